Background: an optimization exercise with open tools, aiming at small area and a short achievable clock period. Do not read the settings as production practice.
Function was checked by simulation only, so behaviour that the tests miss may differ from the original.
The runs stand in the order in which they began. Some may have run side by side, so a run need not build on the results above it, and the first need not be the original design.
The series may have gaps, and a smaller design here may also do less where the tests do not look.
No activity file was given, so power comes from the tool's default toggle rates.

**design/flow/design.v**
```verilog
`timescale 1ns / 1ps
module AddID(
	input [31:0] outShift,PostPc,
	output [31:0] outAddId
    );
reg [31:0] tmpOut;
always @(*)
begin
	tmpOut = PostPc + outShift - 1'b1;
end
assign outAddId = tmpOut;
endmodule
`timescale 1ns / 1ps
module AluEX(
input [31:0] inOutMuxForwardA, inOutMuxForwardB,
input [5:0] instReg,
input [4:0] sa,
input [1:0] ALUOp,
output reg [31:0] outAlu
    );
	always @(*)
	begin
		if(ALUOp == 2'b10 || ALUOp == 2'b11)  
			begin
				case (instReg)
					6'b000000:
						outAlu <= inOutMuxForwardB * 2**sa;
					6'b000010:
						outAlu <= inOutMuxForwardB / 2**sa;
					6'b000011:
						outAlu <= $signed(inOutMuxForwardB) >>> sa;
					6'b000110:
						outAlu <= inOutMuxForwardB >> inOutMuxForwardA;
					6'b000111:
						outAlu <= $signed(inOutMuxForwardB) >>> inOutMuxForwardA;
					6'b100001:
						outAlu <= inOutMuxForwardA + inOutMuxForwardB;
					6'b100011:
						outAlu <= inOutMuxForwardA - inOutMuxForwardB;
					6'b100100:
						outAlu <= inOutMuxForwardA & inOutMuxForwardB;
					6'b100101:
						outAlu <= inOutMuxForwardA | inOutMuxForwardB;
					6'b100110:
						outAlu <= inOutMuxForwardA ^ inOutMuxForwardB;
					6'b101010:
						outAlu <= ($signed(inOutMuxForwardA) < $signed(inOutMuxForwardB)) ? 1 : 0;
					6'b001000:
						outAlu <= inOutMuxForwardA + inOutMuxForwardB;
					6'b001001:
						outAlu <= inOutMuxForwardA + inOutMuxForwardB;			
					6'b001100:
						outAlu <= inOutMuxForwardA & (inOutMuxForwardB & 32'b00000000_00000000_11111111_11111111);
					6'b001101:
						outAlu <= inOutMuxForwardA | (inOutMuxForwardB & 32'b00000000_00000000_11111111_11111111);
					6'b001110:
						outAlu <= inOutMuxForwardA ^ (inOutMuxForwardB & 32'b00000000_00000000_11111111_11111111);
					6'b001111:
						outAlu <= inOutMuxForwardB << 16;
					6'b001010:
						outAlu <= ($signed(inOutMuxForwardA) < $signed(inOutMuxForwardB)) ? 1 : 0;
					6'b001011:
						outAlu <= ($unsigned(inOutMuxForwardA) < $unsigned(inOutMuxForwardB)) ? 1 : 0;
					default:
						outAlu <= {32{1'b1}};
					endcase
			end
		else if(ALUOp == 2'b00)  
			begin
				outAlu <= inOutMuxForwardA + inOutMuxForwardB;
			end
		else
			begin
				outAlu <= 0;
			end
end		
endmodule
`timescale 1ns / 1ps
module EX_MEM_Latch(
	input [31:0] inOutAlu,indataRt,
	input inRegWrite,inMemRead,inMemWrite,clk,rst,inEX_Flush,enable,
	input [1:0] inMemtoReg,inflagStoreWordDividerMEM,
	input [4:0] inOutMuxRtRd, inRegRt,
	input [2:0] inflagLoadWordDividerMEM,
	output reg [31:0] outAlu, dataRt,
	output reg outMemRead,outMemWrite,outRegWrite,
	output reg [4:0] outMuxRtRd,outRegRt,
	output reg [1:0] outMemtoReg, outflagStoreWordDividerMEM,
	output reg [2:0] outflagLoadWordDividerMEM
		);
always @(posedge clk)
begin
if(rst)
	begin
		outRegWrite <= 0;
		outMemRead <= 0;
		outMemWrite <= 0;
		outMemtoReg <= 0;
		outRegRt <= 0;
		outAlu <= 0;
		dataRt <= 0;
		outMuxRtRd <= 0;
		outflagLoadWordDividerMEM <= 0;
		outflagStoreWordDividerMEM <= 0;
	end
else if(enable)
	begin
		if(inEX_Flush)  
			begin
				outRegWrite <= 0;
				outMemRead <= 0;
				outMemWrite <= 0;
				outMemtoReg <= 0;
			end
		else
			begin
				outRegWrite <= inRegWrite;
				outMemRead <= inMemRead;
				outMemWrite <= inMemWrite;
				outMemtoReg <= inMemtoReg;
			end
		outRegRt <= inRegRt;
		outAlu <= inOutAlu;
		dataRt <= indataRt;
		outMuxRtRd <= inOutMuxRtRd;
		outflagLoadWordDividerMEM <= inflagLoadWordDividerMEM;
		outflagStoreWordDividerMEM <= inflagStoreWordDividerMEM;
	end
end
endmodule
`timescale 1ns / 1ps
module EqualBranch(
	input inBranch, inflagBranch,
	input [31:0] inDataAEq, inDataBEq,
	output  outPCSrc
    );
reg tmp;
always @(*)
	begin
			if(inBranch)
				begin
					if(inflagBranch  
					&( inDataAEq == inDataBEq))
						begin
							tmp = 1;  
						end
					else if((inflagBranch == 0)  
						&( inDataAEq != inDataBEq))
						begin
							tmp = 1;
						end
					else
						begin
							tmp = 0;
						end
				end
			else
				begin
					tmp = 0;
				end
	end
assign outPCSrc = tmp;
endmodule
`timescale 1ns / 1ps
module ForwardingUnit(
	input [4:0] inRs, inRt,inRdEX_MEM,inRdMEM_WB,inRegRtMEM_WB,inRegRtEX_MEM,
	input inRegWriteEX_MEM, inRegWriteMEM_WB,inBranch,
   output  [1:0] outForwardA, outForwardB,
	output outForwardAD,outForwardBD
		);
	reg [1:0] tmpA,tmpB;
	reg tmpAD,tmpBD;
always @(*)
begin
	if(inRegWriteEX_MEM
	& (inRdEX_MEM != 0)
	& (inRdEX_MEM == inRs))
		tmpA = 2'b10;  
	else if(inRegWriteMEM_WB
	& (inRdMEM_WB != 0)
	& (inRdEX_MEM != inRs)
	& (inRdMEM_WB == inRs))
		tmpA = 2'b01;
	else
		tmpA = 2'b00;
	if(inRegWriteEX_MEM
	& (inRdEX_MEM != 0)
	& (inRdEX_MEM == inRt))
		tmpB = 2'b10;  
	else if(inRegWriteMEM_WB
	& (inRdMEM_WB != 0)
	& (inRdEX_MEM != inRt)
	& (inRdMEM_WB == inRt))
		tmpB = 2'b01;
	else
		tmpB = 2'b00;
	if(inBranch
	& (inRs != 0)
	& (inRs == inRdEX_MEM ))
		tmpAD = 1;
	else
		tmpAD = 0;
	if(inBranch
	& (inRt != 0)
	& (inRt == inRdEX_MEM ))
		tmpBD = 1;
	else
		tmpBD = 0;
end
assign outForwardA = tmpA;
assign outForwardB = tmpB;
assign outForwardAD = tmpAD;
assign outForwardBD = tmpBD;
endmodule
`timescale 1ns / 1ps
module HazardDetectionUnit(
input inMemRead,inPCSrc,
input [4:0] inID_EXRt,inIF_IDRs,inIF_IDRt,inRegRtMEM,
output reg outPCWrite,outIF_IDWrite,outIF_Flush,outEX_Flush,outStall
    );
always@ (*)
begin			
			if(inPCSrc)  
				begin
					outPCWrite = 1;  
					outIF_IDWrite = 1;  
					outStall=0;  
					outIF_Flush = 1;  
					outEX_Flush = 0;  
				end
			else if(inMemRead
			& ((inID_EXRt == inIF_IDRs)
				| (inID_EXRt == inIF_IDRt)))  
				begin
					outPCWrite = 0;
					outIF_IDWrite = 0;
					outStall = 0;
					outIF_Flush  = 0;
					outEX_Flush = 0;
				end
			else  
				begin
					outPCWrite = 1;
					outIF_IDWrite = 1;
					outStall = 1;
					outIF_Flush = 0;
					outEX_Flush = 0;
				end	
end
endmodule
`timescale 1ns / 1ps
module ID_EX_Latch(
input clk,rst,inMemRead,inMemWrite,inALUSrc,inRegWrite,inoutBranch,enable,
input [31:0] inPc,dataRs,dataRt,inSignExtend,
input [4:0] inRegRt,inRegRd,inRegRs,inSa,
input [1:0] inRegDst,inMemtoReg,inALUOp,inflagStoreWordDividerMEM,
input [2:0] inflagLoadWordDividerMEM,
input [5:0] inoutFunction,
output reg [31:0] outPcLatch,outImmediateLatch,
output reg [4:0] outRegRt,outRegRd,outRegRs,outSa,
output reg [2:0] flagLoadWordDividerMEM,
output reg [1:0] RegDst,MemtoReg,flagStoreWordDividerMEM,
output reg MemRead,MemWrite,ALUSrc,Branch,RegWrite,
output reg [5:0] outFunction,
output reg [31:0] outDataRs,outDataRt,
output reg [1:0] ALUOp
    );
always @(posedge clk)
begin
	if(rst)
	begin
		Branch <= 0;
		MemRead <= 0;
		MemWrite <= 0;
		ALUSrc <= 0;
		RegWrite <= 0;
		outPcLatch <= 0;
		outDataRs <= 0;
		outDataRt <= 0;
		outImmediateLatch <= 0;
		outRegRt <= 0;
		outRegRd <= 0;
		outRegRs <= 0;
		outSa <= 0;
		RegDst <= 0;
		MemtoReg <= 0;
		ALUOp <= 0;
		flagLoadWordDividerMEM <= 0;
		flagStoreWordDividerMEM <= 0;
		outFunction <= 0;
	end
	else if(enable)
	begin
		Branch <= inoutBranch;
		MemRead <= inMemRead;
		MemWrite <= inMemWrite;
		ALUSrc <= inALUSrc;
		RegWrite <= inRegWrite;
		outPcLatch <= inPc;
		outDataRs <= dataRs;
		outDataRt <= dataRt;
		outImmediateLatch <= inSignExtend;
		outRegRt <= inRegRt;
		outRegRd <= inRegRd;
		outRegRs <= inRegRs;
		outSa <= inSa;
		RegDst <= inRegDst;
		MemtoReg <= inMemtoReg;
		ALUOp <= inALUOp;
		flagLoadWordDividerMEM <= inflagLoadWordDividerMEM;
		flagStoreWordDividerMEM <= inflagStoreWordDividerMEM;
		outFunction <= inoutFunction;
	end
end
endmodule
`timescale 1ns / 1ps
module IF_ID_Latch(
input clk,rst,inIF_IDWrite,inIF_Flush,enablePc,
input [31:0] inPc,inInstruction,
output reg [31:0] outPc, outInstruction
    );
always @(posedge clk)
begin
if(rst)
	begin
		outPc <= 0;
		outInstruction <= 0;
	end
else if(enablePc)
	begin
	if (inIF_Flush)
		begin
			outPc <= inPc;
			outInstruction <= 32'b000000_000000_000000_000000;
		end
	else if (inIF_IDWrite)
		begin
			outPc <= inPc;
			outInstruction <= inInstruction;
		end
	end
end
endmodule
`timescale 1ns / 1ps
module InstDecode(
	input [4:0] inInstDecodeRsReg,inInstDecodeRtReg,inInstDecodeWriteReg,
	input RegWrite,clk,rst,enable,
	input [31:0] inInstDecodeWriteData,
	output [31:0] outInstDecodeRsReg,outInstDecodeRtReg
    );
reg [31:0] register[31:0];
always @(posedge clk)
begin
	if(rst)
		begin
			register[0] <= 32'h00000000;
			register[1] <= 32'h00000001;
			register[2] <= 32'h00000002;
			register[3] <= 32'h00000014;
			register[4] <= 32'h00000004;
			register[5] <= 32'h00000005;
			register[6] <= 32'h00000006;
			register[7] <= 32'h00000007;
			register[8] <= 32'h00000008;
			register[9] <= 32'h00000009;
			register[10] <= 32'h0000000a;
			register[11] <= 32'h0000000b;
			register[12] <= 32'h0000000c;
			register[13] <= 32'h0000000d;
			register[14] <= 32'h0000000e;
			register[15] <= 32'h0000000f;
			register[16] <= 32'h06040010;
			register[17] <= 32'h00000011;
			register[18] <= 32'h00000012;
			register[19] <= 32'h00000013;
			register[20] <= 32'hc1800614;
			register[21] <= 32'h00000015;
			register[22] <= 32'h00000016;
			register[23] <= 32'h00000017;
			register[24] <= 32'h00000018;
			register[25] <= 32'h00000018;
			register[26] <= 32'h0000001a;
			register[27] <= 32'h0000001b;
			register[28] <= 32'h0000001c;
			register[29] <= 32'h0000001d;
			register[30] <= 32'h0000001e;
			register[31] <= 32'h0000001f;
		end
	else if(enable & RegWrite)
		register[inInstDecodeWriteReg] <= inInstDecodeWriteData;
end
assign outInstDecodeRsReg = (enable & RegWrite & (inInstDecodeWriteReg == inInstDecodeRsReg)) ? inInstDecodeWriteData : register[inInstDecodeRsReg];
assign outInstDecodeRtReg = (enable & RegWrite & (inInstDecodeWriteReg == inInstDecodeRtReg)) ? inInstDecodeWriteData : register[inInstDecodeRtReg];
endmodule
`timescale 1ns / 1ps
module MEM_WB_Latch(
	input [31:0] inLoadWordDividerMEM, inAluLatch,
	input [4:0] inMuxRtRd,inRegRtMEM,
	input inRegWrite,clk,rst,enable,
	input [1:0]inMemtoReg,
	output reg [31:0] outLoadWordDividerMEM,outAluLatch,
	output reg [4:0] outMuxRtRd,outRegRtMEM,
	output reg outRegWrite,
	output reg [1:0] outMemtoReg
	);
always @(posedge clk)
begin
	if(rst)
		begin
			outLoadWordDividerMEM <= 0;
			outAluLatch <= 0;
			outMuxRtRd <= 0;
			outRegWrite <= 0;
			outMemtoReg <= 0;
			outRegRtMEM <= 0;
		end
	else if(enable)
		begin
			outLoadWordDividerMEM <= inLoadWordDividerMEM;
			outAluLatch <= inAluLatch;
			outMuxRtRd <= inMuxRtRd;
			outRegWrite <= inRegWrite;
			outMemtoReg <= inMemtoReg;
			outRegRtMEM <= inRegRtMEM;
		end
end
endmodule
`timescale 1ns / 1ps
module MuxDataA_ALU(
	input [31:0] inDataRs,inAluOut_EX_MEM,
	input inForwardAD,
	output [31:0] outDataAEq
    );
 reg [31:0] tmp;
always @(*)
begin
	if(inForwardAD)
		begin
			tmp = inAluOut_EX_MEM;
		end
	else
		begin
			tmp = inDataRs;
		end
end
assign outDataAEq = tmp;
endmodule
`timescale 1ns / 1ps
module MuxDataB_ALU(
	input [31:0] inDataRt,inAluOut_EX_MEM,
	input inForwardBD,
	output [31:0] outDataBEq
    );
 reg [31:0] tmp;
always @(*)
begin
	if(inForwardBD)
		begin
			tmp = inAluOut_EX_MEM;
		end
	else
		begin
			tmp = inDataRt;
		end
end
assign outDataBEq = tmp;
endmodule
`timescale 1ns / 1ps
module MuxExForwardA(
	input [31:0] inDataRs, inMuxWb,inOutAlu,
	input [1:0] inForwardA,
	output  [31:0] outMuxForwardA
    );
reg [31:0] tmp;
always @(*)
begin
	case(inForwardA)
		2'b00:
			tmp = inDataRs;
		2'b01:
			tmp = inMuxWb;	
		2'b10:
			tmp = inOutAlu;
		default:
			tmp = 0;
	endcase		
end
assign outMuxForwardA = tmp;
endmodule
`timescale 1ns / 1ps
module MuxExForwardB(
	input [31:0] inDataRt, inMuxWb,inOutAlu,inSignExt,
	input [1:0] inForwardB,
	input ALUSrc,
	output [31:0] outMuxForwardB
    );
reg [31:0] tmp;
always @(*)
begin
	if(ALUSrc)
		begin
			tmp = inSignExt;
		end
	else
		begin
			case(inForwardB)
				2'b00:
					tmp = inDataRt;
				2'b01:
					tmp = inMuxWb;
				2'b10:
					tmp = inOutAlu;
				2'b11:
					tmp = inDataRt;
			endcase		
		end
end
assign outMuxForwardB = tmp;
endmodule
`timescale 1ns / 1ps
module MuxRtRd(
	input [4:0] rt,rd,
	input [1:0] RegDst,
	output reg [4:0] outMuxRtRd
    );
always @(*)
begin
	if(RegDst == 1)
		begin
			outMuxRtRd = rd;  
		end
	else if(RegDst == 0)
		begin
			outMuxRtRd = rt;  
		end
	else if(RegDst == 2)
		begin
			outMuxRtRd = rd;  
		end
	else
		begin
			outMuxRtRd = rd;
		end
end
endmodule
`timescale 1ns / 1ps
module MuxJumpPc(
input [31:0] inMuxPc,inMuxJumpPc,
input Jump,
output [31:0] outMuxJumpPc
    );
reg [31:0] tmp;
always @(*)
begin
	if(Jump)
		begin
			tmp = inMuxJumpPc;
		end
	else
		begin
			tmp = inMuxPc;
		end
end
assign outMuxJumpPc = tmp;
endmodule
`timescale 1ns / 1ps
module MuxWB(
	input [1:0] MemtoReg,
	input [31:0] readDataMem, outAlu, currentPC,
	output reg [31:0] outMuxWb
    );
always @(*)
begin
	if(MemtoReg == 1)
		begin
			outMuxWb = readDataMem;
		end
	else if(MemtoReg == 0)
		begin
			outMuxWb = outAlu;
		end
	else if(MemtoReg == 2)
		begin
			outMuxWb = currentPC;
		end
	else
		begin
			outMuxWb = outAlu;
		end
end
endmodule
`timescale 1ns / 1ps
module ShiftID(
	input [31:0] signExt,
	output reg [31:0] outShift
    );
always @(*)
begin
	outShift = signExt * 1;  
end
endmodule
`timescale 1ns / 1ps
module ShiftIF(
	input [25:0] inInstruction,
	input [5:0] inPostPc,
	output [31:0] outShiftIF
    );
assign outShiftIF = {inPostPc, inInstruction};
endmodule
`timescale 1ns / 1ps
module SignExtend(
input [15:0] immediate,
output reg [31:0] outImmediate
    );
	always @(*)
	begin
		if(immediate[15] == 1'b0)
			outImmediate = immediate & 32'b00000000_00000000_11111111_11111111;
		else
			outImmediate = immediate | 32'b11111111_11111111_00000000_00000000;
	end
endmodule
`timescale 1ns / 1ps
module StageEX(
	input clk,rst,
	input MemRead,MemWrite,ALUSrc,RegWrite,inEX_Flush,enable,
	input [1:0] RegDst,MemtoReg,ALUOp,inflagStoreWordDividerMEM,inForwardA,inForwardB,
	input [2:0] inflagLoadWordDividerMEM,
	input [5:0] instReg,
	input [31:0] inPc,dataRs,dataRt,signExt,inOutMuxWb,
	input [4:0] inRegRt,inRegRd,sa,
	output outMemRead,outMemWrite,outRegWrite,
	output [31:0] outAlu,outDataRt,
	output [4:0] outMuxRtRd,outRegRt,
   output [1:0] outMemtoReg, outflagStoreWordDividerMEM,
	output [2:0] outflagLoadWordDividerMEM
 );
wire [31:0] outMuxEx,outAddExTmp,outAluTmp,outMuxForwardA,outMuxForwardB;
wire [4:0] outMuxRtRdTmp;
	MuxExForwardA callMuxExForwardA(
	.inDataRs(dataRs),
	.inMuxWb(inOutMuxWb),
	.inOutAlu(outAlu),  
	.inForwardA(inForwardA),
	.outMuxForwardA(outMuxForwardA)  
	);
	MuxExForwardB callMuxExForwardB(
	.inDataRt(dataRt),
	.inSignExt(signExt),
	.inMuxWb(inOutMuxWb),
	.inOutAlu(outAlu),  
	.inForwardB(inForwardB),
	.ALUSrc(ALUSrc),
	.outMuxForwardB(outMuxForwardB)  
	);
	MuxRtRd callMuxRtRd(  
	.RegDst(RegDst),
	.rt(inRegRt),
	.rd(inRegRd),
	.outMuxRtRd(outMuxRtRdTmp)
	);
	AluEX callAluEx(
	.ALUOp(ALUOp),
	.inOutMuxForwardA(outMuxForwardA),
	.inOutMuxForwardB(outMuxForwardB),
	.instReg(instReg),
	.sa(sa),
	.outAlu(outAluTmp)
	);
	EX_MEM_Latch callEX_MEM_Latch(
	.clk(clk),
	.rst(rst),
	.inOutAlu(outAluTmp),
	.indataRt(dataRt),
	.inOutMuxRtRd(outMuxRtRdTmp),
	.inMemtoReg(MemtoReg),
	.inRegWrite(RegWrite),
	.inMemRead(MemRead),
	.inMemWrite(MemWrite),
	.inflagLoadWordDividerMEM(inflagLoadWordDividerMEM),
	.inflagStoreWordDividerMEM(inflagStoreWordDividerMEM),
	.inEX_Flush(inEX_Flush),
	.enable(enable),
	.inRegRt(inRegRt),
	.outAlu(outAlu),
	.dataRt(outDataRt),
	.outMuxRtRd(outMuxRtRd),
	.outRegRt(outRegRt),
	.outMemtoReg(outMemtoReg),
	.outRegWrite(outRegWrite),
	.outMemRead(outMemRead),
	.outMemWrite(outMemWrite),
	.outflagLoadWordDividerMEM(outflagLoadWordDividerMEM),
	.outflagStoreWordDividerMEM(outflagStoreWordDividerMEM)
	);
endmodule
`timescale 1ns / 1ps
module StageID(
input clk, rst, inRegWrite, inStall,ForwardAD,ForwardBD,enable,
input [4:0] rs,rt,rd,writeReg,sa,
input [5:0] opCode, inFunction,
input [31:0] writeData, inPc,AluOut_EX_MEM, instruction,
input [15:0] immediate,
output  Branch,MemRead,MemWrite,ALUSrc,RegWrite,Jump,PCSrc,
output  [1:0] ALUOp, MemtoReg, RegDst,
output  [2:0] flagLoadWordDividerMEM,
output  [1:0] flagStoreWordDividerMEM,
output  [31:0] outPcLatch, outDataRs,outDataRt,outImmediateLatch,outAddBranch,outJumpTarget,
output  [4:0] outRegRt,outRegRd,outRegRs,outSa,
output  [5:0] Function
    );
wire [31:0] dataRs,dataRt, outImmediate,DataAEq,DataBEq,outShift;
wire outBranch,outMemRead,outMemWrite,outALUSrc,outRegWrite,outflagBranch;
wire [1:0] outALUOp, outMemtoReg, outRegDst;
wire [2:0] outflagLoadWordDividerMEM;
wire [1:0] outflagStoreWordDividerMEM;
wire [5:0] outFunction;
	ControlUnit callControlUnit(
	.clk(clk),
	.inOpcode(opCode),  
	.inFunction(inFunction),
	.instruction(instruction),
	.inStall(inStall),
	.RegDst(outRegDst),  
	.Branch(outBranch),
	.MemRead(outMemRead),
	.MemtoReg(outMemtoReg),
	.ALUOp(outALUOp),
	.MemWrite(outMemWrite),
	.ALUSrc(outALUSrc),
	.RegWrite(outRegWrite),
	.flagLoadWordDividerMEM(outflagLoadWordDividerMEM),
	.flagStoreWordDividerMEM(outflagStoreWordDividerMEM),
	.outFunction(outFunction),
	.flagBranch(outflagBranch),
	.Jump(Jump)
	);
	InstDecode callInstDecode (
		.inInstDecodeRsReg(rs),  
		.inInstDecodeRtReg(rt),
		.inInstDecodeWriteReg(writeReg),  
		.inInstDecodeWriteData(writeData),
		.RegWrite(inRegWrite),
		.clk(clk),
		.rst(rst),
		.enable(enable),
		.outInstDecodeRsReg(dataRs),  
		.outInstDecodeRtReg(dataRt)
		);
	MuxDataA_ALU callMuxDataA_ALU(  
	.inDataRs(dataRs),
	.inAluOut_EX_MEM(AluOut_EX_MEM),
	.inForwardAD(ForwardAD),
	.outDataAEq(DataAEq)
	);
	MuxDataB_ALU callMuxDataB_ALU(
	.inDataRt(dataRt),
	.inAluOut_EX_MEM(AluOut_EX_MEM),
	.inForwardBD(ForwardBD),
	.outDataBEq(DataBEq)
	);
	EqualBranch callEqualBranch(
	.inBranch(outBranch),  
	.inflagBranch(outflagBranch),  
	.inDataAEq(DataAEq),
	.inDataBEq(DataBEq),
	.outPCSrc(PCSrc)
	);
	SignExtend callSignExtend(
	.immediate(immediate),
	.outImmediate(outImmediate)  
	);
	ShiftID callShiftID(
	.signExt(outImmediate),  
	.outShift(outShift)
	);
	AddID callAddID(
	.PostPc(inPc),  
	.outShift(outShift),  
	.outAddId(outAddBranch)
	);
	ShiftIF callShiftIF(  
	.inInstruction(instruction[25:0]),
	.inPostPc(inPc[31:26]),
	.outShiftIF(outJumpTarget)
	);
	ID_EX_Latch callID_EX_Latch(
	.inoutBranch(outBranch),
	.clk(clk),
	.rst(rst),
	.inPc(inPc),
	.dataRs(dataRs),
	.dataRt(dataRt),
	.inSignExtend(outImmediate),
	.inRegRt(rt),
	.inRegRd(rd),
	.inRegRs(rs),
	.inSa(sa),
	.inRegDst(outRegDst),
	.inMemRead(outMemRead),
	.inMemtoReg(outMemtoReg),
	.inALUOp(outALUOp),
	.inMemWrite(outMemWrite),
	.inALUSrc(outALUSrc),
	.inRegWrite(outRegWrite),
	.inflagLoadWordDividerMEM(outflagLoadWordDividerMEM),
	.inflagStoreWordDividerMEM(outflagStoreWordDividerMEM),
	.inoutFunction(outFunction),
	.enable(enable),
	.outPcLatch(outPcLatch),
	.outDataRs(outDataRs),
	.outDataRt(outDataRt),
	.outImmediateLatch(outImmediateLatch),
	.outRegRt(outRegRt),
	.outRegRd(outRegRd),
	.outRegRs(outRegRs),
	.outSa(outSa),
	.RegDst(RegDst),
	.MemRead(MemRead),
	.MemtoReg(MemtoReg),
	.ALUOp(ALUOp),
	.MemWrite(MemWrite),
	.ALUSrc(ALUSrc),
	.RegWrite(RegWrite),
	.flagLoadWordDividerMEM(flagLoadWordDividerMEM),
	.flagStoreWordDividerMEM(flagStoreWordDividerMEM),
	.outFunction(Function),
	.Branch(Branch)
	);
endmodule
`timescale 1ns / 1ps
module StageIF(
	input clk,rst,Jump,inPCWrite,inIF_IDWrite,inIF_Flush,PCSrc,enablePc,
	input [31:0] outAddId,
	input [31:0] inJumpTarget,
	input [31:0] inInstruction,
	output [31:0] outPc,
	output [31:0] outInstructionLatch,outPostPc
    );
wire [31:0] PcMux, Pc, PcMuxJump, PostPc;
	Pc callPc (
	.inPc(PcMuxJump),
	.clk(clk),
	.rst(rst),
	.inPCWrite(inPCWrite),
	.enablePc(enablePc),
	.outPc(Pc)
	);
	addPc callAddPc (
	.inAddPc(Pc),
	.outAddPc(PostPc)
	);
	muxPc callMuxPc (  
	.inMuxAddPc(PostPc),
	.inMuxAddJmp(outAddId),  
	.PCSrc(PCSrc),
	.outMuxPc(PcMux)
	);
	MuxJumpPc callMuxJumpPc(  
	.inMuxJumpPc(inJumpTarget),
	.inMuxPc(PcMux),
	.Jump(Jump),
	.outMuxJumpPc(PcMuxJump)
	);
	IF_ID_Latch callIF_ID_Latch(
	.clk(clk),
	.rst(rst),
	.inInstruction(inInstruction),
	.inPc(PostPc),
	.inIF_IDWrite(inIF_IDWrite),
	.inIF_Flush(inIF_Flush),
	.enablePc(enablePc),
	.outInstruction(outInstructionLatch),
	.outPc(outPostPc)
	);
assign outPc = Pc;
endmodule
`timescale 1ns / 1ps
module StageMEM(
input [31:0] inMemAddress, inStoreWordDividerMEM,
input MemWrite,MemRead, clk,rst,inRegWrite,enable,
input [1:0] flagStoreWordDividerMEM,inMemtoReg,
input [2:0] flagLoadWordDividerMEM,
input [4:0] inMuxRtRd,inRegRtMEM,
input [31:0] inMemReadData,
output [31:0] outMemAddress, outMemWriteData,
output outMemWrite, outMemRead,
output [31:0] outLoadWordDividerMEM,outAluLatch,
output [1:0] outMemtoReg,
output outRegWrite,
output [4:0] outWriteReg,outRegRtMEM
);
wire [31:0] inMemWriteData,LoadWordDividerMEM;
	StoreWordDividerMEM callStoreWordDividerMEM(
	.flagStoreWordDividerMEM(flagStoreWordDividerMEM),
	.inStoreWordDividerMEM(inStoreWordDividerMEM),
	.outStoreWordDividerMEM(inMemWriteData)
	);
	LoadWordDividerMEM callLoadWordDividerMEM(
	.flagLoadWordDividerMEM(flagLoadWordDividerMEM),  
	.inLoadWordDividerMEM(inMemReadData),
	.outLoadWordDividerMEM(LoadWordDividerMEM)
	);
	MEM_WB_Latch callMEM_WB_Latch(
	.inLoadWordDividerMEM(LoadWordDividerMEM),
	.inAluLatch(inMemAddress),
	.inMuxRtRd(inMuxRtRd),
	.inRegRtMEM(inRegRtMEM),
	.inMemtoReg(inMemtoReg),
	.inRegWrite(inRegWrite),
	.clk(clk),
	.rst(rst),
	.enable(enable),
	.outLoadWordDividerMEM(outLoadWordDividerMEM),
	.outAluLatch(outAluLatch),
	.outMuxRtRd(outWriteReg),
	.outRegRtMEM(outRegRtMEM),
	.outMemtoReg(outMemtoReg),
	.outRegWrite(outRegWrite)
	);
assign outMemAddress = inMemAddress;
assign outMemWriteData = inMemWriteData;
assign outMemWrite = MemWrite & enable;
assign outMemRead = MemRead & enable;
endmodule
`timescale 1ns / 1ps
module StageWB(
	input [1:0] MemtoReg,
	input [31:0] readDataMem, outAlu, currentPC,
	output [31:0] outMuxWb
    );
	MuxWB callMuxWB(
	.MemtoReg(MemtoReg),
	.readDataMem(readDataMem),
	.currentPC(currentPC),  
	.outAlu(outAlu),
	.outMuxWb(outMuxWb)
	);
endmodule
`timescale 1ns / 1ps
module StoreWordDividerMEM(
	input [1:0] flagStoreWordDividerMEM,
	input [31:0] inStoreWordDividerMEM,
	output [31:0] outStoreWordDividerMEM
    );
reg [31:0] tmpStoreWordDividerMEM;
always @ (*)
begin
case(flagStoreWordDividerMEM) 
	0: 
		begin
			tmpStoreWordDividerMEM = inStoreWordDividerMEM;
		end
	1: 
		begin
			if(inStoreWordDividerMEM[7] == 0)
				begin
					tmpStoreWordDividerMEM = inStoreWordDividerMEM & 32'b00000000_00000000_00000000_11111111;
				end
			else
				begin
					tmpStoreWordDividerMEM = inStoreWordDividerMEM | 32'b11111111_11111111_11111111_00000000;
				end
		end
	2:
		begin
			if(inStoreWordDividerMEM[15] == 0)
				begin
					tmpStoreWordDividerMEM = inStoreWordDividerMEM & 32'b00000000_00000000_11111111_11111111;
				end
			else
				begin
					tmpStoreWordDividerMEM = inStoreWordDividerMEM | 32'b11111111_11111111_00000000_00000000;
				end
		end
	default:
		begin
			tmpStoreWordDividerMEM = inStoreWordDividerMEM;
		end
	endcase
end
assign outStoreWordDividerMEM = tmpStoreWordDividerMEM;
endmodule
`timescale 1ns / 1ps
module LoadWordDividerMEM( 
	 input [2:0] flagLoadWordDividerMEM,
    input [31:0] inLoadWordDividerMEM, 
	 output [31:0] outLoadWordDividerMEM
	 );
reg [31:0] tmpLoadWordDividerMEM;
always @(*)
begin
	case(flagLoadWordDividerMEM) 
	0:  
		begin
			tmpLoadWordDividerMEM = inLoadWordDividerMEM;
		end
	1:  
		begin
			tmpLoadWordDividerMEM = inLoadWordDividerMEM;
		end
	2:
		begin
			if(inLoadWordDividerMEM[7] == 0)
				begin
					tmpLoadWordDividerMEM = inLoadWordDividerMEM & 32'b00000000_00000000_00000000_11111111;
				end
			else
				begin
					tmpLoadWordDividerMEM = inLoadWordDividerMEM | 32'b11111111_11111111_11111111_00000000;
				end
		end
	3:
		begin
			tmpLoadWordDividerMEM = inLoadWordDividerMEM & 32'b00000000_00000000_00000000_11111111;
		end
	4:
		begin
			if(inLoadWordDividerMEM[15] == 0)
				begin
					tmpLoadWordDividerMEM = inLoadWordDividerMEM & 32'b00000000_00000000_11111111_11111111;
				end
			else
				begin
					tmpLoadWordDividerMEM = inLoadWordDividerMEM | 32'b11111111_11111111_00000000_00000000;
				end
		end
	5:
		begin
			tmpLoadWordDividerMEM = inLoadWordDividerMEM & 32'b00000000_00000000_11111111_11111111;
		end
	default:
		begin
			tmpLoadWordDividerMEM = inLoadWordDividerMEM;
		end
	endcase
end
assign outLoadWordDividerMEM = tmpLoadWordDividerMEM;
endmodule
`timescale 1ns / 1ps
module addPc(
	input [31:0] inAddPc,
	output [31:0] outAddPc
    );
assign outAddPc = inAddPc + 1;
endmodule
`timescale 1ns / 1ps
module ControlUnit(
	input [5:0] inOpcode, inFunction,  
	input [31:0] instruction,
	input clk,inStall,
	output reg Branch,MemRead,MemWrite,ALUSrc,flagBranch,Jump,RegWrite,
	output reg [1:0] ALUOp, MemtoReg, RegDst,
	output reg [2:0] flagLoadWordDividerMEM,
	output reg [1:0] flagStoreWordDividerMEM,
	output reg [5:0] outFunction
    );
	 reg opCode;
always @(*)
begin
			if(inStall)  
			begin
				if ( inOpcode == 0 & inFunction != 0)  
					begin
						RegDst = 1;
						Branch = 0;
						MemtoReg = 0;
						MemRead = 0;
						MemWrite = 0;
						ALUSrc = 0;
						RegWrite = 1;
						ALUOp = 2'b10;
						flagLoadWordDividerMEM = 0;
						flagStoreWordDividerMEM = 0;
						outFunction = inFunction;  
						flagBranch = 0;  
						Jump = 0;
					end
				else if (inOpcode == 35 )  
					begin
						RegDst = 0;
						Branch = 0;
						MemtoReg = 1;  
						MemRead = 1;
						MemWrite = 0;
						ALUSrc = 1;
						RegWrite = 1;
						ALUOp = 2'b00;
						flagLoadWordDividerMEM = 0;
						flagStoreWordDividerMEM = 0;
						outFunction = inOpcode;  
						flagBranch = 0;  
						Jump = 0;
					end
				else if (inOpcode == 39 )  
					begin
						RegDst = 0;
						Branch = 0;
						MemtoReg = 1;
						MemRead = 1;
						MemWrite = 0;
						ALUSrc = 1;
						RegWrite = 1;
						ALUOp = 2'b00;
						flagLoadWordDividerMEM = 1;
						flagStoreWordDividerMEM = 0;
						outFunction = inOpcode;  
						flagBranch = 0;  
						Jump = 0;
					end
				else if (inOpcode == 32 )  
					begin
						RegDst = 0;
						Branch = 0;
						MemtoReg = 1;
						MemRead = 1;
						MemWrite = 0;
						ALUSrc = 1;
						RegWrite = 1;
						ALUOp = 2'b00;
						flagLoadWordDividerMEM = 2;
						flagStoreWordDividerMEM = 0;
						outFunction = inOpcode;  
						flagBranch = 0;  
						Jump = 0;
					end
				else if (inOpcode == 36 )  
					begin
						RegDst = 0;
						Branch = 0;
						MemtoReg = 1;
						MemRead = 1;
						MemWrite = 0;
						ALUSrc = 1;
						RegWrite = 1;
						ALUOp = 2'b00;
						flagLoadWordDividerMEM = 3;
						flagStoreWordDividerMEM = 0;
						outFunction = inOpcode;  
						flagBranch = 0;  
						Jump = 0;
					end
				else if (inOpcode == 33 )  
					begin
						RegDst = 0;
						Branch = 0;
						MemtoReg = 1;
						MemRead = 1;
						MemWrite = 0;
						ALUSrc = 1;
						RegWrite = 1;
						ALUOp = 2'b00;
						flagLoadWordDividerMEM = 4;
						flagStoreWordDividerMEM = 0;
						outFunction = inOpcode;  
						flagBranch = 0;  
						Jump = 0;
					end
				else if (inOpcode == 37 )  
					begin
						RegDst = 0;
						Branch = 0;
						MemtoReg = 1;
						MemRead = 1;
						MemWrite = 0;
						ALUSrc = 1;
						RegWrite = 1;
						ALUOp = 2'b00;
						flagLoadWordDividerMEM = 5;
						flagStoreWordDividerMEM = 0;
						outFunction = inOpcode;  
						flagBranch = 0;  
						Jump = 0;
					end
				else if (inOpcode == 43 )  
					begin
						RegDst = 0;
						Branch = 0;
						MemtoReg = 0;
						MemRead = 0;
						MemWrite = 1;
						ALUSrc = 1;
						RegWrite = 0;
						ALUOp = 2'b00;
						flagLoadWordDividerMEM = 0;
						flagStoreWordDividerMEM = 0;
						outFunction = inOpcode;  
						flagBranch = 0;  
						Jump = 0;
					end
				else if (inOpcode == 40 )  
					begin
						RegDst = 0;
						Branch = 0;
						MemtoReg = 0;
						MemRead = 0;
						MemWrite = 1;
						ALUSrc = 1;
						RegWrite = 0;
						ALUOp = 2'b00;
						flagLoadWordDividerMEM = 0;
						flagStoreWordDividerMEM = 1;
						outFunction = inOpcode;  
						flagBranch = 0;  
						Jump = 0;
					end
				else if (inOpcode == 41 )  
					begin
						RegDst = 0;
						Branch = 0;
						MemtoReg = 0;
						MemRead = 0;
						MemWrite = 1;
						ALUSrc = 1;
						RegWrite = 0;
						ALUOp = 2'b00;
						flagLoadWordDividerMEM = 0;
						flagStoreWordDividerMEM = 2;
						outFunction = inOpcode;  
						flagBranch = 0;  
						Jump = 0;
					end
				else if (inOpcode == 4 )  
					begin
						RegDst = 0;
						Branch = 1;
						MemtoReg = 0;
						MemRead = 0;
						MemWrite = 0;
						ALUSrc = 0;
						RegWrite = 0;
						ALUOp = 2'b01;
						flagLoadWordDividerMEM = 0;
						flagStoreWordDividerMEM = 0;
						outFunction = inOpcode;  
						flagBranch = 1;  
						Jump = 0;
					end
				else if (inOpcode == 5 )  
					begin
						RegDst = 0;
						Branch = 1;
						MemtoReg = 0;
						MemRead = 0;
						MemWrite = 0;
						ALUSrc = 0;
						RegWrite = 0;
						ALUOp = 2'b01;
						flagLoadWordDividerMEM = 0;
						flagStoreWordDividerMEM = 0;
						outFunction = inOpcode;  
						flagBranch = 0;  
						Jump = 0;
					end
				else if (inOpcode == 2 )  
					begin
						RegDst = 0;
						Branch = 0;
						MemtoReg = 0;
						MemRead = 0;
						MemWrite = 0;
						ALUSrc = 0;
						RegWrite = 0;
						ALUOp = 2'b00;
						flagLoadWordDividerMEM = 0;
						flagStoreWordDividerMEM = 0;
						outFunction = inOpcode;  
						flagBranch = 0;  
						Jump = 1;
					end
				else if (inOpcode == 3 )  
					begin
						RegDst = 2;
						Branch = 0;
						MemtoReg = 2;
						MemRead = 0;
						MemWrite = 0;
						ALUSrc = 0;
						RegWrite = 0;
						ALUOp = 2'b00;
						flagLoadWordDividerMEM = 0;
						flagStoreWordDividerMEM = 0;
						outFunction = inOpcode;  
						flagBranch = 0;  
						Jump = 1;
					end
				else  
					begin
						RegDst = 0;
						Branch = 0;
						MemtoReg = 0;
						MemRead = 0;
						MemWrite = 0;
						ALUSrc = 1;
						RegWrite = 1;
						ALUOp = 2'b11;
						flagLoadWordDividerMEM = 0;
						flagStoreWordDividerMEM = 0;
						outFunction = inOpcode;  
						flagBranch = 0;  
						Jump = 0;
					end
			end
		else
			begin
				RegDst = 0;
				Branch = 0;
				MemtoReg = 0;
				MemRead = 0;
				MemWrite = 0;
				ALUSrc = 0;
				RegWrite = 0;
				ALUOp = 2'b00;
				flagLoadWordDividerMEM = 0;
				flagStoreWordDividerMEM = 0;
				outFunction = inOpcode;  
				flagBranch = 0;  
				Jump = 0;
			end
end
endmodule
`timescale 1ns / 1ps
module muxPc # (parameter tam=8)( 
input [31:0] inMuxAddPc,inMuxAddJmp,
input PCSrc,
output [31:0] outMuxPc
    );
	 reg [31:0] tmp;
always @(*)
begin
	if(PCSrc)
		begin
			tmp = inMuxAddJmp;
		end
	else
		begin
			tmp = inMuxAddPc;
		end
end
assign outMuxPc = tmp;
endmodule
`timescale 1ns / 1ps
module Pc(
input [31:0] inPc,
input clk,rst,inPCWrite,enablePc,
output  [31:0] outPc
    );
reg [31:0] tmpPc;
always @(posedge clk)
begin
	if(rst)
		tmpPc <= 0;
	else if(enablePc & inPCWrite)  
		tmpPc <= inPc;
end
assign outPc = tmpPc;
endmodule
`timescale 1ns / 1ps
module pipeline(
input clk,
input rst,
input en,
output [31:0] imem_addr,
input  [31:0] imem_data,
output [31:0] dmem_addr,
output [31:0] dmem_wdata,
output dmem_we,
output dmem_re,
input  [31:0] dmem_rdata,
output wb_en,
output [4:0] wb_reg,
output [31:0] wb_data
  );
wire [31:0] outPcLatch;
wire [31:0] outImmediate;
wire [31:0] readDataMem;
wire [31:0] jumpTarget;
wire [4:0] sa;
wire Jump,RegWriteMem,MemReadId,MemWriteId,ALUSrcId,RegWriteId,MemReadEx,MemWriteEx,RegWriteEx;
wire PCSrc,PCWrite,IF_IDWrite,IF_Flush,EX_Flush,Stall,ForwardAD,ForwardBD,BranchId;
wire [31:0] instruction,outMuxWb,outAddId,PostPc,dataRsId,dataRtId,dataRtEx,outAluLatchEx,outAluLatchMem;
wire [5:0] FunctionId;
wire [4:0] outMuxRtRd,WriteReg,outRegRt,outRegRd,outRegRs,regRtEX,regRtMEM;
wire [1:0] RegDstId,MemtoRegId,MemtoRegEx,MemtoRegMem,ALUOpId,flagStoreWordDividerMEMId,flagStoreWordDividerMEMEx,forwardA,forwardB;
wire [2:0] flagLoadWordDividerMEMId, flagLoadWordDividerMEMEx;
wire loadUse;
assign loadUse = MemReadId & ((outRegRt == instruction[25:21]) | (outRegRt == instruction[20:16]));
	StageIF callStageIF(
	.Jump(Jump),
	.clk(clk),
	.rst(rst),
	.outAddId(outAddId),
	.inJumpTarget(jumpTarget),
	.inInstruction(imem_data),
	.PCSrc(PCSrc),
	.inPCWrite(PCWrite),
	.inIF_IDWrite(IF_IDWrite),
	.inIF_Flush(IF_Flush),
	.enablePc(en),
	.outPc(imem_addr),
	.outInstructionLatch(instruction),
	.outPostPc(PostPc)
	);
	StageID callStageID(
	.clk(clk),
	.rst(rst),
	.inPc(PostPc),
	.instruction(instruction),
	.inFunction(instruction[5:0]),
	.opCode(instruction[31:26]),
	.rs(instruction[25:21]),
	.rt(instruction[20:16]),
	.rd(instruction[15:11]),
	.immediate(instruction[15:0]),
	.sa(instruction[10:6]),
	.writeData(outMuxWb),
	.writeReg(WriteReg),
	.inRegWrite(RegWriteMem),
	.inStall(~loadUse),
	.AluOut_EX_MEM(outAluLatchEx),
	.ForwardAD(ForwardAD),
	.ForwardBD(ForwardBD),
	.enable(en),
	.outAddBranch(outAddId),
	.outJumpTarget(jumpTarget),
	.outPcLatch(outPcLatch),
	.outDataRs(dataRsId),
	.outDataRt(dataRtId),
	.outImmediateLatch(outImmediate),
	.RegDst(RegDstId),
	.Branch(BranchId),
	.MemRead(MemReadId),
	.MemtoReg(MemtoRegId),
	.ALUOp(ALUOpId),
	.MemWrite(MemWriteId),
	.ALUSrc(ALUSrcId),
	.RegWrite(RegWriteId),
	.flagLoadWordDividerMEM(flagLoadWordDividerMEMId),
	.flagStoreWordDividerMEM(flagStoreWordDividerMEMId),
	.Function(FunctionId),
	.Jump(Jump),
	.outRegRt(outRegRt),
	.outRegRd(outRegRd),
	.outRegRs(outRegRs),
	.outSa(sa),
	.PCSrc(PCSrc)
	);
	StageEX callStageEX(
	.clk(clk),
	.rst(rst),
	.RegDst(RegDstId),
	.MemRead(MemReadId),
	.MemtoReg(MemtoRegId),
	.ALUOp(ALUOpId),
	.MemWrite(MemWriteId),
	.ALUSrc(ALUSrcId),
	.RegWrite(RegWriteId),
	.inflagLoadWordDividerMEM(flagLoadWordDividerMEMId),
	.inflagStoreWordDividerMEM(flagStoreWordDividerMEMId),
	.inPc(outPcLatch),
	.dataRs(dataRsId),
	.dataRt(dataRtId),
	.signExt(outImmediate),
	.sa(sa),
	.inRegRt(outRegRt),
	.inRegRd(outRegRd),
	.instReg(FunctionId),
	.inForwardA(forwardA),
	.inForwardB(forwardB),
	.inOutMuxWb(outMuxWb),
	.inEX_Flush(EX_Flush),
	.enable(en),
	.outAlu(outAluLatchEx),
	.outDataRt(dataRtEx),
	.outMuxRtRd(outMuxRtRd),
	.outRegRt(regRtEX),
	.outMemRead(MemReadEx),
	.outMemWrite(MemWriteEx),
	.outMemtoReg(MemtoRegEx),
	.outRegWrite(RegWriteEx),
	.outflagLoadWordDividerMEM(flagLoadWordDividerMEMEx),
	.outflagStoreWordDividerMEM(flagStoreWordDividerMEMEx)
	);
	StageMEM callStageMEM(
	.clk(clk),
	.rst(rst),
	.inMemAddress(outAluLatchEx),
	.inStoreWordDividerMEM(dataRtEx),
	.MemRead(MemReadEx),
	.MemWrite(MemWriteEx),
	.flagStoreWordDividerMEM(flagStoreWordDividerMEMEx),
	.flagLoadWordDividerMEM(flagLoadWordDividerMEMEx),
	.inMemtoReg(MemtoRegEx),
	.inRegWrite(RegWriteEx),
	.inMuxRtRd(outMuxRtRd),
	.inRegRtMEM(regRtEX),
	.enable(en),
	.inMemReadData(dmem_rdata),
	.outMemAddress(dmem_addr),
	.outMemWriteData(dmem_wdata),
	.outMemWrite(dmem_we),
	.outMemRead(dmem_re),
	.outLoadWordDividerMEM(readDataMem),
	.outAluLatch(outAluLatchMem),
	.outMemtoReg(MemtoRegMem),
	.outRegWrite(RegWriteMem),
	.outWriteReg(WriteReg),
	.outRegRtMEM(regRtMEM)
	);
	StageWB callStageWB(
	.outAlu(outAluLatchMem),
	.readDataMem(readDataMem),
	.currentPC(outPcLatch),
	.MemtoReg(MemtoRegMem),
	.outMuxWb(outMuxWb)
	);
	ForwardingUnit callForwardingUnit(
	.inRs(outRegRs),
	.inRt(outRegRt),
	.inRdEX_MEM(outMuxRtRd),
	.inRdMEM_WB(WriteReg),
	.inRegWriteEX_MEM(RegWriteEx),
	.inRegWriteMEM_WB(RegWriteMem),
	.inBranch(BranchId),
	.inRegRtMEM_WB(regRtMEM),
	.inRegRtEX_MEM(regRtEX),
	.outForwardA(forwardA),
	.outForwardB(forwardB),
	.outForwardAD(ForwardAD),
	.outForwardBD(ForwardBD)
	);
	HazardDetectionUnit callHazardDetectionUnit(
	.inMemRead(MemReadId),
	.inPCSrc(PCSrc),
	.inID_EXRt(outRegRt),
	.inIF_IDRs(instruction[25:21]),
	.inIF_IDRt(instruction[20:16]),
	.inRegRtMEM(regRtMEM),
	.outPCWrite(PCWrite),
	.outIF_IDWrite(IF_IDWrite),
	.outIF_Flush(IF_Flush),
	.outEX_Flush(EX_Flush),
	.outStall(Stall)
	);
assign wb_en = RegWriteMem & en;
assign wb_reg = WriteReg;
assign wb_data = outMuxWb;
endmodule
```
**design/flow/run.sh**
```bash
#!/bin/bash
# synth_recipe.tcl (not shown) runs the flow's synth.tcl, then flattens the netlist and writes it again
# the make line also repeats each setting of config.mk as NAME=value (left out here)
make -C /OpenROAD-flow-scripts/flow DESIGN_CONFIG=/design/flow/config.mk WORK_HOME=/design/flow/orfs CLKGATE_MAP_FILE= SYNTH_SCRIPT=/design/flow/synth_recipe.tcl finish
```
**design/flow/config.mk**
```make
export PLATFORM = sky130hd
export DESIGN_NAME = pipeline
export DESIGN_NICKNAME = pipeline
export VERILOG_FILES = /design/flow/design.v
export SDC_FILE = /design/flow/constraint.sdc
export NUM_CORES = 4
export LEC_CHECK = 0
export CAP_MARGIN = 20
export CORE_MARGIN = 2
export CORE_UTILIZATION = 40
export SLEW_MARGIN = 20
```
**design/flow/constraint.sdc**
```tcl
create_clock -name core_clock -period 70.0 [get_ports {clk}]
set_input_delay 14.0000 -clock core_clock [delete_from_list [all_inputs] [get_ports {clk}]]
set_output_delay 14.0000 -clock core_clock [all_outputs]
set_load 0.01 [all_outputs]
```
==> impl_results.md, run 1 <==
* Gr ovfl total at 0
* Worst-path clk slew at 0.08 ns
* Cell row count at 208
* Setup slack, reg-to-reg at 2.69 ns
* Total negative setup slack at 0 ns
* Total GRT Usage at 0.343
* Avg Cell Area, Syn at 9.45 sq um
* Register area at 38800 sq um
* Skew final at 0.0675 ns
* Syn Inst Count at 13690
* Placed insts at 17954
* Setup crit start kind: flip-flop
* DP HPWL at 425000 um
* Synth warn at 24
* Initial DRC count at 13206
* CP Data Required Time at 70.69 ns
* Hold_buf cts at 0
* Filler cells at 30779
* Layout cells sized above 1 at 0.153
* Post-layout min period at 67.31 ns
* Root Buffer: clkbuf_16
* Worst hold path class: reg2reg
* Worst setup path end: callStageEX.callEX_MEM_Latch.outAlu[0]$_SDFFE_PP0P_
* H-tree Lvls at 4
* CP max stage delay at 0.67 ns
* Post-place setup slack at -2.39 ns
* Multi-input logic area at 84800 sq um
* Worst setup startpoint: callStageEX.callEX_MEM_Latch.outMuxRtRd[0]$_SDFFE_PP0P_
* Vias per cell at 6.32
* Post-layout worst setup margin at 2.69 ns
* Boundary Pins at 203
* Maxcap violations at 0
* Final std cells w/o fill at 18311
* Worst-Margin Slew at 1.23 ns
* Worst slew margin relative to its limit at 0.171
* Final setup violation count at 0
* Post-Syn Area at 129000 sq um
* DR WL/cell at 31.5 um
* Starting Density at 0.402
* Unique masters post-synth at 119
* Post-synth ARST share at 0
* TritonCTS clock tree: done
* CP max FO at 23
* # clock sinks at 1424
* RR Startpoint: callStageEX.callEX_MEM_Latch.outMuxRtRd[0]$_SDFFE_PP0P_
* Max Freq at 14.9 MHz
* Status: timing/DRC/antenna clean
* Sequential area share after synthesis at 0.300
* Endpoint of the worst-slack reg-to-reg timing path: callStageEX.callEX_MEM_Latch.outAlu[0]$_SDFFE_PP0P_
* Main synth FF type: edfxtp_1
* Worst path arrival time at 67.99 ns
* Synth Net Count at 14984
* Seq cells post-synth at 1424
* Clk latency of the worst-skew pair at 0.86 ns
* ANT nets after route at 0
* Slowest-stage cell, CP: or4b_2
* PortBufs at 202
* Final period util at 0.962
* Pin count of the biggest net entering global routing at 110
* First-pass GRT wire length at 815000 um
* WL final at 576000 um
* Number of synthesized flops with an enable pin at 1024
* Total number of vias at 115813
* Final hold violation count at 0
* Gp weighted congestion at 1.07
* Core ar. at 321000 sq um
* DRC violations left at 0
* Die area at 328000 sq um
* # nets final at 15164
* Area Overhead vs Synth at 12.5%
* Die Y at 573 um
* Pins Over Slew Limit at 0
* Initial antenna violation count at 28
* CTS max path bufs at 3
* Die X at 573 um
* Final core utilization at 0.453
* CP Capture Type: flip-flop
* Most frequent CP cell: buf_4
* Reg2Reg Depth at 310
* CP Class: reg2reg
* Total CTS buffers at 153
* TritonRoute pass-1 iters at 8
* Vias in the first global route at 111389
-- sequential cells by signal (all words and copies together), names as in the netlist, 5 cells and up, named ones only --
register and cells:
callStageID.callID_EX_Latch.outDataRt 32, callStageID.callID_EX_Latch.outPcLatch 32, callStageEX.callEX_MEM_Latch.outMuxRtRd 5, callStageIF.callPc.tmpPc 32, callStageIF.callIF_ID_Latch.outPc 32, callStageIF.callIF_ID_Latch.outInstruction 32
callStageID.callID_EX_Latch.outRegRs 5, callStageID.callID_EX_Latch.outDataRs 32, callStageID.callID_EX_Latch.outFunction 6, callStageEX.callEX_MEM_Latch.outAlu 32, callStageMEM.callMEM_WB_Latch.outAluLatch 32, callStageID.callID_EX_Latch.outRegRt 5
callStageMEM.callMEM_WB_Latch.outMuxRtRd 5, callStageMEM.callMEM_WB_Latch.outLoadWordDividerMEM 32, callStageID.callInstDecode.register 1024, callStageID.callID_EX_Latch.outImmediateLatch 12, callStageEX.callEX_MEM_Latch.dataRt 32
-- repair_timing --
| action | CTS | global route |
|---|---|---|
| setup endpoints to repair | 2 | 3 |
| resized for setup | 47 | 243 |
| gates cloned | 0 | 4 |
| pin swaps | 5 | 55 |
| setup buffers | 7 | 48 |
-- routing by layer --
metal / track usage / share of wire
met1: 0.403 / 0.36
met2: 0.548 / 0.45
met3: 0.0762 / 0.093
met4: 0.261 / 0.094
met5: 0 / 0.00027
-- worst min-delay path by stage --
stage,start,cells past startpoint,endpoint
floorplan,callStageIF.callIF_ID_Latch.outInstruction[14]$_SDFFE_PP0P_,2,callStageIF.callIF_ID_Latch.outInstruction[14]$_SDFFE_PP0P_
global placement,callStageID.callID_EX_Latch.MemtoReg[0]$_SDFFE_PP0P_,2,callStageID.callID_EX_Latch.MemtoReg[0]$_SDFFE_PP0P_
detailed placement,callStageID.callID_EX_Latch.MemtoReg[0]$_SDFFE_PP0P_,2,callStageID.callID_EX_Latch.MemtoReg[0]$_SDFFE_PP0P_
CTS,callStageID.callID_EX_Latch.MemtoReg[0]$_SDFFE_PP0P_,2,callStageID.callID_EX_Latch.MemtoReg[0]$_SDFFE_PP0P_
global route,callStageID.callID_EX_Latch.MemtoReg[0]$_SDFFE_PP0P_,2,callStageID.callID_EX_Latch.MemtoReg[0]$_SDFFE_PP0P_
finish,callStageID.callID_EX_Latch.MemtoReg[0]$_SDFFE_PP0P_,2,callStageID.callID_EX_Latch.MemtoReg[0]$_SDFFE_PP0P_
-- critical path, delay by kind of cell (launching register included) --
kind	cells	cell delay [ns]
fa+ha+maj	32	9.72
simple gates	66	12.87
buf+inv	42	7.77
compound gates	164	34.07
flops	1	0.33
mux	6	2.19
-- stage by stage --
stage               hold WS [ns]  cell area [sq um]
floorplan                  0.445             129000
finish                     0.470             145000
global placement           0.458             139000
global route               0.495             145000
CTS                        0.469             144000
detailed placement         0.460             139000
-- Yosys cell counts (79+ instances only) --
master	count	share of area
nor3_1	268	0.010
nand2_1	1136	0.033
o21a_1	159	0.0092
o211ai_1	109	0.0063
o22ai_1	88	0.0043
xnor2_1	351	0.024
buf_2	123	0.0048
edfxtp_1	1024	0.24
and3_1	83	0.0040
mux4_2	577	0.10
xor2_1	201	0.014
a21oi_1	643	0.025
a31oi_1	124	0.0060
o21ai_0	436	0.017
or3_1	79	0.0038
nand2b_1	90	0.0044
a21o_1	248	0.014
inv_1	901	0.026
clkbuf_1	579	0.017
a221oi_1	86	0.0058
nand3_1	259	0.010
fa_1	411	0.064
a211oi_1	144	0.0084
buf_1	153	0.0044
nor2_1	2059	0.060
mux2i_1	728	0.056
mux2_2	104	0.0091
dfxtp_1	400	0.062
ha_1	816	0.079
-- cells in the final DEF (no fill, tap or decap), types with 130 or more instances in the layout --
cell / Yosys / final
a211oi_1: 144 / 130
a21o_1: 248 / 248
a21oi_1: 643 / 606
buf_4: 60 / 719
clkbuf_16: 0 / 155
clkdlybuf4s50_1: 0 / 200
dfxtp_1: 400 / 382
edfxtp_1: 1024 / 1024
fa_1: 411 / 411
ha_1: 816 / 812
inv_1: 901 / 887
mux2i_1: 728 / 717
mux4_2: 577 / 577
nand2_1: 1136 / 1096
nand3_1: 259 / 256
nor2_1: 2059 / 2034
nor3_1: 268 / 257
o21a_1: 159 / 158
o21ai_0: 436 / 400
xnor2_1: 351 / 350
xor2_1: 201 / 201
-- logic make-up after synthesis --
group | Yosys count | share of synthesized area
simple gates | 4393 | 0.147
compound gates | 2826 | 0.149
buf+inv | 1852 | 0.0573
flops | 1424 | 0.300
mux | 1416 | 0.167
fa+ha+maj | 1227 | 0.143
xor+xnor | 552 | 0.0374
-- area by class of cell --
type	instances	area share
diodes	11	0.000189
multi-input cells	10415	0.583
repair buffers	951	0.0543
clock inverters	87	0.00713
well taps	4305	0.0370
flip-flops and latches	1424	0.267
clock buffers	193	0.0276
inverters	925	0.0239
Power of run 1 is left out: the tool's default activity adds up to more than one toggle a clock period on the data nets, which glitch-free logic cannot reach.
==> run 2: changes to the inputs <==
==> design/flow/design.v (replaced) <==
`timescale 1ns / 1ps
module pipeline(
input clk,
input rst,
input en,
output [31:0] imem_addr,
input  [31:0] imem_data,
output [31:0] dmem_addr,
output [31:0] dmem_wdata,
output dmem_we,
output dmem_re,
input  [31:0] dmem_rdata,
output wb_en,
output [4:0] wb_reg,
output [31:0] wb_data
  );
localparam OP_ADD  = 5'd0,  OP_SUB  = 5'd1,  OP_AND  = 5'd2,  OP_OR   = 5'd3,
           OP_XOR  = 5'd4,  OP_ANDM = 5'd5,  OP_ORM  = 5'd6,  OP_XORM = 5'd7,
           OP_LUI  = 5'd8,  OP_SLT  = 5'd9,  OP_SLTU = 5'd10, OP_SLL  = 5'd11,
           OP_SRL  = 5'd12, OP_SRA  = 5'd13, OP_SRLV = 5'd14, OP_SRAV = 5'd15,
           OP_ONES = 5'd16, OP_ZERO = 5'd17;
function [32:0] radd;
	input [31:0] a, b;
	input cin;
	integer k;
	reg c;
	begin
		c = cin;
		for (k = 0; k < 32; k = k + 1) begin
			radd[k] = a[k] ^ b[k] ^ c;
			c = (a[k] & b[k]) | (c & (a[k] ^ b[k]));
		end
		radd[32] = c;
	end
endfunction
function [31:0] rev32;
	input [31:0] a;
	integer k;
	begin
		for (k = 0; k < 32; k = k + 1) rev32[k] = a[31-k];
	end
endfunction
reg  [31:0] pc;
reg  [31:0] id_ir, id_pc;
reg         ex_regwrite, ex_memread, ex_memwrite, ex_branch;
reg         ex_alusrc, ex_regdst;
reg  [4:0]  ex_op;
reg         ex_sbyte, ex_shalf, ex_lbyte, ex_lhalf, ex_lsx;
reg  [31:0] ex_a, ex_b;
reg  [15:0] ex_imm;
reg  [4:0]  ex_rs, ex_rt;
reg         m_regwrite, m_memread, m_memwrite;
reg         m_lbyte, m_lhalf, m_lsx;
reg  [31:0] m_alu, m_st;
reg  [4:0]  m_dest;
reg         w_regwrite;
reg  [4:0]  w_dest;
reg  [31:0] w_data;
wire        fill8  = m_lsx & dmem_rdata[7];
wire        fill16 = m_lsx & dmem_rdata[15];
wire [31:0] ldv = {m_lbyte ? {16{fill8}} : (m_lhalf ? {16{fill16}} : dmem_rdata[31:16]),
                   m_lbyte ? {8{fill8}} : dmem_rdata[15:8],
                   dmem_rdata[7:0]};
wire [31:0] memres = m_memread ? ldv : m_alu;
wire [31:0] rfq [0:31];
genvar gi;
generate
	for (gi = 0; gi < 32; gi = gi + 1) begin : RF
		reg [31:0] q;
		wire [31:0] init = (gi == 3)  ? 32'h00000014 :
		                   (gi == 16) ? 32'h06040010 :
		                   (gi == 20) ? 32'hc1800614 :
		                   (gi == 25) ? 32'h00000018 : gi;
		always @(posedge clk)
			if (rst | (en & m_regwrite & (m_dest == gi)))
				q <= rst ? init : memres;
		assign rfq[gi] = q;
	end
endgenerate
wire [5:0] op = id_ir[31:26];
wire [5:0] fn = id_ir[5:0];
wire [4:0] rs = id_ir[25:21];
wire [4:0] rt = id_ir[20:16];
wire rtype   = (op == 6'd0) & (fn != 6'd0);
wire isLoad  = (op == 6'd35) | (op == 6'd39) | (op == 6'd32) | (op == 6'd36) | (op == 6'd33) | (op == 6'd37);
wire isStore = (op == 6'd43) | (op == 6'd40) | (op == 6'd41);
wire isBr    = (op == 6'd4) | (op == 6'd5);
wire isJ     = (op == 6'd2) | (op == 6'd3);
wire immc    = ~rtype & ~isLoad & ~isStore & ~isBr & ~isJ;
wire loadUse = ex_memread & ((ex_rt == rs) | (ex_rt == rt));
wire [5:0] code = rtype ? fn : op;
reg  [4:0] tabop;
always @(*) begin
	case (code)
		6'h00: tabop = OP_SLL;
		6'h02: tabop = OP_SRL;
		6'h03: tabop = OP_SRA;
		6'h06: tabop = OP_SRLV;
		6'h07: tabop = OP_SRAV;
		6'h21, 6'h08, 6'h09: tabop = OP_ADD;
		6'h23: tabop = OP_SUB;
		6'h24: tabop = OP_AND;
		6'h25: tabop = OP_OR;
		6'h26: tabop = OP_XOR;
		6'h2a, 6'h0a: tabop = OP_SLT;
		6'h0b: tabop = OP_SLTU;
		6'h0c: tabop = OP_ANDM;
		6'h0d: tabop = OP_ORM;
		6'h0e: tabop = OP_XORM;
		6'h0f: tabop = OP_LUI;
		default: tabop = OP_ONES;
	endcase
end
wire [4:0] idop = loadUse ? OP_ADD : ((rtype | immc) ? tabop : (isBr ? OP_ZERO : OP_ADD));
wire [31:0] rsv = rfq[rs];
wire [31:0] rtv = rfq[rt];
wire fwdAD = ex_branch & (ex_rs != 5'd0) & (ex_rs == m_dest);
wire fwdBD = ex_branch & (ex_rt != 5'd0) & (ex_rt == m_dest);
wire [31:0] cmpA = fwdAD ? m_alu : rsv;
wire [31:0] cmpB = fwdBD ? m_alu : rtv;
wire eq = (cmpA == cmpB);
wire pcsrc = ~loadUse & isBr & (op[0] ? ~eq : eq);
wire [31:0] sext_id = {{16{id_ir[15]}}, id_ir[15:0]};
wire [31:0] btarget = radd(id_pc, sext_id, 1'b0);
wire [5:0]  jhi = id_pc[31:26] + {5'd0, &id_pc[25:0]};
wire [31:0] jtarget = {jhi, id_ir[25:0]};
wire [31:0] pcinc = radd(pc, 32'd0, 1'b1);
wire [31:0] pcnext = isJ ? jtarget : (pcsrc ? btarget : pcinc);
always @(posedge clk) begin
	if (rst) begin
		pc <= 32'd0;
		id_ir <= 32'd0;
	end else if (en & ~loadUse) begin
		pc <= pcnext;
		id_ir <= pcsrc ? 32'd0 : imem_data;
	end
end
always @(posedge clk)
	if (en & ~loadUse) id_pc <= pc;
always @(posedge clk) begin
	if (rst) begin
		ex_regwrite <= 1'b0;
		ex_memread <= 1'b0;
		ex_memwrite <= 1'b0;
		ex_branch <= 1'b0;
	end else if (en) begin
		ex_regwrite <= ~loadUse & (rtype | isLoad | immc);
		ex_memread <= ~loadUse & isLoad;
		ex_memwrite <= ~loadUse & isStore;
		ex_branch <= ~loadUse & isBr;
	end
end
always @(posedge clk) begin
	if (en) begin
		ex_alusrc <= ~loadUse & (isLoad | isStore | immc);
		ex_regdst <= ~loadUse & (rtype | (op == 6'd3));
		ex_op <= idop;
		ex_sbyte <= (op == 6'd40);
		ex_shalf <= (op == 6'd41);
		ex_lbyte <= (op == 6'd32) | (op == 6'd36);
		ex_lhalf <= (op == 6'd33) | (op == 6'd37);
		ex_lsx <= (op == 6'd32) | (op == 6'd33);
		ex_a <= rsv;
		ex_b <= rtv;
		ex_imm <= id_ir[15:0];
		ex_rs <= rs;
		ex_rt <= rt;
	end
end
wire [4:0] ex_rd = ex_imm[15:11];
wire [4:0] ex_sa = ex_imm[10:6];
wire [4:0] ex_dest = ex_regdst ? ex_rd : ex_rt;
wire mfw = m_regwrite & (m_dest != 5'd0);
wire wfw = w_regwrite & (w_dest != 5'd0);
wire mhitA = (m_dest == ex_rs);
wire mhitB = (m_dest == ex_rt);
wire [31:0] fa = (mfw & mhitA) ? m_alu : ((wfw & ~mhitA & (w_dest == ex_rs)) ? w_data : ex_a);
wire [31:0] fb = (mfw & mhitB) ? m_alu : ((wfw & ~mhitB & (w_dest == ex_rt)) ? w_data : ex_b);
wire [31:0] aluA = fa;
wire [31:0] aluB = ex_alusrc ? {{16{ex_imm[15]}}, ex_imm} : fb;
wire sub = (ex_op == OP_SUB) | (ex_op == OP_SLT) | (ex_op == OP_SLTU);
wire [32:0] addr_ = radd(aluA, sub ? ~aluB : aluB, sub);
wire [31:0] sum = addr_[31:0];
wire ltu = ~addr_[32];
wire lts = (aluA[31] ^ aluB[31]) ? aluA[31] : sum[31];
wire mask = (ex_op == OP_ANDM) | (ex_op == OP_ORM) | (ex_op == OP_XORM);
wire [31:0] bm = {aluB[31:16] & {16{~mask}}, aluB[15:0]};
wire shl   = (ex_op == OP_SLL);
wire var_  = (ex_op == OP_SRLV) | (ex_op == OP_SRAV);
wire arith = (ex_op == OP_SRA) | (ex_op == OP_SRAV);
wire [4:0]  amt = var_ ? aluA[4:0] : ex_sa;
wire        fill = arith & aluB[31];
wire [31:0] sin = shl ? rev32(aluB) : aluB;
wire [32:0] shx = $signed({fill, sin}) >>> amt;
wire        big = var_ & (|aluA[31:5]);
wire [31:0] shr = big ? {32{fill}} : shx[31:0];
reg [31:0] alu;
always @(*) begin
	case (ex_op)
		OP_ADD, OP_SUB: alu = sum;
		OP_AND, OP_ANDM: alu = aluA & bm;
		OP_OR, OP_ORM: alu = aluA | bm;
		OP_XOR, OP_XORM: alu = aluA ^ bm;
		OP_LUI: alu = {aluB[15:0], 16'd0};
		OP_SLT: alu = {31'd0, lts};
		OP_SLTU: alu = {31'd0, ltu};
		OP_SLL: alu = rev32(shx[31:0]);
		OP_SRL, OP_SRA, OP_SRLV, OP_SRAV: alu = shr;
		OP_ZERO: alu = 32'd0;
		default: alu = 32'hffffffff;
	endcase
end
wire [31:0] stv = ex_sbyte ? {{24{ex_b[7]}}, ex_b[7:0]} :
                  (ex_shalf ? {{16{ex_b[15]}}, ex_b[15:0]} : ex_b);
always @(posedge clk) begin
	if (rst) begin
		m_regwrite <= 1'b0;
		m_memread <= 1'b0;
		m_memwrite <= 1'b0;
	end else if (en) begin
		m_regwrite <= ex_regwrite;
		m_memread <= ex_memread;
		m_memwrite <= ex_memwrite;
	end
end
always @(posedge clk) begin
	if (en) begin
		m_lbyte <= ex_lbyte;
		m_lhalf <= ex_lhalf;
		m_lsx <= ex_lsx;
		m_alu <= alu;
		m_st <= stv;
		m_dest <= ex_dest;
	end
end
always @(posedge clk) begin
	if (rst)
		w_regwrite <= 1'b0;
	else if (en)
		w_regwrite <= m_regwrite;
end
always @(posedge clk) begin
	if (en) begin
		w_dest <= m_dest;
		w_data <= memres;
	end
end
assign imem_addr = pc;
assign dmem_addr = m_alu;
assign dmem_wdata = m_st;
assign dmem_we = m_memwrite & en;
assign dmem_re = m_memread & en;
assign wb_en = w_regwrite & en;
assign wb_reg = w_dest;
assign wb_data = w_data;
endmodule
==> run 2 against run 1 <==
Effect of this change:
- still clean
- register-to-register slack improved by 49 ns
- critical path depth fell by 307
- final cell count fell by 52%
- worst hold slack got worse by 0.045 ns
- worst setup slack improved by 38 ns
- first-iteration DRC count rose by 9.8%
- flip-flop and latch count fell by 85
- non-clock buffer count fell by 473
- utilization rose by 0.83 points
- routed wire length fell by 31%
- fmax rose by 130%
- via count fell by 43%
- largest cell class is now sequential cells
==> impl_results.md, run 2 <==
* # nets final at 6532 (-57%)
* Post-placement cell area at 76700 sq um (-45%)
* Worst path arrival time at 15.12 ns (-52.87 ns)
* Total CTS buffers at 150 (-2.0%)
* Post-synthesis simple-gate area fraction at 0.155 (+0.00803)
* DR WL/cell at 44.9 um (+43%)
* Hold_buf cts at 0 (unchanged)
* Max Freq at 34.3 MHz (+130%)
* Final setup violation count at 0 (unchanged)
* Compound-Gate Fraction of Synth Area at 0.163 (+0.0144)
* Setup crit start kind: primary input
* WL final at 396000 um (-31%)
* PD cells at 29.0 nW/um^2
* Final hold slack at 0.424 ns (-0.0454 ns)
* Sequential area share after synthesis at 0.553 (+0.253)
* Post-layout min period at 29.12 ns (-38.18 ns)
* Vias per cell at 7.55 (+19%)
* Total power at 2.38 mW
* Reg with most FFs: RF.q
* Die X at 427 um (-25%)
* Worst slew margin relative to its limit at 0.0431 (-0.128)
* Gp weighted congestion at 1.06 (-0.68%)
* Starting Density at 0.401 (-0.00102)
* Worst-path clk slew at 0.06 ns (-0.02 ns)
* CP Capture Type: primary output
* Unrepaired setup endpoints after global routing: no
* Worst hold path class: reg2reg
* Number of synthesized flops with an enable pin at 1267 (+24%)
* Skew final at 0.0763 ns (+0.00883 ns)
* Post-synth top area cell: edfxtp_1
* Sw Ratio at 0.326
* Cell row count at 155 (-25%)
* Maxcap violations at 0 (unchanged)
* Post-Syn Area at 71400 sq um (-45%)
* Total negative setup slack at 0 ns (unchanged)
* Root Buffer: clkbuf_16
* Int Power at 1.61 mW
* Seq cells post-synth at 1339 (-6.0%)
* Total GRT Usage at 0.420 (+0.0770)
* Die area at 182000 sq um (-44%)
* DP HPWL at 247000 um (-42%)
* Final hold violation count at 0 (unchanged)
* Net switching power at 0.777 mW
* Vias in the first global route at 59719 (-46%)
* ANT nets after route at 0 (unchanged)
* Sequential Power Share at 0.445
* Pin count of the biggest net entering global routing at 93 (-15%)
* Pins Over Slew Limit at 0 (unchanged)
* Synth Net Count at 6397 (-57%)
* Final Cell Area at 82100 sq um (-44%)
* Initial antenna violation count at 43 (+54%)
* Post_cts resized at 0 (-100%)
* Final period util at 0.416 (-0.545)
* Status: timing/DRC/antenna clean
* Post-Synth Adder-Cell Area at 0.0349 (-0.108)
* Setup slack, reg-to-reg at 51.29 ns (+48.60 ns)
* Initial DRC count at 14495 (+9.8%)
* Largest register FFs at 1024 (unchanged)
* Area Overhead vs Synth at 14.9%
* Boundary Pins at 203 (unchanged)
* Main combinational cell family by area after synthesis: compound AO/OA/AOI/OAI gates
* # clock sinks at 1339 (-6.0%)
* Main synth FF type: edfxtp_1
* Gate power share at 0.197
* Synth Area in XOR/XNOR at 0.0109 (-0.0265)
* Synth warn at 1 (-96%)
* Syn Inst Count at 6168 (-55%)
* Die Y at 427 um (-25%)
* PortBufs at 202 (unchanged)
* CP max FO at 43 (+87%)
* DRC violations left at 0 (unchanged)
* Gr ovfl total at 0 (unchanged)
* Commonest non-fill, non-tap cell in the layout: edfxtp_1
* Final core utilization at 0.461 (+0.00832)
* Clk latency of the worst-skew pair at 0.88 ns (+0.02 ns)
* Core ar. at 178000 sq um (-45%)
* Most frequent cell after synthesis: edfxtp_1
* Most used cells in the layout excluding fill and tap cells: edfxtp_1 (1267), nand3_1 (373), a22oi_1 (367)
* Post-synth ARST share at 0 (unchanged)
* CP Data Required Time at 56.00 ns (-14.69 ns)
* Multiplexer share of the synthesized area at 0.0416 (-0.125)
* H-tree Lvls at 4 (unchanged)
* Avg Cell Area, Syn at 11.6 sq um (+23%)
* Leakage power at 29.6 nW
* First-pass GRT wire length at 521000 um (-36%)
* TritonRoute pass-1 iters at 14 (+6)
* TritonCTS clock tree: done
* Worst-Margin Slew at 1.44 ns (+0.201 ns)
* Unique masters post-synth at 118 (-0.84%)
* Max VDD drop at 0.0000202 V
* Total number of vias at 66571 (-43%)
* Layout cells sized above 1 at 0.136 (-0.0167)
* Synth area leaders: edfxtp_1 (53%), a22oi_1 (3.9%), mux2i_1 (3.2%)
* Clock network power share at 0.358
* Top cell type's share of synthesized area at 0.533 (+0.295)
* Synth cell count leaders: edfxtp_1 (1267), nand3_1 (374), a22oi_1 (367)
* CP Class: in2out
* Setup Fix Bufs, Post-CTS at 0 (-7)
* CTS max path bufs at 3 (unchanged)
run 2: changes by cell type in the layout (fill, tap and decap cells not counted), moves of 354 or more:
cell / before / now
buf_4: 719 / 274
mux2i_1: 717 / 223
nand2_1: 1096 / 323
nor2_1: 2034 / 270
a21oi_1: 606 / 252
mux4_2: 577 / 7
ha_1: 812 / 101
inv_1: 887 / 132
run 2: cell type report:
cell class	count	area (sq um)
Fill cell	16135	96000
Sequential cell	1339	39500
Multi-Input combinational cell	4199	29700
Timing Repair Buffer	478	4100
Clock buffer	179	3940
Tap cell	2355	2950
Clock inverter	97	1250
Inverter	135	507
Antenna cell	32	80.1
run 2: worst paths after layout:
check	start	to	depth (start not counted)
setup reg to reg	m_dest[0]$_DFFE_PP_	m_alu[31]$_DFFE_PP_	46
hold / removal	ex_lsx$_DFFE_PP_	m_lsx$_DFFE_PP_	0
setup / recovery	en	wb_en	3
hold reg to reg	ex_lsx$_DFFE_PP_	m_lsx$_DFFE_PP_	0
run 2: logic make-up after synthesis:
group	after synthesis
compound gates	1618
xor+xnor	89
fa+ha+maj	163
buf+inv	630
flops	1339
mux	282
simple gates	2047
run 2: critical path, cell delays in order:
cell	delay, ns
buf_8	0.25
and2_1	0.21
clkdlybuf4s50_1	0.53
run 2: power groups by stage:
| stage | registers [mW] | clock network [mW] | logic (mW) |
|---|---|---|---|
| 2_1_floorplan | 1.04 | 0 | 0.227 |
| 3_3_place_gp | 1.07 | 0 | 0.429 |
| 3_5_place_dp | 1.07 | 0 | 0.433 |
| 4_1_cts | 1.06 | 0.846 | 0.435 |
| 5_1_grt | 1.06 | 0.877 | 0.473 |
| 6_report | 1.06 | 0.854 | 0.469 |
run 2: layer usage:
layer  track usage  wire, um  part of all wire
met3         0.210     68800              0.17
met5        0.0183       605            0.0015
met4         0.324     39700              0.10
met2         0.574    156000              0.39
met1         0.498    131000              0.33
run 2: stage by stage:
step	cells	setup WS, ns
3_5_place_dp	8502	40.89
3_3_place_gp	8502	40.86
4_1_cts	8778	40.89
5_1_grt	8789	40.86
2_1_floorplan	6168	41.27
6_report	8814	40.88
==> run 3: changes to the inputs <==
--- a/design/flow/design.v
+++ b/design/flow/design.v
@@ -112,8 +112,15 @@
 	endcase
 end
 wire [4:0] idop = loadUse ? OP_ADD : ((rtype | immc) ? tabop : (isBr ? OP_ZERO : OP_ADD));
-wire [31:0] rsv = rfq[rs];
-wire [31:0] rtv = rfq[rt];
+wire [1023:0] rfflat;
+generate
+	for (gi = 0; gi < 32; gi = gi + 1) begin : RFF
+		assign rfflat[gi*32 +: 32] = rfq[gi];
+	end
+endgenerate
+wire [31:0] rsv, rtv;
+rf_rdport rdA (.q(rfflat), .ra(rs), .d(rsv));
+rf_rdport rdB (.q(rfflat), .ra(rt), .d(rtv));
 wire fwdAD = ex_branch & (ex_rs != 5'd0) & (ex_rs == m_dest);
 wire fwdBD = ex_branch & (ex_rt != 5'd0) & (ex_rt == m_dest);
 wire [31:0] cmpA = fwdAD ? m_alu : rsv;
@@ -174,42 +181,33 @@
 wire wfw = w_regwrite & (w_dest != 5'd0);
 wire mhitA = (m_dest == ex_rs);
 wire mhitB = (m_dest == ex_rt);
-wire [31:0] fa = (mfw & mhitA) ? m_alu : ((wfw & ~mhitA & (w_dest == ex_rs)) ? w_data : ex_a);
-wire [31:0] fb = (mfw & mhitB) ? m_alu : ((wfw & ~mhitB & (w_dest == ex_rt)) ? w_data : ex_b);
-wire [31:0] aluA = fa;
-wire [31:0] aluB = ex_alusrc ? {{16{ex_imm[15]}}, ex_imm} : fb;
-wire sub = (ex_op == OP_SUB) | (ex_op == OP_SLT) | (ex_op == OP_SLTU);
-wire [32:0] addr_ = radd(aluA, sub ? ~aluB : aluB, sub);
-wire [31:0] sum = addr_[31:0];
-wire ltu = ~addr_[32];
-wire lts = (aluA[31] ^ aluB[31]) ? aluA[31] : sum[31];
-wire mask = (ex_op == OP_ANDM) | (ex_op == OP_ORM) | (ex_op == OP_XORM);
-wire [31:0] bm = {aluB[31:16] & {16{~mask}}, aluB[15:0]};
-wire shl   = (ex_op == OP_SLL);
-wire var_  = (ex_op == OP_SRLV) | (ex_op == OP_SRAV);
-wire arith = (ex_op == OP_SRA) | (ex_op == OP_SRAV);
-wire [4:0]  amt = var_ ? aluA[4:0] : ex_sa;
-wire        fill = arith & aluB[31];
-wire [31:0] sin = shl ? rev32(aluB) : aluB;
-wire [32:0] shx = $signed({fill, sin}) >>> amt;
-wire        big = var_ & (|aluA[31:5]);
-wire [31:0] shr = big ? {32{fill}} : shx[31:0];
-reg [31:0] alu;
-always @(*) begin
-	case (ex_op)
-		OP_ADD, OP_SUB: alu = sum;
-		OP_AND, OP_ANDM: alu = aluA & bm;
-		OP_OR, OP_ORM: alu = aluA | bm;
-		OP_XOR, OP_XORM: alu = aluA ^ bm;
-		OP_LUI: alu = {aluB[15:0], 16'd0};
-		OP_SLT: alu = {31'd0, lts};
-		OP_SLTU: alu = {31'd0, ltu};
-		OP_SLL: alu = rev32(shx[31:0]);
-		OP_SRL, OP_SRA, OP_SRLV, OP_SRAV: alu = shr;
-		OP_ZERO: alu = 32'd0;
-		default: alu = 32'hffffffff;
-	endcase
-end
+wire selAm = mfw & mhitA;
+wire selAw = wfw & ~mhitA & (w_dest == ex_rs);
+wire selAr = ~selAm & ~selAw;
+wire fBm = mfw & mhitB;
+wire fBw = wfw & ~mhitB & (w_dest == ex_rt);
+wire selBm = ~ex_alusrc & fBm;
+wire selBw = ~ex_alusrc & fBw;
+wire selBr = ~ex_alusrc & ~fBm & ~fBw;
+wire shl = (ex_op == OP_SLL);
+wire selBi = ex_alusrc & ~shl;
+wire kBlo = shl & ex_imm[15];
+wire kBhi = selBi & ex_imm[15];
+wire [31:0] aluA, aluB;
+generate
+	for (gi = 0; gi < 32; gi = gi + 1) begin : OPM
+		ex_opa ma(.sm(selAm), .m(m_alu[gi]), .sw(selAw), .w(w_data[gi]), .sr(selAr), .r(ex_a[gi]), .y(aluA[gi]));
+		if (gi < 16) begin : L
+			ex_opb mb(.sm(selBm), .m(m_alu[gi]), .sw(selBw), .w(w_data[gi]), .sr(selBr), .r(ex_b[gi]),
+			          .si(selBi), .i(ex_imm[gi]), .k(kBlo), .y(aluB[gi]));
+		end else begin : H
+			ex_opb mb(.sm(selBm), .m(m_alu[gi]), .sw(selBw), .w(w_data[gi]), .sr(selBr), .r(ex_b[gi]),
+			          .si(shl), .i(ex_imm[31-gi]), .k(kBhi), .y(aluB[gi]));
+		end
+	end
+endgenerate
+wire [31:0] alu;
+alu_core ALU(.a(aluA), .b(aluB), .op(ex_op), .sa(ex_sa), .y(alu));
 wire [31:0] stv = ex_sbyte ? {{24{ex_b[7]}}, ex_b[7:0]} :
                   (ex_shalf ? {{16{ex_b[15]}}, ex_b[15:0]} : ex_b);
 always @(posedge clk) begin
@@ -254,3 +252,118 @@
 assign wb_reg = w_dest;
 assign wb_data = w_data;
 endmodule
+module alu_dec(input [4:0] op, output sub, output mask, output s_sum, output s_g, output s_x,
+               output s_lui, output s_slt, output s_sltu, output s_shr_n, output s_shl_n, output s_ones,
+               output var_, output arith);
+localparam OP_ADD  = 5'd0,  OP_SUB  = 5'd1,  OP_AND  = 5'd2,  OP_OR   = 5'd3,
+           OP_XOR  = 5'd4,  OP_ANDM = 5'd5,  OP_ORM  = 5'd6,  OP_XORM = 5'd7,
+           OP_LUI  = 5'd8,  OP_SLT  = 5'd9,  OP_SLTU = 5'd10, OP_SLL  = 5'd11,
+           OP_SRL  = 5'd12, OP_SRA  = 5'd13, OP_SRLV = 5'd14, OP_SRAV = 5'd15,
+           OP_ONES = 5'd16, OP_ZERO = 5'd17;
+assign sub = (op == OP_SUB) | (op == OP_SLT) | (op == OP_SLTU);
+assign mask = (op == OP_ANDM) | (op == OP_ORM) | (op == OP_XORM);
+assign s_sum = (op == OP_ADD) | (op == OP_SUB);
+assign s_g = (op == OP_AND) | (op == OP_ANDM) | (op == OP_OR) | (op == OP_ORM);
+assign s_x = (op == OP_XOR) | (op == OP_XORM) | (op == OP_OR) | (op == OP_ORM);
+assign s_lui = (op == OP_LUI);
+assign s_slt = (op == OP_SLT);
+assign s_sltu = (op == OP_SLTU);
+assign s_shr_n = ~((op == OP_SRL) | (op == OP_SRA) | (op == OP_SRLV) | (op == OP_SRAV));
+assign s_shl_n = ~(op == OP_SLL);
+assign s_ones = (op == OP_ONES);
+assign var_ = (op == OP_SRLV) | (op == OP_SRAV);
+assign arith = (op == OP_SRA) | (op == OP_SRAV);
+endmodule
+module alu_ha(input a, input b, output x, output g);
+assign x = a ^ b;
+assign g = a & b;
+endmodule
+module alu_carry(input g, input x, input c, output co);
+assign co = g | (x & c);
+endmodule
+module alu_xor(input a, input b, output y);
+assign y = a ^ b;
+endmodule
+module alu_mux2i(input a, input b, input s, output y);
+assign y = ~(s ? b : a);
+endmodule
+module alu_out(input s_sum, input sum, input s_g, input g, input s_x, input x,
+               input s_shr_n, input shr_n, input s_shl_n, input shl_n, input k, output y);
+assign y = (s_sum & sum) | (s_g & g) | (s_x & x) | (~s_shr_n & ~shr_n) | (~s_shl_n & ~shl_n) | k;
+endmodule
+module alu_outh(input s_sum, input sum, input s_g, input g, input s_x, input x,
+               input s_shr_n, input shr_n, input s_shl_n, input shl_n, input s_lui, input lui, input k, output y);
+assign y = (s_sum & sum) | (s_g & g) | (s_x & x) | (~s_shr_n & ~shr_n) | (~s_shl_n & ~shl_n) | (s_lui & lui) | k;
+endmodule
+module alu_core(input [31:0] a, input [31:0] b, input [4:0] op, input [4:0] sa, output [31:0] y);
+wire sub, mask, s_sum, s_g, s_x, s_lui, s_slt, s_sltu, s_shr_n, s_shl_n, s_ones, var_, arith;
+alu_dec dec(.op(op), .sub(sub), .mask(mask), .s_sum(s_sum), .s_g(s_g), .s_x(s_x), .s_lui(s_lui),
+            .s_slt(s_slt), .s_sltu(s_sltu), .s_shr_n(s_shr_n), .s_shl_n(s_shl_n), .s_ones(s_ones), .var_(var_), .arith(arith));
+wire [31:0] b2 = {b[31:16] & {16{~mask}}, b[15:0]} ^ {32{sub}};
+wire [31:0] x, g, sum;
+wire [32:0] c;
+assign c[0] = sub;
+genvar i, k;
+generate for (i = 0; i < 32; i = i + 1) begin : S
+	alu_ha h(.a(a[i]), .b(b2[i]), .x(x[i]), .g(g[i]));
+	alu_carry cy(.g(g[i]), .x(x[i]), .c(c[i]), .co(c[i+1]));
+	alu_xor sx(.a(x[i]), .b(c[i]), .y(sum[i]));
+end endgenerate
+wire ltu = ~c[32];
+wire lts = (a[31] ^ b[31]) ? a[31] : sum[31];
+wire fill = arith & b[31];
+wire [4:0] amt = var_ ? a[4:0] : sa;
+wire [31:0] st [0:5];
+assign st[0] = b;
+generate for (k = 0; k < 5; k = k + 1) begin : SH
+	wire f = (k % 2 == 0) ? fill : ~fill;
+	for (i = 0; i < 32; i = i + 1) begin : M
+		wire src = (i + (1 << k) < 32) ? st[k][i + (1 << k)] : f;
+		alu_mux2i m(.a(st[k][i]), .b(src), .s(amt[k]), .y(st[k+1][i]));
+	end
+end endgenerate
+wire [31:0] shx_n = st[5];
+wire big = var_ & (|a[31:5]);
+wire kk0 = s_ones | (~s_shr_n & big & fill);
+wire s_shr_n2 = s_shr_n | big;
+generate for (i = 0; i < 32; i = i + 1) begin : O
+	wire kk = (i == 0) ? (kk0 | (s_slt & lts) | (s_sltu & ltu)) : kk0;
+	if (i < 16) begin : L
+		alu_out o(.s_sum(s_sum), .sum(sum[i]), .s_g(s_g), .g(g[i]), .s_x(s_x), .x(x[i]),
+		          .s_shr_n(s_shr_n2), .shr_n(shx_n[i]), .s_shl_n(s_shl_n), .shl_n(shx_n[31-i]), .k(kk), .y(y[i]));
+	end else begin : H
+		alu_outh o(.s_sum(s_sum), .sum(sum[i]), .s_g(s_g), .g(g[i]), .s_x(s_x), .x(x[i]),
+		          .s_shr_n(s_shr_n2), .shr_n(shx_n[i]), .s_shl_n(s_shl_n), .shl_n(shx_n[31-i]), .s_lui(s_lui), .lui(b[i-16]), .k(kk), .y(y[i]));
+	end
+end endgenerate
+endmodule
+module rf_rdport(input [1023:0] q, input [4:0] ra, output [31:0] d);
+wire [31:0] sel;
+genvar k, b;
+generate
+	for (k = 0; k < 32; k = k + 1) begin : DEC
+		assign sel[k] = (ra == k);
+	end
+	for (b = 0; b < 32; b = b + 1) begin : BIT
+		wire [10:0] t;
+		for (k = 0; k < 10; k = k + 1) begin : G
+			rf_aoi222 g(.a1(sel[3*k]), .a2(q[(3*k)*32+b]), .b1(sel[3*k+1]), .b2(q[(3*k+1)*32+b]),
+			            .c1(sel[3*k+2]), .c2(q[(3*k+2)*32+b]), .y(t[k]));
+		end
+		rf_aoi22 g10(.a1(sel[30]), .a2(q[30*32+b]), .b1(sel[31]), .b2(q[31*32+b]), .y(t[10]));
+		assign d[b] = ~&t;
+	end
+endgenerate
+endmodule
+module rf_aoi222(input a1, input a2, input b1, input b2, input c1, input c2, output y);
+assign y = ~((a1 & a2) | (b1 & b2) | (c1 & c2));
+endmodule
+module rf_aoi22(input a1, input a2, input b1, input b2, output y);
+assign y = ~((a1 & a2) | (b1 & b2));
+endmodule
+module ex_opa(input sm, input m, input sw, input w, input sr, input r, output y);
+assign y = (sm & m) | (sw & w) | (sr & r);
+endmodule
+module ex_opb(input sm, input m, input sw, input w, input sr, input r, input si, input i, input k, output y);
+assign y = (sm & m) | (sw & w) | (sr & r) | (si & i) | k;
+endmodule
--- a/design/flow/config.mk
+++ b/design/flow/config.mk
@@ -7,5 +7,6 @@
 export LEC_CHECK = 0
 export CAP_MARGIN = 20
 export CORE_MARGIN = 2
-export CORE_UTILIZATION = 40
+export CORE_UTILIZATION = 55
 export SLEW_MARGIN = 20
+export SYNTH_HIERARCHICAL = 1
==> run 3 against run 2 <==
Effect of this change:
- still clean on timing, DRC and antenna
- critical path depth is the same
- register-to-register slack better by 5.5 ns
- total power down 11%
- worst setup slack worse by 0.25 ns
- fmax decreased by 0.85%
- clock power decreased by 13%
- sequential share of layout area rose by 7.7 points
- global-route usage down 3.5 points
- via count decreased by 30%
- utilization rose by 18 points
- final cell count shrank 31%
- non-clock buffer count is 141 lower
==> impl_results.md, run 3 <==
* Boundary Pins at 203 (unchanged)
* Met3 Routed Length at 28300 um (-59%)
* Synth area leaders: edfxtp_1 (62%), a222oi_1 (12%), mux2i_1 (3.3%)
* Cell depth of the worst hold path at 0 (unchanged)
* Most frequent cell after synthesis: edfxtp_1
* Vias in the first global route at 44021 (-26%)
* Clock network power share at 0.350 (-0.008)
* CP bufs+invs at 2 (unchanged)
* Avg Cell Area, Syn at 14.8 sq um (+28%)
* Total CTS buffers at 142 (-5.3%)
* Met1 Wirelength at 82100 um (-37%)
* Post_cts resized at 0 (unchanged)
* Final setup violation count at 0 (unchanged)
* Final hold violation count at 0 (unchanged)
* Most used cells in the layout excluding fill and tap cells: edfxtp_1 (1267), a222oi_1 (720), mux2i_1 (202)
* Layout cells sized above 1 at 0.128 (-0.00805)
* Total GRT Usage at 0.385 (-0.0351)
* Slowest-stage cell, CP: buf_8
* Worst hold path class: reg2reg
* Initial antenna violation count at 5 (-88%)
* Seq cells post-synth at 1339 (unchanged)
* Setup slack, reg-to-reg at 56.76 ns (+5.47 ns)
* Leakage power at 25.0 nW (-15%)
* Pin count of the biggest net entering global routing at 107 (+15%)
* Vias per cell at 7.60 (+0.66%)
* Reg with most FFs: RF.q
* CTS max path bufs at 3 (unchanged)
* Core ar. at 111000 sq um (-38%)
* Skew final at 0.0239 ns (-0.0524 ns)
* Clk latency of the worst-skew pair at 0.77 ns (-0.11 ns)
* Maxcap violations at 0 (unchanged)
* Total power at 2.12 mW (-11%)
* Synth Net Count at 4300 (-33%)
* WL met2 at 99900 um (-36%)
* Register area at 39500 sq um (about the same)
* Area Overhead vs Synth at 15.7%
* Syn Inst Count at 4134 (-33%)
* Die area at 114000 sq um (-37%)
* CP max FO at 106 (+150%)
* Die Y at 337 um (-21%)
* Top cell type's share of synthesized area at 0.622 (+0.0897)
* Reg2Reg Depth at 36 (-22%)
* Sequential Power Share at 0.498 (+0.053)
* Synth warn at 8 (+7)
* Worst path arrival time at 15.37 ns (+0.25 ns)
* Final period util at 0.420 (+0.00356)
* # clock sinks at 1339 (unchanged)
* CP Class: in2out
* Worst-path clk slew at 0.06 ns (about the same)
* Post-layout min period at 29.37 ns (+0.249 ns)
* # nets final at 4676 (-28%)
* Die X at 337 um (-21%)
* Filler cells at 8373 (-48%)
* Cell row count at 122 (-21%)
* Main synth FF type: edfxtp_1
* Gp weighted congestion at 0.984 (-7.1%)
* H-tree Lvls at 4 (unchanged)
* Largest register FFs at 1024 (unchanged)
* Int Power at 1.53 mW (-4.8%)
* Unique masters post-synth at 64 (-46%)
* Total negative setup slack at 0 ns (unchanged)
* DP HPWL at 145000 um (-41%)
* Root Buffer: clkbuf_16
* Cell family with most CP delay: buffers and inverters
* First-pass GRT wire length at 313000 um (-40%)
* Post-synth ARST share at 0 (unchanged)
* Starting Density at 0.553 (+0.152)
* Total number of vias at 46492 (-30%)
* Cell Chain, Critical Path: buf_8, and2_1, clkdlybuf4s50_1
* Initial DRC count at 9200 (-37%)
* DRC violations left at 0 (unchanged)
* Commonest non-fill, non-tap cell in the layout: edfxtp_1
* PD cells at 30.0 nW/um^2 (+3.3%)
* Number of synthesized flops with an enable pin at 1267 (unchanged)
* CP Data Required Time at 56.00 ns (about the same)
* Unrepaired setup endpoints after global routing: no
* Worst slew margin relative to its limit at 0.196 (+0.153)
* Gate power share at 0.151 (-0.046)
* Max Freq at 34.0 MHz (-0.85%)
* Gr ovfl total at 0 (unchanged)
* PortBufs at 202 (unchanged)
* TritonCTS clock tree: done
* Setup Fix Bufs, Post-CTS at 0 (unchanged)
* Synth cell count leaders: edfxtp_1 (1267), a222oi_1 (720), mux2i_1 (202)
* Max VDD drop at 0.0000232 V (+15%)
* Top layer in use: met5
* Multi-input logic area at 21500 sq um (-28%)
* TritonRoute pass-1 iters at 14 (unchanged)
* Hold_buf cts at 0 (unchanged)
* CP Capture Type: primary output
* Sw Ratio at 0.279 (-0.0472)
* CP max stage delay at 0.57 ns (+0.04 ns)
* Post-synth top area cell: edfxtp_1
* Status: timing/DRC/antenna clean
* Pins Over Slew Limit at 0 (unchanged)
* Levels on crit path at 3 (unchanged)
* Worst-Margin Slew at 1.17 ns (-0.262 ns)
* WL final at 223000 um (-44%)
* Setup crit start kind: primary input
* DR WL/cell at 36.5 um (-19%)
* Net switching power at 0.592 mW (-24%)
* Sequential area share after synthesis at 0.646 (+0.0930)
* Post-Syn Area at 61100 sq um (-14%)
* ANT nets after route at 0 (unchanged)
-- run 3: stage by stage --
step	util	setup slack [ns]	instance area [sq um]	hold slack, ns	std cells
after floorplan	-	41.28	61100	0.400	4134
after global placement	0.598	40.61	66000	0.406	5852
after detailed placement	0.598	40.60	66100	0.419	5853
after CTS	0.639	40.60	70600	0.433	6112
after global routing	0.640	40.55	70700	0.449	6113
final	0.640	40.63	70700	0.433	6115
-- run 3: final cells by class --
class	instances	area share
Antenna cell	2	0.0000708
Multi-Input combinational cell	2622	0.304
Clock buffer	176	0.0532
Timing Repair Buffer	337	0.0431
Inverter	68	0.00361
Clock inverter	83	0.0109
Sequential cell	1339	0.558
Tap cell	1488	0.0263
-- run 3: cells by family (layout without fill, tap and decap cells) --
group | count (synthesis) | in the layout | synth area share
flops | 1339 | 1339 | 0.646
compound gates | 1228 | 1228 | 0.177
simple gates | 946 | 946 | 0.0860
mux | 216 | 216 | 0.0356
buf+inv | 173 | 664 | 0.0121
xor+xnor | 133 | 133 | 0.0191
fa+ha+maj | 99 | 99 | 0.0239
other cells | 0 | 2 | 0
-- run 3: worst register-to-register path, delay by kind of cell, from the launching register on --
| kind | cells | cell delay [ns] |
|---|---|---|
| flops | 1 | 0.42 |
| fa+ha+maj | 31 | 11.91 |
| simple gates | 1 | 0.30 |
| compound gates | 1 | 0.25 |
| xor+xnor | 1 | 0.14 |
| buf+inv | 2 | 0.13 |
-- run 3: power groups by stage --
stage	sequential, mW	combinational (mW)	clock (mW)
6_report	1.06	0.321	0.743
5_1_grt	1.06	0.338	0.780
4_1_cts	1.05	0.312	0.748
3_5_place_dp	1.07	0.310	0
3_3_place_gp	1.07	0.306	0
2_1_floorplan	1.05	0.180	0
-- run 3: final timing paths --
kind | startpoint | endpoint
min | ex_lhalf$_DFFE_PP_ | m_lhalf$_DFFE_PP_
max reg2reg | id_ir[0]$_SDFFE_PP0P_ | pc[31]$_SDFFE_PP0P_
max | en | wb_en
min reg2reg | ex_lhalf$_DFFE_PP_ | m_lhalf$_DFFE_PP_
-- run 3: Yosys stat by module, one instance, submodules excluded --
module	cells inside	flops+latches	copies in the design	area (sq um)
rf_aoi222	1	0	640	10.0
alu_xor	1	0	32	8.76
ex_opb	3	0	32	18.8
rf_aoi22	1	0	64	12.5
alu_ha	1	0	32	12.5
alu_out	4	0	16	26.3
rf_rdport	175	0	2	982
pipeline	2428	1339	1	46700
alu_core	81	0	1	619
alu_dec	27	0	1	180
alu_outh	4	0	16	32.5
alu_mux2i	1	0	160	10.0
ex_opa	2	0	32	13.8
alu_carry	1	0	32	7.51
-- run 3: routing by layer --
metal,GRT usage,vias to the layer above
met4,0.202,2
met5,0.000851,-
met3,0.0710,563
met1,0.531,23098
met2,0.586,3653
li1,-,19176
==> run 4: changes to the inputs <==
--- a/design/flow/design.v
+++ b/design/flow/design.v
@@ -45,7 +45,7 @@
 reg         ex_regwrite, ex_memread, ex_memwrite, ex_branch;
 reg         ex_alusrc, ex_regdst;
 reg  [4:0]  ex_op;
-reg         ex_sbyte, ex_shalf, ex_lbyte, ex_lhalf, ex_lsx;
+reg         ex_lbyte, ex_lhalf, ex_lsx;
 reg  [31:0] ex_a, ex_b;
 reg  [15:0] ex_imm;
 reg  [4:0]  ex_rs, ex_rt;
@@ -56,6 +56,7 @@
 reg         w_regwrite;
 reg  [4:0]  w_dest;
 reg  [31:0] w_data;
+wire ce = en | rst;
 wire        fill8  = m_lsx & dmem_rdata[7];
 wire        fill16 = m_lsx & dmem_rdata[15];
 wire [31:0] ldv = {m_lbyte ? {16{fill8}} : (m_lhalf ? {16{fill16}} : dmem_rdata[31:16]),
@@ -121,6 +122,9 @@
 wire [31:0] rsv, rtv;
 rf_rdport rdA (.q(rfflat), .ra(rs), .d(rsv));
 rf_rdport rdB (.q(rfflat), .ra(rt), .d(rtv));
+wire stb = ~loadUse & (op == 6'd40);
+wire sth = ~loadUse & (op == 6'd41);
+wire [31:0] stv = stb ? {{24{rtv[7]}}, rtv[7:0]} : (sth ? {{16{rtv[15]}}, rtv[15:0]} : rtv);
 wire fwdAD = ex_branch & (ex_rs != 5'd0) & (ex_rs == m_dest);
 wire fwdBD = ex_branch & (ex_rt != 5'd0) & (ex_rt == m_dest);
 wire [31:0] cmpA = fwdAD ? m_alu : rsv;
@@ -133,24 +137,25 @@
 wire [31:0] jtarget = {jhi, id_ir[25:0]};
 wire [31:0] pcinc = radd(pc, 32'd0, 1'b1);
 wire [31:0] pcnext = isJ ? jtarget : (pcsrc ? btarget : pcinc);
+wire fce = rst | (en & ~loadUse);
 always @(posedge clk) begin
 	if (rst) begin
 		pc <= 32'd0;
 		id_ir <= 32'd0;
-	end else if (en & ~loadUse) begin
+	end else if (fce) begin
 		pc <= pcnext;
 		id_ir <= pcsrc ? 32'd0 : imem_data;
 	end
 end
 always @(posedge clk)
-	if (en & ~loadUse) id_pc <= pc;
+	if (fce) id_pc <= pc;
 always @(posedge clk) begin
 	if (rst) begin
 		ex_regwrite <= 1'b0;
 		ex_memread <= 1'b0;
 		ex_memwrite <= 1'b0;
 		ex_branch <= 1'b0;
-	end else if (en) begin
+	end else if (ce) begin
 		ex_regwrite <= ~loadUse & (rtype | isLoad | immc);
 		ex_memread <= ~loadUse & isLoad;
 		ex_memwrite <= ~loadUse & isStore;
@@ -158,17 +163,15 @@
 	end
 end
 always @(posedge clk) begin
-	if (en) begin
+	if (ce) begin
 		ex_alusrc <= ~loadUse & (isLoad | isStore | immc);
 		ex_regdst <= ~loadUse & (rtype | (op == 6'd3));
 		ex_op <= idop;
-		ex_sbyte <= (op == 6'd40);
-		ex_shalf <= (op == 6'd41);
 		ex_lbyte <= (op == 6'd32) | (op == 6'd36);
 		ex_lhalf <= (op == 6'd33) | (op == 6'd37);
 		ex_lsx <= (op == 6'd32) | (op == 6'd33);
 		ex_a <= rsv;
-		ex_b <= rtv;
+		ex_b <= stv;
 		ex_imm <= id_ir[15:0];
 		ex_rs <= rs;
 		ex_rt <= rt;
@@ -208,37 +211,35 @@
 endgenerate
 wire [31:0] alu;
 alu_core ALU(.a(aluA), .b(aluB), .op(ex_op), .sa(ex_sa), .y(alu));
-wire [31:0] stv = ex_sbyte ? {{24{ex_b[7]}}, ex_b[7:0]} :
-                  (ex_shalf ? {{16{ex_b[15]}}, ex_b[15:0]} : ex_b);
 always @(posedge clk) begin
 	if (rst) begin
 		m_regwrite <= 1'b0;
 		m_memread <= 1'b0;
 		m_memwrite <= 1'b0;
-	end else if (en) begin
+	end else if (ce) begin
 		m_regwrite <= ex_regwrite;
 		m_memread <= ex_memread;
 		m_memwrite <= ex_memwrite;
 	end
 end
 always @(posedge clk) begin
-	if (en) begin
+	if (ce) begin
 		m_lbyte <= ex_lbyte;
 		m_lhalf <= ex_lhalf;
 		m_lsx <= ex_lsx;
 		m_alu <= alu;
-		m_st <= stv;
+		m_st <= ex_b;
 		m_dest <= ex_dest;
 	end
 end
 always @(posedge clk) begin
 	if (rst)
 		w_regwrite <= 1'b0;
-	else if (en)
+	else if (ce)
 		w_regwrite <= m_regwrite;
 end
 always @(posedge clk) begin
-	if (en) begin
+	if (ce) begin
 		w_dest <= m_dest;
 		w_data <= memres;
 	end
==> design/flow/flow/run.sh (new file) <==
#!/bin/bash
# The standard layout (standard.sh), with plain buf_2 cells as the port
# buffers instead of the delay cells buffer_ports picks by default. Every
# ORFS step writes its full log under orfs/logs/; make's output is in make.log.
set -euo pipefail
export BUFFER_PORTS_ARGS="-buffer_cell sky130_fd_sc_hd__buf_2"
bash standard.sh > make.log 2>&1
==> design/flow/standard.sh (new file) <==
#!/bin/bash
# synth_recipe.tcl (not shown) runs the flow's synth.tcl, then flattens the netlist and writes it again
# the make line also repeats each setting of config.mk as NAME=value (left out here)
make -C /OpenROAD-flow-scripts/flow DESIGN_CONFIG=/design/flow/config.mk WORK_HOME=/design/flow/orfs CLKGATE_MAP_FILE= SYNTH_SCRIPT=/design/flow/synth_recipe.tcl "${@:-finish}"
--- a/design/flow/config.mk
+++ b/design/flow/config.mk
@@ -5,8 +5,10 @@
 export SDC_FILE = /design/flow/constraint.sdc
 export NUM_CORES = 4
 export LEC_CHECK = 0
-export CAP_MARGIN = 20
+export CAP_MARGIN = 10
 export CORE_MARGIN = 2
 export CORE_UTILIZATION = 55
-export SLEW_MARGIN = 20
+export CTS_CLUSTER_DIAMETER = 100
+export CTS_CLUSTER_SIZE = 20
+export SLEW_MARGIN = 10
 export SYNTH_HIERARCHICAL = 1
removed: design/flow/run.sh
==> run 4 against run 3 <==
Effect of this change:
- first-iteration DRC count rose by 9.6%
- flip-flop and latch count fell by 2
- worst setup slack improved by 0.81 ns
- register-to-register slack is essentially flat
- clock power is 36% lower
- still clean
- critical endpoint unchanged
- combinational power up about 50%
- worst hold slack is essentially flat
- largest power group unchanged
- global-route usage down 0.55 points
==> impl_results.md, run 4 <==
* Root Buffer: clkbuf_16
* Total GRT Usage at 0.380 (-0.00551)
* Die X at 339 um (+0.38%)
* DR WL/cell at 37.5 um (+2.7%)
* Levels on crit path at 3 (unchanged)
* Worst hold path class: reg2reg
* DRC violations left at 0 (unchanged)
* Pin count of the biggest net entering global routing at 75 (-30%)
* Layout cells sized above 1 at 0.155 (+0.0276)
* Sequential area share after synthesis at 0.640 (-0.00585)
* Post-layout worst setup margin at 41.43 ns (+0.807 ns)
* Hold_sp: ex_lbyte$_DFFE_PP_
* Core ar. at 111000 sq um (+0.28%)
* Reg with most FFs: RF.q
* Gr ovfl total at 0 (unchanged)
* Top cell type's share of synthesized area at 0.617 (-0.00568)
* Starting Density at 0.556 (+0.00268)
* CP max stage delay at 0.26 ns (-0.31 ns)
* Boundary Pins at 203 (unchanged)
* Worst-path clk slew at 0.09 ns (+0.03 ns)
* PD cells at 31.7 nW/um^2 (+5.8%)
* Max Freq at 35.0 MHz (+2.8%)
* Worst-Margin Slew at 1.32 ns (+0.144 ns)
* Die Y at 339 um (+0.38%)
* RR Startpoint: id_ir[0]$_SDFFE_PP0P_
* Total number of vias at 46661 (+0.36%)
* Post-place setup slack at 41.43 ns (+0.825 ns)
* Initial DRC count at 10082 (+9.6%)
* Compound-Gate Fraction of Synth Area at 0.193 (+0.0153)
* Most frequent cell after synthesis: edfxtp_1
* Gp weighted congestion at 0.993 (+0.87%)
* Skew final at 0.0439 ns (+0.0199 ns)
* Multiplexer share of the synthesized area at 0.0298 (-0.00587)
* Post-layout min period at 28.57 ns (-0.807 ns)
* Initial antenna violation count at 7 (+2)
* Reg2Reg Depth at 37 (+2.8%)
* Most used cells in the layout excluding fill and tap cells: edfxtp_1 (1265), a222oi_1 (720), buf_2 (201)
* Post_cts resized at 0 (unchanged)
* Number of synthesized flops with an enable pin at 1265 (-0.16%)
* Most frequent CP cell: buf_2
* PortBufs at 202 (unchanged)
* Setup crit start kind: primary input
* CP max FO at 13 (-88%)
* Post-Syn Area at 61600 sq um (+0.76%)
* TritonRoute pass-1 iters at 13 (-1)
* Total negative setup slack at 0 ns (unchanged)
* Final hold violation count at 0 (unchanged)
* Largest register FFs at 1024 (unchanged)
* Main synth FF type: edfxtp_1
* # clock sinks at 1337 (-0.15%)
* CP Data Required Time at 56.00 ns (about the same)
* Unique masters post-synth at 74 (+16%)
* Commonest non-fill, non-tap cell in the layout: edfxtp_1
* H-tree Lvls at 3 (-1)
* TritonCTS clock tree: done
* Cell family with most CP delay: buffers and inverters
* Synth area leaders: edfxtp_1 (62%), a222oi_1 (12%), mux2i_1 (2.8%)
* Main combinational cell family by area after synthesis: compound AO/OA/AOI/OAI gates
* CP bufs+invs at 2 (unchanged)
* Synth Area in XOR/XNOR at 0.0190 (about the same)
* Setup Fix Bufs, Post-CTS at 0 (unchanged)
* Slowest-stage cell, CP: buf_2
* Total CTS buffers at 78 (-45%)
* First-pass GRT wire length at 316000 um (+0.95%)
* Status: timing/DRC/antenna clean
* Clk latency of the worst-skew pair at 0.70 ns (-0.07 ns)
* Worst slew margin relative to its limit at 0.122 (-0.0739)
* Pins Over Slew Limit at 0 (unchanged)
* Hold_buf cts at 0 (unchanged)
* Leakage power at 23.9 nW (-4.2%)
* Cell row count at 122 (unchanged)
* Syn Inst Count at 4169 (+0.85%)
* Die area at 115000 sq um (+0.75%)
* ANT nets after route at 0 (unchanged)
* DP HPWL at 146000 um (+1.2%)
* CP Class: in2out
* Worst path arrival time at 14.57 ns (-0.80 ns)
* Unrepaired setup endpoints after global routing: no
* Vias per cell at 7.79 (+2.5%)
* Post-synthesis simple-gate area fraction at 0.0795 (-0.00648)
* Max VDD drop at 0.0000264 V (+14%)
* Maxcap violations at 0 (unchanged)
* Worst setup startpoint: en
* Post-Synth Adder-Cell Area at 0.0238 (-0.000181)
* Post-synth ARST share at 0 (unchanged)
* Synth Net Count at 4335 (+0.81%)
* Area Overhead vs Synth at 10.1%
* Cell depth of the worst hold path at 0 (unchanged)
* Setup slack, reg-to-reg at 56.77 ns (about the same)
* Seq cells post-synth at 1337 (-0.15%)
* Vias in the first global route at 44129 (+0.25%)
* Avg Cell Area, Syn at 14.8 sq um (about the same)
* Synth warn at 8 (unchanged)
* Synth cell count leaders: edfxtp_1 (1265), a222oi_1 (720), mux2i_1 (172)
* Final period util at 0.408 (-0.0115)
* Cell Chain, Critical Path: buf_2, and2_1, buf_2
* Post-synth top area cell: edfxtp_1
* Final setup violation count at 0 (unchanged)
* CP Capture Type: primary output
* # nets final at 4642 (-0.73%)
* WL final at 225000 um (+0.57%)
* CTS max path bufs at 3 (unchanged)
==> run 4: cell count changes after synthesis, sizes merged, moves of 17 or more <==
cell	change
buf	+17
inv	+19
nor4	-20
a22oi	-19
nand2b	-20
a32o	+31
a21oi	-24
nand3b	+30
a311oi	+25
nand4	-24
mux2i	-30
o211ai	+39
nand2	-18
==> run 4: kinds of logic (layout without fill, tap and decap cells) <==
group           count (synthesis)  count (layout)
xor+xnor                      134             134
buf+inv                       213             542
mux                           182             182
flops                        1337            1337
other cells                     0               3
compound gates               1327            1327
fa+ha+maj                      99              99
simple gates                  877             877
==> run 4: routing by layer <==
metal | wire [um] | vias up | part of all wire | track usage
met5 | 13 | - | 0.000058 | 0
met4 | 11700 | 2 | 0.052 | 0.173
met3 | 28600 | 512 | 0.13 | 0.0717
met2 | 101000 | 3564 | 0.45 | 0.577
met1 | 83400 | 23429 | 0.37 | 0.534
li1 | - | 19154 | - | -
==> run 4: final cells by class <==
cell class,instances,area [sq um]
Clock buffer,90,2020
Timing Repair Buffer,354,2160
Antenna cell,3,7.51
Tap cell,1488,1860
Sequential cell,1337,39400
Clock inverter,12,175
Inverter,86,323
Multi-Input combinational cell,2619,21800
Fill cell,8731,43000
==> run 4: path summary, 6_finish.rpt <==
kind | endpoint
hold / removal | m_lbyte$_DFFE_PP_
hold reg to reg | m_lbyte$_DFFE_PP_
setup / recovery | wb_en
setup reg to reg | pc[31]$_SDFFE_PP0P_
==> run 4: stage by stage <==
| stage | util | instance area [sq um] | total power, mW | cells | hold slack [ns] |
|---|---|---|---|---|---|
| floorplan | - | 61600 | 1.45 | 4169 | 0.400 |
| global placement | 0.592 | 65600 | 1.66 | 5884 | 0.401 |
| detailed placement | 0.592 | 65600 | 1.68 | 5884 | 0.417 |
| CTS | 0.612 | 67800 | 2.14 | 5986 | 0.438 |
| global route | 0.612 | 67800 | 2.22 | 5986 | 0.444 |
| finish | 0.612 | 67800 | 2.15 | 5989 | 0.433 |
==> run 4: modules after synthesis, one instance, submodules excluded, a selection <==
module / copies in the design / area, sq um
pipeline: 1 / 47100
alu_ha: 32 / 12.5
alu_out: 16 / 26.3
ex_opa: 32 / 13.8
rf_aoi22: 64 / 12.5
rf_rdport: 2 / 982
alu_dec: 1 / 180
alu_core: 1 / 619
ex_opb: 32 / 18.8
alu_xor: 32 / 8.76
alu_outh: 16 / 32.5
==> run 4: power breakdown <==
group	internal [mW]	switching [mW]	total [mW]
clock network	0.211	0.264	0.475
registers	1.08	0.114	1.19
logic	0.164	0.318	0.483
total	1.45	0.697	2.15
==> run 5: changes to the inputs <==
==> design/flow/run.sh (new file) <==
#!/bin/bash
# synth_recipe.tcl (not shown) runs the flow's synth.tcl, then flattens the netlist and writes it again
# the make line also repeats each setting of config.mk as NAME=value (left out here)
make -C /OpenROAD-flow-scripts/flow DESIGN_CONFIG=/design/flow/config.mk WORK_HOME=/design/flow/orfs CLKGATE_MAP_FILE= SYNTH_SCRIPT=/design/flow/synth_recipe.tcl finish
--- a/design/flow/config.mk
+++ b/design/flow/config.mk
@@ -5,10 +5,10 @@
 export SDC_FILE = /design/flow/constraint.sdc
 export NUM_CORES = 4
 export LEC_CHECK = 0
-export CAP_MARGIN = 10
+export CAP_MARGIN = 20
 export CORE_MARGIN = 2
 export CORE_UTILIZATION = 55
 export CTS_CLUSTER_DIAMETER = 100
 export CTS_CLUSTER_SIZE = 20
-export SLEW_MARGIN = 10
+export SLEW_MARGIN = 20
 export SYNTH_HIERARCHICAL = 1
removed: design/flow/flow/run.sh
removed: design/flow/standard.sh
==> run 5 against run 4 <==
Effect of this change:
- clock power down 1%
- critical path depth stayed put
- critical path type unchanged
- fmax down 3.5%
- worst hold slack lost 0.017 ns
- first-iteration DRC count rose by 5.3%
- die area unchanged
==> impl_results.md, run 5 <==
* Synth warn at 8 (unchanged)
* Gr ovfl total at 0 (unchanged)
* Initial antenna violation count at 4 (-3)
* Worst-Margin Slew at 1.17 ns (-0.151 ns)
* Post_cts resized at 0 (unchanged)
* Die area at 115000 sq um (unchanged)
* Total negative setup slack at 0 ns (unchanged)
* Worst-path clk slew at 0.09 ns (about the same)
* TritonRoute pass-1 iters at 14 (+1)
* Reg with most FFs: RF.q
* Synth cell count leaders: edfxtp_1 (1265), a222oi_1 (720), mux2i_1 (172)
* Vias in the first global route at 43760 (-0.84%)
* Pin count of the biggest net entering global routing at 77 (+2.7%)
* Final hold violation count at 0 (unchanged)
* Most frequent cell after synthesis: edfxtp_1
* Worst path arrival time at 15.60 ns (+1.03 ns)
* Die X at 339 um (unchanged)
* CP Data Required Time at 56.00 ns (about the same)
* CP max stage delay at 0.85 ns (+0.59 ns)
* Total CTS buffers at 77 (-1.3%)
* Cell row count at 122 (unchanged)
* Setup crit start kind: primary input
* Synth Net Count at 4335 (unchanged)
* Register area at 39400 sq um (unchanged)
* PortBufs at 202 (unchanged)
* Synth area leaders: edfxtp_1 (62%), a222oi_1 (12%), mux2i_1 (2.8%)
* Pins Over Slew Limit at 0 (unchanged)
* Worst hold path class: reg2reg
* Most used cells in the layout excluding fill and tap cells: edfxtp_1 (1265), a222oi_1 (720), clkdlybuf4s50_1 (201)
* Main synth FF type: edfxtp_1
* Slowest-stage cell, CP: clkdlybuf4s50_1
* Gp weighted congestion at 0.984 (-0.91%)
* Status: timing/DRC/antenna clean
* Worst slew margin relative to its limit at 0.200 (+0.0786)
* Number of synthesized flops with an enable pin at 1265 (unchanged)
* Syn Inst Count at 4169 (unchanged)
* Final core utilization at 0.621 (+0.00926)
* Setup Fix Bufs, Post-CTS at 0 (unchanged)
* Cell Chain, Critical Path: clkdlybuf4s50_1, and2_1, clkdlybuf4s50_1
* DP HPWL at 148000 um (+1.4%)
* CTS max path bufs at 3 (unchanged)
* CP max FO at 13 (unchanged)
* Post-Syn Area at 61600 sq um (unchanged)
* Max VDD drop at 0.0000250 V (-5.4%)
* Vias per cell at 7.82 (+0.36%)
* Avg Cell Area, Syn at 14.8 sq um (unchanged)
* Hold_buf cts at 0 (unchanged)
* Total GRT Usage at 0.380 (+0.000460)
* Final setup violation count at 0 (unchanged)
* First-pass GRT wire length at 316000 um (+0.16%)
* Post-synth top area cell: edfxtp_1
* Layout cells sized above 1 at 0.110 (-0.0456)
* DR WL/cell at 37.5 um (+0.12%)
* Multi-input logic area at 21900 sq um (+0.25%)
* Final hold slack at 0.416 ns (-0.0169 ns)
* Final period util at 0.423 (+0.0148)
* Unique masters post-synth at 74 (unchanged)
* Root Buffer: clkbuf_16
* Post-layout worst setup margin at 40.40 ns (-1.04 ns)
* Filler cells at 8547 (-2.1%)
* PD cells at 31.6 nW/um^2 (-0.52%)
* Area Overhead vs Synth at 11.7%
* Post-synth ARST share at 0 (unchanged)
* Clk latency of the worst-skew pair at 0.71 ns (about the same)
* # clock sinks at 1337 (unchanged)
* Unrepaired setup endpoints after global routing: no
* Leakage power at 23.8 nW (-0.42%)
* Seq cells post-synth at 1337 (unchanged)
* TritonCTS clock tree: done
* Total number of vias at 46804 (+0.31%)
* CP Capture Type: primary output
* Most frequent CP cell: clkdlybuf4s50_1
* Post-layout min period at 29.60 ns (+1.04 ns)
* Boundary Pins at 203 (unchanged)
* Sequential area share after synthesis at 0.640 (unchanged)
* CP Class: in2out
* Maxcap violations at 0 (unchanged)
* ANT nets after route at 0 (unchanged)
* # nets final at 4641 (-0.022%)
* Die Y at 339 um (unchanged)
* Largest register FFs at 1024 (unchanged)
* Skew final at 0.0439 ns (+0.0000588 ns)
* Max Freq at 33.8 MHz (-3.5%)
* WL final at 225000 um (about the same)
* Commonest non-fill, non-tap cell in the layout: edfxtp_1
* Starting Density at 0.556 (unchanged)
* Core ar. at 111000 sq um (unchanged)
* Top cell type's share of synthesized area at 0.617 (unchanged)
* Initial DRC count at 10612 (+5.3%)
* Post-place setup slack at 40.38 ns (-1.05 ns)
* H-tree Lvls at 3 (unchanged)
* DRC violations left at 0 (unchanged)
run 5: cell counts after synthesis:
No cell type changed its count.
run 5: kinds of logic after synthesis:
family          synth area share
buf+inv                   0.0152
simple gates              0.0795
xor+xnor                  0.0190
mux                       0.0298
flops                      0.640
fa+ha+maj                 0.0238
compound gates             0.193
run 5: final timing paths:
kind	start	to	slack [ns]	cells after the start
setup / recovery	en	dmem_we	40.40	3
hold reg to reg	ex_lhalf$_DFFE_PP_	m_lhalf$_DFFE_PP_	0.42	0
setup reg to reg	id_ir[0]$_SDFFE_PP0P_	pc[31]$_SDFFE_PP0P_	56.85	37
hold / removal	ex_lhalf$_DFFE_PP_	m_lhalf$_DFFE_PP_	0.42	0
run 5: Yosys stat by module, one instance, submodules excluded:
module / cell area [sq um] / flops+latches
alu_carry: 7.51 / 0
alu_core: 619 / 0
alu_dec: 180 / 0
alu_ha: 12.5 / 0
alu_mux2i: 10.0 / 0
alu_out: 26.3 / 0
alu_outh: 32.5 / 0
alu_xor: 8.76 / 0
ex_opa: 13.8 / 0
ex_opb: 18.8 / 0
pipeline: 47100 / 1337
rf_aoi22: 12.5 / 0
rf_aoi222: 10.0 / 0
rf_rdport: 982 / 0
run 5: area by class of cell:
class / count / area share
inverters: 86 / 0.00469
well taps: 1488 / 0.0270
clock buffers: 95 / 0.0305
flip-flops and latches: 1337 / 0.573
clock inverters: 6 / 0.000927
diodes: 1 / 0.0000364
repair buffers: 354 / 0.0460
multi-input cells: 2619 / 0.318
run 5: where the power goes:
part           leakage [nW]  internal (mW)  total [mW]  switching [mW]
Clock                  1.06          0.213       0.470           0.257
Sequential             13.6           1.08        1.19           0.116
Combinational          9.17          0.190       0.508           0.319
run 5: per-layer routing:
layer,vias to the layer above,wire length [um],track usage
li1,19160,-,-
met1,23466,83100,0.544
met2,3698,99900,0.574
met3,480,29600,0.0630
met4,0,12100,0.172
met5,-,0,0
run 5: metrics by stage:
stage | power [mW] | std cells | instance area, sq um
finish | 2.17 | 5986 | 68800
global route | 2.24 | 5986 | 68800
CTS | 2.16 | 5985 | 68700
detailed placement | 1.70 | 5884 | 66600
global placement | 1.69 | 5884 | 66600
floorplan | 1.45 | 4169 | 61600
run 5: worst max-delay path, delay by kind of cell:
family	cells	cell delay [ns]
buffers and inverters	2	1.38
AND/OR/NAND/NOR	1	0.22
==> run 6: changes to the inputs <==
--- a/design/flow/design.v
+++ b/design/flow/design.v
@@ -56,7 +56,8 @@
 reg         w_regwrite;
 reg  [4:0]  w_dest;
 reg  [31:0] w_data;
-wire ce = en | rst;
+wire ce;
+pl_or2 ceg(.a(en), .b(rst), .y(ce));
 wire        fill8  = m_lsx & dmem_rdata[7];
 wire        fill16 = m_lsx & dmem_rdata[15];
 wire [31:0] ldv = {m_lbyte ? {16{fill8}} : (m_lhalf ? {16{fill16}} : dmem_rdata[31:16]),
@@ -368,3 +369,6 @@
 module ex_opb(input sm, input m, input sw, input w, input sr, input r, input si, input i, input k, output y);
 assign y = (sm & m) | (sw & w) | (sr & r) | (si & i) | k;
 endmodule
+module pl_or2(input a, input b, output y);
+assign y = a | b;
+endmodule
==> design/flow/flow/run.sh (new file) <==
#!/bin/bash
# The standard layout (standard.sh), with plain buf_2 cells as the port
# buffers instead of the delay cells buffer_ports picks by default. Every
# ORFS step writes its full log under orfs/logs/; make's output is in make.log.
set -euo pipefail
export BUFFER_PORTS_ARGS="-buffer_cell sky130_fd_sc_hd__buf_2"
bash standard.sh > make.log 2>&1
==> design/flow/standard.sh (new file) <==
#!/bin/bash
# synth_recipe.tcl (not shown) runs the flow's synth.tcl, then flattens the netlist and writes it again
# the make line also repeats each setting of config.mk as NAME=value (left out here)
make -C /OpenROAD-flow-scripts/flow DESIGN_CONFIG=/design/flow/config.mk WORK_HOME=/design/flow/orfs CLKGATE_MAP_FILE= SYNTH_SCRIPT=/design/flow/synth_recipe.tcl "${@:-finish}"
==> design/flow/config.mk (replaced) <==
export PLATFORM = sky130hd
export DESIGN_NAME = pipeline
export DESIGN_NICKNAME = pipeline
export VERILOG_FILES = /design/flow/design.v
export SDC_FILE = /design/flow/constraint.sdc
export NUM_CORES = 4
export LEC_CHECK = 0
export CAP_MARGIN = 10
export CORE_MARGIN = 2
export CORE_UTILIZATION = 55
export CTS_CLUSTER_DIAMETER = 90
export CTS_CLUSTER_SIZE = 26
export SLEW_MARGIN = 10
export SYNTH_HIERARCHICAL = 1
removed: design/flow/run.sh
==> run 6 against run 5 <==
Effect of this change:
- still clean
- clock skew shrank 0.0034 ns
- global-route usage shrank 0.27 points
- cell area shrank 2.2%
- register-to-register slack lost 0.43 ns
- worst hold slack gained 0.016 ns
- sequential power is essentially flat
- critical path depth is the same
- area after synthesis shrank 0.19%
- die area shrank 0.19%
- critical endpoint is now dmem_re
==> impl_results.md, run 6 <==
* Total CTS buffers at 61 (-21%)
* Final core utilization at 0.607 (-0.0138)
* # nets final at 4573 (-1.5%)
* Die Y at 338 um (about the same)
* Gr ovfl total at 0 (unchanged)
* Setup slack, reg-to-reg at 56.42 ns (-0.43 ns)
* Skew final at 0.0405 ns (-0.00344 ns)
* Post-synth ARST share at 0 (unchanged)
* Most Crowded Layer GR: met2
* Worst path arrival time at 14.47 ns (-1.13 ns)
* Post-layout min period at 28.47 ns (-1.13 ns)
* DRC violations left at 0 (unchanged)
* Unrepaired setup endpoints after global routing: no
* GRT met2 Usage at 0.578 (+0.00376)
* Sequential area share after synthesis at 0.641 (+0.00122)
* CP Data Required Time at 56.00 ns (about the same)
* Placed insts at 5832 (-0.88%)
* Synth area leaders: edfxtp_1 (62%), a222oi_1 (12%), mux2i_1 (3.4%)
* Synth warn at 8 (unchanged)
* Filler cells at 8574 (+0.32%)
* Cell depth of the worst hold path at 0 (unchanged)
* Syn Inst Count at 4120 (-1.2%)
* Root Buffer: clkbuf_16
* Clk latency of the worst-skew pair at 0.76 ns (+0.05 ns)
* Post-place setup slack at 41.53 ns (+1.15 ns)
* Post_cts resized at 0 (unchanged)
* Die area at 115000 sq um (-0.19%)
* Hold_sp: ex_lbyte$_DFFE_PP_
* Endpoint of the worst-slack reg-to-reg timing path: pc[31]$_SDFFE_PP0P_
* Hold_buf cts at 0 (unchanged)
* Setup crit start kind: primary input
* TritonCTS clock tree: done
* Status: timing/DRC/antenna clean
* PD cells at 31.0 nW/um^2 (-1.8%)
* Max VDD drop at 0.0000242 V (-3.2%)
* TritonRoute pass-1 iters at 11 (-3)
* Final period util at 0.407 (-0.0162)
* PortBufs at 202 (unchanged)
* Boundary Pins at 203 (unchanged)
* Max Freq at 35.1 MHz (+4.0%)
* Total power at 2.09 mW (-4.0%)
* Die X at 338 um (about the same)
* Met1 GRT Util at 0.529 (-0.0143)
* Worst setup startpoint: en
* Main synth FF type: edfxtp_1
* WL final at 222000 um (-1.1%)
* CTS max path bufs at 3 (unchanged)
* Initial DRC count at 9751 (-8.1%)
* Post-Syn Area at 61500 sq um (-0.19%)
* Vias in the first global route at 42900 (-2.0%)
* Worst-Margin Slew at 1.20 ns (+0.0344 ns)
* Commonest non-fill, non-tap cell in the layout: edfxtp_1
* Unique masters post-synth at 73 (-1.4%)
* Top cell type's share of synthesized area at 0.618 (+0.00118)
* Leakage power at 24.2 nW (+1.5%)
* Layout cells sized above 1 at 0.150 (+0.0405)
* Final std cells w/o fill at 5921 (-1.1%)
* Worst slew margin relative to its limit at 0.200 (-0.000671)
* Total negative setup slack at 0 ns (unchanged)
* Starting Density at 0.555 (-0.00106)
* Largest register FFs at 1024 (unchanged)
* Seq cells post-synth at 1337 (unchanged)
* Worst-path clk slew at 0.10 ns (about the same)
* ANT nets after route at 0 (unchanged)
* DR WL/cell at 37.6 um (about the same)
* Met3 usage at 0.0704 (+0.00733)
* RR Startpoint: id_ir[0]$_SDFFE_PP0P_
* Final hold violation count at 0 (unchanged)
* Vias per cell at 7.74 (-0.97%)
* H-tree Lvls at 2 (-1)
* Most frequent cell after synthesis: edfxtp_1
* Synth cell count leaders: edfxtp_1 (1265), a222oi_1 (720), mux2i_1 (206)
* Total number of vias at 45845 (-2.0%)
* Reg with most FFs: RF.q
* CP Class: in2out
* DP HPWL at 144000 um (-3.1%)
* Most used cells in the layout excluding fill and tap cells: edfxtp_1 (1265), a222oi_1 (720), mux2i_1 (206)
* Reg2Reg Depth at 39 (+5.4%)
* Post-synth top area cell: edfxtp_1
* CP Capture Type: primary output
* Total GRT Usage at 0.377 (-0.00269)
* Setup Fix Bufs, Post-CTS at 0 (unchanged)
* Core ar. at 111000 sq um (unchanged)
* Hold endpoint: m_lbyte$_DFFE_PP_
* Final setup violation count at 0 (unchanged)
* # clock sinks at 1337 (unchanged)
* Area Overhead vs Synth at 9.44%
* CP max FO at 8 (-5)
* Cell row count at 122 (unchanged)
* Synth Net Count at 4286 (-1.1%)
* Post-layout worst setup margin at 41.53 ns (+1.13 ns)
* First-pass GRT wire length at 313000 um (-0.89%)
* Number of synthesized flops with an enable pin at 1265 (unchanged)
* Pin count of the biggest net entering global routing at 189 (+150%)
* Initial antenna violation count at 2 (-2)
* Pins Over Slew Limit at 0 (unchanged)
* Gp weighted congestion at 0.997 (+1.4%)
* Maxcap violations at 0 (unchanged)
* Worst hold path class: reg2reg
* Avg Cell Area, Syn at 14.9 sq um (+1.0%)
-- run 6: cell types whose count changed in the layout (fill, tap and decap cells not counted), moves of 29 or more --
cell,delta
buf_2,+201
clkdlybuf4s50_1,-201
and2_1,+44
a22o_1,+34
mux2i_1,+34
nand3_1,-33
a32o_1,-32
nand2_1,+32
a311oi_1,-30
a31oi_1,+29
nand3b_1,-29
-- run 6: cells by family after synthesis --
kind of cell / Yosys count / share of synthesized area
muxes: 218 / 0.0359
AOI/OAI and AO/OA: 1247 / 0.187
adders and majority gates: 99 / 0.0238
buffers and inverters: 205 / 0.0145
xor gates and xnor gates: 133 / 0.0189
and+or+nand+nor: 881 / 0.0789
DFF: 1337 / 0.641
-- run 6: worst max path at each step --
stage / end / cells after the start / slack, ns
3_5_place_dp: dmem_re / 3 / 41.53
6_report: dmem_re / 3 / 41.53
2_1_floorplan: dmem_re / 1 / 41.84
3_3_place_gp: dmem_re / 3 / 41.53
4_1_cts: dmem_re / 3 / 41.53
5_1_grt: wb_en / 3 / 41.51
-- run 6: worst max-delay path, stage by stage --
cell and delay, ns:
buf_2 0.16, and2_1 0.17, buf_2 0.13
-- run 6: area by class of cell --
class	count	area [sq um]	share of cell area
Timing Repair Buffer	342	2080	0.0309
Clock inverter	16	206	0.00307
Multi-Input combinational cell	2578	21800	0.324
Clock buffer	70	1580	0.0235
Tap cell	1488	1860	0.0277
Inverter	87	329	0.00489
Sequential cell	1337	39400	0.586
Antenna cell	3	7.51	0.000112
-- run 6: metrics by stage --
step | area [sq um] | hold slack, ns
2_1_floorplan | 61500 | 0.400
3_3_place_gp | 65500 | 0.400
3_5_place_dp | 65500 | 0.411
4_1_cts | 67300 | 0.436
5_1_grt | 67300 | 0.456
6_report | 67300 | 0.432
-- run 6: routing by layer --
layer  part of all wire  routed length (um)  vias up
li1                   -                   -    18938
met3               0.13               28600      434
met5            0.00012                  27        -
met4              0.051               11400        4
met1               0.37               82000    22976
met2               0.45              100000     3493
-- run 6: per-module statistics from Yosys (local to each module, per instance), a selection --
module     flops+latches  cells  copies in the design
alu_carry              0      1                    32
rf_aoi222              0      1                   640
pipeline            1337   2413                     1
alu_ha                 0      1                    32
alu_dec                0     27                     1
ex_opa                 0      2                    32
alu_xor                0      1                    32
alu_core               0     81                     1
pl_or2                 0      1                     1
rf_aoi22               0      1                    64
alu_mux2i              0      1                   160
-- run 6: power breakdown --
| part | switching (mW) | internal, mW | leakage (nW) |
|---|---|---|---|
| Combinational | 0.317 | 0.156 | 9.72 |
| Sequential | 0.113 | 1.08 | 13.6 |
| Clock | 0.257 | 0.167 | 0.874 |
==> run 7: changes to the inputs <==
--- a/design/flow/design.v
+++ b/design/flow/design.v
@@ -56,8 +56,7 @@
 reg         w_regwrite;
 reg  [4:0]  w_dest;
 reg  [31:0] w_data;
-wire ce;
-pl_or2 ceg(.a(en), .b(rst), .y(ce));
+wire ce = en | rst;
 wire        fill8  = m_lsx & dmem_rdata[7];
 wire        fill16 = m_lsx & dmem_rdata[15];
 wire [31:0] ldv = {m_lbyte ? {16{fill8}} : (m_lhalf ? {16{fill16}} : dmem_rdata[31:16]),
@@ -369,6 +368,3 @@
 module ex_opb(input sm, input m, input sw, input w, input sr, input r, input si, input i, input k, output y);
 assign y = (sm & m) | (sw & w) | (sr & r) | (si & i) | k;
 endmodule
-module pl_or2(input a, input b, output y);
-assign y = a | b;
-endmodule
--- a/design/flow/config.mk
+++ b/design/flow/config.mk
@@ -7,8 +7,8 @@
 export LEC_CHECK = 0
 export CAP_MARGIN = 10
 export CORE_MARGIN = 2
-export CORE_UTILIZATION = 55
-export CTS_CLUSTER_DIAMETER = 90
-export CTS_CLUSTER_SIZE = 26
+export CORE_UTILIZATION = 62
+export CTS_CLUSTER_DIAMETER = 100
+export CTS_CLUSTER_SIZE = 20
 export SLEW_MARGIN = 10
 export SYNTH_HIERARCHICAL = 1
==> run 7 against run 6 <==
Effect of this change:
- clock-buffer cell count increased by 24
- clock power increased by 11%
- largest power group unchanged
- global-route usage increased by 3.9 points
- die area decreased by 11%
- flip-flop and latch count unchanged
- clock skew decreased by 0.012 ns
==> impl_results.md, run 7 <==
* Status: timing/DRC/antenna clean
* Post-synth ARST share at 0 (unchanged)
* Initial DRC count at 11181 (+15%)
* CP Class: in2out
* Unique masters post-synth at 74 (+1.4%)
* Seq cells post-synth at 1337 (unchanged)
* Vias per cell at 8.16 (+5.4%)
* H-tree Lvls at 3 (+1)
* Worst slew margin relative to its limit at 0.164 (-0.0354)
* Post-synth top area cell: edfxtp_1
* # nets final at 4631 (+1.3%)
* Clk latency of the worst-skew pair at 0.70 ns (-0.06 ns)
* Hold_buf cts at 0 (unchanged)
* Most used cells in the layout excluding fill and tap cells: edfxtp_1 (1265), a222oi_1 (720), buf_2 (201)
* Syn Inst Count at 4169 (+1.2%)
* Post-place setup slack at 41.42 ns (-0.105 ns)
* Final hold violation count at 0 (unchanged)
* Worst-path clk slew at 0.09 ns (about the same)
* Total GRT Usage at 0.417 (+0.0394)
* Met3 usage at 0.0899 (+0.0196)
* Commonest non-fill, non-tap cell in the layout: edfxtp_1
* Starting Density at 0.626 (+0.0711)
* Post-layout worst setup margin at 41.43 ns (-0.104 ns)
* Avg Cell Area, Syn at 14.8 sq um (-0.99%)
* Most frequent CP cell: buf_2
* Vias in the first global route at 44536 (+3.8%)
* Max VDD drop at 0.0000229 V (-5.1%)
* Total number of vias at 47117 (+2.8%)
* Post-synthesis simple-gate area fraction at 0.0795 (+0.000641)
* Met1 GRT Util at 0.581 (+0.0513)
* WL final at 218000 um (-1.9%)
* CP Data Required Time at 56.00 ns (about the same)
* Gr ovfl total at 0 (unchanged)
* Post-Syn Area at 61600 sq um (+0.19%)
* Synth area leaders: edfxtp_1 (62%), a222oi_1 (12%), mux2i_1 (2.8%)
* Filler cells at 6969 (-19%)
* Pin count of the biggest net entering global routing at 176 (-6.9%)
* Largest register FFs at 1024 (unchanged)
* Reg with most FFs: RF.q
* Multiplexer share of the synthesized area at 0.0298 (-0.00614)
* Pins Over Slew Limit at 0 (unchanged)
* Max Freq at 35.0 MHz (-0.36%)
* Boundary Pins at 203 (unchanged)
* CP Capture Type: primary output
* Cell Chain, Critical Path: buf_2, and2_1, buf_2
* Final hold slack at 0.430 ns (-0.00271 ns)
* ANT nets after route at 0 (unchanged)
* TritonRoute pass-1 iters at 15 (+4)
* # clock sinks at 1337 (unchanged)
* Gp weighted congestion at 1.04 (+4.4%)
* Worst hold path class: reg2reg
* Most frequent cell after synthesis: edfxtp_1
* Post-Synth Adder-Cell Area at 0.0238 (-0.0000454)
* Top cell type's share of synthesized area at 0.617 (-0.00118)
* Root Buffer: clkbuf_16
* Sequential area share after synthesis at 0.640 (-0.00122)
* Post-layout min period at 28.57 ns (+0.104 ns)
* Maxcap violations at 0 (unchanged)
* Core ar. at 98400 sq um (-11%)
* Synth warn at 8 (unchanged)
* Synth Net Count at 4335 (+1.1%)
* Final Cell Area at 67300 sq um (about the same)
* TritonCTS clock tree: done
* Main combinational cell family by area after synthesis: compound AO/OA/AOI/OAI gates
* Die area at 102000 sq um (-11%)
* PD cells at 31.9 nW/um^2 (+2.7%)
* Most Crowded Layer GR: met2
* Final setup violation count at 0 (unchanged)
* Synth cell count leaders: edfxtp_1 (1265), a222oi_1 (720), mux2i_1 (172)
* Placed insts at 5673 (-2.7%)
* DR WL/cell at 37.8 um (+0.60%)
* CP max FO at 13 (+5)
* Die Y at 319 um (-5.7%)
* Die X at 319 um (-5.7%)
* Main synth FF type: edfxtp_1
* Layout cells sized above 1 at 0.152 (+0.00118)
* DP HPWL at 141000 um (-2.3%)
* Skew final at 0.0286 ns (-0.0119 ns)
* Unrepaired setup endpoints after global routing: no
* Final period util at 0.408 (+0.00148)
* Synth Area in XOR/XNOR at 0.0190 (+0.000106)
* PortBufs at 202 (unchanged)
* Area Overhead vs Synth at 9.30%
* GRT met2 Usage at 0.611 (+0.0333)
* First-pass GRT wire length at 308000 um (-1.6%)
* Cell row count at 115 (-5.7%)
* Setup Fix Bufs, Post-CTS at 0 (unchanged)
* Post-placement cell area at 65200 sq um (-0.53%)
* Number of synthesized flops with an enable pin at 1265 (unchanged)
* Slowest-stage cell, CP: buf_2
* Initial antenna violation count at 2 (unchanged)
* Total CTS buffers at 77 (+26%)
* Leakage power at 23.9 nW (-1.3%)
* CTS max path bufs at 3 (unchanged)
* Total negative setup slack at 0 ns (unchanged)
* Compound-Gate Fraction of Synth Area at 0.193 (+0.00596)
* DRC violations left at 0 (unchanged)
* Setup crit start kind: primary input
* Final std cells w/o fill at 5776 (-2.4%)
* Worst path arrival time at 14.57 ns (+0.10 ns)
* Worst-Margin Slew at 1.25 ns (+0.0475 ns)
* Post_cts resized at 0 (unchanged)
* CP max stage delay at 0.27 ns (+0.10 ns)
==> run 7: changes by cell type in the layout (fill, tap and decap cells not counted), moves of 29 or more <==
cell,previous run,this run
a22o_1,34,0
a311oi_1,2,32
a31oi_1,34,5
a32o_1,0,32
and2_1,53,9
mux2i_1,206,172
nand2_1,124,92
nand3_1,107,140
nand3b_1,10,39
==> run 7: final timing paths <==
| path | from | depth (start not counted) | slack [ns] | endpoint |
|---|---|---|---|---|
| hold / removal | ex_lhalf$_DFFE_PP_ | 0 | 0.43 | m_lhalf$_DFFE_PP_ |
| hold reg to reg | ex_lhalf$_DFFE_PP_ | 0 | 0.43 | m_lhalf$_DFFE_PP_ |
| setup / recovery | en | 3 | 41.43 | wb_en |
| setup reg to reg | id_ir[0]$_SDFFE_PP0P_ | 37 | 56.83 | pc[31]$_SDFFE_PP0P_ |
==> run 7: cell families after synthesis <==
group	count (synthesis)
compound gates	1327
xor+xnor	134
fa+ha+maj	99
buf+inv	213
flops	1337
mux	182
simple gates	877
==> run 7: layout make-up <==
type | count | area [sq um] | area share
Tap cell | 1287 | 1610 | 0.0239
Inverter | 86 | 323 | 0.00479
Clock inverter | 8 | 124 | 0.00184
Sequential cell | 1337 | 39400 | 0.585
Timing Repair Buffer | 344 | 2090 | 0.0311
Clock buffer | 94 | 2050 | 0.0305
Antenna cell | 1 | 2.50 | 0.0000372
Multi-Input combinational cell | 2619 | 21700 | 0.322
==> run 7: through the flow <==
step | utilization | total power [mW]
after detailed placement | 0.662 | 1.67
after global routing | 0.684 | 2.21
after global placement | 0.662 | 1.65
after floorplan | - | 1.45
final | 0.684 | 2.15
after CTS | 0.684 | 2.12
==> run 7: worst max-delay path: cells and delay by family <==
family / cells / cell delay [ns]
AND/OR/NAND/NOR: 1 / 0.18
buffers and inverters: 2 / 0.39
==> run 7: power by group <==
part	internal (mW)	switching, mW	total (mW)	leakage, nW
sequential	1.08	0.116	1.19	13.6
clock	0.216	0.257	0.473	1.06
combinational	0.164	0.314	0.478	9.21
==> run 7: Yosys stat by module, one instance, submodules excluded, excerpt <==
module     times used  area (sq um)  flops+latches  cells
alu_carry          32          7.51              0      1
alu_core            1           619              0     81
alu_mux2i         160          10.0              0      1
alu_out            16          26.3              0      4
alu_xor            32          8.76              0      1
ex_opa             32          13.8              0      2
ex_opb             32          18.8              0      3
rf_aoi222         640          10.0              0      1
==> run 7: layer usage <==
layer  vias to the layer above  wire length [um]
met2                      4225             95000
met4                         0             14700
met5                         -                 0
met3                       661             32900
met1                     23072             75600
li1                      19159                 -
==> run 8: changes to the inputs <==
--- a/design/flow/design.v
+++ b/design/flow/design.v
@@ -56,7 +56,8 @@
 reg         w_regwrite;
 reg  [4:0]  w_dest;
 reg  [31:0] w_data;
-wire ce = en | rst;
+wire ce;
+pl_or2 ceg(.a(en), .b(rst), .y(ce));
 wire        fill8  = m_lsx & dmem_rdata[7];
 wire        fill16 = m_lsx & dmem_rdata[15];
 wire [31:0] ldv = {m_lbyte ? {16{fill8}} : (m_lhalf ? {16{fill16}} : dmem_rdata[31:16]),
@@ -368,3 +369,6 @@
 module ex_opb(input sm, input m, input sw, input w, input sr, input r, input si, input i, input k, output y);
 assign y = (sm & m) | (sw & w) | (sr & r) | (si & i) | k;
 endmodule
+module pl_or2(input a, input b, output y);
+assign y = a | b;
+endmodule
--- a/design/flow/config.mk
+++ b/design/flow/config.mk
@@ -8,7 +8,7 @@
 export CAP_MARGIN = 10
 export CORE_MARGIN = 2
 export CORE_UTILIZATION = 62
-export CTS_CLUSTER_DIAMETER = 100
-export CTS_CLUSTER_SIZE = 20
+export CTS_CLUSTER_DIAMETER = 90
+export CTS_CLUSTER_SIZE = 26
 export SLEW_MARGIN = 10
 export SYNTH_HIERARCHICAL = 1
==> run 8 against run 7 <==
Effect of this change:
- still clean
- register-to-register slack worse by 0.28 ns
- fmax is 0.40% higher
- area after synthesis is 0.19% lower
- non-clock buffer count is 10 lower
- critical endpoint unchanged
==> impl_results.md, run 8 <==
* Int Power at 1.40 mW (-4.4%)
* Endpoint of the worst-slack reg-to-reg timing path: pc[31]$_SDFFE_PP0P_
* Maxcap violations at 0 (unchanged)
* Vias per cell at 8.14 (-0.19%)
* Synth cell count leaders: edfxtp_1 (1265), a222oi_1 (720), mux2i_1 (206)
* Worst setup startpoint: en
* Most frequent CP cell: buf_2
* CP Data Required Time at 56.00 ns (about the same)
* Largest register FFs at 1024 (unchanged)
* H-tree Lvls at 2 (-1)
* Root Buffer: clkbuf_16
* Unrepaired setup endpoints after global routing: no
* Final setup violation count at 0 (unchanged)
* PortBufs at 202 (unchanged)
* Net switching power at 0.677 mW (-1.3%)
* Vias in the first global route at 43510 (-2.3%)
* DRC violations left at 0 (unchanged)
* Hold_buf cts at 0 (unchanged)
* Sequential Power Share at 0.576 (+0.019)
* Post-synth top area cell: edfxtp_1
* Top cell type's share of synthesized area at 0.618 (+0.00118)
* Reg with most FFs: RF.q
* Die Y at 319 um (about the same)
* Max Freq at 35.1 MHz (+0.40%)
* Worst setup path end: wb_en
* Post-Syn Area at 61500 sq um (-0.19%)
* DP HPWL at 140000 um (-0.24%)
* Area Overhead vs Synth at 8.64%
* Gate power share at 0.227 (+0.004)
* CP max stage delay at 0.17 ns (-0.10 ns)
* Sequential area share after synthesis at 0.641 (+0.00122)
* Total number of vias at 46449 (-1.4%)
* Boundary Pins at 203 (unchanged)
* First-pass GRT wire length at 304000 um (-1.4%)
* Pins Over Slew Limit at 0 (unchanged)
* WL final at 216000 um (-1.2%)
* Cell row count at 115 (unchanged)
* Main synth FF type: edfxtp_1
* Initial antenna violation count at 12 (+10)
* Synth Net Count at 4286 (-1.1%)
* Worst hold path class: reg2reg
* Reg2Reg Depth at 39 (+5.4%)
* Status: timing/DRC/antenna clean
* Clock network power share at 0.197 (-0.023)
* Unique masters post-synth at 73 (-1.4%)
* Die X at 319 um (about the same)
* Max VDD drop at 0.0000251 V (+9.4%)
* Setup Fix Bufs, Post-CTS at 0 (unchanged)
* Final hold violation count at 0 (unchanged)
* Worst slew margin relative to its limit at 0.149 (-0.0154)
* Worst-path clk slew at 0.10 ns (about the same)
* Die area at 102000 sq um (-0.19%)
* Total CTS buffers at 59 (-23%)
* Initial DRC count at 10633 (-4.9%)
* Post_cts resized at 0 (unchanged)
* Post-synth ARST share at 0 (unchanged)
* PD cells at 31.0 nW/um^2 (-2.6%)
* Post-layout min period at 28.46 ns (-0.114 ns)
* CP Class: in2out
* Core ar. at 98300 sq um (-0.15%)
* ANT nets after route at 0 (unchanged)
* Pin count of the biggest net entering global routing at 183 (+4.0%)
* DR WL/cell at 37.8 um (about the same)
* Gp weighted congestion at 0.999 (-4.0%)
* Syn Inst Count at 4120 (-1.2%)
* # clock sinks at 1337 (unchanged)
* Starting Density at 0.626 (about the same)
* TritonCTS clock tree: done
* CP Capture Type: primary output
* Leakage power at 24.1 nW (+0.89%)
* Number of synthesized flops with an enable pin at 1265 (unchanged)
* CTS max path bufs at 3 (unchanged)
* # nets final at 4563 (-1.5%)
* Worst path arrival time at 14.46 ns (-0.11 ns)
* Final core utilization at 0.680 (-0.00446)
* Most frequent cell after synthesis: edfxtp_1
* Skew final at 0.0332 ns (+0.00466 ns)
* Clk latency of the worst-skew pair at 0.74 ns (+0.04 ns)
* Layout cells sized above 1 at 0.147 (-0.00500)
* Setup crit start kind: primary input
* CP max FO at 8 (-5)
* Synth warn at 8 (unchanged)
* RR Startpoint: id_ir[0]$_SDFFE_PP0P_
* Commonest non-fill, non-tap cell in the layout: edfxtp_1
* Setup slack, reg-to-reg at 56.55 ns (-0.28 ns)
* Avg Cell Area, Syn at 14.9 sq um (+1.0%)
* Sw Ratio at 0.327 (+0.00683)
* Slowest-stage cell, CP: and2_1
* Most used cells in the layout excluding fill and tap cells: edfxtp_1 (1265), a222oi_1 (720), mux2i_1 (206)
* TritonRoute pass-1 iters at 14 (-1)
* Cell Chain, Critical Path: buf_2, and2_1, buf_2
* Total negative setup slack at 0 ns (unchanged)
* Gr ovfl total at 0 (unchanged)
* Final period util at 0.407 (-0.00163)
* Seq cells post-synth at 1337 (unchanged)
* Total GRT Usage at 0.413 (-0.00431)
* Synth area leaders: edfxtp_1 (62%), a222oi_1 (12%), mux2i_1 (3.4%)
* Worst-Margin Slew at 1.28 ns (+0.0288 ns)
## run 8: cells by family after synthesis
family,after synthesis,share of synthesized area
AND/OR/NAND/NOR,881,0.0789
flip-flops,1337,0.641
XOR/XNOR,133,0.0189
AO/OA/AOI/OAI,1247,0.187
adder cells (fa/ha/maj),99,0.0238
multiplexers,218,0.0359
buffers and inverters,205,0.0145
## run 8: area by class of cell
cell class / count / area, sq um
Tap cell: 1287 / 1610
Clock buffer: 69 / 1540
Clock inverter: 11 / 133
Antenna cell: 2 / 5.00
Inverter: 87 / 329
Sequential cell: 1337 / 39400
Fill cell: 6935 / 31500
Timing Repair Buffer: 334 / 2020
Multi-Input combinational cell: 2578 / 21700
## run 8: routing by layer
metal,up-vias,wire length [um],global-route usage
met5,-,38,0.000946
met4,6,14100,0.226
met3,618,31400,0.0932
met2,4068,95900,0.618
met1,22865,74300,0.565
li1,18892,-,-
## run 8: worst max-delay path: cells and delay by family
| family | cells | cell delay (ns) |
|---|---|---|
| buffers and inverters | 2 | 0.29 |
| and+or+nand+nor | 1 | 0.17 |
## run 8: power by group through the flow
stage / Combinational [mW] / Clock [mW] / Sequential (mW)
global route: 0.495 / 0.432 / 1.20
global placement: 0.448 / 0 / 1.20
detailed placement: 0.457 / 0 / 1.21
finish: 0.471 / 0.408 / 1.19
CTS: 0.459 / 0.408 / 1.19
floorplan: 0.274 / 0 / 1.16
## run 8: worst min path at each step
stage | start | depth (start not counted) | end
global placement | ex_lsx$_DFFE_PP_ | 0 | m_lsx$_DFFE_PP_
global route | ex_lhalf$_DFFE_PP_ | 0 | m_lhalf$_DFFE_PP_
CTS | ex_lsx$_DFFE_PP_ | 0 | m_lsx$_DFFE_PP_
detailed placement | ex_lsx$_DFFE_PP_ | 0 | m_lsx$_DFFE_PP_
floorplan | ex_lbyte$_DFFE_PP_ | 0 | m_lbyte$_DFFE_PP_
finish | ex_lsx$_DFFE_PP_ | 0 | m_lsx$_DFFE_PP_
## run 8: stage by stage
stage	instance area, sq um	instances	setup WS (ns)	hold WS [ns]	power (mW)
2_1_floorplan	61500	4120	41.84	0.400	1.44
4_1_cts	66800	5703	41.54	0.445	2.05
3_5_place_dp	65100	5623	41.54	0.422	1.66
5_1_grt	66800	5704	41.51	0.453	2.13
6_report	66800	5705	41.54	0.446	2.07
3_3_place_gp	65100	5623	41.53	0.407	1.65
## run 8: Yosys stat by module, one instance, submodules excluded, a selection
module    flip-flops and latches  cells  times used
pipeline                    1337   2413           1
alu_dec                        0     27           1
alu_outh                       0      4          16
alu_out                        0      4          16
ex_opb                         0      3          32
alu_ha                         0      1          32
alu_xor                        0      1          32
pl_or2                         0      1           1
==> run 9: changes to the inputs <==
--- a/design/flow/config.mk
+++ b/design/flow/config.mk
@@ -7,7 +7,7 @@
 export LEC_CHECK = 0
 export CAP_MARGIN = 10
 export CORE_MARGIN = 2
-export CORE_UTILIZATION = 62
+export CORE_UTILIZATION = 66
 export CTS_CLUSTER_DIAMETER = 90
 export CTS_CLUSTER_SIZE = 26
 export SLEW_MARGIN = 10
==> run 9 against run 8 <==
Effect of this change:
- still clean on timing, DRC and antenna
- non-clock buffer count fell by 3
- worst setup slack worse by 0.14 ns
- register-to-register slack hardly changed
- clock power about the same
- critical path type unchanged
- largest cell class unchanged
==> impl_results.md, run 9 <==
* Status: timing/DRC/antenna clean
* Final hold slack at 0.439 ns (-0.00617 ns)
* CP max stage delay at 0.22 ns (+0.05 ns)
* Max Freq at 35.0 MHz (-0.50%)
* Synth Net Count at 4286 (unchanged)
* Initial antenna violation count at 5 (-7)
* Post_cts resized at 0 (unchanged)
* Reg with most FFs: RF.q
* # clock sinks at 1337 (unchanged)
* Total CTS buffers at 59 (unchanged)
* Avg Cell Area, Syn at 14.9 sq um (unchanged)
* Synth area leaders: edfxtp_1 (62%), a222oi_1 (12%), mux2i_1 (3.4%)
* Cell row count at 111 (-3.5%)
* TritonCTS clock tree: done
* Clk latency of the worst-skew pair at 0.74 ns (about the same)
* Worst slew margin relative to its limit at 0.147 (-0.00205)
* Final Cell Area at 66600 sq um (-0.28%)
* Boundary Pins at 203 (unchanged)
* Unrepaired setup endpoints after global routing: no
* Post-synth top area cell: edfxtp_1
* ANT nets after route at 0 (unchanged)
* Largest register FFs at 1024 (unchanged)
* TritonRoute pass-1 iters at 15 (+1)
* Leakage power at 24.1 nW (about the same)
* Final core utilization at 0.725 (+0.0448)
* Area Overhead vs Synth at 8.33%
* Post-placement cell area at 65000 sq um (-0.26%)
* Number of synthesized flops with an enable pin at 1265 (unchanged)
* Worst path arrival time at 14.60 ns (+0.14 ns)
* Die X at 309 um (-3.0%)
* Worst-Margin Slew at 1.28 ns (-0.00144 ns)
* Die Y at 309 um (-3.0%)
* Setup Fix Bufs, Post-CTS at 0 (unchanged)
* Total negative setup slack at 0 ns (unchanged)
* Die area at 95600 sq um (-6.0%)
* Synth cell count leaders: edfxtp_1 (1265), a222oi_1 (720), mux2i_1 (206)
* Gp weighted congestion at 1.02 (+1.7%)
* DR WL/cell at 38.0 um (+0.41%)
* CP max FO at 8 (unchanged)
* Total number of vias at 46849 (+0.86%)
* Pin count of the biggest net entering global routing at 142 (-22%)
* Commonest non-fill, non-tap cell in the layout: edfxtp_1
* Unique masters post-synth at 73 (unchanged)
* Root Buffer: clkbuf_16
* PortBufs at 202 (unchanged)
* Total GRT Usage at 0.441 (+0.0280)
* # diodes at 0 (-2)
* PD cells at 31.0 nW/um^2 (about the same)
* Sequential area share after synthesis at 0.641 (unchanged)
* Gr ovfl total at 0 (unchanged)
* Setup crit start kind: primary input
* Worst hold path class: reg2reg
* Most frequent CP cell: buf_2
* Vias per cell at 8.28 (+1.7%)
* Skew final at 0.0337 ns (+0.000485 ns)
* Total power at 2.07 mW (-0.20%)
* Final hold violation count at 0 (unchanged)
* Multi-input logic area at 21700 sq um (-0.42%)
* Core ar. at 91900 sq um (-6.4%)
* Cell Chain, Critical Path: buf_2, and2_1, buf_2
* DRC violations left at 0 (unchanged)
* Cell depth of the worst hold path at 0 (unchanged)
* Filler cells at 6255 (-9.8%)
* Pins Over Slew Limit at 0 (unchanged)
* Register area at 39400 sq um (unchanged)
* Syn Inst Count at 4120 (unchanged)
* CP Capture Type: primary output
* Main synth FF type: edfxtp_1
* Vias in the first global route at 43724 (+0.49%)
* Post-Syn Area at 61500 sq um (unchanged)
* Final period util at 0.409 (+0.00206)
* Starting Density at 0.669 (+0.0431)
* Final setup violation count at 0 (unchanged)
* DP HPWL at 140000 um (-0.29%)
* CTS max path bufs at 3 (unchanged)
* Layout cells sized above 1 at 0.147 (about the same)
* Most frequent cell after synthesis: edfxtp_1
* Post-synth ARST share at 0 (unchanged)
* WL final at 215000 um (-0.45%)
* Reg2Reg Depth at 39 (unchanged)
* Setup slack, reg-to-reg at 56.56 ns (about the same)
* # nets final at 4560 (-0.066%)
* Initial DRC count at 11677 (+9.8%)
* Worst-path clk slew at 0.11 ns (about the same)
* Maxcap violations at 0 (unchanged)
* Top cell type's share of synthesized area at 0.618 (unchanged)
* Most used cells in the layout excluding fill and tap cells: edfxtp_1 (1265), a222oi_1 (720), mux2i_1 (206)
* Seq cells post-synth at 1337 (unchanged)
* Synth warn at 8 (unchanged)
* First-pass GRT wire length at 302000 um (-0.63%)
* Post-layout min period at 28.60 ns (+0.144 ns)
* CP Data Required Time at 56.00 ns (about the same)
* Max VDD drop at 0.0000250 V (-0.19%)
* H-tree Lvls at 2 (unchanged)
* CP Class: in2out
* Slowest-stage cell, CP: buf_2
* Hold_buf cts at 0 (unchanged)
-- run 9: metal layers --
metal / part of all wire / up-vias / wire length (um) / global-route usage
li1: - / 18880 / - / -
met1: 0.33 / 22623 / 70800 / 0.604
met2: 0.44 / 4591 / 93600 / 0.649
met3: 0.16 / 751 / 33900 / 0.0998
met4: 0.076 / 4 / 16400 / 0.267
met5: 0.00012 / - / 25 / 0
-- run 9: logic make-up after synthesis --
kind of cell,share of synthesized area
AOI/OAI and AO/OA,0.187
xor gates and xnor gates,0.0189
adders and majority gates,0.0238
buffers and inverters,0.0145
DFF,0.641
muxes,0.0359
and+or+nand+nor,0.0789
-- run 9: Yosys stat by module, one instance, submodules excluded, excerpt --
module,flip-flops and latches,cells inside,times used,area (sq um)
ex_opb,0,3,32,18.8
rf_aoi22,0,1,64,12.5
rf_rdport,0,175,2,982
alu_core,0,81,1,619
pl_or2,0,1,1,6.26
alu_carry,0,1,32,7.51
alu_outh,0,4,16,32.5
alu_out,0,4,16,26.3
alu_xor,0,1,32,8.76
alu_ha,0,1,32,12.5
-- run 9: worst paths after layout --
| path | startpoint | endpoint |
|---|---|---|
| max | en | dmem_re |
| min | ex_lsx$_DFFE_PP_ | m_lsx$_DFFE_PP_ |
| max reg2reg | id_ir[0]$_SDFFE_PP0P_ | pc[31]$_SDFFE_PP0P_ |
| min reg2reg | ex_lsx$_DFFE_PP_ | m_lsx$_DFFE_PP_ |
-- run 9: layout make-up --
type                            count  area share
Clock buffer                       70      0.0233
Tap cell                         1243      0.0233
Sequential cell                  1337       0.592
Clock inverter                     10     0.00156
Multi-Input combinational cell   2578       0.325
Timing Repair Buffer              331      0.0299
Inverter                           87     0.00494
-- run 9: stage by stage --
stage | setup slack [ns] | std cells
floorplan | 41.84 | 4120
finish | 41.40 | 5656
CTS | 41.41 | 5656
detailed placement | 41.42 | 5576
global placement | 41.41 | 5576
global route | 41.39 | 5656
-- run 9: report_power, final --
part	leakage, nW	internal [mW]	total (mW)	switching, mW
sequential	13.6	1.08	1.19	0.117
combinational	9.67	0.156	0.469	0.313
clock	0.803	0.159	0.406	0.247
total	24.1	1.39	2.07	0.677
-- run 9: critical path, delay by kind of cell --
kind / cells / cell delay, ns
simple gates: 1 / 0.22
buf+inv: 2 / 0.38
==> run 10: changes to the inputs <==
==> design/flow/flow/run.sh (replaced) <==
#!/bin/bash
# The standard layout (standard.sh), with two changes:
#  - plain buf_2 cells as the port buffers instead of the delay cells that
#    buffer_ports picks by default;
#  - after placement, the en port's buffer is upsized to buf_8 and the
#    placement legalized again (flow/upsize_en.tcl), then the standard flow
#    continues from CTS.
# Every ORFS step writes its full log under orfs/logs/; make's output is in
# make_place.log and make.log, the resize step's in upsize_en.log.
set -euo pipefail
export BUFFER_PORTS_ARGS="-buffer_cell sky130_fd_sc_hd__buf_2"
bash standard.sh place > make_place.log 2>&1
PLACE_ODB="orfs/results/${FLOW_PLATFORM:-sky130hd}/pipeline/base/3_place.odb" \
  openroad -no_init -exit flow/upsize_en.tcl > upsize_en.log 2>&1
bash standard.sh > make.log 2>&1
==> design/flow/flow/upsize_en.tcl (new file) <==
# Upsize the buffer on the en input port. en reaches wb_en, dmem_we and dmem_re
# through one AND gate each, and that input-to-output path sets the achieved
# clock period; the port buffer also drives en's other few loads.
read_db $::env(PLACE_ODB)
set db [ord::get_db]
set block [ord::get_db_block]
set master [$db findMaster sky130_fd_sc_hd__buf_8]
set net [[$block findBTerm en] getNet]
foreach iterm [$net getITerms] {
  set inst [$iterm getInst]
  set m [[$inst getMaster] getName]
  puts "en drives [$inst getName] ($m)"
  if {[string match "sky130_fd_sc_hd__buf_*" $m]} {
    $inst swapMaster $master
    puts "resized [$inst getName] to sky130_fd_sc_hd__buf_8"
  }
}
detailed_placement
check_placement -verbose
write_db $::env(PLACE_ODB)
--- a/design/flow/config.mk
+++ b/design/flow/config.mk
@@ -7,7 +7,7 @@
 export LEC_CHECK = 0
 export CAP_MARGIN = 10
 export CORE_MARGIN = 2
-export CORE_UTILIZATION = 66
+export CORE_UTILIZATION = 62
 export CTS_CLUSTER_DIAMETER = 90
 export CTS_CLUSTER_SIZE = 26
 export SLEW_MARGIN = 10
==> run 10 against run 9 <==
Effect of this change:
- area after synthesis did not move
- clock skew decreased by 0.0070 ns
- critical path type unchanged
- critical path depth stayed put
- final cell count up 0.90%
- sequential share of layout area shrank 0.18 points
- combinational power about the same
- largest power group unchanged
- via count fell by 0.69%
- still clean on timing, DRC and antenna
- largest cell class unchanged
- clock-buffer cell count is the same
- clock power is essentially flat
- utilization is 4.5 points lower
- worst hold slack gained 0.0019 ns
==> impl_results.md, run 10 <==
* Avg Cell Area, Syn at 14.9 sq um (unchanged)
* PortBufs at 202 (unchanged)
* Post_cts resized at 0 (unchanged)
* Commonest non-fill, non-tap cell in the layout: edfxtp_1
* Synth cell count leaders: edfxtp_1 (1265), a222oi_1 (720), mux2i_1 (206)
* CP bufs+invs at 2 (unchanged)
* Final core utilization at 0.680 (-0.0447)
* Gr ovfl total at 0 (unchanged)
* Worst hold path class: reg2reg
* Cell Chain, Critical Path: buf_8, and2_1, buf_2
* # nets final at 4564 (+0.088%)
* TritonCTS clock tree: done
* Most used cells in the layout excluding fill and tap cells: edfxtp_1 (1265), a222oi_1 (720), mux2i_1 (206)
* Max Freq at 35.2 MHz (+0.74%)
* DP HPWL at 140000 um (+0.29%)
* RR Startpoint: id_ir[0]$_SDFFE_PP0P_
* Synth warn at 8 (unchanged)
* Cell row count at 115 (+3.6%)
* Leakage power at 24.1 nW (about the same)
* DR WL/cell at 37.8 um (-0.31%)
* Final setup violation count at 0 (unchanged)
* ANT nets after route at 0 (unchanged)
* Sequential area share after synthesis at 0.641 (unchanged)
* Setup Fix Bufs, Post-CTS at 0 (unchanged)
* Pin count of the biggest net entering global routing at 183 (+29%)
* Largest register FFs at 1024 (unchanged)
* Die Y at 319 um (+3.1%)
* Synth Net Count at 4286 (unchanged)
* Layout cells sized above 1 at 0.146 (-0.000392)
* Final std cells w/o fill at 5707 (+0.90%)
* Clk latency of the worst-skew pair at 0.74 ns (about the same)
* CP Data Required Time at 56.00 ns (about the same)
* Post-layout min period at 28.39 ns (-0.210 ns)
* # clock sinks at 1337 (unchanged)
* Worst path arrival time at 14.39 ns (-0.21 ns)
* Worst-Margin Slew at 1.28 ns (+0.0000525 ns)
* WL final at 216000 um (+0.59%)
* Post-place setup slack at 41.54 ns (+0.113 ns)
* Starting Density at 0.626 (-0.0431)
* Post-Syn Area at 61500 sq um (unchanged)
* Worst-path clk slew at 0.11 ns (about the same)
* Total power at 2.07 mW (about the same)
* Vias per cell at 8.15 (-1.6%)
* CP max FO at 8 (unchanged)
* Status: timing/DRC/antenna clean
* H-tree Lvls at 2 (unchanged)
* Area Overhead vs Synth at 8.65%
* Core ar. at 98300 sq um (+6.9%)
* Synth area leaders: edfxtp_1 (62%), a222oi_1 (12%), mux2i_1 (3.4%)
* Vias in the first global route at 43458 (-0.61%)
* Cell family with most CP delay: buffers and inverters
* Worst slew margin relative to its limit at 0.147 (about the same)
* Top cell type's share of synthesized area at 0.618 (unchanged)
* PD cells at 31.0 nW/um^2 (-0.22%)
* Post-synth top area cell: edfxtp_1
* Setup crit start kind: primary input
* DRC violations left at 0 (unchanged)
* Total number of vias at 46524 (-0.69%)
* CP max stage delay at 0.15 ns (-0.07 ns)
* Main synth FF type: edfxtp_1
* Hold_buf cts at 0 (unchanged)
* Die area at 102000 sq um (+6.4%)
* Final hold violation count at 0 (unchanged)
* Post-layout worst setup margin at 41.61 ns (+0.210 ns)
* Hold_sp: ex_lhalf$_DFFE_PP_
* Unique masters post-synth at 73 (unchanged)
* Worst setup startpoint: en
* Maxcap violations at 0 (unchanged)
* CP Capture Type: primary output
* Most frequent cell after synthesis: edfxtp_1
* Total CTS buffers at 59 (unchanged)
* Die X at 319 um (+3.1%)
* Reg with most FFs: RF.q
* Final hold slack at 0.441 ns (+0.00188 ns)
* Syn Inst Count at 4120 (unchanged)
* TritonRoute pass-1 iters at 13 (-2)
* Max VDD drop at 0.0000268 V (+7.1%)
* Number of synthesized flops with an enable pin at 1265 (unchanged)
* Gp weighted congestion at 0.999 (-1.7%)
* Initial antenna violation count at 13 (+8)
* Seq cells post-synth at 1337 (unchanged)
* Root Buffer: clkbuf_16
* Final period util at 0.406 (-0.00300)
* Final Cell Area at 66800 sq um (+0.30%)
* Total negative setup slack at 0 ns (unchanged)
* First-pass GRT wire length at 304000 um (+0.82%)
* Unrepaired setup endpoints after global routing: no
* Post-placement cell area at 65100 sq um (+0.26%)
* Boundary Pins at 203 (unchanged)
* Pins Over Slew Limit at 0 (unchanged)
* Slowest-stage cell, CP: and2_1
* CP Class: in2out
* Skew final at 0.0267 ns (-0.00696 ns)
* Initial DRC count at 10395 (-11%)
* Placed insts at 5623 (+0.84%)
* Post-synth ARST share at 0 (unchanged)
* Total GRT Usage at 0.414 (-0.0270)
* CTS max path bufs at 3 (unchanged)
==> run 10: cell counts after synthesis <==
Identical to the previous run, type by type.
==> run 10: kinds of logic after synthesis <==
family,Yosys count,share of synthesized area
xor gates and xnor gates,133,0.0189
AOI/OAI and AO/OA,1247,0.187
buffers and inverters,205,0.0145
muxes,218,0.0359
and+or+nand+nor,881,0.0789
adders and majority gates,99,0.0238
DFF,1337,0.641
==> run 10: path summary, 6_finish.rpt <==
kind / endpoint / slack [ns] / cells after the start
setup / recovery: dmem_re / 41.61 / 3
hold reg to reg: m_lhalf$_DFFE_PP_ / 0.44 / 0
setup reg to reg: pc[31]$_SDFFE_PP0P_ / 56.55 / 39
hold / removal: m_lhalf$_DFFE_PP_ / 0.44 / 0
==> run 10: per-layer routing <==
layer,wire (um),up-vias,GRT usage
met3,31000,683,0.0860
met5,69,-,0
li1,-,18884,-
met1,74200,22876,0.569
met2,95600,4073,0.615
met4,15100,8,0.242
==> run 10: cell type report <==
class                           count  area (sq um)
Antenna cell                        2          5.00
Clock buffer                       70          1540
Tap cell                         1287          1610
Multi-Input combinational cell   2578         21700
Inverter                           87           329
Clock inverter                     11           108
Timing Repair Buffer              335          2050
Sequential cell                  1337         39400
Fill cell                        6946         31500
==> run 10: power breakdown <==
group | total, mW | switching, mW | leakage, nW | internal (mW)
Combinational | 0.472 | 0.314 | 9.69 | 0.157
Clock | 0.405 | 0.247 | 0.795 | 0.158
Sequential | 1.19 | 0.117 | 13.6 | 1.08
Total | 2.07 | 0.678 | 24.1 | 1.39
==> run 10: Yosys stat by module, one instance, submodules excluded, excerpt <==
| module | area (sq um) | cells inside | times used | flops+latches |
|---|---|---|---|---|
| alu_carry | 7.51 | 1 | 32 | 0 |
| alu_core | 619 | 81 | 1 | 0 |
| alu_dec | 180 | 27 | 1 | 0 |
| alu_ha | 12.5 | 1 | 32 | 0 |
| alu_mux2i | 10.0 | 1 | 160 | 0 |
| alu_out | 26.3 | 4 | 16 | 0 |
| alu_outh | 32.5 | 4 | 16 | 0 |
| alu_xor | 8.76 | 1 | 32 | 0 |
| ex_opa | 13.8 | 2 | 32 | 0 |
| pipeline | 47000 | 2413 | 1 | 1337 |
| pl_or2 | 6.26 | 1 | 1 | 0 |
| rf_aoi22 | 12.5 | 1 | 64 | 0 |
| rf_aoi222 | 10.0 | 1 | 640 | 0 |
| rf_rdport | 982 | 175 | 2 | 0 |
==> run 10: worst reg2reg max path, delay by kind of cell (launching register included) <==
kind                     cells  cell delay, ns
AND/OR/NAND/NOR              1            0.19
XOR/XNOR                     1            0.25
AO/OA/AOI/OAI                3            0.38
buffers and inverters        3            0.17
adder cells (fa/ha/maj)     31           11.90
flip-flops                   1            0.43
==> run 11: changes to the inputs <==
--- a/design/flow/flow/run.sh
+++ b/design/flow/flow/run.sh
@@ -2,7 +2,7 @@
 # The standard layout (standard.sh), with two changes:
 #  - plain buf_2 cells as the port buffers instead of the delay cells that
 #    buffer_ports picks by default;
-#  - after placement, the en port's buffer is upsized to buf_8 and the
+#  - after placement, the cells on the en-to-output paths are upsized and the
 #    placement legalized again (flow/upsize_en.tcl), then the standard flow
 #    continues from CTS.
 # Every ORFS step writes its full log under orfs/logs/; make's output is in
==> design/flow/flow/upsize_en.tcl (replaced) <==
# Upsize the cells on the en-to-output paths. en reaches wb_en, dmem_we and
# dmem_re through one AND gate each, and those input-to-output paths set the
# achieved clock period: the en port's buffer becomes buf_8, and each of those
# AND gates and output port buffers one size up.
read_db $::env(PLACE_ODB)
set db [ord::get_db]
set block [ord::get_db_block]

proc driver_of {net} {
  foreach iterm [$net getITerms] {
    if {[$iterm isOutputSignal]} { return [$iterm getInst] }
  }
  return ""
}

set net [[$block findBTerm en] getNet]
foreach iterm [$net getITerms] {
  set inst [$iterm getInst]
  set m [[$inst getMaster] getName]
  if {[string match "sky130_fd_sc_hd__buf_*" $m]} {
    $inst swapMaster [$db findMaster sky130_fd_sc_hd__buf_8]
    puts "resized [$inst getName] ($m) to sky130_fd_sc_hd__buf_8"
  }
}
foreach port {wb_en dmem_we dmem_re} {
  set obuf [driver_of [[$block findBTerm $port] getNet]]
  if {$obuf eq ""} { continue }
  set m [[$obuf getMaster] getName]
  if {$m eq "sky130_fd_sc_hd__buf_2"} {
    $obuf swapMaster [$db findMaster sky130_fd_sc_hd__buf_4]
    puts "resized [$obuf getName] ($m) to sky130_fd_sc_hd__buf_4"
  }
  set in [$obuf findITerm A]
  set gate [driver_of [$in getNet]]
  if {$gate eq ""} { continue }
  set m [[$gate getMaster] getName]
  if {$m eq "sky130_fd_sc_hd__and2_1"} {
    $gate swapMaster [$db findMaster sky130_fd_sc_hd__and2_2]
    puts "resized [$gate getName] ($m) to sky130_fd_sc_hd__and2_2"
  }
}
detailed_placement
check_placement -verbose
write_db $::env(PLACE_ODB)
==> run 11 against run 10 <==
Effect of this change:
- die area is the same
- global-route usage about the same
- sequential share of layout area hardly changed
- critical path type unchanged
- largest cell class unchanged
==> impl_results.md, run 11 <==
* Total GRT Usage at 0.414 (about the same)
* Worst-path clk slew at 0.11 ns (about the same)
* Largest register FFs at 1024 (unchanged)
* DR WL/cell at 37.9 um (about the same)
* RR Startpoint: id_ir[0]$_SDFFE_PP0P_
* Final period util at 0.406 (+0.000739)
* Worst path arrival time at 14.45 ns (+0.06 ns)
* Worst slew margin relative to its limit at 0.135 (-0.0116)
* # nets final at 4564 (unchanged)
* CP max FO at 8 (unchanged)
* Clock network power share at 0.195 (about the same)
* Worst-Margin Slew at 1.29 ns (+0.0174 ns)
* Seq cells post-synth at 1337 (unchanged)
* Clk latency of the worst-skew pair at 0.73 ns (about the same)
* Max VDD drop at 0.0000270 V (+0.78%)
* Total number of vias at 46554 (+0.064%)
* Final hold slack at 0.445 ns (+0.00368 ns)
* Main synth FF type: edfxtp_1
* Sequential Power Share at 0.576 (about the same)
* Vias in the first global route at 43461 (+0.0069%)
* Synth area leaders: edfxtp_1 (62%), a222oi_1 (12%), mux2i_1 (3.4%)
* Layout cells sized above 1 at 0.147 (+0.000679)
* DP HPWL at 140000 um (unchanged)
* Most frequent cell after synthesis: edfxtp_1
* Vias per cell at 8.16 (about the same)
* Final hold violation count at 0 (unchanged)
* Final Cell Area at 66800 sq um (about the same)
* Post-synth ARST share at 0 (unchanged)
* # clock sinks at 1337 (unchanged)
* Core ar. at 98300 sq um (unchanged)
* Reg2Reg Depth at 39 (unchanged)
* Filler cells at 6944 (-0.029%)
* Cell row count at 115 (unchanged)
* WL final at 216000 um (about the same)
* TritonCTS clock tree: done
* Post-synth top area cell: edfxtp_1
* Top cell type's share of synthesized area at 0.618 (unchanged)
* Synth Net Count at 4286 (unchanged)
* Post_cts resized at 0 (unchanged)
* PortBufs at 202 (unchanged)
* Gate power share at 0.228 (about the same)
* Root Buffer: clkbuf_16
* Starting Density at 0.626 (unchanged)
* Most used cells in the layout excluding fill and tap cells: edfxtp_1 (1265), a222oi_1 (720), mux2i_1 (206)
* Maxcap violations at 0 (unchanged)
* Hold_sp: ex_lhalf$_DFFE_PP_
* Avg Cell Area, Syn at 14.9 sq um (unchanged)
* Synth warn at 8 (unchanged)
* Int Power at 1.39 mW (about the same)
* Pins Over Slew Limit at 0 (unchanged)
* Sw Ratio at 0.328 (about the same)
* Total CTS buffers at 59 (unchanged)
* Area Overhead vs Synth at 8.67% (about the same)
* CTS max path bufs at 3 (unchanged)
* Net switching power at 0.678 mW (about the same)
* Commonest non-fill, non-tap cell in the layout: edfxtp_1
* Pin count of the biggest net entering global routing at 183 (unchanged)
* Total power at 2.07 mW (about the same)
* Setup Fix Bufs, Post-CTS at 0 (unchanged)
* TritonRoute pass-1 iters at 14 (+1)
* Final std cells w/o fill at 5707 (unchanged)
* Initial DRC count at 10279 (-1.1%)
* Syn Inst Count at 4120 (unchanged)
* Hold endpoint: m_lhalf$_DFFE_PP_
* Status: timing/DRC/antenna clean
* Die X at 319 um (unchanged)
* Placed insts at 5623 (unchanged)
* CP Capture Type: primary output
* H-tree Lvls at 2 (unchanged)
* Setup crit start kind: primary input
* Endpoint of the worst-slack reg-to-reg timing path: pc[31]$_SDFFE_PP0P_
* Die Y at 319 um (unchanged)
* Skew final at 0.0263 ns (-0.000476 ns)
* Sequential area share after synthesis at 0.641 (unchanged)
* Gr ovfl total at 0 (unchanged)
* Reg with most FFs: RF.q
* ANT nets after route at 0 (unchanged)
* Post-Syn Area at 61500 sq um (unchanged)
* Gp weighted congestion at 0.999 (unchanged)
* Hold_buf cts at 0 (unchanged)
* Initial antenna violation count at 13 (unchanged)
* Post-placement cell area at 65100 sq um (unchanged)
* PD cells at 31.0 nW/um^2 (about the same)
* Synth cell count leaders: edfxtp_1 (1265), a222oi_1 (720), mux2i_1 (206)
* First-pass GRT wire length at 304000 um (about the same)
* Number of synthesized flops with an enable pin at 1265 (unchanged)
* CP Data Required Time at 56.00 ns (about the same)
* Final setup violation count at 0 (unchanged)
* DRC violations left at 0 (unchanged)
* Post-layout min period at 28.45 ns (+0.0517 ns)
* Boundary Pins at 203 (unchanged)
* Max Freq at 35.2 MHz (-0.18%)
* CP Class: in2out
* Worst hold path class: reg2reg
* Unrepaired setup endpoints after global routing: no
* Unique masters post-synth at 73 (unchanged)
* Total negative setup slack at 0 ns (unchanged)
* Die area at 102000 sq um (unchanged)
* Setup slack, reg-to-reg at 56.54 ns (about the same)
* Leakage power at 24.1 nW (about the same)
* Cell depth of the worst hold path at 0 (unchanged)
==> run 11: cell counts after synthesis <==
No cell type changed its count.
==> run 11: metrics by stage <==
stage,worst slack (ns),util
3_5_place_dp,41.54,0.663
5_1_grt,41.54,0.680
3_3_place_gp,41.53,0.663
2_1_floorplan,41.84,-
4_1_cts,41.55,0.680
6_report,41.55,0.680
==> run 11: worst max path at each step <==
stage          from      end  cells past startpoint
2_1_floorplan    en  dmem_re                      1
3_3_place_gp     en    wb_en                      3
3_5_place_dp     en  dmem_re                      3
4_1_cts          en  dmem_we                      3
5_1_grt          en  dmem_we                      3
6_report         en  dmem_we                      3
==> run 11: metal layers <==
layer,routed length [um],up-vias,GRT usage
li1,-,18881,-
met1,74100,22852,0.569
met2,95600,4108,0.615
met3,31100,707,0.0860
met4,15300,6,0.242
met5,41,-,0
==> run 11: critical path: stages <==
cell	delay, ns
buf_8	0.11
and2_2	0.19
buf_4	0.14
==> run 11: logic make-up (layout without fill, tap and decap cells) <==
| group | count (synthesis) | in the layout | synth area share |
|---|---|---|---|
| other cells | 0 | 2 | 0 |
| simple gates | 881 | 881 | 0.0789 |
| mux | 218 | 218 | 0.0359 |
| fa+ha+maj | 99 | 99 | 0.0238 |
| buf+inv | 205 | 503 | 0.0145 |
| compound gates | 1247 | 1247 | 0.187 |
| flops | 1337 | 1337 | 0.641 |
| xor+xnor | 133 | 133 | 0.0189 |
==> run 11: area by class of cell <==
class,instances,area [sq um],share of cell area
well taps,1287,1610,0.0241
inverters,87,329,0.00492
multi-input cells,2578,21800,0.326
repair buffers,335,2050,0.0307
clock buffers,70,1540,0.0230
clock inverters,11,108,0.00161
flip-flops and latches,1337,39400,0.590
diodes,2,5.00,0.0000749
==> run 11: per-module statistics from Yosys, one instance, submodules excluded, excerpt <==
module / cells / times used / cell area (sq um)
rf_rdport: 175 / 2 / 982
alu_core: 81 / 1 / 619
pl_or2: 1 / 1 / 6.26
alu_out: 4 / 16 / 26.3
alu_xor: 1 / 32 / 8.76
rf_aoi22: 1 / 64 / 12.5
pipeline: 2413 / 1 / 47000
ex_opb: 3 / 32 / 18.8
ex_opa: 2 / 32 / 13.8
==> run 11: power by group through the flow <==
stage	Combinational [mW]	Sequential (mW)	Clock [mW]
after CTS	0.459	1.19	0.404
final	0.472	1.19	0.405
after global placement	0.448	1.20	0
after detailed placement	0.457	1.21	0
after floorplan	0.274	1.16	0
after global routing	0.495	1.20	0.428

static timing again, ports no longer ideal:
No port has a modelled driver above. Below, the same layouts with a new extraction and two added sets of constraints.
Step 1 assumes that a clkbuf_16 drives the clock port and a buf_2 every other input.
Step 2 also shifts input and output timing later by t, the mid clock arrival at the registers, as if the neighbouring blocks saw the same clock.
a / b / c = ideal / step 1 / step 2; a / b = the first two.
| run | t (ns) | setup WS [ns] | worst hold slack (ns) | worst setup path after step 2 | pins driven straight from the clock port |
|---|---|---|---|---|---|
| run 1 | 0.915 | 2.694 / 2.694 / 2.694 | 0.470 / 0.470 / 0.470 | register to register | 1 |
| run 2 | 0.925 | 40.875 / 40.819 / 40.819 | 0.424 / 0.424 / 0.424 | input to output | 1 |
| run 3 | 0.839 | 40.626 / 40.579 / 40.579 | 0.433 / 0.433 / 0.433 | input to output | 1 |
| run 4 | 0.764 | 41.434 / 41.408 / 41.408 | 0.433 / 0.433 / 0.433 | input to output | 1 |
| run 5 | 0.771 | 40.396 / 40.374 / 40.374 | 0.416 / 0.416 / 0.416 | input to output | 1 |
| run 6 | 0.818 | 41.529 / 41.509 / 41.509 | 0.432 / 0.432 / 0.432 | input to output | 1 |
| run 7 | 0.762 | 41.425 / 41.405 / 41.405 | 0.430 / 0.430 / 0.430 | input to output | 1 |
| run 8 | 0.797 | 41.540 / 41.521 / 41.521 | 0.446 / 0.446 / 0.446 | input to output | 1 |
| run 9 | 0.803 | 41.396 / 41.372 / 41.372 | 0.439 / 0.439 / 0.439 | input to output | 1 |
| run 10 | 0.797 | 41.606 / 41.558 / 41.558 | 0.441 / 0.441 / 0.441 | input to output | 1 |
| run 11 | 0.794 | 41.554 / 41.507 / 41.507 | 0.445 / 0.445 / 0.445 | input to output | 1 |
After both steps setup and hold are still met in every run listed. The setup slack of run 2, which loses most, moves by -0.056 ns with the drivers and by -0.056 ns with both steps.
